What follows belongs to an exercise in optimizing a design on an open flow for small area; a production flow would make more cautious choices. In this exercise RTL edits were held to simulation tests only and were not proved equivalent to the original. Runs are listed by start time; runs that overlapped did not see each other's results, and the first one shown may already differ from the original design. Some runs may be left out. An edit can pass the tests and still lose a function that they never use. The clock cells of runs 14 to 28 come from the design's own scripts or RTL, not from TritonCTS. The clock input has no modelled driver; a real chip could not lean on it and would need a root buffer or a full tree. No activity file was given, so power comes from the tool's default toggle rates.

[flow/design.v]
`default_nettype none
module ws2812_gammasight(input wire [7:0] in, output wire [7:0] out);
	assign out = in;
endmodule
`default_nettype none
module ws2812_output_shifter(input wire clk, input wire rst, input wire trigger, input wire [7:0] data_in, input wire data_valid,
		output wire data_request, output wire out);
	parameter INPUT_CLOCK = 12_000_000;
	localparam TIME_T0H   = ((INPUT_CLOCK/1000) * 350 / 1000000) - 1;
	localparam TIME_T0L   = ((INPUT_CLOCK/1000) * 1050 / 1000000) - 1;
	localparam TIME_T1H   = ((INPUT_CLOCK/1000) * 800 / 1000000) - 1;
	localparam TIME_T1L   = ((INPUT_CLOCK/1000) * 600 / 1000000) - 1;
	localparam TIME_RESET = ((INPUT_CLOCK/1000) * 60000 / 1000000) - 1;
	localparam MAXTIME_HI = (TIME_T0H > TIME_T1H) ? TIME_T0H : TIME_T1H;
	localparam MAXTIME_LO = (TIME_T0L > TIME_T1L) ? TIME_T0L : TIME_T1L;
	localparam IDLE = 0;
	localparam RECEIVE = 1;
	localparam TRANSMIT_HI = 2;
	localparam TRANSMIT_LO = 3;
	localparam TAILGUARD = 4;
	reg [$clog2(TAILGUARD):0] state;
	reg [6:0] tx_data;
	reg [$clog2(7)-1:0] tx_bits;
	reg [$clog2(MAXTIME_HI):0] timer_high;
	reg [$clog2(MAXTIME_LO):0] timer_low;
	reg [$clog2(TIME_RESET):0] timer_tail;
	assign data_request = (RECEIVE == state);
	assign out = (TRANSMIT_HI == state);
	always @ (posedge clk) begin
		if(rst) begin
			state <= TAILGUARD;
			timer_tail <= TIME_RESET;
		end else begin
			case(state)
				IDLE: begin
					if(trigger) begin
						state <= RECEIVE;
					end
				end
				RECEIVE: begin
					if(data_valid) begin
						timer_high <= (data_in[7]) ? TIME_T1H : TIME_T0H;
						timer_low  <= (data_in[7]) ? TIME_T1L : TIME_T0L;
						tx_data <= data_in[6:0];
						tx_bits <= 7;
						state <= TRANSMIT_HI;
					end else begin
						timer_tail <= TIME_RESET;
						state <= TAILGUARD;
					end
				end
				TRANSMIT_HI: begin
					if(timer_high) begin
						timer_high <= timer_high-1;
					end else begin
						state <= TRANSMIT_LO;
					end
				end
				TRANSMIT_LO: begin
					if(timer_low) begin
						timer_low <= timer_low-1;
					end else begin
						if(tx_bits) begin
							timer_high <= (tx_data[6]) ? TIME_T1H : TIME_T0H;
							timer_low  <= (tx_data[6]) ? TIME_T1L : TIME_T0L;
							tx_data <= {tx_data[5:0], 1'b0};
							tx_bits <= tx_bits-1;
							state <= TRANSMIT_HI;
						end else begin
							state <= RECEIVE;
						end
					end
				end
				TAILGUARD: begin
					if(timer_tail)
						timer_tail <= timer_tail-1;
					else
						state <= IDLE;
				end
				default: begin
					state <= TAILGUARD;
					timer_tail <= TIME_RESET;
				end
			endcase
		end
	end
endmodule
`default_nettype none
module ws2812_fancy_fader(input wire clk, input wire rst, input wire [15:0] random, input wire data_request,
		output wire trigger, output wire [7:0] color_now);
	parameter LEDS=128;
	parameter INTERPOLATIONS=16;
	parameter HOLDOFF_TIME=700000;
	localparam MILESTONES=((LEDS+INTERPOLATIONS-1)/INTERPOLATIONS) + 1;
	reg [$clog2(HOLDOFF_TIME)-1 : 0] holdoff;
	reg [7:0] milestones [MILESTONES:0][3-1:0];
	reg [$clog2(INTERPOLATIONS)-1:0] start_interpolation;
	reg [$clog2(LEDS)-1:0] current_led;
	reg [$clog2(MILESTONES)-1:0] forward_milestone;
	reg [$clog2(INTERPOLATIONS)-1:0] current_interpolation;
	reg [$clog2(3)-1:0] current_rgb;
	assign trigger = (0 == holdoff);
	wire [7:0] milestone_color_next = milestones[forward_milestone][current_rgb];
	wire [7:0] milestone_color_prev = milestones[forward_milestone+1][current_rgb];
	assign color_now =  (  milestone_color_next*(INTERPOLATIONS-current_interpolation)
				 + milestone_color_prev*current_interpolation
				) / INTERPOLATIONS;
	integer i;
	integer k;
	always @(posedge clk) begin
		if(rst) begin
			holdoff <= 0;
			for(i=0; i<MILESTONES; i=i+1)
				for(k=0; k<3; k=k+1)
					milestones[i][k] <= 0;
			start_interpolation <= 0;
			current_led <= 0;
			forward_milestone <= 0;
			current_interpolation <= 0;
			current_rgb <= 0;
		end else begin
			if(holdoff) begin
				holdoff <= holdoff-1;
			end else if(data_request) begin
				if(2 > current_rgb) begin
					current_rgb <= current_rgb+1;
				end else begin
					current_rgb <= 0;
					if(LEDS-1 > current_led) begin
						current_led <= current_led + 1;
						if(INTERPOLATIONS-1 > current_interpolation) begin
							current_interpolation <= current_interpolation+1;
						end else begin
							current_interpolation <= 0;
							forward_milestone <= forward_milestone+1;
						end
					end else begin
						holdoff <= HOLDOFF_TIME;
						current_led <= 0;
						forward_milestone <= 0;
						if(0 != start_interpolation) begin
							start_interpolation <= start_interpolation-1;
							current_interpolation <= start_interpolation-1;
						end else begin
							start_interpolation <= INTERPOLATIONS-1;
							current_interpolation <= INTERPOLATIONS-1;
							for(i=MILESTONES; i > 0; i=i-1)
								for(k=0; k<3; k=k+1)
									milestones[i][k] <= milestones[i-1][k];
							milestones[0][2] <= {random[14:10], 3'b0};
							milestones[0][1] <= {random[9:5], 3'b0};
							milestones[0][0] <= {random[4:0], 3'b0};
						end
					end
				end
			end
		end
	end
endmodule
`default_nettype none
module fancy_fader(input wire clk, input wire rst, input wire [15:0] random,
	output wire ws2812_out, output wire trigger, output wire data_request);
	wire [7:0] color_now;
	ws2812_fancy_fader #(.HOLDOFF_TIME(2000)) fader(clk, rst, random, data_request, trigger, color_now);
	wire [7:0] color_now_postgamma;
	ws2812_gammasight gammasight(color_now, color_now_postgamma);
	ws2812_output_shifter shifter(clk, rst, trigger, color_now_postgamma, trigger, data_request, ws2812_out);
endmodule
[flow/run.sh]
#!/bin/bash
# synth_recipe.tcl (not shown) runs the flow's synth.tcl, then flattens the netlist and writes it again
# the make line also repeats each setting of config.mk as NAME=value (left out here)
make -C /OpenROAD-flow-scripts/flow DESIGN_CONFIG=/design/flow/config.mk WORK_HOME=/design/flow/orfs CLKGATE_MAP_FILE= SYNTH_SCRIPT=/design/flow/synth_recipe.tcl finish
[flow/config.mk]
export PLATFORM = sky130hd
export DESIGN_NAME = fancy_fader
export DESIGN_NICKNAME = fancy_fader
export VERILOG_FILES = /design/flow/design.v
export SDC_FILE = /design/flow/constraint.sdc
export NUM_CORES = 4
export LEC_CHECK = 0
export CAP_MARGIN = 20
export CORE_MARGIN = 2
export CORE_UTILIZATION = 40
export SLEW_MARGIN = 20
[flow/constraint.sdc]
create_clock -name core_clock -period 12.0 [get_ports {clk}]
set_input_delay 2.4000 -clock core_clock [delete_from_list [all_inputs] [get_ports {clk}]]
set_output_delay 2.4000 -clock core_clock [all_outputs]
set_load 0.01 [all_outputs]
==> results of run 1 <==
## worst max-delay path, delay by kind of cell (launching register included)
kind | cells | cell delay [ns]
compound gates | 11 | 2.59
mux | 1 | 0.14
buf+inv | 4 | 0.48
flops | 1 | 0.58
simple gates | 2 | 0.54
xor+xnor | 3 | 1.34
fa+ha+maj | 10 | 4.15
## flip-flops by register name, indices dropped and copies added (netlist names)
signal                       count
fader.milestones               150
shifter.tx_data                  7
shifter.timer_low                5
shifter.tx_bits                  3
shifter.timer_tail              11
shifter.state                    3
fader.forward_milestone          4
shifter.timer_high               4
fader.current_led                7
fader.current_interpolation      4
fader.start_interpolation        4
fader.current_rgb                2
fader.holdoff                   11
## per-stage QoR
stage,util,cell area (µm²),setup WS [ns]
2_1_floorplan,-,13600,3.47
3_3_place_gp,0.421,14100,2.06
3_5_place_dp,0.421,14100,1.92
4_1_cts,0.446,14900,1.91
5_1_grt,0.446,14900,1.30
6_report,0.446,14900,1.95
## worst paths after layout
kind                             to                        from  depth (start not counted)
max           shifter.timer_high[3]  fader.forward_milestone[1]                         31
min          shifter.timer_tail[10]      shifter.timer_tail[10]                          1
max reg2reg   shifter.timer_high[3]  fader.forward_milestone[1]                         31
min reg2reg  shifter.timer_tail[10]      shifter.timer_tail[10]                          1
## cell type report
type / count / area [µm²] / share of cell area
repair buffers: 43 / 372 / 0.0249
clock buffers: 39 / 779 / 0.0522
multi-input cells: 1281 / 8250 / 0.553
well taps: 448 / 561 / 0.0376
clock inverters: 4 / 53.8 / 0.00361
flip-flops and latches: 215 / 4640 / 0.311
inverters: 69 / 259 / 0.0174
## cell usage in the layout (no fill, tap or decap), types with 9 or more instances in the layout
cell             instances
a211oi_1                18
a21oi_1                192
a221oi_1                13
a22o_1                  14
a22oi_1                 22
a31oi_1                 12
and2_1                  14
and3_1                  12
buf_4                   24
clkbuf_16               26
clkdlybuf4s50_1         18
dfxtp_1                181
edfxtp_1                34
fa_1                    32
ha_1                    53
inv_1                   69
mux2_2                  24
mux2i_1                 38
nand2_1                391
nand2b_1                17
nand3_1                 55
nand4_1                 21
nor2_1                  78
nor2b_1                 11
nor3_1                  17
o21ai_0                 39
or2_2                    9
xnor2_1                 21
xor2_1                  23
## logic make-up after synthesis
family / Yosys count / share of synthesized area
compound gates: 397 / 0.186
fa+ha+maj: 86 / 0.0971
flops: 215 / 0.343
xor+xnor: 52 / 0.0377
mux: 69 / 0.0585
buf+inv: 181 / 0.0521
simple gates: 677 / 0.226
## metal layers
| layer | routed length (µm) | share of wire | vias up |
|---|---|---|---|
| met2 | 17900 | 0.45 | 516 |
| met5 | 0 | 0 | - |
| li1 | - | - | 5791 |
| met4 | 1530 | 0.039 | 0 |
| met3 | 2940 | 0.074 | 103 |
| met1 | 17300 | 0.44 | 5739 |
## power by group
group,internal (mW),total (mW),switching (mW)
registers,0.749,0.768,0.0188
clock network,0.465,0.773,0.307
logic,0.0674,0.149,0.0814
total,1.28,1.69,0.408
==> results.cfg, run 1 <==
[route]
ant_nets = 0
drtIter0Drc = 1335
dr.pass1.iters = 5
drc = 0
via_per_inst = 5.79
routed_wl_mm = 39.7
vias = 12100
wl_per_cell_um = 18.9

[pwr]
p_total_mw = 1.69
power.leakage_nw = 5.35
peakVddDrop_mv = 0.102
cellPowerDensity_nw_per_um2 = 113

[cts]
cts_setup_buffers = 0
hold_buffers = 0
insertion_delay_ns = 0.54
clockBufferDepth = 3
clk_pin_slew_ns = 0.06
cts.sinks = 215
cts_tree = built
cts_buffers = 25
htree_levels = 1
cts_resized = 0
cts_root_buf = clkbuf_16

[timing]
max_freq_mhz = 99.5
hold_slack_ns = 0.471
setup_viol = 0
tns_ns = 0
worst_slew_pin_slew_ns = 1.35
rsz0062_at_grt = no
fin_crit_sh = 0.837
hold_viol_final = 0
fin_crit_ns = 10.05
skew_ns = 0.0296
drv_slew = 0
maxSlewHeadroom = 0.0962

[cells_and_area]
fin_nets = 1739
antenna_cells = 0
area.growth.synth_to_final_pct = 10.1
num-fill-cells = 3348
stdcell_count = 2099
drive_gt1_frac = 0.0775

[die]
core_area_um2 = 33400
dieHeight_um = 188
dieArea_um2 = 35400
die_x_um = 188
rows = 67
start_util = 0.405
pin_count = 21

[run]
maxCapViolCount = 0

[global_route]
grt_start_max_net_pins = 90
use_met3 = 0.0339
busiest_layer = met2
grt_util_met2 = 0.353
grt-ovfl-total = 0
met1_usage = 0.295
grt_pass1_vias = 11400
antenna_found_initial = 0
grt_pass1_wl_mm = 63.2
grt_use_total = 0.219

[critical_path]
arrival_ns = 10.32
slowest_stage = a211oi_1
slowest_delay_ns = 0.80
crit_required_ns = 12.27
r2r_slack_ns = 1.95
path_class = flop to flop
critPathCaptureType = flop
start_kind = flop
crit_fanout = 13

[yosys]
yosysTopAreaCell = dfxtp_1
synth-seq-area-share = 0.343
synthTopCellsByArea = dfxtp_1 27%, nand2_1 11%, edfxtp_1 7.5%
synth_edf_count = 34
synth_common_cells = 391 x nand2_1, 192 x a21oi_1, 181 x dfxtp_1
synth.distinct_cells = 85
synthCells = 1677
synthesis.nets = 1781
synth_top_cell_area_share = 0.267
synth.most_common_cell = nand2_1
synthArstFlopShare = 0
synth_seq_cells = 215
syn_avg_cell_area_um2 = 8.08
synthFlopType = dfxtp_1
synth_warnings = 3
synth_area_um2 = 13600

[placement]
place_inst = 2056
io_buffers = 19
hpwlAfterDp_mm = 26.7
gp_congestion = 0.932

[min_path]
min_path_type = flop to flop

[status]
status = no timing/DRC/antenna violations
==> inputs of run 2 (changes only) <==
==> flow/design.v (replaced) <==
`default_nettype none
`default_nettype none
`default_nettype none
`default_nettype none
module fancy_fader(input wire clk, input wire rst, input wire [15:0] random,
	output wire ws2812_out, output wire trigger, output wire data_request);
	reg [10:0] cnt;
	reg hold;
	reg [3:0] fm;
	reg [3:0] ci;
	reg [3:0] start;
	reg [1:0] rgb;
	reg [14:0] ring [0:9];
	reg [3:0] q;
	reg [14:0] newcol;
	reg pending;
	reg [7:0] tx;
	wire in_tx = (cnt[10:7] == 4'd0);
	wire req = (cnt == 11'd128);
	wire [7:0] led_next = {fm, ci} + 8'd1;
	wire last = (rgb == 2'd2) && (led_next == {4'd8, start});
	wire step = in_tx && (cnt[6:0] == 7'd64);
	assign data_request = req;
	assign trigger = ~hold;
	wire bit_now = tx[~cnt[6:4]];
	assign ws2812_out = in_tx && ((cnt[3:0] < 4'd4) || (bit_now && (cnt[3:0] < 4'd9)));
	always @(posedge clk) begin
		if (rst) begin
			cnt <= 11'd1280;
			hold <= 1'b0;
		end else begin
			if (req && !hold)
				cnt <= 11'd0;
			else if (cnt == 11'd2000)
				cnt <= 11'd128;
			else
				cnt <= cnt + 11'd1;
			if (req && !hold && last)
				hold <= 1'b1;
			else if (cnt == 11'd1999)
				hold <= 1'b0;
		end
	end
	always @(posedge clk) begin
		if (rst) begin
			fm <= 4'd0;
			ci <= 4'd0;
			start <= 4'd0;
			rgb <= 2'd0;
			pending <= 1'b0;
		end else begin
			if (step) begin
				if (rgb != 2'd2) begin
					rgb <= rgb + 2'd1;
				end else begin
					rgb <= 2'd0;
					if (!last) begin
						{fm, ci} <= led_next;
					end else begin
						fm <= 4'd0;
						ci <= start - 4'd1;
						start <= start - 4'd1;
						pending <= (start == 4'd0);
					end
				end
			end
			if (pending && q == 4'd8)
				pending <= 1'b0;
		end
	end
	always @(posedge clk)
		if (req && last)
			newcol <= random[14:0];
	wire clear = !hold && cnt[10] && !cnt[4];
	wire insert = pending && (q == 4'd8);
	integer i;
	always @(posedge clk) begin
		for (i = 1; i < 10; i = i + 1)
			ring[i] <= ring[i-1];
		ring[0] <= clear ? 15'd0 : insert ? newcol : ring[9];
	end
	always @(posedge clk) begin
		if (rst || q == 4'd9 || insert)
			q <= 4'd0;
		else
			q <= q + 4'd1;
	end
	wire [4:0] a = (rgb == 2'd0) ? ring[0][4:0] : (rgb == 2'd1) ? ring[0][9:5] : ring[0][14:10];
	wire [4:0] b = (rgb == 2'd0) ? ring[9][4:0] : (rgb == 2'd1) ? ring[9][9:5] : ring[9][14:10];
	wire [8:0] mix = a * (5'd16 - ci) + b * ci;
	wire load_ok = !in_tx || (cnt[6:3] == 4'hf) || (cnt[6:1] == 6'd0);
	always @(posedge clk)
		if (load_ok && q == fm)
			tx <= mix[8:1];
endmodule
==> run 2 against run 1 <==
  * Routed wire length down 69%
  * Largest cell class is now flip-flops and latches
  * Global-route usage fell by 8.7 points
  * Sequential share of layout area is 20 points higher
  * Maximum frequency increased by 86%
  * Die area is 45% lower
  * Final area down 43%
  * Clock skew shrank 0.020 ns
  * Via count fell by 65%
  * Cell count fell by 57%
  * Synthesized area decreased by 46%
==> results.cfg, run 2 <==
[status]
status = no timing/DRC/antenna violations

[yosys]
synthArstFlopShare = 0
synth_common_cells = 181 x dfxtp_1, 61 x nand2_1, 55 x inv_1
synth_warnings = 2
synthCells = 643
synth_edf_count = 23
synth.distinct_cells = 52
synth.most_common_cell = dfxtp_1
synth-seq-area-share = 0.585
synthFlopType = dfxtp_1
syn_avg_cell_area_um2 = 11.5
synth_area_um2 = 7380
synthTopCellsByArea = dfxtp_1 49%, edfxtp_1 9.4%, fa_1 7.3%
synth_top_cell_area_share = 0.491
synthesis.nets = 717
synth_seq_cells = 204
yosysTopAreaCell = dfxtp_1

[cells_and_area]
antenna_cells = 0
final_cell_mix = 181 x dfxtp_1, 61 x nand2_1, 55 x inv_1
drive_gt1_frac = 0.0636
reg.largest.list = ring: 150 flops, newcol: 15 flops, cnt: 11 flops
multiInputGateArea_um2 = 2760
largest_register_ffs = 150
fin_nets = 736
design_area_um2 = 8490
area.growth.synth_to_final_pct = 15.0
top_register = ring
layout_commonest_cell = dfxtp_1
regArea_um2 = 4310
num-fill-cells = 1668

[critical_path]
critPathCaptureType = flop
arrival_ns = 5.62
r2r_slack_ns = 6.61
critical_path.most_common_cell = fa_1
slowest_stage = dfxtp_1
start_kind = flop
crit_required_ns = 12.23
crit_fanout = 15
path_cells = mux2i_1, o21ai_0, nand2_1, fa_1, fa_1, inv_1, fa_1, fa_1, inv_1, fa_1, inv_1, a21oi_1, o21bai_1, a21o_1, a21oi_1, xnor2_1
path_class = flop to flop
slowest_delay_ns = 0.83

[cts]
cts_tree = built
clk_pin_slew_ns = 0.06
cts_root_buf = clkbuf_16
cts_resized = 0
cts.sinks = 204
hold_buffers = 0
cts_buffers = 21
clockBufferDepth = 3
insertion_delay_ns = 0.50
htree_levels = 1
cts_setup_buffers = 0

[global_route]
grt_pass1_vias = 4395
grt_use_total = 0.132
antenna_found_initial = 0
grt_start_max_net_pins = 26
grt-ovfl-total = 0
grt_pass1_wl_mm = 21.3

[timing]
fin_crit_sh = 0.449
fin_crit_ns = 5.39
skew_ns = 0.00973
setup_viol = 0
worst_slew_pin_slew_ns = 0.888
rsz0062_at_grt = no
hold_viol_final = 0
drv_slew = 0
tns_ns = 0
max_freq_mhz = 185
maxSlewHeadroom = 0.406

[route]
dr_wl_met3_um = 431
wl_met2_mm = 5.44
drt-met1-wl_mm = 6.08
vias = 4286
dr.pass1.iters = 4
wl_per_cell_um = 13.6
ant_nets = 0
drtIter0Drc = 131
top_layer = met4
drc = 0
via_per_inst = 4.74
routed_wl_mm = 12.3

[placement]
io_buffers = 19
gp_congestion = 0.860
hpwlAfterDp_mm = 8.59
place_area_um2 = 7760

[min_path]
min_path_type = flop to flop

[run]
maxCapViolCount = 0

[die]
core_area_um2 = 18000
start_util = 0.409
rows = 49
dieArea_um2 = 19600
pin_count = 21
dieHeight_um = 140
die_x_um = 140

[pwr]
cellPowerDensity_nw_per_um2 = 165
power.leakage_nw = 3.36
p_total_mw = 1.40
peakVddDrop_mv = 0.0996
## run 2: cell types whose count changed after synthesis, sizes merged, moves of 25 or more
cell / previous run / this run
clkbuf: 88 / 14
a21oi: 192 / 32
nand2: 391 / 61
ha: 54 / 29
o21ai: 39 / 9
mux2i: 39 / 13
mux2: 26 / 1
nand3: 55 / 11
nor2: 79 / 43
## run 2: worst max-delay path: cells and delay by family (launching register included)
kind | cells | cell delay [ns]
compound gates | 5 | 1.02
flops | 1 | 0.83
fa+ha+maj | 5 | 2.61
buf+inv | 3 | 0.20
mux | 1 | 0.15
simple gates | 1 | 0.17
xor+xnor | 1 | 0.13
## run 2: kinds of logic (layout without fill, tap and decap cells)
logic type / after synthesis / in the layout / synth area share
AO/OA/AOI/OAI: 61 / 61 / 0.0485
adder cells (fa/ha/maj): 56 / 56 / 0.122
flip-flops: 204 / 204 / 0.585
multiplexers: 16 / 16 / 0.0253
XOR/XNOR: 39 / 39 / 0.0463
AND/OR/NAND/NOR: 187 / 187 / 0.130
buffers and inverters: 80 / 113 / 0.0432
## run 2: final timing paths
check,from,to,depth (start not counted)
worst min register to register,ring[1][12],ring[2][12],0
worst min-delay path,ring[1][12],ring[2][12],0
worst max-delay path,rgb[0],tx[7],16
worst max register to register,rgb[0],tx[7],16
## run 2: where the power goes
part           switching [mW]  total (mW)  internal [mW]
registers             0.00682       0.703          0.696
clock network           0.261       0.667          0.406
logic                  0.0133      0.0274         0.0142
## run 2: metrics by stage
step	utilization	instances	setup WS, ns	hold slack (ns)
after global placement	0.431	868	6.68	0.310
after CTS	0.471	905	6.59	0.325
after global routing	0.471	905	6.22	0.330
final	0.471	905	6.61	0.320
after floorplan	-	643	7.12	0.310
after detailed placement	0.431	868	6.61	0.312
## run 2: layout make-up
cell class	count	area share
Timing Repair Buffer	20	0.0233
Clock buffer	28	0.0724
Sequential cell	204	0.508
Tap cell	229	0.0338
Multi-Input combinational cell	359	0.325
Inverter	56	0.0248
Clock inverter	9	0.0128
## run 2: per-layer routing
layer | vias up | GRT usage
met5 | - | 0
met4 | 0 | 0.0395
met3 | 27 | 0.0279
met2 | 54 | 0.209
met1 | 2060 | 0.183
li1 | 2145 | -
==> inputs of run 3 (changes only) <==
==> flow/design.v (replaced) <==
`default_nettype none
`default_nettype none
`default_nettype none
`default_nettype none
module fancy_fader(input wire clk, input wire rst, input wire [15:0] random,
	output wire ws2812_out, output wire trigger, output wire data_request);
	reg [10:0] cnt;
	reg hold;
	reg [3:0] fm;
	reg [3:0] ci;
	reg [3:0] start;
	reg [1:0] rgb;
	reg [14:0] ring [0:9];
	reg [3:0] q;
	reg curbit;
	wire in_tx = (cnt[10:7] == 4'd0);
	wire req = (cnt == 11'd128);
	wire [7:0] led_next = {fm, ci} + 8'd1;
	wire last = (rgb == 2'd2) && (led_next == {4'd8, start});
	wire step = in_tx && (cnt[6:0] == 7'd119);
	wire frame_end = step && last;
	wire renumber = frame_end && (start == 4'd0);
	wire insert = req && !hold && last && (start == 4'd0);
	assign data_request = req;
	assign trigger = ~hold;
	assign ws2812_out = in_tx && ((cnt[3:0] < 4'd4) || (curbit && (cnt[3:0] < 4'd9)));
	always @(posedge clk) begin
		if (rst) begin
			cnt <= 11'd1280;
			hold <= 1'b0;
		end else begin
			if (req && !hold)
				cnt <= 11'd0;
			else if (cnt == 11'd2000)
				cnt <= 11'd128;
			else
				cnt <= cnt + 11'd1;
			if (req && !hold && last)
				hold <= 1'b1;
			else if (cnt == 11'd1999)
				hold <= 1'b0;
		end
	end
	always @(posedge clk) begin
		if (rst) begin
			fm <= 4'd0;
			ci <= 4'd0;
			start <= 4'd0;
			rgb <= 2'd0;
		end else if (step) begin
			if (rgb != 2'd2) begin
				rgb <= rgb + 2'd1;
			end else begin
				rgb <= 2'd0;
				if (!last) begin
					{fm, ci} <= led_next;
				end else begin
					fm <= 4'd0;
					ci <= start - 4'd1;
					start <= start - 4'd1;
				end
			end
		end
	end
	wire clear = !hold && cnt[10] && !cnt[4];
	integer i;
	always @(posedge clk) begin
		for (i = 1; i < 10; i = i + 1)
			ring[i] <= ring[i-1];
		ring[0] <= clear ? 15'd0 : (insert && q[3]) ? random[14:0] : ring[9];
		ring[5] <= (insert && !q[3]) ? random[14:0] : ring[4];
	end
	wire [3:0] q_inc = renumber ? 4'd2 : 4'd1;
	wire [4:0] q_sum = q + q_inc;
	always @(posedge clk) begin
		if (rst)
			q <= 4'd0;
		else
			q <= (q_sum >= 5'd10) ? q_sum - 5'd10 : q_sum;
	end
	wire [4:0] a = (rgb == 2'd0) ? ring[0][4:0] : (rgb == 2'd1) ? ring[0][9:5] : ring[0][14:10];
	wire [4:0] b = (rgb == 2'd0) ? ring[9][4:0] : (rgb == 2'd1) ? ring[9][9:5] : ring[9][14:10];
	wire [8:0] mix = a * (5'd16 - ci) + b * ci;
	wire [2:0] bsel = in_tx ? cnt[6:4] + {2'd0, cnt[3]} : 3'd0;
	wire load_ok = !in_tx || (cnt[3:2] != 2'b01);
	wire [2:0] bpos = ~bsel;
	wire [7:0] color = mix[8:1];
	always @(posedge clk)
		if (load_ok && q == fm)
			curbit <= color[bpos];
endmodule
==> run 3 against run 2 <==
  * Still clean
  * Clock power fell by 13%
  * Via count grew 8.6%
  * Final area fell by 3.5%
  * Sequential cell count shrank 23
  * Core utilization fell by 1.2 points
  * Power decreased by 12%
  * Maximum frequency decreased by 3.0%
  * Largest cell class unchanged
==> results.cfg, run 3 <==
[status]
status = no timing/DRC/antenna violations

[global_route]
grt_pass1_wl_mm = 23.6
grt_start_max_net_pins = 32
antenna_found_initial = 0
grt_use_total = 0.154
grt-ovfl-total = 0
grt_pass1_vias = 4775

[cts]
cts_resized = 0
cts_buffers = 17
insertion_delay_ns = 0.43
clk_pin_slew_ns = 0.07
hold_buffers = 0
cts_root_buf = clkbuf_16
clockBufferDepth = 2
htree_levels = 4
cts_setup_buffers = 0
cts_tree = built
cts.sinks = 181

[pwr]
power.leakage_nw = 3.19
internal_power_mw = 0.973
p_sw_frac = 0.210
peakVddDrop_mv = 0.133
seqPwrFrac = 0.497
pwr-share-clk = 0.472
p_comb_frac = 0.031
switching_power_mw = 0.258
cellPowerDensity_nw_per_um2 = 150

[timing]
fin_crit_ns = 5.56
worst_slew_pin_slew_ns = 0.980
fin_crit_sh = 0.463
setup_viol = 0
maxSlewHeadroom = 0.347
tns_ns = 0
max_freq_mhz = 180
hold_viol_final = 0
drv_slew = 0
skew_ns = 0.0205
rsz0062_at_grt = no

[cells_and_area]
drive_gt1_frac = 0.0609
largest_register_ffs = 150
num-fill-cells = 1629
antenna_cells = 0
top_register = ring
final_cell_mix = 180 x dfxtp_1, 62 x inv_1, 48 x nor2_1
area.growth.synth_to_final_pct = 13.8
design_area_um2 = 8190
layout_commonest_cell = dfxtp_1
reg.largest.list = ring: 150 flops, cnt: 11 flops
fin_nets = 772

[die]
rows = 49
die_x_um = 138
dieArea_um2 = 19100
core_area_um2 = 17800
start_util = 0.404
pin_count = 21
dieHeight_um = 138

[critical_path]
rr_startpoint = rgb[0]
crit_buf_inv = 3
r2r-end = curbit
reg2regPathDepth = 18
critPathCaptureType = flop
r2r_slack_ns = 6.44
path_cells = mux2i_1, nor2_1, a21oi_1, or2_1, fa_1, inv_1, fa_1, fa_1, inv_1, fa_1, inv_1, ha_1, nor2b_1, o31a_1, o21ai_0, a21oi_1, and3b_1, o21ai_1
path_class = flop to flop
start_kind = flop
slowest_stage = dfxtp_1
slowest_delay_ns = 0.76
crit_fanout = 14
cp_top_family = adder cells
crit_required_ns = 12.17
arrival_ns = 5.73
critical_path.most_common_cell = fa_1

[yosys]
synth-seq-area-share = 0.505
synthTopCellsByArea = dfxtp_1 50%, fa_1 7.8%, ha_1 5.6%
synthArstFlopShare = 0
synth.most_common_cell = dfxtp_1
syn_avg_cell_area_um2 = 10.5
synth_warnings = 2
synthFlopType = dfxtp_1
synth_top_cell_area_share = 0.501
yosysTopAreaCell = dfxtp_1
synth_area_um2 = 7200
synthCells = 683
synthesis.nets = 761
synth_seq_cells = 181
synth_edf_count = 1
synth_common_cells = 180 x dfxtp_1, 62 x inv_1, 48 x nor2_1
synth.distinct_cells = 61

[min_path]
min_path_type = flop to flop
min_from = ring[6][14]
min_path_cells = 0
min_to = ring[7][14]

[route]
routed_wl_mm = 14.1
drc = 0
ant_nets = 0
vias = 4653
dr.pass1.iters = 4
wl_per_cell_um = 15.1
via_per_inst = 4.98
drtIter0Drc = 225

[placement]
hpwlAfterDp_mm = 10.0
place_area_um2 = 7560
io_buffers = 19
gp_congestion = 0.852

[run]
maxCapViolCount = 0
[run 3: cell types whose count changed after synthesis, sizes merged, moves of 5 or more]
cell    change
o21ai      +22
nand3       +7
nor3        +9
nor2        +5
or4b        +5
edfxtp     -22
mux2       +15
nand4      +12
inv         +7
nand2b      +7
clkbuf      +6
nand2      -36
[run 3: per-layer routing]
layer / wire (µm) / track usage / vias to the layer above
li1: - / - / 2325
met1: 6840 / 0.203 / 2234
met3: 445 / 0.0364 / 26
met5: 0 / 0 / -
met2: 6520 / 0.245 / 68
met4: 277 / 0.0623 / 0
[run 3: power groups by stage]
| stage | Sequential [mW] | Combinational, mW | Clock [mW] |
|---|---|---|---|
| after global placement | 0.624 | 0.0365 | 0 |
| after detailed placement | 0.625 | 0.0383 | 0 |
| final | 0.611 | 0.0386 | 0.581 |
| after floorplan | 0.621 | 0.0273 | 0 |
| after CTS | 0.611 | 0.0386 | 0.593 |
| after global routing | 0.611 | 0.0430 | 0.619 |
[run 3: cell type report]
cell class                      count  area, µm²  share of cell area
Clock buffer                       17        425              0.0519
Multi-Input combinational cell    410       3210               0.391
Timing Repair Buffer               21        205              0.0250
Tap cell                          229        287              0.0350
Sequential cell                   181       3630               0.443
Inverter                           63        236              0.0289
Clock inverter                     14        200              0.0244
[run 3: how the worst max path moves through the flow]
stage / slack (ns) / to / start / cells past startpoint
2_1_floorplan: 6.89 / curbit / rgb[0] / 19
3_3_place_gp: 6.54 / curbit / rgb[0] / 18
3_5_place_dp: 6.44 / curbit / rgb[0] / 18
4_1_cts: 6.44 / curbit / rgb[0] / 18
5_1_grt: 6.19 / curbit / rgb[0] / 18
6_report: 6.44 / curbit / rgb[0] / 18
[run 3: cells by family (layout without fill, tap and decap cells)]
| group | after synthesis | after routing | synth area share |
|---|---|---|---|
| simple gates | 191 | 191 | 0.147 |
| flops | 181 | 181 | 0.505 |
| compound gates | 97 | 97 | 0.0786 |
| buf+inv | 92 | 115 | 0.0516 |
| fa+ha+maj | 60 | 60 | 0.133 |
| xor+xnor | 34 | 34 | 0.0434 |
| mux | 28 | 28 | 0.0417 |
[run 3: per-stage QoR]
stage | utilization | setup WS (ns) | total power, mW | hold slack, ns | std cells
3_3_place_gp | 0.424 | 6.54 | 0.661 | 0.310 | 904
2_1_floorplan | - | 6.89 | 0.648 | 0.310 | 683
5_1_grt | 0.459 | 6.19 | 1.27 | 0.327 | 935
6_report | 0.459 | 6.44 | 1.23 | 0.318 | 935
4_1_cts | 0.459 | 6.44 | 1.24 | 0.324 | 935
3_5_place_dp | 0.424 | 6.44 | 0.663 | 0.312 | 904
==> inputs of run 4 (changes only) <==
--- a/flow/config.mk
+++ b/flow/config.mk
@@ -9,3 +9,5 @@
 export CORE_MARGIN = 2
 export CORE_UTILIZATION = 40
+export CTS_BUF_LIST = sky130_fd_sc_hd__clkbuf_8
+export CTS_CLUSTER_SIZE = 24
 export SLEW_MARGIN = 20
==> run 4 against run 3 <==
  * Routed wire length shrank 1.5%
  * Via count shrank 0.37%
  * Register-to-register slack is essentially flat
  * First-iteration DRC count grew 3.1%
  * Sequential power is essentially flat
  * Clock skew shrank 0.0070 ns
  * Sequential share of layout area grew 1.1 points
  * Synthesized area is the same
  * Die area is the same
  * Final area shrank 2.3%
  * Clock power shrank 24%
  * Synthesized cell count is the same
==> results.cfg, run 4 <==
[yosys]
synth_seq_cells = 181
synth.distinct_cells = 61
synthFlopType = dfxtp_1
synthTopCellsByArea = dfxtp_1 50%, fa_1 7.8%, ha_1 5.6%
synth_warnings = 2
synth_top_cell_area_share = 0.501
synth-seq-area-share = 0.505
yosysTopAreaCell = dfxtp_1
synth_fa_ha_area_frac = 0.133
syn_avg_cell_area_um2 = 10.5
synthesis.nets = 761
synth_top_family_by_area = simple AND/OR/NAND/NOR gates
synth_compound_area_frac = 0.0786
synthArstFlopShare = 0
synth_common_cells = 180 x dfxtp_1, 62 x inv_1, 48 x nor2_1
synthCells = 683
synth.area.mux_share = 0.0417
synth.most_common_cell = dfxtp_1
synthSimpleGateAreaFrac = 0.147
synth_area_um2 = 7200
synth_edf_count = 1
synth_xor_area_frac = 0.0434

[cts]
cts_setup_buffers = 0
cts_tree = built
cts_root_buf = clkbuf_8
htree_levels = 4
clockBufferDepth = 2
clk_pin_slew_ns = 0.10
cts_resized = 0
insertion_delay_ns = 0.44
hold_buffers = 0
cts_buffers = 17
cts.sinks = 181

[cells_and_area]
final_cell_mix = 180 x dfxtp_1, 62 x inv_1, 48 x nor2_1
drive_gt1_frac = 0.0622
layout_commonest_cell = dfxtp_1
stdcell_count = 936
largest_register_ffs = 150
top_register = ring
antenna_cells = 0
area.growth.synth_to_final_pct = 11.2
reg.largest.list = ring: 150 flops, cnt: 11 flops
fin_nets = 773

[timing]
rsz0062_at_grt = no
fin_crit_ns = 5.56
setup_viol = 0
drv_slew = 0
setup_slack_ns = 6.44
hold_viol_final = 0
max_freq_mhz = 180
fin_crit_sh = 0.464
worst_slew_pin_slew_ns = 0.941
maxSlewHeadroom = 0.373
tns_ns = 0
skew_ns = 0.0135

[critical_path]
start_kind = flop
reg2regPathDepth = 18
slowest_stage = dfxtp_1
slowest_delay_ns = 0.77
cp_top_family = adder cells
r2r_slack_ns = 6.44
crit_required_ns = 12.20
critPathCaptureType = flop
arrival_ns = 5.76
crit_buf_inv = 3
path_class = flop to flop
rr_startpoint = rgb[0]
r2r-end = curbit
critical_path.most_common_cell = fa_1
path_cells = mux2i_1, nor2_1, a21oi_1, or2_1, fa_1, inv_1, fa_1, fa_1, inv_1, fa_1, inv_1, ha_1, nor2b_1, o31a_1, o21ai_0, a21oi_1, and3b_1, o21ai_1
crit_fanout = 14

[die]
rows = 49
pin_count = 21
start_util = 0.404
core_area_um2 = 17800
dieHeight_um = 138
die_x_um = 138
dieArea_um2 = 19100

[global_route]
grt_start_max_net_pins = 32
grt_pass1_vias = 4697
antenna_found_initial = 0
grt-ovfl-total = 0
grt_use_total = 0.151
grt_pass1_wl_mm = 23.3

[route]
drc = 0
drtIter0Drc = 232
dr.pass1.iters = 4
via_per_inst = 4.95
vias = 4636
wl_per_cell_um = 14.8
routed_wl_mm = 13.9
ant_nets = 0

[pwr]
power.leakage_nw = 3.11
cellPowerDensity_nw_per_um2 = 136
peakVddDrop_mv = 0.158

[placement]
gp_congestion = 0.852
pre_cts_ws_ns = 6.44
place_inst = 904
io_buffers = 19
hpwlAfterDp_mm = 10.0

[min_path]
min_path_type = flop to flop
min_path_cells = 0
min_from = ring[3][0]
min_to = ring[4][0]

[run]
maxCapViolCount = 0

[status]
status = no timing/DRC/antenna violations
## run 4: cell types whose count changed in the layout (fill, tap and decap cells not counted), sizes merged
cell,previous run,this run
buf,2,3
## run 4: worst max path at each step
stage	cells after the start	endpoint	from	slack (ns)
3_5_place_dp	18	curbit	rgb[0]	6.44
5_1_grt	17	curbit	rgb[0]	6.18
3_3_place_gp	18	curbit	rgb[0]	6.54
6_report	18	curbit	rgb[0]	6.44
2_1_floorplan	19	curbit	rgb[0]	6.89
4_1_cts	18	curbit	rgb[0]	6.44
## run 4: cell families after synthesis
group	count (synthesis)
DFF	181
adders and majority gates	60
muxes	28
buffers and inverters	92
and+or+nand+nor	191
AOI/OAI and AO/OA	97
xor gates and xnor gates	34
## run 4: per-stage QoR
step | utilization | instance area, µm² | hold WS, ns | power, mW
after global routing | 0.449 | 8000 | 0.326 | 1.13
after CTS | 0.448 | 8000 | 0.325 | 1.10
after floorplan | - | 7200 | 0.310 | 0.648
final | 0.449 | 8000 | 0.322 | 1.09
after global placement | 0.424 | 7560 | 0.310 | 0.661
after detailed placement | 0.424 | 7560 | 0.312 | 0.663
## run 4: layer usage
| metal | vias to the layer above | share of wire | global-route usage |
|---|---|---|---|
| met5 | - | 0 | 0 |
| met3 | 20 | 0.030 | 0.0333 |
| met1 | 2226 | 0.49 | 0.203 |
| met2 | 62 | 0.46 | 0.243 |
| met4 | 0 | 0.014 | 0.0494 |
| li1 | 2328 | - | - |
## run 4: final cells by class
| cell class | count | area, µm² |
|---|---|---|
| Fill cell | 1652 | 9840 |
| Sequential cell | 181 | 3630 |
| Multi-Input combinational cell | 410 | 3200 |
| Tap cell | 229 | 287 |
| Inverter | 63 | 236 |
| Clock buffer | 17 | 234 |
| Timing Repair Buffer | 22 | 213 |
| Clock inverter | 14 | 200 |
## run 4: power by group
group	switching (mW)	internal (mW)	total, mW	leakage (nW)
clock network	0.212	0.229	0.441	0.211
logic	0.0207	0.0177	0.0385	1.44
registers	0.00618	0.604	0.611	1.46
==> inputs of run 5 (changes only) <==
--- a/flow/design.v
+++ b/flow/design.v
@@ -81,5 +81,9 @@
 	wire [4:0] a = (rgb == 2'd0) ? ring[0][4:0] : (rgb == 2'd1) ? ring[0][9:5] : ring[0][14:10];
 	wire [4:0] b = (rgb == 2'd0) ? ring[9][4:0] : (rgb == 2'd1) ? ring[9][9:5] : ring[9][14:10];
-	wire [8:0] mix = a * (5'd16 - ci) + b * ci;
+	wire [4:0] m0 = ci[0] ? b : a;
+	wire [4:0] m1 = ci[1] ? b : a;
+	wire [4:0] m2 = ci[2] ? b : a;
+	wire [4:0] m3 = ci[3] ? b : a;
+	wire [8:0] mix = {4'd0, a} + {4'd0, m0} + {3'd0, m1, 1'b0} + {2'd0, m2, 2'b0} + {1'b0, m3, 3'b0};
 	wire [2:0] bsel = in_tx ? cnt[6:4] + {2'd0, cnt[3]} : 3'd0;
 	wire load_ok = !in_tx || (cnt[3:2] != 2'b01);
==> flow/flow/run.sh (new file) <==
#!/bin/bash
# own flow: the standard flow (standard.sh, unchanged synthesis) with
# extra ORFS settings: no dummy clock loads in CTS, small port buffers,
# and power recovery (downsizing of gates off the critical paths).
cat >> config.mk <<'EOC'
export CTS_ARGS = -sink_clustering_enable -repair_clock_nets -buf_list sky130_fd_sc_hd__clkbuf_8 -sink_clustering_size 24 -dont_use_dummy_load
export RECOVER_POWER = 100
EOC
bash standard.sh > standard.log 2>&1
==> flow/standard.sh (new file) <==
#!/bin/bash
# synth_recipe.tcl (not shown) runs the flow's synth.tcl, then flattens the netlist and writes it again
# the make line also repeats each setting of config.mk as NAME=value (left out here)
make -C /OpenROAD-flow-scripts/flow DESIGN_CONFIG=/design/flow/config.mk WORK_HOME=/design/flow/orfs CLKGATE_MAP_FILE= SYNTH_SCRIPT=/design/flow/synth_recipe.tcl "${@:-finish}"
--- a/flow/config.mk
+++ b/flow/config.mk
@@ -9,5 +9,5 @@
 export CORE_MARGIN = 2
 export CORE_UTILIZATION = 40
-export CTS_BUF_LIST = sky130_fd_sc_hd__clkbuf_8
-export CTS_CLUSTER_SIZE = 24
 export SLEW_MARGIN = 20
+export CTS_ARGS = -sink_clustering_enable -repair_clock_nets -buf_list sky130_fd_sc_hd__clkbuf_8 -sink_clustering_size 24 -dont_use_dummy_load
+export RECOVER_POWER = 100
removed: flow/run.sh
==> run 5 against run 4 <==
  * Now fails the layout checks on capacitance limit, slew limit
  * Routed wire length down 20%
  * Synthesized cell count down 16%
  * Cell count down 14%
  * Synthesized area down 10%
  * Die area down 10%
  * Clock power down 32%
  * Non-clock buffer count down 1
  * Hold slack worse by 0.0095 ns
  * Sequential power about the same
==> results.cfg, run 5 <==
[status]
violations = capacitance limit, slew limit
status = finished with violations

[die]
pin_count = 21
dieHeight_um = 131
die_x_um = 131
rows = 46
start_util = 0.407
dieArea_um2 = 17200
core_area_um2 = 15800

[placement]
gp_congestion = 0.808
io_buffers = 19
pre_cts_ws_ns = 6.97
hpwlAfterDp_mm = 7.40
place_inst = 784

[cells_and_area]
final_core_util = 0.441
fin_nets = 640
top_register = ring
area.growth.synth_to_final_pct = 8.27
final_cell_mix = 180 x dfxtp_1, 61 x nor2_1, 33 x mux2i_1
drive_gt1_frac = 0.0632
layout_commonest_cell = dfxtp_1
largest_register_ffs = 150
stdcell_count = 801
antenna_cells = 0
reg.largest.list = ring: 150 flops, cnt: 11 flops

[timing]
fin_crit_ns = 4.98
fin_crit_sh = 0.415
worst_slew_pin_slew_ns = 1.56
setup_viol = 0
rsz0062_at_grt = no
drv_slew = 17
hold_viol_final = 0
skew_ns = 0.0360
setup_slack_ns = 7.02
maxSlewHeadroom = -0.0508
tns_ns = 0
max_freq_mhz = 201

[yosys]
synth.most_common_cell = dfxtp_1
synthTopCellsByArea = dfxtp_1 56%, mux2i_1 5.1%, ha_1 4.9%
synthCells = 572
synth_top_cell_area_share = 0.559
syn_avg_cell_area_um2 = 11.3
synth.distinct_cells = 53
synthFlopType = dfxtp_1
synth_seq_cells = 181
synthesis.nets = 625
synth_edf_count = 1
synthArstFlopShare = 0
yosysTopAreaCell = dfxtp_1
synth_warnings = 2
synth_common_cells = 180 x dfxtp_1, 61 x nor2_1, 33 x mux2i_1
synth-seq-area-share = 0.564
synth_area_um2 = 6450

[global_route]
grt-ovfl-total = 0
grt_start_max_net_pins = 26
grt_use_total = 0.143
antenna_found_initial = 0
grt_pass1_vias = 3841
grt_pass1_wl_mm = 18.7

[pwr]
cellPowerDensity_nw_per_um2 = 135
p_total_mw = 0.944
peakVddDrop_mv = 0.100
power.leakage_nw = 2.92

[critical_path]
critPathCaptureType = flop
crit_required_ns = 12.17
path_class = flop to flop
crit_fanout = 14
start_kind = flop
arrival_ns = 5.15
r2r_slack_ns = 7.02

[cts]
cts.sinks = 181
cts_resized = 0
cts_tree = built
cts_setup_buffers = 0
insertion_delay_ns = 0.45
htree_levels = 4
clockBufferDepth = 2
cts_root_buf = clkbuf_8
hold_buffers = 0
cts_buffers = 17
clk_pin_slew_ns = 0.09

[route]
ant_nets = 0
via_per_inst = 4.80
drc = 0
vias = 3844
routed_wl_mm = 11.1
wl_per_cell_um = 13.8
drtIter0Drc = 292
dr.pass1.iters = 4

[min_path]
min_path_type = flop to flop

[run]
maxCapViolCount = 1
[run 5: cell count changes after synthesis, sizes merged, moves of 6 or more]
cell | before | now
nor3 | 14 | 8
or4 | 6 | 0
inv | 62 | 32
nand4 | 22 | 7
ha | 32 | 25
a21oi | 35 | 29
nand3 | 18 | 9
nor2 | 48 | 61
mux2i | 12 | 33
fa | 28 | 10
nor2b | 13 | 4
nand2b | 10 | 4
o21ai | 31 | 14
[run 5: kinds of logic after synthesis]
logic type | Yosys count | synth area share
adders and majority gates | 35 | 0.0796
AOI/OAI and AO/OA | 76 | 0.0755
xor gates and xnor gates | 32 | 0.0456
and+or+nand+nor | 138 | 0.107
buffers and inverters | 57 | 0.0371
DFF | 181 | 0.564
muxes | 53 | 0.0920
[run 5: stage by stage]
step                instance area [µm²]  hold WS, ns
floorplan                          6450        0.310
global placement                   6800        0.310
detailed placement                 6800        0.312
CTS                                7040        0.320
global route                       6980        0.321
finish                             6980        0.313
[run 5: final timing paths]
path / startpoint / to / cells past startpoint
hold reg to reg: ring[5][13] / ring[6][13] / 0
setup / recovery: rgb[0] / curbit / 16
setup reg to reg: rgb[0] / curbit / 16
hold / removal: ring[5][13] / ring[6][13] / 0
[run 5: cell type report]
type / count / area (µm²)
fill: 1477 / 8850
timing repair buffer: 21 / 205
inverter: 32 / 120
clock buffer: 17 / 234
multi-input combinational: 334 / 2520
tap: 216 / 270
sequential: 181 / 3630
[run 5: power breakdown]
part | total (mW) | switching (mW) | leakage (nW) | internal, mW
Combinational | 0.0296 | 0.0148 | 1.33 | 0.0149
Clock | 0.302 | 0.177 | 0.122 | 0.125
Sequential | 0.612 | 0.00722 | 1.46 | 0.605
Total | 0.944 | 0.199 | 2.92 | 0.745
[run 5: routing by layer]
metal	vias up	global-route usage	routed length [µm]
met4	0	0.0594	172
met2	37	0.226	5210
met3	13	0.0371	270
met5	-	0	0
met1	1855	0.187	5440
li1	1939	-	-
[run 5: critical path, stage by stage (launching register included)]
cell and delay, ns:
dfxtp_1 0.83, mux2i_1 0.38, nor2_1 0.07, a21oi_1 0.31, mux2i_1 0.16, fa_1 0.53
inv_1 0.05, fa_1 0.50, fa_1 0.55, inv_1 0.07, fa_1 0.46, a21o_1 0.17
a21oi_1 0.16, xor2_1 0.16, nand3_1 0.10, a31oi_1 0.19, a21oi_1 0.06
==> inputs of run 6 (changes only) <==
--- a/flow/flow/run.sh
+++ b/flow/flow/run.sh
@@ -5,5 +5,5 @@
 cat >> config.mk <<'EOC'
 export CTS_ARGS = -sink_clustering_enable -repair_clock_nets -buf_list sky130_fd_sc_hd__clkbuf_8 -sink_clustering_size 24 -dont_use_dummy_load
-export RECOVER_POWER = 100
+export BUFFER_PORTS_ARGS = -buffer_cell sky130_fd_sc_hd__buf_1
 EOC
 bash standard.sh > standard.log 2>&1
--- a/flow/config.mk
+++ b/flow/config.mk
@@ -11,3 +11,3 @@
 export SLEW_MARGIN = 20
 export CTS_ARGS = -sink_clustering_enable -repair_clock_nets -buf_list sky130_fd_sc_hd__clkbuf_8 -sink_clustering_size 24 -dont_use_dummy_load
-export RECOVER_POWER = 100
+export BUFFER_PORTS_ARGS = -buffer_cell sky130_fd_sc_hd__buf_1
==> run 6 against run 5 <==
  * The run now finishes clean
  * Non-clock buffer count increased by 1
  * Critical path depth increased by 3
  * Sequential power is essentially flat
  * Sequential cell count stayed put
  * Hold slack lost 0.00052 ns
  * Register-to-register slack got worse by 0.06 ns
  * Worst setup slack worse by 0.057 ns
  * Clock skew up 0.0017 ns
  * Cell count up 0.12%
  * Sequential share of layout area rose by 0.40 points
  * Synthesized area did not move
  * Maximum frequency fell by 1.1%
==> results.cfg, run 6 <==
[status]
status = no timing/DRC/antenna violations

[min_path]
min_path_cells = 0
min_from = ring[6][13]
min_path_type = flop to flop

[timing]
max_freq_mhz = 198
rsz0062_at_grt = no
fin_crit_ns = 5.04
setup_viol = 0
tns_ns = 0
hold_viol_final = 0
maxSlewHeadroom = 0.370
drv_slew = 0
worst_slew_pin_slew_ns = 0.938
hold_slack_ns = 0.312
fin_crit_sh = 0.420
skew_ns = 0.0377

[critical_path]
r2r_slack_ns = 6.96
reg2regPathDepth = 19
crit_start = rgb[0]
crit_required_ns = 12.17
rr_startpoint = rgb[0]
crit_fanout = 14
path_class = flop to flop
start_kind = flop
critPathCaptureType = flop
arrival_ns = 5.21

[die]
dieHeight_um = 131
core_area_um2 = 15800
pin_count = 21
rows = 46
dieArea_um2 = 17200
start_util = 0.407
die_x_um = 131

[cells_and_area]
layout_commonest_cell = dfxtp_1
final_cell_mix = 180 x dfxtp_1, 61 x nor2_1, 33 x mux2i_1
largest_register_ffs = 150
stdcell_count = 802
fin_nets = 641
drive_gt1_frac = 0.0853
antenna_cells = 0
top_register = ring
design_area_um2 = 6930
area.growth.synth_to_final_pct = 7.43
reg.largest.list = ring: 150 flops, cnt: 11 flops

[yosys]
synthesis.nets = 625
synthArstFlopShare = 0
syn_avg_cell_area_um2 = 11.3
yosysTopAreaCell = dfxtp_1
synthFlopType = dfxtp_1
synth_warnings = 2
synth_top_cell_area_share = 0.559
synth_common_cells = 180 x dfxtp_1, 61 x nor2_1, 33 x mux2i_1
synthCells = 572
synthTopCellsByArea = dfxtp_1 56%, mux2i_1 5.1%, ha_1 4.9%
synth.distinct_cells = 53
synth-seq-area-share = 0.564
synth.most_common_cell = dfxtp_1
synth_seq_cells = 181
synth_area_um2 = 6450
synth_edf_count = 1

[cts]
cts_buffers = 17
insertion_delay_ns = 0.45
htree_levels = 4
hold_buffers = 0
cts_root_buf = clkbuf_8
cts_tree = built
clockBufferDepth = 2
cts.sinks = 181
cts_resized = 0
clk_pin_slew_ns = 0.10
cts_setup_buffers = 0

[placement]
place_area_um2 = 6690
place_inst = 785
hpwlAfterDp_mm = 7.46
io_buffers = 19
gp_congestion = 0.821

[run]
maxCapViolCount = 0

[route]
drtIter0Drc = 198
dr.pass1.iters = 4
vias = 3833
drc = 0
via_per_inst = 4.78
ant_nets = 0
routed_wl_mm = 11.0
wl_per_cell_um = 13.7

[pwr]
cellPowerDensity_nw_per_um2 = 136
power.leakage_nw = 2.95
peakVddDrop_mv = 0.101
p_total_mw = 0.942

[global_route]
antenna_found_initial = 0
grt_pass1_wl_mm = 18.2
grt_use_total = 0.140
grt_pass1_vias = 3687
grt-ovfl-total = 0
grt_start_max_net_pins = 26
==> run 6: cell types whose count changed in the layout (fill, tap and decap cells not counted), sizes merged <==
cell and delta:
dlygate4sd3 -19, buf +20
==> run 6: worst paths after layout <==
path	end
worst max-delay path	curbit
worst min-delay path	ring[7][13]
worst max register to register	curbit
worst min register to register	ring[7][13]
==> run 6: logic make-up (layout without fill, tap and decap cells) <==
family,Yosys count,count (layout),synth area share
flip-flops,181,181,0.564
AND/OR/NAND/NOR,138,138,0.107
AO/OA/AOI/OAI,76,76,0.0755
buffers and inverters,57,71,0.0371
multiplexers,53,53,0.0920
adder cells (fa/ha/maj),35,35,0.0796
XOR/XNOR,32,32,0.0456
==> run 6: metrics by stage <==
step                      utilization  setup slack (ns)
after floorplan                     -              7.24
after global placement          0.423              6.99
after detailed placement        0.423              6.97
after CTS                       0.438              6.92
after global routing            0.438              6.60
final                           0.438              6.96
==> run 6: area by class of cell <==
class	count	area, µm²
repair buffers	22	93.8
well taps	216	270
inverters	32	120
multi-input cells	334	2570
fillers	1492	8900
flip-flops and latches	181	3630
clock buffers	17	234
==> run 6: per-layer routing <==
| metal | part of all wire | GRT usage | up-vias |
|---|---|---|---|
| met5 | 0 | 0 | - |
| li1 | - | - | 1937 |
| met2 | 0.48 | 0.225 | 51 |
| met3 | 0.025 | 0.0342 | 21 |
| met4 | 0.023 | 0.0670 | 0 |
| met1 | 0.48 | 0.177 | 1824 |
==> run 6: worst max-delay path: stages, from the launching register on <==
cell,delay [ns]
dfxtp_1,0.83
mux2i_1,0.27
nor2_1,0.06
a21oi_1,0.40
xnor2_1,0.10
and2_1,0.17
ha_1,0.17
o21bai_1,0.17
fa_1,0.52
inv_1,0.05
fa_1,0.53
inv_1,0.04
ha_1,0.21
fa_1,0.40
a21o_1,0.17
a21oi_1,0.18
xor2_1,0.17
nand3_1,0.09
a31oi_1,0.17
a21oi_1,0.06
==> run 6: power by group <==
group          switching, mW  leakage [nW]  internal (mW)
clock                  0.176         0.122          0.125
sequential           0.00728          1.46          0.605
combinational         0.0154          1.37         0.0128
==> inputs of run 7 (changes only) <==
==> flow/flow/run.sh (replaced) <==
#!/bin/bash
# own flow: the standard flow (standard.sh, unchanged synthesis) with
# extra ORFS settings: no dummy clock loads in CTS, small port buffers,
# and logic cells taken down to their smallest drive strength before
# repair_design (flow/downsize.tcl).
HERE=$(pwd)
cat >> config.mk <<EOC
export CTS_ARGS = -sink_clustering_enable -repair_clock_nets -buf_list sky130_fd_sc_hd__clkbuf_8 -sink_clustering_size 24 -dont_use_dummy_load
export BUFFER_PORTS_ARGS = -buffer_cell sky130_fd_sc_hd__buf_1
export PRE_RESIZE_TCL = $HERE/flow/downsize.tcl
EOC
bash standard.sh > standard.log 2>&1
==> flow/flow/downsize.tcl (new file) <==
# PRE_RESIZE hook: move every combinational cell to the smallest drive
# strength of its function; repair_design, which runs right after, adds
# back buffering or sizing wherever slew, capacitance or fanout need it.
set block [ord::get_db_block]
set db [ord::get_db]
set n 0
foreach inst [$block getInsts] {
  set m [[$inst getMaster] getName]
  if { ![regexp {^sky130_fd_sc_hd__([a-z0-9]+)_([0-9]+)$} $m all base drive] } { continue }
  if { [regexp {^(df|edf|sdf|dl|tap|fill|decap|conb|clk|buf|inv)} $base] } { continue }
  if { $drive <= 1 } { continue }
  foreach d {0 1} {
    if { $d >= $drive } { break }
    set cand "sky130_fd_sc_hd__${base}_$d"
    set cm [$db findMaster $cand]
    if { $cm != "NULL" && [lsearch -exact $::env(DONT_USE_CELLS) $cand] < 0 } {
      replace_cell [$inst getName] $cand
      incr n
      break
    }
  }
}
puts "downsize.tcl: replaced $n cells"
--- a/flow/config.mk
+++ b/flow/config.mk
@@ -12,2 +12,3 @@
 export CTS_ARGS = -sink_clustering_enable -repair_clock_nets -buf_list sky130_fd_sc_hd__clkbuf_8 -sink_clustering_size 24 -dont_use_dummy_load
 export BUFFER_PORTS_ARGS = -buffer_cell sky130_fd_sc_hd__buf_1
+export PRE_RESIZE_TCL = /design/flow/flow/downsize.tcl
==> run 7 against run 6 <==
  * Via count barely moved
  * Critical path type unchanged
  * Hold slack improved by 0.0034 ns
  * Routed wire length barely moved
  * Non-clock buffer count rose by 1
  * Sequential share of layout area rose by 0.54 points
  * Register-to-register slack barely moved
  * Sequential cell count did not move
  * Sequential power barely moved
  * Core utilization fell by 0.44 points
  * Still clean on timing, DRC and antenna
  * Die area did not move
==> results.cfg, run 7 <==
[yosys]
synthCells = 572
synthesis.nets = 625
synth_edf_count = 1
synth_warnings = 2
syn_avg_cell_area_um2 = 11.3
synth_common_cells = 180 x dfxtp_1, 61 x nor2_1, 33 x mux2i_1
synthArstFlopShare = 0
synth_top_cell_area_share = 0.559
synth.most_common_cell = dfxtp_1
synth_area_um2 = 6450
synth-seq-area-share = 0.564
synth_seq_cells = 181
yosysTopAreaCell = dfxtp_1
synthFlopType = dfxtp_1
synthTopCellsByArea = dfxtp_1 56%, mux2i_1 5.1%, ha_1 4.9%
synth.distinct_cells = 53

[global_route]
grt_use_total = 0.142
grt-ovfl-total = 0
grt_pass1_vias = 3777
antenna_found_initial = 0
grt_start_max_net_pins = 26
grt_pass1_wl_mm = 18.6

[route]
routed_wl_mm = 11.0
dr.pass1.iters = 4
wl_per_cell_um = 13.7
drtIter0Drc = 220
vias = 3830
via_per_inst = 4.77
ant_nets = 0
drc = 0

[timing]
setup_viol = 0
max_freq_mhz = 199
skew_ns = 0.0406
drv_slew = 0
fin_crit_ns = 5.03
worst_slew_pin_slew_ns = 0.964
maxSlewHeadroom = 0.353
hold_viol_final = 0
tns_ns = 0
setup_slack_ns = 6.97
fin_crit_sh = 0.419
rsz0062_at_grt = no

[critical_path]
slowest_delay_ns = 0.85
crit_required_ns = 12.17
critPathCaptureType = flop
arrival_ns = 5.21
slowest_stage = dfxtp_1
critical_path.most_common_cell = fa_1
path_class = flop to flop
start_kind = flop
path_cells = mux2i_1, o21ai_0, xnor2_1, and2_1, ha_1, o21bai_1, fa_1, inv_1, fa_1, inv_1, ha_1, fa_1, a21o_1, a21oi_1, xor2_1, nand3_1, a31oi_1, a21oi_1
crit_fanout = 14

[cells_and_area]
drive_gt1_frac = 0.0358
layout_commonest_cell = dfxtp_1
top_register = ring
final_cell_mix = 180 x dfxtp_1, 61 x nor2_1, 33 x mux2i_1
area.growth.synth_to_final_pct = 6.35
antenna_cells = 0
fin_nets = 642
largest_register_ffs = 150
reg.largest.list = ring: 150 flops, cnt: 11 flops
num-fill-cells = 1480
design_area_um2 = 6860

[die]
pin_count = 21
dieHeight_um = 131
rows = 46
dieArea_um2 = 17200
start_util = 0.407
core_area_um2 = 15800
die_x_um = 131

[cts]
cts_setup_buffers = 0
cts.sinks = 181
insertion_delay_ns = 0.45
cts_root_buf = clkbuf_8
clockBufferDepth = 2
hold_buffers = 0
htree_levels = 4
cts_tree = built
clk_pin_slew_ns = 0.07
cts_buffers = 17
cts_resized = 0

[pwr]
switching_power_mw = 0.196
peakVddDrop_mv = 0.0963
p_comb_frac = 0.029
p_sw_frac = 0.209
internal_power_mw = 0.743
p_total_mw = 0.939
power.leakage_nw = 2.87
seqPwrFrac = 0.652
pwr-share-clk = 0.318
cellPowerDensity_nw_per_um2 = 137

[min_path]
min_path_type = flop to flop

[placement]
gp_congestion = 0.821
pre_cts_ws_ns = 6.97
hpwlAfterDp_mm = 7.52
place_area_um2 = 6620
io_buffers = 19

[status]
status = no timing/DRC/antenna violations

[run]
maxCapViolCount = 0
==> run 7: changes by cell type in the layout (fill, tap and decap cells not counted), moves of 2 or more <==
cell,before,now
o21ba_1,0,2
mux2_1,0,20
mux2_4,10,0
o21ba_2,2,0
mux2_2,10,0
==> run 7: logic make-up (layout without fill, tap and decap cells) <==
family,count (synthesis),in the layout,synth area share
muxes,53,53,0.0920
xor gates and xnor gates,32,32,0.0456
AOI/OAI and AO/OA,76,76,0.0755
buffers and inverters,57,72,0.0371
adders and majority gates,35,35,0.0796
DFF,181,181,0.564
and+or+nand+nor,138,138,0.107
==> run 7: power groups by stage <==
stage	sequential, mW	clock, mW	combinational, mW
finish	0.612	0.299	0.0274
global route	0.613	0.333	0.0310
CTS	0.612	0.312	0.0280
detailed placement	0.626	0	0.0278
global placement	0.626	0	0.0267
floorplan	0.622	0	0.0226
==> run 7: worst paths after layout <==
path	slack, ns	depth (start not counted)	end	start
setup / recovery	6.97	18	curbit	rgb[0]
hold reg to reg	0.32	0	ring[9][2]	ring[8][2]
setup reg to reg	6.97	18	curbit	rgb[0]
hold / removal	0.32	0	ring[9][2]	ring[8][2]
==> run 7: layout make-up <==
| type | instances | area (µm²) | share of cell area |
|---|---|---|---|
| well taps | 216 | 270 | 0.0394 |
| inverters | 32 | 120 | 0.0175 |
| multi-input cells | 334 | 2490 | 0.364 |
| flip-flops and latches | 181 | 3630 | 0.530 |
| clock buffers | 17 | 234 | 0.0341 |
| repair buffers | 23 | 105 | 0.0153 |
==> run 7: through the flow <==
step,std cells,hold slack (ns),util
finish,803,0.316,0.433
global route,803,0.318,0.433
CTS,803,0.317,0.433
detailed placement,786,0.312,0.418
global placement,785,0.311,0.423
floorplan,572,0.310,-
==> run 7: worst max-delay path: cells and delay by family, from the launching register on <==
kind                     cells  cell delay, ns
AO/OA/AOI/OAI                6            1.24
XOR/XNOR                     2            0.30
adder cells (fa/ha/maj)      5            1.83
buffers and inverters        2            0.10
flip-flops                   1            0.85
multiplexers                 1            0.19
AND/OR/NAND/NOR              2            0.27
==> run 7: per-layer routing <==
layer / share of wire / vias up / global-route usage
met3: 0.025 / 14 / 0.0354
met1: 0.49 / 1831 / 0.182
met4: 0.015 / 0 / 0.0632
met5: 0 / - / 0
met2: 0.47 / 44 / 0.227
li1: - / 1941 / -
==> inputs of run 8 (changes only) <==
--- a/flow/flow/run.sh
+++ b/flow/flow/run.sh
@@ -6,5 +6,5 @@
 HERE=$(pwd)
 cat >> config.mk <<EOC
-export CTS_ARGS = -sink_clustering_enable -repair_clock_nets -buf_list sky130_fd_sc_hd__clkbuf_8 -sink_clustering_size 24 -dont_use_dummy_load
+export CTS_ARGS = -sink_clustering_enable -repair_clock_nets -buf_list sky130_fd_sc_hd__clkbuf_8 -sink_clustering_size 30 -sink_clustering_max_diameter 100 -dont_use_dummy_load
 export BUFFER_PORTS_ARGS = -buffer_cell sky130_fd_sc_hd__buf_1
 export PRE_RESIZE_TCL = $HERE/flow/downsize.tcl
--- a/flow/config.mk
+++ b/flow/config.mk
@@ -10,5 +10,5 @@
 export CORE_UTILIZATION = 40
 export SLEW_MARGIN = 20
-export CTS_ARGS = -sink_clustering_enable -repair_clock_nets -buf_list sky130_fd_sc_hd__clkbuf_8 -sink_clustering_size 24 -dont_use_dummy_load
+export CTS_ARGS = -sink_clustering_enable -repair_clock_nets -buf_list sky130_fd_sc_hd__clkbuf_8 -sink_clustering_size 30 -sink_clustering_max_diameter 100 -dont_use_dummy_load
 export BUFFER_PORTS_ARGS = -buffer_cell sky130_fd_sc_hd__buf_1
 export PRE_RESIZE_TCL = /design/flow/flow/downsize.tcl
==> run 8 against run 7 <==
  * Maximum frequency stayed put
  * Cell count stayed put
  * Clock power hardly changed
  * Power stayed put
  * Still clean on timing, DRC and antenna
  * Combinational power hardly changed
  * Clock skew stayed put
==> results.cfg, run 8 <==
[yosys]
synthFlopType = dfxtp_1
synth_area_um2 = 6450
synth_top_cell_area_share = 0.559
synth.distinct_cells = 53
synth.most_common_cell = dfxtp_1
synth_edf_count = 1
synthArstFlopShare = 0
synthCells = 572
yosysTopAreaCell = dfxtp_1
syn_avg_cell_area_um2 = 11.3
synthTopCellsByArea = dfxtp_1 56%, mux2i_1 5.1%, ha_1 4.9%
synth-seq-area-share = 0.564
synth_common_cells = 180 x dfxtp_1, 61 x nor2_1, 33 x mux2i_1
synth_warnings = 2
synth_seq_cells = 181
synthesis.nets = 625

[timing]
hold_viol_final = 0
tns_ns = 0
rsz0062_at_grt = no
fin_crit_ns = 5.03
worst_slew_pin_slew_ns = 0.964
setup_viol = 0
max_freq_mhz = 199
drv_slew = 0
skew_ns = 0.0406
fin_crit_sh = 0.419
maxSlewHeadroom = 0.353

[cells_and_area]
largest_register_ffs = 150
final_cell_mix = 180 x dfxtp_1, 61 x nor2_1, 33 x mux2i_1
top_register = ring
antenna_cells = 0
layout_commonest_cell = dfxtp_1
fin_nets = 642
reg.largest.list = ring: 150 flops, cnt: 11 flops
area.growth.synth_to_final_pct = 6.35
drive_gt1_frac = 0.0358
num-fill-cells = 1480

[die]
rows = 46
dieArea_um2 = 17200
start_util = 0.407
die_x_um = 131
core_area_um2 = 15800
dieHeight_um = 131
pin_count = 21

[cts]
insertion_delay_ns = 0.45
cts_buffers = 17
cts_tree = built
cts_setup_buffers = 0
htree_levels = 4
cts.sinks = 181
clk_pin_slew_ns = 0.07
hold_buffers = 0
cts_resized = 0
clockBufferDepth = 2
cts_root_buf = clkbuf_8

[critical_path]
slowest_stage = dfxtp_1
start_kind = flop
crit_fanout = 14
path_cells = mux2i_1, o21ai_0, xnor2_1, and2_1, ha_1, o21bai_1, fa_1, inv_1, fa_1, inv_1, ha_1, fa_1, a21o_1, a21oi_1, xor2_1, nand3_1, a31oi_1, a21oi_1
slowest_delay_ns = 0.85
crit_required_ns = 12.17
path_class = flop to flop
arrival_ns = 5.21
critPathCaptureType = flop
critical_path.most_common_cell = fa_1

[placement]
gp_congestion = 0.821
hpwlAfterDp_mm = 7.52
io_buffers = 19

[global_route]
grt_pass1_vias = 3777
grt_start_max_net_pins = 26
grt-ovfl-total = 0
grt_use_total = 0.142
grt_pass1_wl_mm = 18.6
antenna_found_initial = 0

[route]
wl_per_cell_um = 13.7
via_per_inst = 4.77
routed_wl_mm = 11.0
ant_nets = 0
dr.pass1.iters = 4
drtIter0Drc = 220
drc = 0
vias = 3830

[status]
status = no timing/DRC/antenna violations

[pwr]
peakVddDrop_mv = 0.0963
p_total_mw = 0.939
power.leakage_nw = 2.87
cellPowerDensity_nw_per_um2 = 137

[run]
maxCapViolCount = 0

[min_path]
min_path_type = flop to flop
-- run 8: stage by stage --
step	hold WS (ns)	utilization	setup slack, ns	std cells	area [µm²]
2_1_floorplan	0.310	-	7.24	572	6450
3_3_place_gp	0.311	0.423	6.99	785	6690
3_5_place_dp	0.312	0.418	6.97	786	6620
4_1_cts	0.317	0.433	6.94	803	6860
5_1_grt	0.318	0.433	6.60	803	6860
6_report	0.316	0.433	6.97	803	6860
-- run 8: final timing paths --
kind | endpoint | slack, ns | from | cells after the start
worst min-delay path | ring[9][2] | 0.32 | ring[8][2] | 0
worst max register to register | curbit | 6.97 | rgb[0] | 18
worst min register to register | ring[9][2] | 0.32 | ring[8][2] | 0
worst max-delay path | curbit | 6.97 | rgb[0] | 18
-- run 8: worst max-delay path, delay by kind of cell, from the launching register on --
| family | cells | cell delay, ns |
|---|---|---|
| AND/OR/NAND/NOR | 2 | 0.27 |
| adder cells (fa/ha/maj) | 5 | 1.83 |
| multiplexers | 1 | 0.19 |
| buffers and inverters | 2 | 0.10 |
| flip-flops | 1 | 0.85 |
| XOR/XNOR | 2 | 0.30 |
| AO/OA/AOI/OAI | 6 | 1.24 |
-- run 8: cells by family after synthesis --
family,synth area share
AO/OA/AOI/OAI,0.0755
XOR/XNOR,0.0456
adder cells (fa/ha/maj),0.0796
buffers and inverters,0.0371
AND/OR/NAND/NOR,0.107
flip-flops,0.564
multiplexers,0.0920
-- run 8: layer usage --
layer  wire (µm)  track usage
met2        5210        0.227
met1        5340        0.182
met3         273       0.0354
met5           0            0
met4         163       0.0632
-- run 8: power by group --
group	switching, mW	internal [mW]	total (mW)	leakage (nW)
registers	0.00732	0.605	0.612	1.46
clock network	0.174	0.125	0.299	0.122
logic	0.0150	0.0124	0.0274	1.29
total	0.196	0.743	0.939	2.87
-- run 8: cell type report --
| type | instances | area, µm² | share of cell area |
|---|---|---|---|
| multi-input cells | 334 | 2490 | 0.364 |
| repair buffers | 23 | 105 | 0.0153 |
| well taps | 216 | 270 | 0.0394 |
| clock buffers | 17 | 234 | 0.0341 |
| inverters | 32 | 120 | 0.0175 |
| flip-flops and latches | 181 | 3630 | 0.530 |
==> inputs of run 9 (changes only) <==
--- a/flow/flow/run.sh
+++ b/flow/flow/run.sh
@@ -6,5 +6,5 @@
 HERE=$(pwd)
 cat >> config.mk <<EOC
-export CTS_ARGS = -sink_clustering_enable -repair_clock_nets -buf_list sky130_fd_sc_hd__clkbuf_8 -sink_clustering_size 30 -sink_clustering_max_diameter 100 -dont_use_dummy_load
+export CTS_ARGS = -sink_clustering_enable -repair_clock_nets -buf_list sky130_fd_sc_hd__clkbuf_16 -sink_clustering_size 40 -sink_clustering_max_diameter 120 -dont_use_dummy_load
 export BUFFER_PORTS_ARGS = -buffer_cell sky130_fd_sc_hd__buf_1
 export PRE_RESIZE_TCL = $HERE/flow/downsize.tcl
--- a/flow/config.mk
+++ b/flow/config.mk
@@ -10,5 +10,5 @@
 export CORE_UTILIZATION = 40
 export SLEW_MARGIN = 20
-export CTS_ARGS = -sink_clustering_enable -repair_clock_nets -buf_list sky130_fd_sc_hd__clkbuf_8 -sink_clustering_size 30 -sink_clustering_max_diameter 100 -dont_use_dummy_load
+export CTS_ARGS = -sink_clustering_enable -repair_clock_nets -buf_list sky130_fd_sc_hd__clkbuf_16 -sink_clustering_size 40 -sink_clustering_max_diameter 120 -dont_use_dummy_load
 export BUFFER_PORTS_ARGS = -buffer_cell sky130_fd_sc_hd__buf_1
 export PRE_RESIZE_TCL = /design/flow/flow/downsize.tcl
==> run 9 against run 8 <==
  * Critical endpoint unchanged
  * Non-clock buffer count unchanged
  * Maximum frequency about the same
  * Global-route usage up 0.19 points
  * Highest routed layer unchanged
  * Synthesized area unchanged
  * Largest power group unchanged
==> results.cfg, run 9 <==
[yosys]
synth_common_cells = 180 x dfxtp_1, 61 x nor2_1, 33 x mux2i_1
synth_area_um2 = 6450
synthesis.nets = 625
synth-seq-area-share = 0.564
synthTopCellsByArea = dfxtp_1 56%, mux2i_1 5.1%, ha_1 4.9%
synth_edf_count = 1
synth.most_common_cell = dfxtp_1
synthFlopType = dfxtp_1
synthCells = 572
synth.distinct_cells = 53
syn_avg_cell_area_um2 = 11.3
synth_seq_cells = 181
synth_top_cell_area_share = 0.559
synthArstFlopShare = 0
synth_warnings = 2
yosysTopAreaCell = dfxtp_1

[critical_path]
crit_fanout = 14
rr_startpoint = rgb[0]
r2r_slack_ns = 6.97
path_class = flop to flop
crit_buf_inv = 2
path_cells = mux2i_1, o21ai_0, xnor2_1, and2_1, ha_1, o21bai_1, fa_1, inv_1, fa_1, inv_1, ha_1, fa_1, a21o_1, a21oi_1, xor2_1, nand3_1, a31oi_1, a21oi_1
slowest_delay_ns = 0.84
slowest_stage = dfxtp_1
crit_required_ns = 12.15
reg2regPathDepth = 18
critical_path.most_common_cell = fa_1
critPathCaptureType = flop
start_kind = flop
r2r-end = curbit
arrival_ns = 5.18
cp_top_family = adder cells

[timing]
tns_ns = 0
setup_slack_ns = 6.97
worst_slew_pin_slew_ns = 0.964
setup_viol = 0
skew_ns = 0.0282
fin_crit_ns = 5.03
maxSlewHeadroom = 0.353
max_freq_mhz = 199
hold_viol_final = 0
rsz0062_at_grt = no
fin_crit_sh = 0.419
drv_slew = 0

[cells_and_area]
antenna_cells = 0
largest_register_ffs = 150
reg.largest.list = ring: 150 flops, cnt: 11 flops
regArea_um2 = 3630
drive_gt1_frac = 0.0358
layout_commonest_cell = dfxtp_1
num-fill-cells = 1468
multiInputGateArea_um2 = 2490
final_cell_mix = 180 x dfxtp_1, 61 x nor2_1, 33 x mux2i_1
top_register = ring
area.growth.synth_to_final_pct = 9.31
final_core_util = 0.445
fin_nets = 642

[cts]
clk_pin_slew_ns = 0.07
htree_levels = 4
cts_root_buf = clkbuf_16
clockBufferDepth = 2
insertion_delay_ns = 0.42
cts_buffers = 17
cts_setup_buffers = 0
cts_resized = 0
cts.sinks = 181
hold_buffers = 0
cts_tree = built

[die]
dieHeight_um = 131
pin_count = 21
rows = 46
core_area_um2 = 15800
dieArea_um2 = 17200
die_x_um = 131
start_util = 0.407

[pwr]
cellPowerDensity_nw_per_um2 = 153
pwr-share-clk = 0.407
internal_power_mw = 0.864
p_sw_frac = 0.200
power.leakage_nw = 2.96
peakVddDrop_mv = 0.107
p_total_mw = 1.08
p_comb_frac = 0.025
seqPwrFrac = 0.568
switching_power_mw = 0.216

[min_path]
min_to = ring[7][13]
min_path_type = flop to flop
min_path_cells = 0
min_from = ring[6][13]

[route]
dr.pass1.iters = 4
via_per_inst = 4.80
vias = 3852
routed_wl_mm = 11.1
drc = 0
wl_per_cell_um = 13.8
ant_nets = 0
drtIter0Drc = 207

[placement]
pre_cts_ws_ns = 6.97
io_buffers = 19
hpwlAfterDp_mm = 7.52
gp_congestion = 0.821

[run]
maxCapViolCount = 0

[global_route]
grt_pass1_wl_mm = 18.8
grt-ovfl-total = 0
antenna_found_initial = 0
grt_start_max_net_pins = 26
grt_pass1_vias = 3788
grt_use_total = 0.144

[status]
status = no timing/DRC/antenna violations
## run 9: cell counts after synthesis
Identical to the previous run, type by type.
## run 9: layer usage
layer / part of all wire / routed length [µm] / global-route usage / vias up
li1: - / - / - / 1942
met1: 0.49 / 5420 / 0.183 / 1841
met2: 0.47 / 5170 / 0.229 / 48
met3: 0.023 / 252 / 0.0379 / 21
met4: 0.021 / 235 / 0.0651 / 0
met5: 0 / 0 / 0 / -
## run 9: worst reg2reg max path, cell delays in order, from the launching register on
cell      delay [ns]
dfxtp_1         0.84
mux2i_1         0.20
o21ai_0         0.49
xnor2_1         0.13
and2_1          0.17
ha_1            0.17
o21bai_1        0.17
fa_1            0.52
inv_1           0.06
fa_1            0.53
inv_1           0.04
ha_1            0.21
fa_1            0.40
a21o_1          0.17
a21oi_1         0.18
xor2_1          0.17
nand3_1         0.10
a31oi_1         0.17
a21oi_1         0.05
## run 9: worst max path at each step
stage | to | startpoint | cells past startpoint
6_report | curbit | rgb[0] | 18
5_1_grt | curbit | rgb[0] | 19
4_1_cts | curbit | rgb[0] | 18
3_5_place_dp | curbit | rgb[0] | 18
3_3_place_gp | curbit | rgb[0] | 18
2_1_floorplan | curbit | rgb[0] | 21
## run 9: stage by stage
step                cells  instance area, µm²  hold WS (ns)
floorplan             572                6450         0.310
global placement      785                6690         0.311
detailed placement    786                6620         0.312
CTS                   803                7050         0.319
global route          803                7050         0.321
finish                803                7050         0.318
## run 9: final cells by class
class | instances | area share
timing repair buffer | 23 | 0.0149
sequential | 181 | 0.516
inverter | 32 | 0.0170
multi-input combinational | 334 | 0.354
clock buffer | 17 | 0.0604
tap | 216 | 0.0383
## run 9: cell families (layout without fill, tap and decap cells)
family / Yosys count / in the layout / synth area share
xor gates and xnor gates: 32 / 32 / 0.0456
muxes: 53 / 53 / 0.0920
DFF: 181 / 181 / 0.564
buffers and inverters: 57 / 72 / 0.0371
AOI/OAI and AO/OA: 76 / 76 / 0.0755
adders and majority gates: 35 / 35 / 0.0796
and+or+nand+nor: 138 / 138 / 0.107
## run 9: power by group through the flow
stage / Sequential [mW] / Clock [mW] / Combinational [mW]
2_1_floorplan: 0.622 / 0 / 0.0226
3_3_place_gp: 0.626 / 0 / 0.0267
3_5_place_dp: 0.626 / 0 / 0.0278
4_1_cts: 0.613 / 0.451 / 0.0280
5_1_grt: 0.614 / 0.474 / 0.0310
6_report: 0.613 / 0.439 / 0.0274
==> inputs of run 10 (changes only) <==
--- a/flow/flow/run.sh
+++ b/flow/flow/run.sh
@@ -6,5 +6,5 @@
 HERE=$(pwd)
 cat >> config.mk <<EOC
-export CTS_ARGS = -sink_clustering_enable -repair_clock_nets -buf_list sky130_fd_sc_hd__clkbuf_16 -sink_clustering_size 40 -sink_clustering_max_diameter 120 -dont_use_dummy_load
+export CTS_ARGS = -sink_clustering_enable -repair_clock_nets -buf_list sky130_fd_sc_hd__clkbuf_16 -sink_buffer_max_cap_derate 1.0 -sink_clustering_size 40 -sink_clustering_max_diameter 150 -dont_use_dummy_load
 export BUFFER_PORTS_ARGS = -buffer_cell sky130_fd_sc_hd__buf_1
 export PRE_RESIZE_TCL = $HERE/flow/downsize.tcl
--- a/flow/config.mk
+++ b/flow/config.mk
@@ -10,5 +10,5 @@
 export CORE_UTILIZATION = 40
 export SLEW_MARGIN = 20
-export CTS_ARGS = -sink_clustering_enable -repair_clock_nets -buf_list sky130_fd_sc_hd__clkbuf_16 -sink_clustering_size 40 -sink_clustering_max_diameter 120 -dont_use_dummy_load
+export CTS_ARGS = -sink_clustering_enable -repair_clock_nets -buf_list sky130_fd_sc_hd__clkbuf_16 -sink_buffer_max_cap_derate 1.0 -sink_clustering_size 40 -sink_clustering_max_diameter 150 -dont_use_dummy_load
 export BUFFER_PORTS_ARGS = -buffer_cell sky130_fd_sc_hd__buf_1
 export PRE_RESIZE_TCL = /design/flow/flow/downsize.tcl
==> run 10 against run 9 <==
  * Via count stayed put
  * Synthesized area stayed put
  * Critical path depth stayed put
  * Count of clock-buffer cells in the layout stayed put
  * Cell count stayed put
  * Clock skew stayed put
  * Die area stayed put
  * Sequential power hardly changed
  * Still clean on timing, DRC and antenna
  * Combinational power hardly changed
  * First-iteration DRC count stayed put
==> results.cfg, run 10 <==
[cells_and_area]
multiInputGateArea_um2 = 2490
reg.largest.list = ring: 150 flops, cnt: 11 flops
layout_commonest_cell = dfxtp_1
drive_gt1_frac = 0.0358
antenna_cells = 0
regArea_um2 = 3630
fin_nets = 642
num-fill-cells = 1468
largest_register_ffs = 150
area.growth.synth_to_final_pct = 9.31
final_cell_mix = 180 x dfxtp_1, 61 x nor2_1, 33 x mux2i_1
top_register = ring

[cts]
clk_pin_slew_ns = 0.07
cts_setup_buffers = 0
clockBufferDepth = 2
hold_buffers = 0
cts_resized = 0
cts_tree = built
cts.sinks = 181
insertion_delay_ns = 0.42
cts_root_buf = clkbuf_16
htree_levels = 4
cts_buffers = 17

[yosys]
synthesis.nets = 625
yosysTopAreaCell = dfxtp_1
synth_top_cell_area_share = 0.559
synth_area_um2 = 6450
synthCells = 572
synth_edf_count = 1
synth_seq_cells = 181
synthArstFlopShare = 0
synthFlopType = dfxtp_1
synthTopCellsByArea = dfxtp_1 56%, mux2i_1 5.1%, ha_1 4.9%
synth_warnings = 2
synth.distinct_cells = 53
synth-seq-area-share = 0.564
syn_avg_cell_area_um2 = 11.3
synth.most_common_cell = dfxtp_1
synth_common_cells = 180 x dfxtp_1, 61 x nor2_1, 33 x mux2i_1

[die]
pin_count = 21
die_x_um = 131
dieHeight_um = 131
dieArea_um2 = 17200
rows = 46
start_util = 0.407
core_area_um2 = 15800

[timing]
max_freq_mhz = 199
drv_slew = 0
hold_slack_ns = 0.318
skew_ns = 0.0282
hold_viol_final = 0
fin_crit_sh = 0.419
fin_crit_ns = 5.03
tns_ns = 0
maxSlewHeadroom = 0.353
setup_viol = 0
worst_slew_pin_slew_ns = 0.964
rsz0062_at_grt = no

[status]
status = no timing/DRC/antenna violations

[critical_path]
cp_top_family = adder cells
crit_required_ns = 12.15
path_class = flop to flop
path_cells = mux2i_1, o21ai_0, xnor2_1, and2_1, ha_1, o21bai_1, fa_1, inv_1, fa_1, inv_1, ha_1, fa_1, a21o_1, a21oi_1, xor2_1, nand3_1, a31oi_1, a21oi_1
arrival_ns = 5.18
r2r_slack_ns = 6.97
start_kind = flop
crit_buf_inv = 2
slowest_stage = dfxtp_1
critical_path.most_common_cell = fa_1
crit_fanout = 14
critPathCaptureType = flop
slowest_delay_ns = 0.84

[global_route]
grt_pass1_wl_mm = 18.8
antenna_found_initial = 0
grt_start_max_net_pins = 26
grt-ovfl-total = 0
grt_use_total = 0.144
grt_pass1_vias = 3788

[route]
wl_per_cell_um = 13.8
ant_nets = 0
drc = 0
dr.pass1.iters = 4
via_per_inst = 4.80
drtIter0Drc = 207
routed_wl_mm = 11.1
vias = 3852

[placement]
io_buffers = 19
hpwlAfterDp_mm = 7.52
gp_congestion = 0.821

[pwr]
peakVddDrop_mv = 0.107
cellPowerDensity_nw_per_um2 = 153
power.leakage_nw = 2.96

[min_path]
min_path_type = flop to flop

[run]
maxCapViolCount = 0
[run 10: cell counts after synthesis]
No cell type changed its count.
[run 10: path summary, 6_finish.rpt]
path	from	end	cells past startpoint
setup / recovery	rgb[0]	curbit	18
hold / removal	ring[6][13]	ring[7][13]	0
setup reg to reg	rgb[0]	curbit	18
hold reg to reg	ring[6][13]	ring[7][13]	0
[run 10: final cells by class]
class,instances,area share
tap,216,0.0383
timing repair buffer,23,0.0149
clock buffer,17,0.0604
sequential,181,0.516
inverter,32,0.0170
multi-input combinational,334,0.354
[run 10: worst register-to-register path: cells and delay by family (launching register included)]
| kind | cells | cell delay [ns] |
|---|---|---|
| AOI/OAI and AO/OA | 6 | 1.23 |
| xor gates and xnor gates | 2 | 0.30 |
| adders and majority gates | 5 | 1.83 |
| buffers and inverters | 2 | 0.10 |
| DFF | 1 | 0.84 |
| muxes | 1 | 0.20 |
| and+or+nand+nor | 2 | 0.27 |
[run 10: metal layers]
layer | vias up | track usage | wire, µm
met5 | - | 0 | 0
li1 | 1942 | - | -
met2 | 48 | 0.229 | 5170
met1 | 1841 | 0.183 | 5420
met3 | 21 | 0.0379 | 252
met4 | 0 | 0.0651 | 235
[run 10: cell families after synthesis]
| kind of cell | Yosys count | synth area share |
|---|---|---|
| DFF | 181 | 0.564 |
| AOI/OAI and AO/OA | 76 | 0.0755 |
| buffers and inverters | 57 | 0.0371 |
| muxes | 53 | 0.0920 |
| xor gates and xnor gates | 32 | 0.0456 |
| adders and majority gates | 35 | 0.0796 |
| and+or+nand+nor | 138 | 0.107 |
[run 10: power by group]
part | internal, mW | switching (mW)
clock network | 0.246 | 0.193
registers | 0.606 | 0.00729
logic | 0.0125 | 0.0150
[run 10: through the flow]
step	setup slack (ns)	util	total power, mW	area, µm²	cells
after global placement	6.99	0.423	0.653	6690	785
after detailed placement	6.97	0.418	0.654	6620	786
after CTS	6.95	0.445	1.09	7050	803
final	6.97	0.445	1.08	7050	803
after floorplan	7.24	-	0.645	6450	572
after global routing	6.61	0.445	1.12	7050	803
==> inputs of run 11 (changes only) <==
--- a/flow/flow/run.sh
+++ b/flow/flow/run.sh
@@ -6,5 +6,5 @@
 HERE=$(pwd)
 cat >> config.mk <<EOC
-export CTS_ARGS = -sink_clustering_enable -repair_clock_nets -buf_list sky130_fd_sc_hd__clkbuf_16 -sink_buffer_max_cap_derate 1.0 -sink_clustering_size 40 -sink_clustering_max_diameter 150 -dont_use_dummy_load
+export CTS_ARGS = -sink_clustering_enable -repair_clock_nets -buf_list sky130_fd_sc_hd__clkbuf_8 -sink_buffer_max_cap_derate 1.0 -dont_use_dummy_load
 export BUFFER_PORTS_ARGS = -buffer_cell sky130_fd_sc_hd__buf_1
 export PRE_RESIZE_TCL = $HERE/flow/downsize.tcl
==> flow/config.mk (replaced) <==
export PLATFORM = sky130hd
export DESIGN_NAME = fancy_fader
export DESIGN_NICKNAME = fancy_fader
export VERILOG_FILES = /design/flow/design.v
export SDC_FILE = /design/flow/constraint.sdc
export NUM_CORES = 4
export LEC_CHECK = 0
export CAP_MARGIN = 20
export CORE_MARGIN = 2
export CORE_UTILIZATION = 40
export SLEW_MARGIN = 20
export CTS_ARGS = -sink_clustering_enable -repair_clock_nets -buf_list sky130_fd_sc_hd__clkbuf_8 -sink_buffer_max_cap_derate 1.0 -dont_use_dummy_load
export BUFFER_PORTS_ARGS = -buffer_cell sky130_fd_sc_hd__buf_1
export PRE_RESIZE_TCL = /design/flow/flow/downsize.tcl
==> run 11 against run 10 <==
  * Still clean
  * Routed wire length shrank 0.82%
  * Combinational power barely moved
  * Count of clock-buffer cells in the layout did not move
  * Largest cell class unchanged
  * Largest power group unchanged
  * Highest routed layer unchanged
==> results.cfg, run 11 <==
[placement]
place_inst = 786
hpwlAfterDp_mm = 7.52
pre_cts_ws_ns = 6.97
gp_congestion = 0.821
io_buffers = 19

[critical_path]
critical_path.most_common_cell = fa_1
slowest_delay_ns = 0.85
path_class = flop to flop
start_kind = flop
crit_required_ns = 12.17
critPathCaptureType = flop
cp_top_family = adder cells
path_cells = mux2i_1, o21ai_0, xnor2_1, and2_1, ha_1, o21bai_1, fa_1, inv_1, fa_1, inv_1, ha_1, fa_1, a21o_1, a21oi_1, xor2_1, nand3_1, a31oi_1, a21oi_1
crit_buf_inv = 2
arrival_ns = 5.21
crit_fanout = 14
slowest_stage = dfxtp_1

[cells_and_area]
reg.largest.list = ring: 150 flops, cnt: 11 flops
top_register = ring
fin_nets = 642
drive_gt1_frac = 0.0358
layout_commonest_cell = dfxtp_1
antenna_cells = 0
stdcell_count = 803
area.growth.synth_to_final_pct = 6.35
final_cell_mix = 180 x dfxtp_1, 61 x nor2_1, 33 x mux2i_1
num-fill-cells = 1480
largest_register_ffs = 150

[cts]
cts.sinks = 181
cts_resized = 0
htree_levels = 4
cts_root_buf = clkbuf_8
hold_buffers = 0
insertion_delay_ns = 0.45
clockBufferDepth = 2
cts_buffers = 17
cts_tree = built
cts_setup_buffers = 0
clk_pin_slew_ns = 0.07

[timing]
fin_crit_sh = 0.419
hold_slack_ns = 0.316
setup_viol = 0
fin_crit_ns = 5.03
worst_slew_pin_slew_ns = 0.964
max_freq_mhz = 199
tns_ns = 0
hold_viol_final = 0
maxSlewHeadroom = 0.353
rsz0062_at_grt = no
setup_slack_ns = 6.97
skew_ns = 0.0406
drv_slew = 0

[die]
die_x_um = 131
dieHeight_um = 131
pin_count = 21
rows = 46
dieArea_um2 = 17200
core_area_um2 = 15800
start_util = 0.407

[yosys]
synthFlopType = dfxtp_1
synth.distinct_cells = 53
synth-seq-area-share = 0.564
synth_top_cell_area_share = 0.559
synth.most_common_cell = dfxtp_1
synthCells = 572
synth_common_cells = 180 x dfxtp_1, 61 x nor2_1, 33 x mux2i_1
synth_seq_cells = 181
synth_warnings = 2
synth_area_um2 = 6450
synthTopCellsByArea = dfxtp_1 56%, mux2i_1 5.1%, ha_1 4.9%
synthesis.nets = 625
yosysTopAreaCell = dfxtp_1
synth_edf_count = 1
synthArstFlopShare = 0
syn_avg_cell_area_um2 = 11.3

[pwr]
switching_power_mw = 0.196
p_sw_frac = 0.209
internal_power_mw = 0.743
seqPwrFrac = 0.652
power.leakage_nw = 2.87
pwr-share-clk = 0.318
p_total_mw = 0.939
peakVddDrop_mv = 0.0963
p_comb_frac = 0.029
cellPowerDensity_nw_per_um2 = 137

[global_route]
grt_pass1_wl_mm = 18.6
grt-ovfl-total = 0
antenna_found_initial = 0
grt_start_max_net_pins = 26
grt_pass1_vias = 3777
grt_use_total = 0.142

[run]
maxCapViolCount = 0

[route]
ant_nets = 0
via_per_inst = 4.77
routed_wl_mm = 11.0
drc = 0
vias = 3830
wl_per_cell_um = 13.7
drtIter0Drc = 220
dr.pass1.iters = 4

[min_path]
min_path_type = flop to flop

[status]
status = no timing/DRC/antenna violations
run 11: cell counts after synthesis:
No cell type changed its count.
run 11: final timing paths:
kind	startpoint	cells past startpoint	slack [ns]	end
setup reg to reg	rgb[0]	18	6.97	curbit
hold reg to reg	ring[8][2]	0	0.32	ring[9][2]
setup / recovery	rgb[0]	18	6.97	curbit
hold / removal	ring[8][2]	0	0.32	ring[9][2]
run 11: per-stage QoR:
| stage | utilization | area [µm²] |
|---|---|---|
| 2_1_floorplan | - | 6450 |
| 3_3_place_gp | 0.423 | 6690 |
| 3_5_place_dp | 0.418 | 6620 |
| 4_1_cts | 0.433 | 6860 |
| 5_1_grt | 0.433 | 6860 |
| 6_report | 0.433 | 6860 |
run 11: cell type report:
cell class | instances | area (µm²) | share of cell area
clock buffers | 17 | 234 | 0.0341
repair buffers | 23 | 105 | 0.0153
inverters | 32 | 120 | 0.0175
flip-flops and latches | 181 | 3630 | 0.530
well taps | 216 | 270 | 0.0394
multi-input cells | 334 | 2490 | 0.364
run 11: logic make-up (layout without fill, tap and decap cells):
kind of cell	count (synthesis)	after routing	share of synthesized area
xor gates and xnor gates	32	32	0.0456
buffers and inverters	57	72	0.0371
AOI/OAI and AO/OA	76	76	0.0755
muxes	53	53	0.0920
DFF	181	181	0.564
and+or+nand+nor	138	138	0.107
adders and majority gates	35	35	0.0796
run 11: power by group through the flow:
stage	logic (mW)	registers (mW)	clock network, mW
finish	0.0274	0.612	0.299
CTS	0.0280	0.612	0.312
floorplan	0.0226	0.622	0
global placement	0.0267	0.626	0
global route	0.0310	0.613	0.333
detailed placement	0.0278	0.626	0
run 11: metal layers:
layer	global-route usage	wire length, µm	vias to the layer above
li1	-	-	1941
met1	0.182	5340	1831
met2	0.227	5210	44
met3	0.0354	273	14
met4	0.0632	163	0
met5	0	0	-
run 11: worst register-to-register path, cell delays in order (launching register included):
cell and delay, ns:
dfxtp_1 0.85, mux2i_1 0.19, o21ai_0 0.49, xnor2_1 0.13, and2_1 0.17, ha_1 0.17
o21bai_1 0.17, fa_1 0.52, inv_1 0.06, fa_1 0.53, inv_1 0.04, ha_1 0.21
fa_1 0.40, a21o_1 0.17, a21oi_1 0.18, xor2_1 0.17, nand3_1 0.10, a31oi_1 0.17
a21oi_1 0.06
==> inputs of run 12 (changes only) <==
--- a/flow/design.v
+++ b/flow/design.v
@@ -12,13 +12,12 @@
 	reg [1:0] rgb;
 	reg [14:0] ring [0:9];
-	reg [3:0] q;
+	reg [3:0] d;
 	reg curbit;
 	wire in_tx = (cnt[10:7] == 4'd0);
 	wire req = (cnt == 11'd128);
 	wire [7:0] led_next = {fm, ci} + 8'd1;
-	wire last = (rgb == 2'd2) && (led_next == {4'd8, start});
+	wire led_end = (rgb == 2'd2);
+	wire last = led_end && (led_next == {4'd8, start});
 	wire step = in_tx && (cnt[6:0] == 7'd119);
-	wire frame_end = step && last;
-	wire renumber = frame_end && (start == 4'd0);
 	wire insert = req && !hold && last && (start == 4'd0);
 	assign data_request = req;
@@ -49,5 +48,5 @@
 			rgb <= 2'd0;
 		end else if (step) begin
-			if (rgb != 2'd2) begin
+			if (!led_end) begin
 				rgb <= rgb + 2'd1;
 			end else begin
@@ -57,9 +56,18 @@
 				end else begin
 					fm <= 4'd0;
-					ci <= start - 4'd1;
-					start <= start - 4'd1;
+					start <= ci;
 				end
 			end
 		end
+	end
+	wire d_hold = step && led_end && !last && (ci == 4'hf);
+	wire d_dec = step && last;
+	always @(posedge clk) begin
+		if (rst)
+			d <= 4'd0;
+		else if (d_dec)
+			d <= (d == 4'd0) ? 4'd9 : d - 4'd1;
+		else if (!d_hold)
+			d <= (d == 4'd9) ? 4'd0 : d + 4'd1;
 	end
 	wire clear = !hold && cnt[10] && !cnt[4];
@@ -68,14 +76,6 @@
 		for (i = 1; i < 10; i = i + 1)
 			ring[i] <= ring[i-1];
-		ring[0] <= clear ? 15'd0 : (insert && q[3]) ? random[14:0] : ring[9];
-		ring[5] <= (insert && !q[3]) ? random[14:0] : ring[4];
-	end
-	wire [3:0] q_inc = renumber ? 4'd2 : 4'd1;
-	wire [4:0] q_sum = q + q_inc;
-	always @(posedge clk) begin
-		if (rst)
-			q <= 4'd0;
-		else
-			q <= (q_sum >= 5'd10) ? q_sum - 5'd10 : q_sum;
+		ring[0] <= clear ? 15'd0 : (insert && !d[2]) ? random[14:0] : ring[9];
+		ring[5] <= (insert && d[2]) ? random[14:0] : ring[4];
 	end
 	wire [4:0] a = (rgb == 2'd0) ? ring[0][4:0] : (rgb == 2'd1) ? ring[0][9:5] : ring[0][14:10];
@@ -91,5 +91,5 @@
 	wire [7:0] color = mix[8:1];
 	always @(posedge clk)
-		if (load_ok && q == fm)
+		if (load_ok && d == 4'd0)
 			curbit <= color[bpos];
 endmodule
--- a/flow/flow/run.sh
+++ b/flow/flow/run.sh
@@ -6,5 +6,5 @@
 HERE=$(pwd)
 cat >> config.mk <<EOC
-export CTS_ARGS = -sink_clustering_enable -repair_clock_nets -buf_list sky130_fd_sc_hd__clkbuf_8 -sink_buffer_max_cap_derate 1.0 -dont_use_dummy_load
+export CTS_ARGS = -sink_clustering_enable -repair_clock_nets -buf_list sky130_fd_sc_hd__clkbuf_8 -sink_clustering_size 24 -dont_use_dummy_load
 export BUFFER_PORTS_ARGS = -buffer_cell sky130_fd_sc_hd__buf_1
 export PRE_RESIZE_TCL = $HERE/flow/downsize.tcl
--- a/flow/config.mk
+++ b/flow/config.mk
@@ -10,5 +10,5 @@
 export CORE_UTILIZATION = 40
 export SLEW_MARGIN = 20
-export CTS_ARGS = -sink_clustering_enable -repair_clock_nets -buf_list sky130_fd_sc_hd__clkbuf_8 -sink_buffer_max_cap_derate 1.0 -dont_use_dummy_load
+export CTS_ARGS = -sink_clustering_enable -repair_clock_nets -buf_list sky130_fd_sc_hd__clkbuf_8 -sink_clustering_size 24 -dont_use_dummy_load
 export BUFFER_PORTS_ARGS = -buffer_cell sky130_fd_sc_hd__buf_1
 export PRE_RESIZE_TCL = /design/flow/flow/downsize.tcl
==> run 12 against run 11 <==
  * Maximum frequency is 2.1% lower
  * Final area down 1.2%
  * Cell count increased by 0.37%
  * Non-clock buffer count fell by 1
  * Hold slack got worse by 0.015 ns
  * Clock skew is 0.0041 ns higher
  * Register-to-register slack got worse by 0.11 ns
  * Synthesized area fell by 1.3%
  * Global-route usage is 0.76 points higher
  * Core utilization fell by 0.20 points
==> results.cfg, run 12 <==
[status]
status = no timing/DRC/antenna violations

[cts]
cts_setup_buffers = 0
hold_buffers = 0
cts_root_buf = clkbuf_8
htree_levels = 4
cts_buffers = 17
cts_resized = 0
cts.sinks = 181
insertion_delay_ns = 0.46
clk_pin_slew_ns = 0.10
clockBufferDepth = 2
cts_tree = built

[route]
ant_nets = 0
dr.pass1.iters = 4
vias = 3995
via_per_inst = 4.96
drtIter0Drc = 261
wl_per_cell_um = 14.6
drc = 0
routed_wl_mm = 11.7

[yosys]
synth_common_cells = 180 x dfxtp_1, 52 x nor2_1, 42 x a21oi_1
yosysTopAreaCell = dfxtp_1
synth_seq_cells = 181
synth-seq-area-share = 0.571
synth.distinct_cells = 61
synth.most_common_cell = dfxtp_1
synthArstFlopShare = 0
synth_top_cell_area_share = 0.566
synth_area_um2 = 6370
synth_edf_count = 1
syn_avg_cell_area_um2 = 11.0
synthTopCellsByArea = dfxtp_1 57%, ha_1 3.9%, mux2i_1 3.9%
synthFlopType = dfxtp_1
synthesis.nets = 624
synthCells = 577
synth_warnings = 2

[global_route]
grt_pass1_wl_mm = 19.4
grt-ovfl-total = 0
grt_use_total = 0.149
antenna_found_initial = 0
grt_pass1_vias = 3963
grt_start_max_net_pins = 25

[critical_path]
arrival_ns = 5.41
crit_fanout = 14
critPathCaptureType = flop
start_kind = flop
crit_required_ns = 12.26
path_class = flop to flop

[timing]
skew_ns = 0.0447
max_freq_mhz = 195
hold_slack_ns = 0.301
maxSlewHeadroom = 0.419
tns_ns = 0
hold_viol_final = 0
fin_crit_sh = 0.428
rsz0062_at_grt = no
fin_crit_ns = 5.14
drv_slew = 0
worst_slew_pin_slew_ns = 0.871
setup_viol = 0

[cells_and_area]
antenna_cells = 0
fin_nets = 639
num-fill-cells = 1463
design_area_um2 = 6780
area.growth.synth_to_final_pct = 6.43
final_cell_mix = 180 x dfxtp_1, 52 x nor2_1, 42 x a21oi_1
layout_commonest_cell = dfxtp_1
largest_register_ffs = 150
top_register = ring
drive_gt1_frac = 0.0373
reg.largest.list = ring: 150 flops, cnt: 11 flops

[pwr]
pwr-share-clk = 0.315
power.leakage_nw = 2.66
p_sw_frac = 0.214
internal_power_mw = 0.744
switching_power_mw = 0.202
p_total_mw = 0.946
p_comb_frac = 0.034
cellPowerDensity_nw_per_um2 = 140
peakVddDrop_mv = 0.0998
seqPwrFrac = 0.651

[placement]
io_buffers = 19
hpwlAfterDp_mm = 8.02
place_area_um2 = 6540
gp_congestion = 0.803

[min_path]
min_path_type = flop to flop

[die]
die_x_um = 130
dieHeight_um = 130
start_util = 0.405
rows = 46
dieArea_um2 = 16900
pin_count = 21
core_area_um2 = 15700

[run]
maxCapViolCount = 0
run 12: cells by family after synthesis:
kind of cell,after synthesis,share of synthesized area
xor+xnor,30,0.0413
fa+ha+maj,29,0.0676
flops,181,0.571
compound gates,97,0.0902
buf+inv,52,0.0338
simple gates,144,0.118
mux,44,0.0788
run 12: layer usage:
metal / vias to the layer above / wire (µm) / share of wire / track usage
met5: - / 0 / 0 / 0
met4: 0 / 218 / 0.019 / 0.0620
met3: 18 / 386 / 0.033 / 0.0418
met2: 67 / 5460 / 0.47 / 0.239
met1: 1912 / 5680 / 0.48 / 0.191
li1: 1998 / - / - / -
run 12: worst max-delay path: stages (launching register included):
cell	delay, ns
dfxtp_1	0.79
mux2i_1	0.27
nor2_1	0.06
a21oi_1	0.47
mux2i_1	0.16
ha_1	0.23
o21bai_1	0.17
fa_1	0.53
inv_1	0.06
fa_1	0.54
inv_1	0.04
ha_1	0.23
fa_1	0.41
a21o_1	0.18
a21oi_1	0.17
xnor2_1	0.16
o31ai_1	0.09
a211o_1	0.30
a22oi_1	0.14
run 12: power groups by stage:
stage	Combinational (mW)	Clock (mW)	Sequential, mW
2_1_floorplan	0.0288	0	0.622
3_3_place_gp	0.0320	0	0.630
3_5_place_dp	0.0322	0	0.630
4_1_cts	0.0324	0.307	0.616
5_1_grt	0.0364	0.333	0.617
6_report	0.0320	0.298	0.616
run 12: final cells by class:
type | instances | area, µm² | share of cell area
Sequential cell | 181 | 3630 | 0.536
Multi-Input combinational cell | 344 | 2450 | 0.361
Tap cell | 216 | 270 | 0.0399
Clock buffer | 17 | 234 | 0.0345
Inverter | 26 | 97.6 | 0.0144
Timing Repair Buffer | 22 | 93.8 | 0.0139
run 12: final timing paths:
path / from / to / slack, ns / depth (start not counted)
worst min-delay path: ring[7][5] / ring[8][5] / 0.30 / 0
worst max register to register: rgb[0] / curbit / 6.86 / 18
worst max-delay path: rgb[0] / curbit / 6.86 / 18
worst min register to register: ring[7][5] / ring[8][5] / 0.30 / 0
run 12: metrics by stage:
step	utilization	std cells	worst slack (ns)
after floorplan	-	577	7.23
after global placement	0.421	788	6.94
after detailed placement	0.416	789	6.84
after CTS	0.431	806	6.83
after global routing	0.431	806	6.51
final	0.431	806	6.86
==> inputs of run 13 (changes only) <==
--- a/flow/design.v
+++ b/flow/design.v
@@ -12,12 +12,13 @@
 	reg [1:0] rgb;
 	reg [14:0] ring [0:9];
-	reg [3:0] d;
+	reg [3:0] q;
 	reg curbit;
 	wire in_tx = (cnt[10:7] == 4'd0);
 	wire req = (cnt == 11'd128);
 	wire [7:0] led_next = {fm, ci} + 8'd1;
-	wire led_end = (rgb == 2'd2);
-	wire last = led_end && (led_next == {4'd8, start});
+	wire last = (rgb == 2'd2) && (led_next == {4'd8, start});
 	wire step = in_tx && (cnt[6:0] == 7'd119);
+	wire frame_end = step && last;
+	wire renumber = frame_end && (start == 4'd0);
 	wire insert = req && !hold && last && (start == 4'd0);
 	assign data_request = req;
@@ -48,5 +49,5 @@
 			rgb <= 2'd0;
 		end else if (step) begin
-			if (!led_end) begin
+			if (rgb != 2'd2) begin
 				rgb <= rgb + 2'd1;
 			end else begin
@@ -56,18 +57,9 @@
 				end else begin
 					fm <= 4'd0;
-					start <= ci;
+					ci <= start - 4'd1;
+					start <= start - 4'd1;
 				end
 			end
 		end
-	end
-	wire d_hold = step && led_end && !last && (ci == 4'hf);
-	wire d_dec = step && last;
-	always @(posedge clk) begin
-		if (rst)
-			d <= 4'd0;
-		else if (d_dec)
-			d <= (d == 4'd0) ? 4'd9 : d - 4'd1;
-		else if (!d_hold)
-			d <= (d == 4'd9) ? 4'd0 : d + 4'd1;
 	end
 	wire clear = !hold && cnt[10] && !cnt[4];
@@ -76,6 +68,14 @@
 		for (i = 1; i < 10; i = i + 1)
 			ring[i] <= ring[i-1];
-		ring[0] <= clear ? 15'd0 : (insert && !d[2]) ? random[14:0] : ring[9];
-		ring[5] <= (insert && d[2]) ? random[14:0] : ring[4];
+		ring[0] <= clear ? 15'd0 : (insert && q[3]) ? random[14:0] : ring[9];
+		ring[5] <= (insert && !q[3]) ? random[14:0] : ring[4];
+	end
+	wire [3:0] q_inc = renumber ? 4'd2 : 4'd1;
+	wire [4:0] q_sum = q + q_inc;
+	always @(posedge clk) begin
+		if (rst)
+			q <= 4'd0;
+		else
+			q <= (q_sum >= 5'd10) ? q_sum - 5'd10 : q_sum;
 	end
 	wire [4:0] a = (rgb == 2'd0) ? ring[0][4:0] : (rgb == 2'd1) ? ring[0][9:5] : ring[0][14:10];
@@ -91,5 +91,5 @@
 	wire [7:0] color = mix[8:1];
 	always @(posedge clk)
-		if (load_ok && d == 4'd0)
+		if (load_ok && q == fm)
 			curbit <= color[bpos];
 endmodule
==> flow/flow/run.sh (replaced) <==
#!/bin/bash
# own flow: the standard flow (standard.sh, unchanged synthesis) with
# extra ORFS settings: a hand-built two-level clock tree (flow/mycts.tcl)
# instead of TritonCTS, small port buffers, and logic cells taken down to
# their smallest drive strength before repair_design (flow/downsize.tcl).
HERE=$(pwd)
cat >> config.mk <<EOC
export CTS_LEAVES = 10
export CTS_LEAF_CELL = sky130_fd_sc_hd__clkbuf_8
export CTS_ROOT_CELL = sky130_fd_sc_hd__clkbuf_8
export PRE_CTS_TCL = $HERE/flow/mycts.tcl
export BUFFER_PORTS_ARGS = -buffer_cell sky130_fd_sc_hd__buf_1
export PRE_RESIZE_TCL = $HERE/flow/downsize.tcl
EOC
bash standard.sh > standard.log 2>&1
==> flow/flow/mycts.tcl (new file) <==
# PRE_CTS hook: a two-level clock tree built here instead of TritonCTS.
# The flip-flops are split into CTS_LEAVES groups of neighbours (recursive
# halving along the longer side), each group gets a clock buffer at its
# centre, and one root buffer driven by the clock port feeds the group
# buffers. Every register sees the same two buffer levels; the rest of
# cts.tcl (placement legalisation, timing repair) runs as usual, and
# clock_tree_synthesis itself is turned into a no-op below.
set leaves $::env(CTS_LEAVES)
set leafcell $::env(CTS_LEAF_CELL)
set rootcell $::env(CTS_ROOT_CELL)

set block [ord::get_db_block]
set clknet [$block findNet clk]

set pts {}
foreach it [$clknet getITerms] {
  set inst [$it getInst]
  set bb [$inst getBBox]
  set x [expr {([$bb xMin] + [$bb xMax]) / 2}]
  set y [expr {([$bb yMin] + [$bb yMax]) / 2}]
  lappend pts [list $x $y [$inst getName] [[$it getMTerm] getName]]
}
puts "mycts: [llength $pts] clock sinks, $leaves groups"

proc split_groups {pts k} {
  if {$k <= 1 || [llength $pts] <= 1} { return [list $pts] }
  set xs [lmap p $pts {lindex $p 0}]
  set ys [lmap p $pts {lindex $p 1}]
  set w [expr {[tcl::mathfunc::max {*}$xs] - [tcl::mathfunc::min {*}$xs]}]
  set h [expr {[tcl::mathfunc::max {*}$ys] - [tcl::mathfunc::min {*}$ys]}]
  set axis [expr {$w >= $h ? 0 : 1}]
  set sorted [lsort -integer -index $axis $pts]
  set k1 [expr {$k / 2}]
  set n1 [expr {int(round(double([llength $pts]) * $k1 / $k))}]
  return [concat [split_groups [lrange $sorted 0 [expr {$n1 - 1}]] $k1] \
                 [split_groups [lrange $sorted $n1 end] [expr {$k - $k1}]]]
}

set groups [split_groups $pts $leaves]

proc place_at {name x y} {
  set inst [[ord::get_db_block] findInst $name]
  set m [$inst getMaster]
  set x [expr {$x - [$m getWidth] / 2}]
  set y [expr {$y - [$m getHeight] / 2}]
  $inst setLocation $x $y
  $inst setPlacementStatus PLACED
}

make_net clk_root
[$block findNet clk_root] setSigType CLOCK
make_instance cts_root $rootcell
connect_pin clk cts_root/A
connect_pin clk_root cts_root/X

set i 0
set sx 0
set sy 0
foreach g $groups {
  set n [llength $g]
  set cx 0
  set cy 0
  foreach p $g {
    set cx [expr {$cx + [lindex $p 0]}]
    set cy [expr {$cy + [lindex $p 1]}]
  }
  set cx [expr {$cx / $n}]
  set cy [expr {$cy / $n}]
  set net "clk_leaf_$i"
  set buf "cts_leaf_$i"
  make_net $net
  [$block findNet $net] setSigType CLOCK
  make_instance $buf $leafcell
  connect_pin clk_root $buf/A
  connect_pin $net $buf/X
  foreach p $g {
    set pin "[lindex $p 2]/[lindex $p 3]"
    disconnect_pin clk $pin
    connect_pin $net $pin
  }
  place_at $buf $cx $cy
  puts "mycts: group $i: $n sinks at ($cx, $cy)"
  set sx [expr {$sx + $cx}]
  set sy [expr {$sy + $cy}]
  incr i
}
place_at cts_root [expr {$sx / $i}] [expr {$sy / $i}]

set_propagated_clock [all_clocks]
detailed_placement
estimate_parasitics -placement
report_clock_skew
proc clock_tree_synthesis {args} { puts "mycts: clock_tree_synthesis skipped, the tree is built by mycts.tcl" }
--- a/flow/config.mk
+++ b/flow/config.mk
@@ -10,5 +10,8 @@
 export CORE_UTILIZATION = 40
 export SLEW_MARGIN = 20
-export CTS_ARGS = -sink_clustering_enable -repair_clock_nets -buf_list sky130_fd_sc_hd__clkbuf_8 -sink_clustering_size 24 -dont_use_dummy_load
+export CTS_LEAVES = 10
+export CTS_LEAF_CELL = sky130_fd_sc_hd__clkbuf_8
+export CTS_ROOT_CELL = sky130_fd_sc_hd__clkbuf_8
+export PRE_CTS_TCL = /design/flow/flow/mycts.tcl
 export BUFFER_PORTS_ARGS = -buffer_cell sky130_fd_sc_hd__buf_1
 export PRE_RESIZE_TCL = /design/flow/flow/downsize.tcl
==> run 13 against run 12 <==
  * Synthesized area increased by 1.3%
  * The flow now stops in 4_1_cts
  * Synthesized cell count shrank 0.87%
==> results.cfg, run 13 <==
[status]
status = did not finish
error = Error: cts.tcl, 6 invalid command name "NULL"
lastStage = 4_1_cts

[yosys]
synthCells = 572
synth_warnings = 2
synthArstFlopShare = 0
yosysTopAreaCell = dfxtp_1
synth_common_cells = 180 x dfxtp_1, 61 x nor2_1, 33 x mux2i_1
synthTopCellsByArea = dfxtp_1 56%, mux2i_1 5.1%, ha_1 4.9%
synth_edf_count = 1
synth.most_common_cell = dfxtp_1
synthFlopType = dfxtp_1
synth.distinct_cells = 53
synth-seq-area-share = 0.564
synth_area_um2 = 6450
synthesis.nets = 625
synth_seq_cells = 181
synth_top_cell_area_share = 0.559
syn_avg_cell_area_um2 = 11.3

[placement]
gp_congestion = 0.821
hpwlAfterDp_mm = 7.52
io_buffers = 19

[die]
die_x_um = 131
dieHeight_um = 131
start_util = 0.407
rows = 46
pin_count = 21
[run 13: cell count changes after synthesis, sizes merged, moves of 7 or more]
cell,previous run,this run
mux2i,25,33
nand3,23,9
inv,25,32
nor2,52,61
o21ai,25,14
a21oi,42,29
[run 13: how the worst max path moves through the flow]
stage	endpoint	slack (ns)	cells after the start
floorplan	curbit	7.24	21
global placement	curbit	6.99	18
detailed placement	curbit	6.97	18
[run 13: kinds of logic after synthesis]
| logic type | after synthesis | share of synthesized area |
|---|---|---|
| simple gates | 138 | 0.107 |
| compound gates | 76 | 0.0755 |
| flops | 181 | 0.564 |
| fa+ha+maj | 35 | 0.0796 |
| mux | 53 | 0.0920 |
| xor+xnor | 32 | 0.0456 |
| buf+inv | 57 | 0.0371 |
[run 13: stage by stage]
stage                     setup slack, ns  std cells  instance area, µm²   util
after floorplan                      7.24        572                6450      -
after global placement               6.99        785                6690  0.423
after detailed placement             6.97        786                6620  0.418
[run 13: power by group through the flow]
| stage | Sequential, mW | Combinational (mW) | Clock (mW) |
|---|---|---|---|
| after detailed placement | 0.626 | 0.0278 | 0 |
| after global placement | 0.626 | 0.0267 | 0 |
| after floorplan | 0.622 | 0.0226 | 0 |
==> inputs of run 14 (changes only) <==
--- a/flow/flow/run.sh
+++ b/flow/flow/run.sh
@@ -6,5 +6,5 @@
 HERE=$(pwd)
 cat >> config.mk <<EOC
-export CTS_LEAVES = 10
+export CTS_LEAVES = 12
 export CTS_LEAF_CELL = sky130_fd_sc_hd__clkbuf_8
 export CTS_ROOT_CELL = sky130_fd_sc_hd__clkbuf_8
--- a/flow/flow/mycts.tcl
+++ b/flow/flow/mycts.tcl
@@ -48,9 +48,18 @@
 }
 
-make_net clk_root
-[$block findNet clk_root] setSigType CLOCK
-make_instance cts_root $rootcell
-connect_pin clk cts_root/A
-connect_pin clk_root cts_root/X
+set db [ord::get_db]
+proc new_buf {name cell in out} {
+  set inst [odb::dbInst_create [ord::get_db_block] [[ord::get_db] findMaster $cell] $name]
+  [$inst findITerm A] connect $in
+  [$inst findITerm X] connect $out
+  return $inst
+}
+proc new_net {name} {
+  set net [odb::dbNet_create [ord::get_db_block] $name]
+  $net setSigType CLOCK
+  return $net
+}
+set rootnet [new_net clk_root]
+new_buf cts_root $rootcell $clknet $rootnet
 
 set i 0
@@ -69,13 +78,10 @@
   set net "clk_leaf_$i"
   set buf "cts_leaf_$i"
-  make_net $net
-  [$block findNet $net] setSigType CLOCK
-  make_instance $buf $leafcell
-  connect_pin clk_root $buf/A
-  connect_pin $net $buf/X
+  set leafnet [new_net $net]
+  new_buf $buf $leafcell $rootnet $leafnet
   foreach p $g {
-    set pin "[lindex $p 2]/[lindex $p 3]"
-    disconnect_pin clk $pin
-    connect_pin $net $pin
+    set it [[$block findInst [lindex $p 2]] findITerm [lindex $p 3]]
+    $it disconnect
+    $it connect $leafnet
   }
   place_at $buf $cx $cy
--- a/flow/config.mk
+++ b/flow/config.mk
@@ -10,5 +10,5 @@
 export CORE_UTILIZATION = 40
 export SLEW_MARGIN = 20
-export CTS_LEAVES = 10
+export CTS_LEAVES = 12
 export CTS_LEAF_CELL = sky130_fd_sc_hd__clkbuf_8
 export CTS_ROOT_CELL = sky130_fd_sc_hd__clkbuf_8
==> run 14 against run 13 <==
  * Synthesized area is the same
  * The run now finishes clean
  * Synthesized cell count did not move
==> results.cfg, run 14 <==
[status]
status = no timing/DRC/antenna violations

[yosys]
synthTopCellsByArea = dfxtp_1 56%, mux2i_1 5.1%, ha_1 4.9%
synth-seq-area-share = 0.564
synth_top_cell_area_share = 0.559
synthFlopType = dfxtp_1
synthesis.nets = 625
synthCells = 572
synth_area_um2 = 6450
synth_edf_count = 1
yosysTopAreaCell = dfxtp_1
synth.distinct_cells = 53
synth_seq_cells = 181
synthArstFlopShare = 0
synth_warnings = 2
synth_common_cells = 180 x dfxtp_1, 61 x nor2_1, 33 x mux2i_1
synth.most_common_cell = dfxtp_1
syn_avg_cell_area_um2 = 11.3

[cells_and_area]
largest_register_ffs = 150
antenna_cells = 0
drive_gt1_frac = 0.0292
final_cell_mix = 180 x dfxtp_1, 61 x nor2_1, 33 x mux2i_1
area.growth.synth_to_final_pct = 5.49
fin_nets = 638
top_register = ring
num-fill-cells = 1491
reg.largest.list = ring: 150 flops, cnt: 11 flops
layout_commonest_cell = dfxtp_1

[route]
routed_wl_mm = 11.0
drc = 0
drtIter0Drc = 221
via_per_inst = 4.79
ant_nets = 0
wl_per_cell_um = 13.8
vias = 3827
dr.pass1.iters = 4

[placement]
hpwlAfterDp_mm = 7.52
pre_cts_ws_ns = 6.97
io_buffers = 19
gp_congestion = 0.821

[pwr]
p_sw_frac = 0.212
switching_power_mw = 0.193
p_comb_frac = 0.030
power.leakage_nw = 2.84
seqPwrFrac = 0.675
peakVddDrop_mv = 0.0977
cellPowerDensity_nw_per_um2 = 133
internal_power_mw = 0.714
pwr-share-clk = 0.295

[global_route]
grt_start_max_net_pins = 26
grt_use_total = 0.132
grt-ovfl-total = 0
antenna_found_initial = 0
grt_pass1_vias = 3752
grt_pass1_wl_mm = 18.7

[critical_path]
critPathCaptureType = flop
start_kind = flop
crit_required_ns = 12.20
reg2regPathDepth = 19
arrival_ns = 5.20
r2r_slack_ns = 6.99
r2r-end = curbit
rr_startpoint = rgb[0]
crit_fanout = 14
path_class = flop to flop

[timing]
setup_slack_ns = 6.99
worst_slew_pin_slew_ns = 0.962
skew_ns = 0.0222
setup_viol = 0
hold_viol_final = 0
rsz0062_at_grt = no
drv_slew = 0
fin_crit_ns = 5.01
maxSlewHeadroom = 0.354
fin_crit_sh = 0.417
max_freq_mhz = 200
tns_ns = 0

[die]
die_x_um = 131
start_util = 0.407
pin_count = 21
rows = 46
dieHeight_um = 131
core_area_um2 = 15800
dieArea_um2 = 17200

[min_path]
min_from = ring[1][1]
min_path_type = flop to flop
min_to = ring[2][1]
min_path_cells = 0

[cts]
cts_resized = 0
insertion_delay_ns = 0.44
cts_setup_buffers = 0
clk_pin_slew_ns = 0.11
hold_buffers = 0

[run]
maxCapViolCount = 0
-- run 14: cell counts after synthesis --
Identical to the previous run, type by type.
-- run 14: power groups by stage --
stage	clock, mW	sequential [mW]	combinational (mW)
after floorplan	0	0.622	0.0226
after CTS	0.279	0.612	0.0280
after global placement	0	0.626	0.0267
after detailed placement	0	0.626	0.0278
final	0.268	0.612	0.0274
after global routing	0.300	0.613	0.0311
-- run 14: layer usage --
layer,routed length [µm],GRT usage,vias up
li1,-,-,1937
met2,5150,0.226,38
met3,206,0.00977,21
met5,0,0,-
met1,5360,0.183,1831
met4,279,0.0325,0
-- run 14: worst max-delay path by stage --
stage / start / end / slack, ns / cells past startpoint
after global placement: rgb[0] / curbit / 6.99 / 18
after CTS: rgb[0] / curbit / 6.97 / 18
after global routing: rgb[0] / curbit / 6.63 / 19
after detailed placement: rgb[0] / curbit / 6.97 / 18
final: rgb[0] / curbit / 6.99 / 19
after floorplan: rgb[0] / curbit / 7.24 / 21
-- run 14: through the flow --
step | total power, mW | hold slack [ns] | instance area, µm² | util | instances
after global placement | 0.653 | 0.311 | 6690 | 0.423 | 785
after detailed placement | 0.654 | 0.312 | 6620 | 0.418 | 786
after global routing | 0.944 | 0.332 | 6800 | 0.430 | 799
final | 0.907 | 0.326 | 6800 | 0.430 | 799
after CTS | 0.919 | 0.330 | 6800 | 0.430 | 799
after floorplan | 0.645 | 0.310 | 6450 | - | 572
-- run 14: area by class of cell --
class,instances,area (µm²),area share
multi-input combinational,334,2490,0.367
sequential,181,3630,0.534
inverter,32,120,0.0177
tap,216,270,0.0397
timing repair buffer,23,105,0.0155
buffer,13,179,0.0263
-- run 14: worst max-delay path, cell delays in order, from the launching register on --
cell	delay, ns
dfxtp_1	0.85
mux2i_1	0.26
nor2_1	0.06
a21oi_1	0.39
xnor2_1	0.10
and2_1	0.17
ha_1	0.17
o21bai_1	0.17
fa_1	0.52
inv_1	0.06
fa_1	0.53
inv_1	0.04
ha_1	0.21
fa_1	0.40
a21o_1	0.17
a21oi_1	0.18
xor2_1	0.17
nand3_1	0.09
a31oi_1	0.17
a21oi_1	0.05
-- run 14: kinds of logic (layout without fill, tap and decap cells) --
family / count (synthesis) / in the layout / share of synthesized area
AO/OA/AOI/OAI: 76 / 76 / 0.0755
multiplexers: 53 / 53 / 0.0920
buffers and inverters: 57 / 68 / 0.0371
AND/OR/NAND/NOR: 138 / 138 / 0.107
flip-flops: 181 / 181 / 0.564
XOR/XNOR: 32 / 32 / 0.0456
adder cells (fa/ha/maj): 35 / 35 / 0.0796
==> inputs of run 15 (changes only) <==
--- a/flow/flow/run.sh
+++ b/flow/flow/run.sh
@@ -6,5 +6,5 @@
 HERE=$(pwd)
 cat >> config.mk <<EOC
-export CTS_LEAVES = 12
+export CTS_LEAVES = 10
 export CTS_LEAF_CELL = sky130_fd_sc_hd__clkbuf_8
 export CTS_ROOT_CELL = sky130_fd_sc_hd__clkbuf_8
--- a/flow/config.mk
+++ b/flow/config.mk
@@ -10,5 +10,5 @@
 export CORE_UTILIZATION = 40
 export SLEW_MARGIN = 20
-export CTS_LEAVES = 12
+export CTS_LEAVES = 10
 export CTS_LEAF_CELL = sky130_fd_sc_hd__clkbuf_8
 export CTS_ROOT_CELL = sky130_fd_sc_hd__clkbuf_8
==> run 15 against run 14 <==
  * Still clean
  * Hold slack lost 0.0060 ns
  * Sequential share of layout area grew 0.22 points
  * Via count is essentially flat
  * Synthesized cell count is the same
  * Die area is the same
  * Core utilization shrank 0.17 points
  * Critical path type unchanged
  * Combinational power is essentially flat
  * Final area shrank 0.40%
  * First-iteration DRC count grew 1.4%
  * Worst setup slack lost 0.0068 ns
  * Critical path depth shrank 1
==> results.cfg, run 15 <==
[yosys]
synth_xor_area_frac = 0.0456
synth.area.mux_share = 0.0920
synth_fa_ha_area_frac = 0.0796
yosysTopAreaCell = dfxtp_1
synthSimpleGateAreaFrac = 0.107
synthFlopType = dfxtp_1
synthCells = 572
synth_area_um2 = 6450
synth_top_family_by_area = simple AND/OR/NAND/NOR gates
syn_avg_cell_area_um2 = 11.3
synth.most_common_cell = dfxtp_1
synth_warnings = 2
synthArstFlopShare = 0
synth_seq_cells = 181
synth_compound_area_frac = 0.0755
synthTopCellsByArea = dfxtp_1 56%, mux2i_1 5.1%, ha_1 4.9%
synth_edf_count = 1
synth_top_cell_area_share = 0.559
synth_common_cells = 180 x dfxtp_1, 61 x nor2_1, 33 x mux2i_1
synth.distinct_cells = 53
synthesis.nets = 625
synth-seq-area-share = 0.564

[cells_and_area]
fin_nets = 636
reg.largest.list = ring: 150 flops, cnt: 11 flops
top_register = ring
drive_gt1_frac = 0.0258
stdcell_count = 797
design_area_um2 = 6770
final_cell_mix = 180 x dfxtp_1, 61 x nor2_1, 33 x mux2i_1
layout_commonest_cell = dfxtp_1
area.growth.synth_to_final_pct = 5.07
antenna_cells = 0
largest_register_ffs = 150

[route]
routed_wl_mm = 11.0
dr.pass1.iters = 4
top_layer = met4
drc = 0
vias = 3830
drt-met1-wl_mm = 5.24
wl_per_cell_um = 13.8
via_per_inst = 4.81
dr_wl_met3_um = 257
drtIter0Drc = 224
wl_met2_mm = 5.18
ant_nets = 0

[timing]
worst_slew_pin_slew_ns = 0.961
rsz0062_at_grt = no
fin_crit_ns = 5.01
maxSlewHeadroom = 0.355
hold_viol_final = 0
setup_viol = 0
skew_ns = 0.0210
max_freq_mhz = 199
tns_ns = 0
drv_slew = 0
fin_crit_sh = 0.418

[die]
dieHeight_um = 131
pin_count = 21
die_x_um = 131
start_util = 0.407
dieArea_um2 = 17200
core_area_um2 = 15800
rows = 46

[critical_path]
path_class = flop to flop
r2r_slack_ns = 6.99
crit_fanout = 14
rr_startpoint = rgb[0]
critical_path.most_common_cell = fa_1
crit_start = rgb[0]
arrival_ns = 5.21
r2r-end = curbit
crit_required_ns = 12.19
cp_top_family = adder cells
critPathCaptureType = flop
cp.depth = 18
crit_buf_inv = 2
slowest_delay_ns = 0.86
start_kind = flop
slowest_stage = dfxtp_1
path_cells = mux2i_1, o21ai_0, xnor2_1, and2_1, ha_1, o21bai_1, fa_1, inv_1, fa_1, inv_1, ha_1, fa_1, a21o_1, a21oi_1, xor2_1, nand3_1, a31oi_1, a21oi_1
endpoint = curbit
reg2regPathDepth = 18

[status]
status = no timing/DRC/antenna violations

[placement]
io_buffers = 19
place_area_um2 = 6620
hpwlAfterDp_mm = 7.52
gp_congestion = 0.821
place_inst = 786

[cts]
insertion_delay_ns = 0.43
cts_resized = 0
cts_setup_buffers = 0
clk_pin_slew_ns = 0.12
hold_buffers = 0

[pwr]
power.leakage_nw = 2.83
cellPowerDensity_nw_per_um2 = 131
peakVddDrop_mv = 0.0910

[global_route]
grt_use_total = 0.132
antenna_found_initial = 0
grt-ovfl-total = 0
grt_start_max_net_pins = 26
grt_pass1_vias = 3728
grt_pass1_wl_mm = 18.6

[min_path]
min_path_type = flop to flop

[run]
maxCapViolCount = 0
-- run 15: cell type report --
cell class / count / area, µm²
fillers: 1496 / 9050
flip-flops and latches: 181 / 3630
multi-input cells: 334 / 2490
well taps: 216 / 270
plain buffers: 11 / 151
inverters: 32 / 120
repair buffers: 23 / 105
-- run 15: cell families after synthesis --
group                      after synthesis
muxes                                   53
buffers and inverters                   57
adders and majority gates               35
xor gates and xnor gates                32
and+or+nand+nor                        138
AOI/OAI and AO/OA                       76
DFF                                    181
-- run 15: how the worst min path moves through the flow --
stage	from	to	slack, ns	depth (start not counted)
final	ring[8][14]	ring[9][14]	0.32	0
after global routing	ring[6][0]	ring[7][0]	0.33	0
after CTS	ring[6][0]	ring[7][0]	0.32	0
after detailed placement	ring[3][2]	ring[4][2]	0.31	0
after global placement	ring[5][1]	ring[6][1]	0.31	0
after floorplan	ring[1][0]	ring[2][0]	0.31	0
-- run 15: metrics by stage --
stage / util / hold slack, ns / worst slack (ns) / power, mW
global route: 0.428 / 0.325 / 6.63 / 0.928
CTS: 0.428 / 0.321 / 6.96 / 0.902
detailed placement: 0.418 / 0.312 / 6.97 / 0.654
finish: 0.428 / 0.320 / 6.99 / 0.890
floorplan: - / 0.310 / 7.24 / 0.645
global placement: 0.423 / 0.311 / 6.99 / 0.653
-- run 15: layer usage --
layer,vias to the layer above,global-route usage
li1,1931,-
met1,1830,0.181
met3,20,0.0114
met4,0,0.0313
met5,-,0
met2,49,0.226
-- run 15: where the power goes --
| part | internal [mW] | total [mW] | switching (mW) |
|---|---|---|---|
| registers | 0.605 | 0.612 | 0.00732 |
| clock network | 0.0830 | 0.250 | 0.167 |
| logic | 0.0124 | 0.0274 | 0.0150 |
==> inputs of run 16 (changes only) <==
--- a/flow/design.v
+++ b/flow/design.v
@@ -12,13 +12,12 @@
 	reg [1:0] rgb;
 	reg [14:0] ring [0:9];
-	reg [3:0] q;
+	reg [3:0] d;
 	reg curbit;
 	wire in_tx = (cnt[10:7] == 4'd0);
 	wire req = (cnt == 11'd128);
 	wire [7:0] led_next = {fm, ci} + 8'd1;
-	wire last = (rgb == 2'd2) && (led_next == {4'd8, start});
+	wire led_end = (rgb == 2'd2);
+	wire last = led_end && (led_next == {4'd8, start});
 	wire step = in_tx && (cnt[6:0] == 7'd119);
-	wire frame_end = step && last;
-	wire renumber = frame_end && (start == 4'd0);
 	wire insert = req && !hold && last && (start == 4'd0);
 	assign data_request = req;
@@ -49,5 +48,5 @@
 			rgb <= 2'd0;
 		end else if (step) begin
-			if (rgb != 2'd2) begin
+			if (!led_end) begin
 				rgb <= rgb + 2'd1;
 			end else begin
@@ -57,9 +56,15 @@
 				end else begin
 					fm <= 4'd0;
-					ci <= start - 4'd1;
-					start <= start - 4'd1;
+					start <= ci;
 				end
 			end
 		end
+	end
+	wire d_hold = in_tx && led_end && (cnt[6:1] == 6'd59) && (last || (cnt[0] && ci == 4'hf));
+	always @(posedge clk) begin
+		if (rst)
+			d <= 4'd0;
+		else if (!d_hold)
+			d <= (d == 4'd9) ? 4'd0 : d + 4'd1;
 	end
 	wire clear = !hold && cnt[10] && !cnt[4];
@@ -68,14 +73,6 @@
 		for (i = 1; i < 10; i = i + 1)
 			ring[i] <= ring[i-1];
-		ring[0] <= clear ? 15'd0 : (insert && q[3]) ? random[14:0] : ring[9];
-		ring[5] <= (insert && !q[3]) ? random[14:0] : ring[4];
-	end
-	wire [3:0] q_inc = renumber ? 4'd2 : 4'd1;
-	wire [4:0] q_sum = q + q_inc;
-	always @(posedge clk) begin
-		if (rst)
-			q <= 4'd0;
-		else
-			q <= (q_sum >= 5'd10) ? q_sum - 5'd10 : q_sum;
+		ring[0] <= clear ? 15'd0 : (insert && !d[2]) ? random[14:0] : ring[9];
+		ring[5] <= (insert && d[2]) ? random[14:0] : ring[4];
 	end
 	wire [4:0] a = (rgb == 2'd0) ? ring[0][4:0] : (rgb == 2'd1) ? ring[0][9:5] : ring[0][14:10];
@@ -91,5 +88,5 @@
 	wire [7:0] color = mix[8:1];
 	always @(posedge clk)
-		if (load_ok && q == fm)
+		if (load_ok && d == 4'd0)
 			curbit <= color[bpos];
 endmodule
--- a/flow/flow/run.sh
+++ b/flow/flow/run.sh
@@ -6,5 +6,5 @@
 HERE=$(pwd)
 cat >> config.mk <<EOC
-export CTS_LEAVES = 10
+export CTS_LEAVES = 12
 export CTS_LEAF_CELL = sky130_fd_sc_hd__clkbuf_8
 export CTS_ROOT_CELL = sky130_fd_sc_hd__clkbuf_8
--- a/flow/config.mk
+++ b/flow/config.mk
@@ -10,5 +10,5 @@
 export CORE_UTILIZATION = 40
 export SLEW_MARGIN = 20
-export CTS_LEAVES = 10
+export CTS_LEAVES = 12
 export CTS_LEAF_CELL = sky130_fd_sc_hd__clkbuf_8
 export CTS_ROOT_CELL = sky130_fd_sc_hd__clkbuf_8
==> run 16 against run 15 <==
  * Core utilization grew 0.58 points
  * Still clean
  * Clock skew shrank 0.0010 ns
  * Largest power group unchanged
  * Cell count shrank 3.0%
  * Final area shrank 1.9%
  * Hold slack gained 0.0076 ns
  * Global-route usage shrank 0.18 points
  * Sequential cell count is the same
  * Critical endpoint unchanged
  * Synthesized cell count shrank 4.9%
==> results.cfg, run 16 <==
[timing]
rsz0062_at_grt = no
worst_slew_pin_slew_ns = 1.02
setup_viol = 0
skew_ns = 0.0200
hold_viol_final = 0
tns_ns = 0
fin_crit_sh = 0.432
fin_crit_ns = 5.19
maxSlewHeadroom = 0.318
max_freq_mhz = 193
drv_slew = 0

[min_path]
min_path_cells = 0
min_from = ring[7][1]
min_path_type = flop to flop
min_to = ring[8][1]

[yosys]
synth_area_um2 = 6330
synth_edf_count = 1
synthesis.nets = 592
synth.distinct_cells = 58
synth.most_common_cell = dfxtp_1
synthArstFlopShare = 0
synthFlopType = dfxtp_1
synthTopCellsByArea = dfxtp_1 57%, mux2i_1 6.2%, ha_1 4.2%
yosysTopAreaCell = dfxtp_1
synth_warnings = 2
synth_top_cell_area_share = 0.569
synthCells = 544
synth-seq-area-share = 0.574
syn_avg_cell_area_um2 = 11.6
synth_common_cells = 180 x dfxtp_1, 61 x nor2_1, 39 x mux2i_1
synth_seq_cells = 181

[critical_path]
start_kind = flop
slowest_stage = dfxtp_1
r2r_slack_ns = 6.81
reg2regPathDepth = 19
rr_startpoint = rgb[0]
slowest_delay_ns = 0.85
crit_fanout = 14
r2r-end = curbit
critical_path.most_common_cell = fa_1
crit_required_ns = 12.19
arrival_ns = 5.38
path_class = flop to flop
path_cells = mux2i_1, nor2_1, a21oi_1, xnor2_1, and2_1, ha_1, o21bai_1, fa_1, inv_1, fa_1, inv_1, ha_1, fa_1, a21o_1, a21oi_1, xor2_1, nor4_1, a31oi_1, a31oi_1
critPathCaptureType = flop

[pwr]
power.leakage_nw = 2.61
peakVddDrop_mv = 0.0968
cellPowerDensity_nw_per_um2 = 133

[cts]
insertion_delay_ns = 0.44
hold_buffers = 0
cts_resized = 0
cts_setup_buffers = 0
clk_pin_slew_ns = 0.11

[cells_and_area]
drive_gt1_frac = 0.0285
num-fill-cells = 1474
area.growth.synth_to_final_pct = 4.92
multiInputGateArea_um2 = 2370
layout_commonest_cell = dfxtp_1
largest_register_ffs = 150
regArea_um2 = 3630
final_cell_mix = 180 x dfxtp_1, 61 x nor2_1, 39 x mux2i_1
top_register = ring
reg.largest.list = ring: 150 flops, cnt: 11 flops
fin_nets = 612
antenna_cells = 0
final_core_util = 0.434

[global_route]
grt-ovfl-total = 0
grt_start_max_net_pins = 27
antenna_found_initial = 0
grt_pass1_wl_mm = 18.0
grt_use_total = 0.130
grt_pass1_vias = 3709

[die]
rows = 45
start_util = 0.413
core_area_um2 = 15300
pin_count = 21
dieArea_um2 = 16900
die_x_um = 130
dieHeight_um = 130

[placement]
gp_congestion = 0.833
io_buffers = 19
hpwlAfterDp_mm = 7.62

[route]
drtIter0Drc = 162
wl_per_cell_um = 13.9
dr.pass1.iters = 4
routed_wl_mm = 10.8
vias = 3711
ant_nets = 0
via_per_inst = 4.80
drc = 0

[run]
maxCapViolCount = 0

[status]
status = no timing/DRC/antenna violations
-- run 16: area by class of cell --
cell class,count,area share
inverter,28,0.0158
buffer,13,0.0269
sequential,181,0.547
multi-input combinational,318,0.356
timing repair buffer,22,0.0141
tap,211,0.0397
-- run 16: how the worst max path moves through the flow --
stage	start	to	depth (start not counted)
2_1_floorplan	rgb[0]	curbit	21
5_1_grt	rgb[0]	curbit	18
6_report	rgb[0]	curbit	19
4_1_cts	rgb[0]	curbit	19
3_5_place_dp	rgb[0]	curbit	19
3_3_place_gp	rgb[0]	curbit	19
-- run 16: metal layers --
metal / up-vias / routed length [µm] / share of wire / GRT usage
li1: 1875 / - / - / -
met1: 1775 / 5200 / 0.48 / 0.180
met2: 43 / 4960 / 0.46 / 0.220
met3: 18 / 348 / 0.032 / 0.0168
met4: 0 / 259 / 0.024 / 0.0291
met5: - / 0 / 0 / 0
-- run 16: cell families after synthesis --
kind of cell,synth area share
buf+inv,0.0296
flops,0.574
compound gates,0.0656
fa+ha+maj,0.0700
mux,0.101
simple gates,0.124
xor+xnor,0.0360
-- run 16: power breakdown --
part	switching (mW)	leakage [nW]	internal, mW
Combinational	0.00950	1.06	0.00607
Clock	0.167	0.0935	0.0970
Sequential	0.00342	1.46	0.603
-- run 16: stage by stage --
stage          area (µm²)  cells  total power [mW]  hold slack, ns  setup WS, ns
2_1_floorplan        6330    544             0.630           0.310          7.25
3_3_place_gp         6610    760             0.637           0.311          6.93
3_5_place_dp         6460    760             0.637           0.312          6.87
6_report             6640    773             0.886           0.328          6.81
4_1_cts              6640    773             0.901           0.328          6.84
5_1_grt              6640    773             0.925           0.331          6.47
-- run 16: worst max-delay path, delay by kind of cell, from the launching register on --
| kind | cells | cell delay, ns |
|---|---|---|
| AOI/OAI and AO/OA | 6 | 1.13 |
| xor gates and xnor gates | 2 | 0.30 |
| adders and majority gates | 5 | 1.87 |
| buffers and inverters | 2 | 0.10 |
| DFF | 1 | 0.85 |
| muxes | 1 | 0.37 |
| and+or+nand+nor | 3 | 0.33 |
==> inputs of run 17 (changes only) <==
--- a/flow/design.v
+++ b/flow/design.v
@@ -7,8 +7,8 @@
 	reg [10:0] cnt;
 	reg hold;
-	reg [3:0] fm;
 	reg [3:0] ci;
 	reg [3:0] start;
-	reg [1:0] rgb;
+	reg [2:0] e;
+	reg [2:0] rgb;    
 	reg [14:0] ring [0:9];
 	reg [3:0] d;
@@ -16,7 +16,8 @@
 	wire in_tx = (cnt[10:7] == 4'd0);
 	wire req = (cnt == 11'd128);
-	wire [7:0] led_next = {fm, ci} + 8'd1;
-	wire led_end = (rgb == 2'd2);
-	wire last = led_end && (led_next == {4'd8, start});
+	wire [3:0] ci_next = ci + 4'd1;
+	wire led_end = rgb[2];
+	wire sixteenth = (ci_next == start);
+	wire last = led_end && sixteenth && (e == 3'd7);
 	wire step = in_tx && (cnt[6:0] == 7'd119);
 	wire insert = req && !hold && last && (start == 4'd0);
@@ -43,17 +44,19 @@
 	always @(posedge clk) begin
 		if (rst) begin
-			fm <= 4'd0;
 			ci <= 4'd0;
 			start <= 4'd0;
-			rgb <= 2'd0;
+			e <= 3'd0;
+			rgb <= 3'b001;
 		end else if (step) begin
 			if (!led_end) begin
-				rgb <= rgb + 2'd1;
+				rgb <= {rgb[1:0], 1'b0};
 			end else begin
-				rgb <= 2'd0;
+				rgb <= 3'b001;
 				if (!last) begin
-					{fm, ci} <= led_next;
+					ci <= ci_next;
+					if (sixteenth)
+						e <= e + 3'd1;
 				end else begin
-					fm <= 4'd0;
+					e <= 3'd0;
 					start <= ci;
 				end
@@ -76,11 +79,13 @@
 		ring[5] <= (insert && d[2]) ? random[14:0] : ring[4];
 	end
-	wire [4:0] a = (rgb == 2'd0) ? ring[0][4:0] : (rgb == 2'd1) ? ring[0][9:5] : ring[0][14:10];
-	wire [4:0] b = (rgb == 2'd0) ? ring[9][4:0] : (rgb == 2'd1) ? ring[9][9:5] : ring[9][14:10];
+	wire [4:0] a = ({5{rgb[0]}} & ring[0][4:0]) | ({5{rgb[1]}} & ring[0][9:5]) | ({5{rgb[2]}} & ring[0][14:10]);
+	wire [4:0] b = ({5{rgb[0]}} & ring[9][4:0]) | ({5{rgb[1]}} & ring[9][9:5]) | ({5{rgb[2]}} & ring[9][14:10]);
 	wire [4:0] m0 = ci[0] ? b : a;
 	wire [4:0] m1 = ci[1] ? b : a;
 	wire [4:0] m2 = ci[2] ? b : a;
 	wire [4:0] m3 = ci[3] ? b : a;
-	wire [8:0] mix = {4'd0, a} + {4'd0, m0} + {3'd0, m1, 1'b0} + {2'd0, m2, 2'b0} + {1'b0, m3, 3'b0};
+	wire [5:0] s0 = a + m0;
+	wire [6:0] s1 = {m2, 1'b0} + m1;
+	wire [8:0] mix = {s1, 1'b0} + s0 + {m3, 3'b0};
 	wire [2:0] bsel = in_tx ? cnt[6:4] + {2'd0, cnt[3]} : 3'd0;
 	wire load_ok = !in_tx || (cnt[3:2] != 2'b01);
==> run 17 against run 16 <==
  * Final area fell by 3.8%
  * Cell count fell by 7.0%
  * Power fell by 0.15%
  * Clock skew fell by 0.0024 ns
  * Critical endpoint unchanged
  * Largest cell class unchanged
  * Largest power group unchanged
==> results.cfg, run 17 <==
[status]
status = no timing/DRC/antenna violations

[yosys]
syn_avg_cell_area_um2 = 11.5
synthTopCellsByArea = dfxtp_1 60%, ha_1 5.0%, mux2i_1 3.7%
synthCells = 523
yosysTopAreaCell = dfxtp_1
synth.distinct_cells = 47
synthSimpleGateAreaFrac = 0.106
synthArstFlopShare = 0
synth_warnings = 2
synth-seq-area-share = 0.606
synth_edf_count = 1
synth_seq_cells = 181
synth.area.mux_share = 0.0687
synth_top_family_by_area = simple AND/OR/NAND/NOR gates
synth_compound_area_frac = 0.0680
synth_area_um2 = 5990
synth.most_common_cell = dfxtp_1
synth_common_cells = 180 x dfxtp_1, 55 x nor2_1, 31 x nand2_1
synth_fa_ha_area_frac = 0.0802
synth_xor_area_frac = 0.0417
synth_top_cell_area_share = 0.601
synthFlopType = dfxtp_1
synthesis.nets = 574

[cells_and_area]
area.growth.synth_to_final_pct = 6.62
largest_register_ffs = 150
layout_commonest_cell = dfxtp_1
final_core_util = 0.438
antenna_cells = 0
stdcell_count = 719
final_cell_mix = 180 x dfxtp_1, 55 x nor2_1, 31 x nand2_1
design_area_um2 = 6390
top_register = ring
reg.largest.list = ring: 150 flops, cnt: 11 flops
drive_gt1_frac = 0.0299
fin_nets = 588

[critical_path]
r2r-end = curbit
reg2regPathDepth = 15
critical_path.most_common_cell = ha_1
crit_required_ns = 12.19
r2r_slack_ns = 7.62
path_class = flop to flop
slowest_stage = a222oi_1
arrival_ns = 4.57
path_cells = a222oi_1, a21oi_1, ha_1, fa_1, a21o_1, a21oi_1, xnor2_1, ha_1, inv_1, fa_1, inv_1, ha_1, xnor2_1, o311ai_0, a2bb2oi_1
crit_start = rgb[0]
rr_startpoint = rgb[0]
critPathCaptureType = flop
crit_fanout = 12
start_kind = flop
slowest_delay_ns = 0.68

[die]
rows = 44
die_x_um = 126
start_util = 0.411
core_area_um2 = 14600
dieArea_um2 = 16000
dieHeight_um = 126
pin_count = 21

[route]
routed_wl_mm = 10.1
via_per_inst = 4.95
ant_nets = 0
vias = 3559
drc = 0
dr.pass1.iters = 4
wl_per_cell_um = 14.1
drtIter0Drc = 248

[cts]
hold_buffers = 0
cts_setup_buffers = 0
cts_resized = 0
clk_pin_slew_ns = 0.10
insertion_delay_ns = 0.43

[timing]
worst_slew_pin_slew_ns = 1.03
drv_slew = 0
fin_crit_ns = 4.38
hold_viol_final = 0
rsz0062_at_grt = no
max_freq_mhz = 228
setup_viol = 0
maxSlewHeadroom = 0.315
tns_ns = 0
hold_slack_ns = 0.327
fin_crit_sh = 0.365
skew_ns = 0.0176

[pwr]
power.leakage_nw = 2.62
cellPowerDensity_nw_per_um2 = 138
peakVddDrop_mv = 0.0993

[global_route]
grt_pass1_wl_mm = 17.2
grt-ovfl-total = 0
antenna_found_initial = 0
grt_pass1_vias = 3605
grt_use_total = 0.126
grt_start_max_net_pins = 26

[min_path]
min_path_cells = 0
min_from = ring[2][9]
min_path_type = flop to flop
min_to = ring[3][9]

[placement]
place_inst = 706
hpwlAfterDp_mm = 7.01
place_area_um2 = 6210
gp_congestion = 0.791
io_buffers = 19

[run]
maxCapViolCount = 0
-- run 17: metrics by stage --
| step | setup WS [ns] | total power, mW |
|---|---|---|
| finish | 7.62 | 0.884 |
| global route | 7.19 | 0.922 |
| detailed placement | 7.62 | 0.637 |
| floorplan | 8.03 | 0.630 |
| global placement | 7.69 | 0.636 |
| CTS | 7.60 | 0.897 |
-- run 17: cell families (layout without fill, tap and decap cells) --
group                    after synthesis  in the layout
multiplexers                          39             39
XOR/XNOR                              27             27
buffers and inverters                 43             55
flip-flops                           181            181
AND/OR/NAND/NOR                      136            136
adder cells (fa/ha/maj)               33             33
AO/OA/AOI/OAI                         64             64
-- run 17: worst max-delay path: cells and delay by family (launching register included) --
family | cells | cell delay (ns)
adders and majority gates | 5 | 1.64
AOI/OAI and AO/OA | 6 | 1.63
DFF | 1 | 0.50
xor gates and xnor gates | 2 | 0.28
buffers and inverters | 2 | 0.09
-- run 17: worst max path at each step --
stage              to  depth (start not counted)
2_1_floorplan  curbit                         17
3_3_place_gp   curbit                         15
3_5_place_dp   curbit                         15
4_1_cts        curbit                         15
5_1_grt        curbit                         15
6_report       curbit                         15
-- run 17: power by group --
part / internal (mW) / switching [mW] / leakage (nW)
clock network: 0.0970 / 0.165 / 0.0935
logic: 0.00611 / 0.00933 / 1.07
registers: 0.603 / 0.00362 / 1.46
total: 0.706 / 0.178 / 2.62
-- run 17: area by class of cell --
type / instances / area, µm²
plain buffers: 13 / 179
fillers: 1361 / 8200
inverters: 21 / 78.8
multi-input cells: 299 / 2180
flip-flops and latches: 181 / 3630
well taps: 184 / 230
repair buffers: 21 / 87.6
-- run 17: per-layer routing --
layer	up-vias	track usage	wire length (µm)
met5	-	0	0
met4	0	0.0284	257
met3	18	0.0152	410
met2	57	0.213	4530
met1	1701	0.175	4910
li1	1783	-	-
==> inputs of run 18 (changes only) <==
--- a/flow/flow/run.sh
+++ b/flow/flow/run.sh
@@ -6,6 +6,6 @@
 HERE=$(pwd)
 cat >> config.mk <<EOC
-export CTS_LEAVES = 12
-export CTS_LEAF_CELL = sky130_fd_sc_hd__clkbuf_8
+export CTS_LEAVES = 16
+export CTS_LEAF_CELL = sky130_fd_sc_hd__clkbuf_4
 export CTS_ROOT_CELL = sky130_fd_sc_hd__clkbuf_8
 export PRE_CTS_TCL = $HERE/flow/mycts.tcl
--- a/flow/config.mk
+++ b/flow/config.mk
@@ -10,6 +10,6 @@
 export CORE_UTILIZATION = 40
 export SLEW_MARGIN = 20
-export CTS_LEAVES = 12
-export CTS_LEAF_CELL = sky130_fd_sc_hd__clkbuf_8
+export CTS_LEAVES = 16
+export CTS_LEAF_CELL = sky130_fd_sc_hd__clkbuf_4
 export CTS_ROOT_CELL = sky130_fd_sc_hd__clkbuf_8
 export PRE_CTS_TCL = /design/flow/flow/mycts.tcl
==> run 18 against run 17 <==
  * Critical path depth stayed put
  * Global-route usage is 0.090 points higher
  * Largest power group unchanged
  * Sequential power hardly changed
  * Synthesized area stayed put
  * Synthesized cell count stayed put
  * Clock power is 11% lower
  * Highest routed layer unchanged
  * Die area stayed put
  * Clock skew is 0.0018 ns lower
==> results.cfg, run 18 <==
[global_route]
grt_use_total = 0.127
grt_pass1_vias = 3645
grt_pass1_wl_mm = 17.3
antenna_found_initial = 0
grt-ovfl-total = 0
grt_start_max_net_pins = 26

[die]
rows = 44
start_util = 0.411
core_area_um2 = 14600
die_x_um = 126
pin_count = 21
dieArea_um2 = 16000
dieHeight_um = 126

[cts]
cts_resized = 0
insertion_delay_ns = 0.45
cts_setup_buffers = 0
clk_pin_slew_ns = 0.12
hold_buffers = 0

[timing]
rsz0062_at_grt = no
drv_slew = 0
setup_viol = 0
skew_ns = 0.0158
fin_crit_sh = 0.369
tns_ns = 0
fin_crit_ns = 4.43
hold_viol_final = 0
maxSlewHeadroom = 0.315
worst_slew_pin_slew_ns = 1.03
max_freq_mhz = 226

[critical_path]
start_kind = flop
slowest_stage = a222oi_1
crit_required_ns = 12.20
slowest_delay_ns = 0.67
path_cells = a222oi_1, a21oi_1, ha_1, fa_1, a21o_1, a21oi_1, xnor2_1, ha_1, inv_1, fa_1, inv_1, ha_1, xnor2_1, o311ai_0, a2bb2oi_1
crit_fanout = 12
critical_path.most_common_cell = ha_1
path_class = flop to flop
arrival_ns = 4.63
critPathCaptureType = flop

[cells_and_area]
area.growth.synth_to_final_pct = 5.87
fin_nets = 592
layout_commonest_cell = dfxtp_1
final_core_util = 0.435
reg.largest.list = ring: 150 flops, cnt: 11 flops
drive_gt1_frac = 0.0371
regArea_um2 = 3630
top_register = ring
multiInputGateArea_um2 = 2180
largest_register_ffs = 150
final_cell_mix = 180 x dfxtp_1, 55 x nor2_1, 31 x nand2_1
antenna_cells = 0
num-fill-cells = 1371

[yosys]
synthFlopType = dfxtp_1
synth_edf_count = 1
synth_top_cell_area_share = 0.601
synthArstFlopShare = 0
synth.most_common_cell = dfxtp_1
synth.distinct_cells = 47
synth-seq-area-share = 0.606
synth_area_um2 = 5990
synthTopCellsByArea = dfxtp_1 60%, ha_1 5.0%, mux2i_1 3.7%
syn_avg_cell_area_um2 = 11.5
synth_warnings = 2
synth_common_cells = 180 x dfxtp_1, 55 x nor2_1, 31 x nand2_1
synth_seq_cells = 181
synthesis.nets = 574
synthCells = 523
yosysTopAreaCell = dfxtp_1

[placement]
gp_congestion = 0.791
hpwlAfterDp_mm = 7.01
io_buffers = 19

[pwr]
peakVddDrop_mv = 0.0823
cellPowerDensity_nw_per_um2 = 135
power.leakage_nw = 2.61

[route]
vias = 3569
dr.pass1.iters = 4
via_per_inst = 4.94
ant_nets = 0
routed_wl_mm = 10.1
wl_per_cell_um = 14.0
drc = 0
drtIter0Drc = 204

[min_path]
min_path_type = flop to flop

[run]
maxCapViolCount = 0

[status]
status = no timing/DRC/antenna violations
[run 18: per-layer routing]
| metal | global-route usage | vias to the layer above | part of all wire |
|---|---|---|---|
| met4 | 0.0226 | 0 | 0.015 |
| met1 | 0.174 | 1689 | 0.48 |
| li1 | - | 1798 | - |
| met2 | 0.218 | 68 | 0.45 |
| met5 | 0 | - | 0 |
| met3 | 0.0186 | 14 | 0.055 |
[run 18: critical path: cells and delay by family, from the launching register on]
family          cells  cell delay (ns)
buf+inv             2             0.09
xor+xnor            2             0.28
compound gates      6             1.68
flops               1             0.51
fa+ha+maj           5             1.64
[run 18: through the flow]
stage | cell area (µm²) | power (mW) | hold slack [ns] | cells | worst slack, ns
finish | 6350 | 0.856 | 0.331 | 723 | 7.57
CTS | 6340 | 0.871 | 0.331 | 723 | 7.59
global placement | 6220 | 0.636 | 0.311 | 706 | 7.69
floorplan | 5990 | 0.630 | 0.310 | 523 | 8.03
detailed placement | 6210 | 0.637 | 0.312 | 706 | 7.62
global route | 6350 | 0.897 | 0.334 | 723 | 7.18
[run 18: power by group]
part	switching, mW	internal (mW)	total [mW]
Combinational	0.00943	0.00611	0.0155
Clock	0.163	0.0695	0.233
Sequential	0.00359	0.604	0.607
[run 18: final cells by class]
type / instances / area share
inverters: 21 / 0.0124
well taps: 184 / 0.0363
multi-input cells: 299 / 0.344
repair buffers: 21 / 0.0138
flip-flops and latches: 181 / 0.573
plain buffers: 17 / 0.0211
[run 18: final timing paths]
path | from | to | slack [ns] | cells after the start
hold reg to reg | ring[6][10] | ring[7][10] | 0.33 | 0
hold / removal | ring[6][10] | ring[7][10] | 0.33 | 0
setup reg to reg | rgb[0] | curbit | 7.57 | 15
setup / recovery | rgb[0] | curbit | 7.57 | 15
[run 18: cells by family after synthesis]
logic type / count (synthesis) / synth area share
simple gates: 136 / 0.106
compound gates: 64 / 0.0680
xor+xnor: 27 / 0.0417
mux: 39 / 0.0687
fa+ha+maj: 33 / 0.0802
buf+inv: 43 / 0.0290
flops: 181 / 0.606
==> inputs of run 19 (changes only) <==
--- a/flow/flow/run.sh
+++ b/flow/flow/run.sh
@@ -6,7 +6,7 @@
 HERE=$(pwd)
 cat >> config.mk <<EOC
-export CTS_LEAVES = 16
-export CTS_LEAF_CELL = sky130_fd_sc_hd__clkbuf_4
-export CTS_ROOT_CELL = sky130_fd_sc_hd__clkbuf_8
+export CTS_LEAVES = 12
+export CTS_LEAF_CELL = sky130_fd_sc_hd__clkbuf_8
+export CTS_ROOT_CELL = sky130_fd_sc_hd__clkbuf_4
 export PRE_CTS_TCL = $HERE/flow/mycts.tcl
 export BUFFER_PORTS_ARGS = -buffer_cell sky130_fd_sc_hd__buf_1
--- a/flow/config.mk
+++ b/flow/config.mk
@@ -10,7 +10,7 @@
 export CORE_UTILIZATION = 40
 export SLEW_MARGIN = 20
-export CTS_LEAVES = 16
-export CTS_LEAF_CELL = sky130_fd_sc_hd__clkbuf_4
-export CTS_ROOT_CELL = sky130_fd_sc_hd__clkbuf_8
+export CTS_LEAVES = 12
+export CTS_LEAF_CELL = sky130_fd_sc_hd__clkbuf_8
+export CTS_ROOT_CELL = sky130_fd_sc_hd__clkbuf_4
 export PRE_CTS_TCL = /design/flow/flow/mycts.tcl
 export BUFFER_PORTS_ARGS = -buffer_cell sky130_fd_sc_hd__buf_1
==> run 19 against run 18 <==
  * Sequential power about the same
  * First-iteration DRC count increased by 28%
  * Still clean on timing, DRC and antenna
  * Clock skew increased by 0.00089 ns
  * Cell count decreased by 0.55%
  * Largest cell class unchanged
==> results.cfg, run 19 <==
[status]
status = no timing/DRC/antenna violations

[yosys]
synth.distinct_cells = 47
synthCells = 523
synth_seq_cells = 181
synthesis.nets = 574
synthTopCellsByArea = dfxtp_1 60%, ha_1 5.0%, mux2i_1 3.7%
synthArstFlopShare = 0
synthFlopType = dfxtp_1
synth.most_common_cell = dfxtp_1
synth_edf_count = 1
yosysTopAreaCell = dfxtp_1
syn_avg_cell_area_um2 = 11.5
synth_area_um2 = 5990
synth_common_cells = 180 x dfxtp_1, 55 x nor2_1, 31 x nand2_1
synth-seq-area-share = 0.606
synth_warnings = 2
synth_top_cell_area_share = 0.601

[pwr]
peakVddDrop_mv = 0.0990
seqPwrFrac = 0.690
internal_power_mw = 0.701
power.leakage_nw = 2.62
switching_power_mw = 0.178
cellPowerDensity_nw_per_um2 = 138
p_sw_frac = 0.203
p_comb_frac = 0.018
pwr-share-clk = 0.293

[die]
core_area_um2 = 14600
pin_count = 21
start_util = 0.411
die_x_um = 126
dieArea_um2 = 16000
rows = 44
dieHeight_um = 126

[cells_and_area]
largest_register_ffs = 150
layout_commonest_cell = dfxtp_1
multiInputGateArea_um2 = 2180
num-fill-cells = 1363
area.growth.synth_to_final_pct = 6.51
reg.largest.list = ring: 150 flops, cnt: 11 flops
final_cell_mix = 180 x dfxtp_1, 55 x nor2_1, 31 x nand2_1
drive_gt1_frac = 0.0299
antenna_cells = 0
top_register = ring
regArea_um2 = 3630
fin_nets = 588

[critical_path]
crit_start = rgb[0]
r2r_slack_ns = 7.61
crit_required_ns = 12.32
arrival_ns = 4.71
crit_fanout = 12
start_kind = flop
reg2regPathDepth = 15
path_class = flop to flop
r2r-end = curbit
rr_startpoint = rgb[0]
critPathCaptureType = flop

[timing]
maxSlewHeadroom = 0.313
tns_ns = 0
skew_ns = 0.0167
setup_slack_ns = 7.61
worst_slew_pin_slew_ns = 1.03
rsz0062_at_grt = no
hold_slack_ns = 0.327
max_freq_mhz = 228
drv_slew = 0
fin_crit_ns = 4.39
fin_crit_sh = 0.366
hold_viol_final = 0
setup_viol = 0

[global_route]
antenna_found_initial = 0
grt_pass1_wl_mm = 17.2
grt_pass1_vias = 3605
grt_start_max_net_pins = 26
grt-ovfl-total = 0
grt_use_total = 0.126

[placement]
hpwlAfterDp_mm = 7.01
gp_congestion = 0.791
io_buffers = 19
pre_cts_ws_ns = 7.62

[cts]
hold_buffers = 0
insertion_delay_ns = 0.56
cts_setup_buffers = 0
clk_pin_slew_ns = 0.10
cts_resized = 0

[route]
drtIter0Drc = 262
dr.pass1.iters = 5
routed_wl_mm = 10.0
ant_nets = 0
wl_per_cell_um = 13.9
vias = 3536
via_per_inst = 4.92
drc = 0

[min_path]
min_to = ring[3][9]
min_path_type = flop to flop
min_from = ring[2][9]
min_path_cells = 0

[run]
maxCapViolCount = 0
run 19: changes by cell type in the layout (fill, tap and decap cells not counted), sizes merged:
cell    before  now
clkbuf      18   14
run 19: power by group through the flow:
stage	combinational [mW]	clock, mW	sequential, mW
finish	0.0154	0.257	0.607
global route	0.0176	0.292	0.608
CTS	0.0158	0.270	0.607
detailed placement	0.0157	0	0.621
global placement	0.0154	0	0.621
floorplan	0.0107	0	0.619
run 19: worst max-delay path, stage by stage, from the launching register on:
cell	delay (ns)
dfxtp_1	0.49
a222oi_1	0.68
a21oi_1	0.16
ha_1	0.26
fa_1	0.42
a21o_1	0.21
a21oi_1	0.17
xnor2_1	0.14
ha_1	0.17
inv_1	0.05
fa_1	0.48
inv_1	0.04
ha_1	0.31
xnor2_1	0.14
o311ai_0	0.31
a2bb2oi_1	0.11
run 19: through the flow:
step	power [mW]	std cells	util	cell area [µm²]
floorplan	0.630	523	-	5990
global placement	0.636	706	0.426	6220
detailed placement	0.637	706	0.426	6210
CTS	0.892	719	0.438	6380
global route	0.917	719	0.438	6380
finish	0.880	719	0.438	6380
run 19: worst max-delay path by stage:
| stage | to | depth (start not counted) |
|---|---|---|
| after floorplan | curbit | 17 |
| after global placement | curbit | 15 |
| after detailed placement | curbit | 15 |
| after CTS | ws2812_out | 3 |
| after global routing | curbit | 15 |
| final | curbit | 15 |
run 19: cells by family (layout without fill, tap and decap cells):
kind of cell | Yosys count | after routing | share of synthesized area
buffers and inverters | 43 | 55 | 0.0290
multiplexers | 39 | 39 | 0.0687
AND/OR/NAND/NOR | 136 | 136 | 0.106
AO/OA/AOI/OAI | 64 | 64 | 0.0680
XOR/XNOR | 27 | 27 | 0.0417
adder cells (fa/ha/maj) | 33 | 33 | 0.0802
flip-flops | 181 | 181 | 0.606
run 19: final cells by class:
type / count / area share
Buffer: 13 / 0.0270
Inverter: 21 / 0.0123
Multi-Input combinational cell: 299 / 0.342
Sequential cell: 181 / 0.569
Tap cell: 184 / 0.0361
Timing Repair Buffer: 21 / 0.0137
run 19: per-layer routing:
layer,share of wire,track usage
met5,0,0
met4,0.021,0.0284
met3,0.037,0.0152
met2,0.47,0.213
met1,0.48,0.175
==> inputs of run 20 (changes only) <==
--- a/flow/flow/run.sh
+++ b/flow/flow/run.sh
@@ -6,7 +6,7 @@
 HERE=$(pwd)
 cat >> config.mk <<EOC
-export CTS_LEAVES = 12
-export CTS_LEAF_CELL = sky130_fd_sc_hd__clkbuf_8
-export CTS_ROOT_CELL = sky130_fd_sc_hd__clkbuf_4
+export CTS_LEAVES = 20
+export CTS_LEAF_CELL = sky130_fd_sc_hd__clkbuf_4
+export CTS_ROOT_CELL = sky130_fd_sc_hd__clkbuf_8
 export PRE_CTS_TCL = $HERE/flow/mycts.tcl
 export BUFFER_PORTS_ARGS = -buffer_cell sky130_fd_sc_hd__buf_1
--- a/flow/config.mk
+++ b/flow/config.mk
@@ -10,7 +10,7 @@
 export CORE_UTILIZATION = 40
 export SLEW_MARGIN = 20
-export CTS_LEAVES = 12
-export CTS_LEAF_CELL = sky130_fd_sc_hd__clkbuf_8
-export CTS_ROOT_CELL = sky130_fd_sc_hd__clkbuf_4
+export CTS_LEAVES = 20
+export CTS_LEAF_CELL = sky130_fd_sc_hd__clkbuf_4
+export CTS_ROOT_CELL = sky130_fd_sc_hd__clkbuf_8
 export PRE_CTS_TCL = /design/flow/flow/mycts.tcl
 export BUFFER_PORTS_ARGS = -buffer_cell sky130_fd_sc_hd__buf_1
==> run 20 against run 19 <==
  * Still clean
  * Hold slack worse by 0.0036 ns
  * Via count up 1.6%
  * Global-route usage up 0.14 points
  * Combinational power about the same
  * Final area down 0.14%
  * Power down 0.70%
  * Synthesized area unchanged
  * Register-to-register slack worse by 0.04 ns
  * Sequential power about the same
  * Clock power down 2%
  * Clock skew up 0.0013 ns
  * Critical endpoint unchanged
  * Largest cell class unchanged
==> results.cfg, run 20 <==
[timing]
hold_viol_final = 0
setup_viol = 0
max_freq_mhz = 226
hold_slack_ns = 0.323
setup_slack_ns = 7.57
drv_slew = 0
rsz0062_at_grt = no
fin_crit_sh = 0.369
tns_ns = 0
worst_slew_pin_slew_ns = 1.02
fin_crit_ns = 4.43
maxSlewHeadroom = 0.318
skew_ns = 0.0180

[min_path]
min_path_cells = 0
min_from = ring[8][5]
min_path_type = flop to flop
min_to = ring[9][5]

[yosys]
synth-seq-area-share = 0.606
synthArstFlopShare = 0
yosysTopAreaCell = dfxtp_1
synth_top_cell_area_share = 0.601
syn_avg_cell_area_um2 = 11.5
synth.most_common_cell = dfxtp_1
synth_seq_cells = 181
synth_common_cells = 180 x dfxtp_1, 55 x nor2_1, 31 x nand2_1
synthesis.nets = 574
synth_edf_count = 1
synthTopCellsByArea = dfxtp_1 60%, ha_1 5.0%, mux2i_1 3.7%
synthCells = 523
synthFlopType = dfxtp_1
synth_warnings = 2
synth_area_um2 = 5990
synth.distinct_cells = 47

[cells_and_area]
reg.largest.list = ring: 150 flops, cnt: 11 flops
largest_register_ffs = 150
antenna_cells = 0
drive_gt1_frac = 0.0442
area.growth.synth_to_final_pct = 6.37
num-fill-cells = 1365
design_area_um2 = 6380
fin_nets = 596
multiInputGateArea_um2 = 2180
regArea_um2 = 3630
stdcell_count = 727
top_register = ring
final_cell_mix = 180 x dfxtp_1, 55 x nor2_1, 31 x nand2_1
layout_commonest_cell = dfxtp_1

[global_route]
grt-ovfl-total = 0
grt_start_max_net_pins = 26
antenna_found_initial = 0
grt_pass1_wl_mm = 17.4
grt_pass1_vias = 3688
grt_use_total = 0.128

[route]
drc = 0
routed_wl_mm = 10.1
ant_nets = 0
wl_per_cell_um = 13.9
drtIter0Drc = 240
via_per_inst = 4.94
dr.pass1.iters = 4
vias = 3592

[die]
die_x_um = 126
core_area_um2 = 14600
dieHeight_um = 126
pin_count = 21
start_util = 0.411
dieArea_um2 = 16000
rows = 44

[critical_path]
slowest_delay_ns = 0.66
r2r-end = curbit
rr_startpoint = rgb[1]
slowest_stage = a222oi_1
arrival_ns = 4.64
path_class = flop to flop
crit_buf_inv = 2
r2r_slack_ns = 7.57
crit_required_ns = 12.21
reg2regPathDepth = 15
cp_top_family = compound AO/OA/AOI/OAI gates
crit_fanout = 12
critical_path.most_common_cell = ha_1
start_kind = flop
critPathCaptureType = flop
path_cells = a222oi_1, a21oi_1, ha_1, fa_1, a21o_1, a21oi_1, xnor2_1, ha_1, inv_1, fa_1, inv_1, ha_1, xnor2_1, o311ai_0, a2bb2oi_1

[placement]
io_buffers = 19
hpwlAfterDp_mm = 7.01
gp_congestion = 0.791
place_area_um2 = 6210
place_inst = 706
pre_cts_ws_ns = 7.62

[cts]
hold_buffers = 0
cts_resized = 0
cts_setup_buffers = 0
clk_pin_slew_ns = 0.11
insertion_delay_ns = 0.46

[status]
status = no timing/DRC/antenna violations

[pwr]
peakVddDrop_mv = 0.0862
cellPowerDensity_nw_per_um2 = 137
power.leakage_nw = 2.63

[run]
maxCapViolCount = 0
==> run 20: cell counts after synthesis <==
Identical to the previous run, type by type.
==> run 20: final cells by class <==
| class | count | area share |
|---|---|---|
| Multi-Input combinational cell | 299 | 0.342 |
| Buffer | 21 | 0.0257 |
| Tap cell | 184 | 0.0361 |
| Inverter | 21 | 0.0124 |
| Timing Repair Buffer | 21 | 0.0137 |
| Sequential cell | 181 | 0.570 |
==> run 20: cell families after synthesis <==
group	Yosys count	share of synthesized area
AND/OR/NAND/NOR	136	0.106
XOR/XNOR	27	0.0417
buffers and inverters	43	0.0290
multiplexers	39	0.0687
flip-flops	181	0.606
adder cells (fa/ha/maj)	33	0.0802
AO/OA/AOI/OAI	64	0.0680
==> run 20: per-layer routing <==
layer	global-route usage	part of all wire	vias to the layer above
met5	0	0	-
met4	0.0297	0.022	0
met3	0.0156	0.056	22
met2	0.217	0.45	75
met1	0.175	0.47	1681
li1	-	-	1814
==> run 20: through the flow <==
| step | utilization | total power [mW] |
|---|---|---|
| 2_1_floorplan | - | 0.630 |
| 3_3_place_gp | 0.426 | 0.636 |
| 4_1_cts | 0.437 | 0.888 |
| 5_1_grt | 0.437 | 0.916 |
| 3_5_place_dp | 0.426 | 0.637 |
| 6_report | 0.437 | 0.874 |
==> run 20: where the power goes <==
| part | total, mW | switching [mW] | internal, mW |
|---|---|---|---|
| sequential | 0.607 | 0.00359 | 0.603 |
| combinational | 0.0155 | 0.00937 | 0.00611 |
| clock | 0.251 | 0.167 | 0.0843 |
==> run 20: worst max path at each step <==
stage,startpoint,endpoint,slack [ns],cells past startpoint
after CTS,rgb[0],curbit,7.60,15
after floorplan,rgb[2],curbit,8.03,17
final,rgb[1],curbit,7.57,15
after detailed placement,rgb[0],curbit,7.62,15
after global placement,rgb[0],curbit,7.69,15
after global routing,rgb[0],curbit,7.20,15
==> run 20: worst register-to-register path, cell delays in order (launching register included) <==
cell and delay [ns]:
dfxtp_1 0.50, a222oi_1 0.66, a21oi_1 0.15, ha_1 0.26, fa_1 0.42, a21o_1 0.21
a21oi_1 0.17, xnor2_1 0.14, ha_1 0.17, inv_1 0.05, fa_1 0.48, inv_1 0.04
ha_1 0.31, xnor2_1 0.14, o311ai_0 0.36, a2bb2oi_1 0.12
==> inputs of run 21 (changes only) <==
--- a/flow/flow/run.sh
+++ b/flow/flow/run.sh
@@ -6,7 +6,7 @@
 HERE=$(pwd)
 cat >> config.mk <<EOC
-export CTS_LEAVES = 20
+export CTS_LEAVES = 18
 export CTS_LEAF_CELL = sky130_fd_sc_hd__clkbuf_4
-export CTS_ROOT_CELL = sky130_fd_sc_hd__clkbuf_8
+export CTS_ROOT_CELL = sky130_fd_sc_hd__clkbuf_4
 export PRE_CTS_TCL = $HERE/flow/mycts.tcl
 export BUFFER_PORTS_ARGS = -buffer_cell sky130_fd_sc_hd__buf_1
--- a/flow/config.mk
+++ b/flow/config.mk
@@ -10,7 +10,7 @@
 export CORE_UTILIZATION = 40
 export SLEW_MARGIN = 20
-export CTS_LEAVES = 20
+export CTS_LEAVES = 18
 export CTS_LEAF_CELL = sky130_fd_sc_hd__clkbuf_4
-export CTS_ROOT_CELL = sky130_fd_sc_hd__clkbuf_8
+export CTS_ROOT_CELL = sky130_fd_sc_hd__clkbuf_4
 export PRE_CTS_TCL = /design/flow/flow/mycts.tcl
 export BUFFER_PORTS_ARGS = -buffer_cell sky130_fd_sc_hd__buf_1
==> run 21 against run 20 <==
  * Clock skew up 0.0021 ns
  * First-iteration DRC count down 5.8%
  * Final area down 0.33%
  * Sequential power about the same
  * Global-route usage down 0.11 points
  * Critical path depth unchanged
  * Combinational power about the same
  * Cell count down 0.28%
  * Worst setup slack worse by 0.0061 ns
  * Synthesized cell count unchanged
==> results.cfg, run 21 <==
[cells_and_area]
layout_commonest_cell = dfxtp_1
reg.largest.list = ring: 150 flops, cnt: 11 flops
largest_register_ffs = 150
fin_nets = 594
final_cell_mix = 180 x dfxtp_1, 55 x nor2_1, 31 x nand2_1
stdcell_count = 725
drive_gt1_frac = 0.0407
antenna_cells = 0
area.growth.synth_to_final_pct = 6.01
top_register = ring

[critical_path]
path_class = flop to flop
r2r-end = curbit
crit_required_ns = 12.36
cp_top_family = compound AO/OA/AOI/OAI gates
r2r_slack_ns = 7.57
reg2regPathDepth = 15
arrival_ns = 4.79
crit_buf_inv = 2
critical_path.most_common_cell = ha_1
slowest_stage = a222oi_1
start_kind = flop
crit_fanout = 12
critPathCaptureType = flop
path_cells = a222oi_1, a21oi_1, ha_1, fa_1, a21o_1, a21oi_1, xnor2_1, ha_1, inv_1, fa_1, inv_1, ha_1, xnor2_1, o311ai_0, a2bb2oi_1
slowest_delay_ns = 0.68
rr_startpoint = rgb[0]

[placement]
gp_congestion = 0.791
pre_cts_ws_ns = 7.62
place_inst = 706
hpwlAfterDp_mm = 7.01
io_buffers = 19

[yosys]
synth-seq-area-share = 0.606
synthTopCellsByArea = dfxtp_1 60%, ha_1 5.0%, mux2i_1 3.7%
synth_warnings = 2
synth_seq_cells = 181
synth_top_cell_area_share = 0.601
yosysTopAreaCell = dfxtp_1
synth_area_um2 = 5990
synth_common_cells = 180 x dfxtp_1, 55 x nor2_1, 31 x nand2_1
syn_avg_cell_area_um2 = 11.5
synthCells = 523
synth_edf_count = 1
synth.most_common_cell = dfxtp_1
synthFlopType = dfxtp_1
synthesis.nets = 574
synth.distinct_cells = 47
synthArstFlopShare = 0

[pwr]
p_total_mw = 0.860
switching_power_mw = 0.178
power.leakage_nw = 2.61
internal_power_mw = 0.682
pwr-share-clk = 0.276
cellPowerDensity_nw_per_um2 = 135
p_sw_frac = 0.207
seqPwrFrac = 0.706
peakVddDrop_mv = 0.0775
p_comb_frac = 0.018

[die]
start_util = 0.411
dieArea_um2 = 16000
dieHeight_um = 126
die_x_um = 126
pin_count = 21
rows = 44
core_area_um2 = 14600

[min_path]
min_to = ring[8][7]
min_from = ring[7][7]
min_path_cells = 0
min_path_type = flop to flop

[timing]
fin_crit_sh = 0.369
maxSlewHeadroom = 0.317
drv_slew = 0
tns_ns = 0
hold_viol_final = 0
rsz0062_at_grt = no
setup_slack_ns = 7.57
hold_slack_ns = 0.328
skew_ns = 0.0200
fin_crit_ns = 4.43
worst_slew_pin_slew_ns = 1.02
max_freq_mhz = 226
setup_viol = 0

[global_route]
grt_pass1_vias = 3651
antenna_found_initial = 0
grt-ovfl-total = 0
grt_use_total = 0.127
grt_start_max_net_pins = 26
grt_pass1_wl_mm = 17.3

[cts]
hold_buffers = 0
cts_resized = 0
clk_pin_slew_ns = 0.11
insertion_delay_ns = 0.60
cts_setup_buffers = 0

[run]
maxCapViolCount = 0

[route]
drtIter0Drc = 226
routed_wl_mm = 10.1
dr.pass1.iters = 7
via_per_inst = 4.93
wl_per_cell_um = 13.9
vias = 3577
drc = 0
ant_nets = 0

[status]
status = no timing/DRC/antenna violations
==> run 21: cell counts after synthesis <==
Identical to the previous run, type by type.
==> run 21: cell type report <==
type                       count  area, µm²
timing repair buffer          21       87.6
fill                        1362       8230
sequential                   181       3630
buffer                        19        143
multi-input combinational    299       2180
inverter                      21       78.8
tap                          184        230
==> run 21: logic make-up after synthesis <==
logic type	Yosys count	share of synthesized area
buffers and inverters	43	0.0290
muxes	39	0.0687
xor gates and xnor gates	27	0.0417
adders and majority gates	33	0.0802
AOI/OAI and AO/OA	64	0.0680
DFF	181	0.606
and+or+nand+nor	136	0.106
==> run 21: metrics by stage <==
stage | area [µm²] | util
2_1_floorplan | 5990 | -
3_3_place_gp | 6220 | 0.426
3_5_place_dp | 6210 | 0.426
4_1_cts | 6350 | 0.436
5_1_grt | 6350 | 0.436
6_report | 6350 | 0.436
==> run 21: routing by layer <==
| layer | track usage | vias to the layer above | part of all wire |
|---|---|---|---|
| met1 | 0.174 | 1692 | 0.48 |
| li1 | - | 1802 | - |
| met5 | 0 | - | 0 |
| met3 | 0.0148 | 23 | 0.048 |
| met4 | 0.0297 | 0 | 0.025 |
| met2 | 0.215 | 60 | 0.45 |
==> run 21: power by group through the flow <==
stage                     combinational, mW  sequential, mW  clock (mW)
after floorplan                      0.0107           0.619           0
after global placement               0.0154           0.621           0
after detailed placement             0.0157           0.621           0
after CTS                            0.0158           0.607       0.251
after global routing                 0.0176           0.608       0.274
final                                0.0155           0.607       0.237
==> run 21: worst max path at each step <==
stage	from	to	slack, ns	cells after the start
detailed placement	rgb[0]	curbit	7.62	15
global placement	rgb[0]	curbit	7.69	15
finish	rgb[0]	curbit	7.57	15
global route	rgb[0]	curbit	7.18	15
CTS	cnt[7]	ws2812_out	7.50	3
floorplan	rgb[2]	curbit	8.03	17
==> inputs of run 22 (changes only) <==
--- a/flow/design.v
+++ b/flow/design.v
@@ -23,20 +23,19 @@
 	wire insert = req && !hold && last && (start == 4'd0);
 	assign data_request = req;
-	assign trigger = ~hold;
+	wire gap_end = &cnt;
+	assign trigger = ~hold | gap_end;
 	assign ws2812_out = in_tx && ((cnt[3:0] < 4'd4) || (curbit && (cnt[3:0] < 4'd9)));
 	always @(posedge clk) begin
 		if (rst) begin
-			cnt <= 11'd1280;
+			cnt <= 11'd1327;
 			hold <= 1'b0;
 		end else begin
-			if (req && !hold)
-				cnt <= 11'd0;
-			else if (cnt == 11'd2000)
-				cnt <= 11'd128;
+			if (req)
+				cnt <= hold ? 11'd176 : 11'd0;
 			else
-				cnt <= cnt + 11'd1;
+				cnt <= (cnt + 11'd1) | {3'd0, gap_end, 7'd0};
 			if (req && !hold && last)
 				hold <= 1'b1;
-			else if (cnt == 11'd1999)
+			else if (gap_end)
 				hold <= 1'b0;
 		end
==> run 22 against run 21 <==
  * Synthesized area did not move
  * Cell count rose by 0.69%
  * Clock power barely moved
  * Via count hardly changed
  * Critical endpoint unchanged
  * Sequential cell count unchanged
  * Largest power group unchanged
  * Synthesized cell count decreased by 0.76%
  * Sequential power rose by 1%
==> results.cfg, run 22 <==
[route]
drc = 0
routed_wl_mm = 10.2
wl_per_cell_um = 13.9
vias = 3576
dr.pass1.iters = 4
via_per_inst = 4.90
ant_nets = 0
drtIter0Drc = 204

[critical_path]
crit_required_ns = 12.30
cp.depth = 15
crit_start = rgb[0]
start_kind = flop
crit_fanout = 12
crit_buf_inv = 2
reg2regPathDepth = 15
r2r_slack_ns = 7.50
rr_startpoint = rgb[0]
critical_path.most_common_cell = ha_1
slowest_delay_ns = 0.75
critPathCaptureType = flop
path_cells = a222oi_1, a21oi_1, ha_1, fa_1, a21o_1, a21oi_1, xnor2_1, ha_1, inv_1, fa_1, inv_1, ha_1, xnor2_1, o311ai_0, a32oi_1
arrival_ns = 4.80
cp_top_family = compound AO/OA/AOI/OAI gates
r2r-end = curbit
slowest_stage = a222oi_1
path_class = flop to flop
endpoint = curbit

[timing]
fin_crit_ns = 4.50
max_freq_mhz = 222
fin_crit_sh = 0.375
skew_ns = 0.0164
setup_viol = 0
tns_ns = 0
worst_slew_pin_slew_ns = 1.08
rsz0062_at_grt = no
maxSlewHeadroom = 0.282
hold_viol_final = 0
drv_slew = 0
hold_slack_ns = 0.324

[die]
pin_count = 21
rows = 44
dieArea_um2 = 16000
dieHeight_um = 126
die_x_um = 126
core_area_um2 = 14600
start_util = 0.411

[yosys]
syn_avg_cell_area_um2 = 11.6
synth_common_cells = 180 x dfxtp_1, 46 x nor2_1, 35 x nand2_1
synth-seq-area-share = 0.606
synthFlopType = dfxtp_1
synth.distinct_cells = 48
synth_top_cell_area_share = 0.601
synth_edf_count = 1
synth_area_um2 = 5990
synth.most_common_cell = dfxtp_1
synth_warnings = 2
synthArstFlopShare = 0
synthTopCellsByArea = dfxtp_1 60%, ha_1 5.0%, fa_1 3.0%
yosysTopAreaCell = dfxtp_1
synthesis.nets = 570
synth_seq_cells = 181
synthCells = 519

[cells_and_area]
fin_nets = 598
area.growth.synth_to_final_pct = 6.12
largest_register_ffs = 150
layout_commonest_cell = dfxtp_1
stdcell_count = 730
multiInputGateArea_um2 = 2170
final_core_util = 0.436
num-fill-cells = 1341
final_cell_mix = 180 x dfxtp_1, 46 x nor2_1, 35 x nand2_1
top_register = ring
design_area_um2 = 6360
drive_gt1_frac = 0.0440
reg.largest.list = ring: 150 flops, cnt: 11 flops
regArea_um2 = 3630

[pwr]
cellPowerDensity_nw_per_um2 = 140
power.leakage_nw = 2.55
peakVddDrop_mv = 0.0868

[status]
status = no timing/DRC/antenna violations

[cts]
hold_buffers = 0
insertion_delay_ns = 0.58
clk_pin_slew_ns = 0.11
cts_setup_buffers = 0
cts_resized = 0

[min_path]
min_path_type = flop to flop
min_from = ring[2][0]

[placement]
place_inst = 710
hpwlAfterDp_mm = 6.99
io_buffers = 19
gp_congestion = 0.810
place_area_um2 = 6210

[global_route]
antenna_found_initial = 0
grt-ovfl-total = 0
grt_pass1_vias = 3714
grt_start_max_net_pins = 31
grt_pass1_wl_mm = 17.5
grt_use_total = 0.129

[run]
maxCapViolCount = 0
## run 22: changes by cell type after synthesis, moves of 3 or more
| cell | delta |
|---|---|
| a21o_1 | +3 |
| a21oi_1 | +5 |
| buf_2 | -3 |
| clkbuf_1 | -5 |
| mux2_2 | -4 |
| mux2i_1 | -4 |
| nand2_1 | +4 |
| nand2b_1 | +3 |
| nor2_1 | -9 |
| nor4_1 | -3 |
| o21ai_0 | +6 |
| or3_1 | -3 |
## run 22: layout make-up
cell class                 instances  area share
antenna                            1    0.000393
buffer                            19      0.0224
inverter                          21      0.0124
multi-input combinational        302       0.341
sequential                       181       0.571
tap                              184      0.0362
timing repair buffer              22      0.0159
## run 22: power by group
group	leakage (nW)	internal, mW	switching [mW]
combinational	0.998	0.0167	0.0230
sequential	1.46	0.605	0.00780
clock	0.0874	0.0721	0.165
total	2.55	0.694	0.196
## run 22: logic make-up after synthesis
logic type               count (synthesis)  share of synthesized area
AO/OA/AOI/OAI                           79                     0.0814
adder cells (fa/ha/maj)                 33                     0.0802
buffers and inverters                   36                     0.0263
XOR/XNOR                                25                     0.0388
multiplexers                            33                     0.0582
flip-flops                             181                      0.606
AND/OR/NAND/NOR                        132                      0.109
## run 22: through the flow
stage / setup slack, ns / total power, mW
final: 7.50 / 0.890
after global routing: 7.17 / 0.934
after CTS: 7.45 / 0.905
after detailed placement: 7.45 / 0.667
after global placement: 7.54 / 0.665
after floorplan: 8.04 / 0.654
## run 22: worst min path at each step
stage                  end  slack (ns)  depth (start not counted)
4_1_cts         ring[3][0]        0.32                          0
2_1_floorplan   ring[2][0]        0.31                          0
6_report        ring[3][0]        0.32                          0
3_3_place_gp   ring[3][14]        0.31                          0
5_1_grt         ring[3][0]        0.33                          0
3_5_place_dp   ring[6][12]        0.31                          0
## run 22: routing by layer
layer	global-route usage	vias up	part of all wire
met5	0	-	0
met4	0.0323	0	0.023
met3	0.0139	18	0.035
met2	0.214	51	0.45
met1	0.182	1684	0.50
li1	-	1823	-
==> inputs of run 23 (changes only) <==
--- a/flow/config.mk
+++ b/flow/config.mk
@@ -9,4 +9,5 @@
 export CORE_MARGIN = 2
 export CORE_UTILIZATION = 40
+export GPL_TIMING_DRIVEN = 0
 export SLEW_MARGIN = 20
 export CTS_LEAVES = 18
==> run 23 against run 22 <==
  * Still clean on timing, DRC and antenna
  * Maximum frequency shrank 3.6%
  * Synthesized area unchanged
  * Clock power hardly changed
  * Clock skew up 0.0025 ns
  * Sequential power barely moved
  * Hold slack lost 0.0014 ns
  * Power is 0.28% higher
==> results.cfg, run 23 <==
[status]
status = no timing/DRC/antenna violations

[yosys]
synth_edf_count = 1
synth_seq_cells = 181
synth_warnings = 2
synth-seq-area-share = 0.606
synthArstFlopShare = 0
yosysTopAreaCell = dfxtp_1
synth_top_family_by_area = simple AND/OR/NAND/NOR gates
synth.distinct_cells = 48
synthFlopType = dfxtp_1
synth_xor_area_frac = 0.0388
synthTopCellsByArea = dfxtp_1 60%, ha_1 5.0%, fa_1 3.0%
synth_compound_area_frac = 0.0814
syn_avg_cell_area_um2 = 11.6
synth_fa_ha_area_frac = 0.0802
synthSimpleGateAreaFrac = 0.109
synth.most_common_cell = dfxtp_1
synth.area.mux_share = 0.0582
synthCells = 519
synth_area_um2 = 5990
synthesis.nets = 570
synth_top_cell_area_share = 0.601
synth_common_cells = 180 x dfxtp_1, 46 x nor2_1, 35 x nand2_1

[pwr]
internal_power_mw = 0.694
p_total_mw = 0.893
pwr-share-clk = 0.268
cellPowerDensity_nw_per_um2 = 139
power.leakage_nw = 2.56
p_comb_frac = 0.047
p_sw_frac = 0.223
seqPwrFrac = 0.685
peakVddDrop_mv = 0.0907
switching_power_mw = 0.199

[cells_and_area]
largest_register_ffs = 150
top_register = ring
num-fill-cells = 1396
drive_gt1_frac = 0.0414
final_cell_mix = 180 x dfxtp_1, 47 x nor2_1, 35 x nand2_1
fin_nets = 609
reg.largest.list = ring: 150 flops, cnt: 11 flops
multiInputGateArea_um2 = 2170
layout_commonest_cell = dfxtp_1
area.growth.synth_to_final_pct = 6.83
regArea_um2 = 3630

[timing]
hold_viol_final = 0
setup_viol = 0
drv_slew = 0
fin_crit_ns = 4.67
max_freq_mhz = 214
worst_slew_pin_slew_ns = 1.03
fin_crit_sh = 0.389
tns_ns = 0
maxSlewHeadroom = 0.306
rsz0062_at_grt = no
skew_ns = 0.0189

[global_route]
grt-ovfl-total = 0
grt_pass1_vias = 3649
grt_use_total = 0.131
grt_start_max_net_pins = 19
grt_pass1_wl_mm = 17.6
antenna_found_initial = 0

[min_path]
min_path_cells = 0
min_path_type = flop to flop

[die]
dieArea_um2 = 16000
rows = 44
die_x_um = 126
core_area_um2 = 14600
dieHeight_um = 126
pin_count = 21
start_util = 0.411

[run]
maxCapViolCount = 0

[route]
via_per_inst = 4.97
drtIter0Drc = 122
routed_wl_mm = 10.7
wl_per_cell_um = 14.5
ant_nets = 0
dr.pass1.iters = 5
vias = 3680
drc = 0

[critical_path]
critical_path.most_common_cell = ha_1
start_kind = flop
crit_required_ns = 12.30
path_cells = clkbuf_1, a222oi_1, a21oi_1, ha_1, fa_1, a21o_1, a21oi_1, xnor2_1, ha_1, inv_1, fa_1, inv_1, ha_1, xnor2_1, o311ai_0, a32oi_1
slowest_stage = a222oi_1
slowest_delay_ns = 0.65
reg2regPathDepth = 16
crit_fanout = 10
cp_top_family = compound AO/OA/AOI/OAI gates
critPathCaptureType = flop
arrival_ns = 4.97
crit_buf_inv = 3
path_class = flop to flop
cp.depth = 16

[cts]
clk_pin_slew_ns = 0.11
cts_resized = 0
cts_setup_buffers = 0
hold_buffers = 0
insertion_delay_ns = 0.58

[placement]
hpwlAfterDp_mm = 7.59
gp_congestion = 0.820
io_buffers = 18
## run 23: cell count changes in the layout (fill, tap and decap cells not counted)
cell      previous run  this run
nor3b_2              0         1
nor3_1               9        10
nor3b_1              2         1
buf_1               19        18
nor3_2               1         0
nor2_1              46        47
nor2_2               1         0
buf_4                2         1
buf_6                0         1
clkbuf_1             0        12
## run 23: area by class of cell
cell class | count | area share
sequential | 181 | 0.567
antenna | 1 | 0.000391
buffer | 34 | 0.0346
tap | 184 | 0.0360
inverter | 21 | 0.0123
timing repair buffer | 18 | 0.0106
multi-input combinational | 302 | 0.339
## run 23: worst paths after layout
kind / end / start / slack (ns)
setup / recovery: curbit / rgb[2] / 7.33
hold / removal: ring[2][14] / ring[1][14] / 0.32
setup reg to reg: curbit / rgb[2] / 7.33
hold reg to reg: ring[2][14] / ring[1][14] / 0.32
## run 23: power groups by stage
| stage | logic, mW | registers [mW] | clock network [mW] |
|---|---|---|---|
| finish | 0.0416 | 0.612 | 0.239 |
| global route | 0.0472 | 0.613 | 0.274 |
| CTS | 0.0426 | 0.612 | 0.251 |
| detailed placement | 0.0421 | 0.626 | 0 |
| global placement | 0.0402 | 0.625 | 0 |
| floorplan | 0.0303 | 0.624 | 0 |
## run 23: stage by stage
stage          area (µm²)  hold slack (ns)  setup WS [ns]   util  instances
3_5_place_dp         6260            0.312           7.38  0.429        721
2_1_floorplan        5990            0.310           8.04      -        519
6_report             6400            0.323           7.33  0.439        741
4_1_cts              6400            0.328           7.31  0.439        740
3_3_place_gp         6290            0.311           7.43  0.431        721
5_1_grt              6400            0.325           7.05  0.439        740
## run 23: per-layer routing
| metal | vias to the layer above | global-route usage | share of wire |
|---|---|---|---|
| li1 | 1848 | - | - |
| met1 | 1730 | 0.182 | 0.48 |
| met2 | 80 | 0.220 | 0.45 |
| met3 | 22 | 0.0169 | 0.046 |
| met4 | 0 | 0.0265 | 0.023 |
| met5 | - | 0 | 0 |
## run 23: cells by family (layout without fill, tap and decap cells)
kind of cell / count (synthesis) / after routing
other: 0 / 1
buffers and inverters: 36 / 73
AND/OR/NAND/NOR: 132 / 132
AO/OA/AOI/OAI: 79 / 79
multiplexers: 33 / 33
XOR/XNOR: 25 / 25
flip-flops: 181 / 181
adder cells (fa/ha/maj): 33 / 33
==> inputs of run 24 (changes only) <==
--- a/flow/config.mk
+++ b/flow/config.mk
@@ -6,9 +6,8 @@
 export NUM_CORES = 4
 export LEC_CHECK = 0
-export CAP_MARGIN = 20
+export CAP_MARGIN = 5
 export CORE_MARGIN = 2
 export CORE_UTILIZATION = 40
-export GPL_TIMING_DRIVEN = 0
-export SLEW_MARGIN = 20
+export SLEW_MARGIN = 5
 export CTS_LEAVES = 18
 export CTS_LEAF_CELL = sky130_fd_sc_hd__clkbuf_4
==> run 24 against run 23 <==
  * Sequential power about the same
  * Combinational power decreased by 4.8%
  * Sequential cell count unchanged
  * Still clean
  * Global-route usage decreased by 0.12 points
  * Synthesized area unchanged
  * Largest cell class unchanged
  * Cell count decreased by 1.5%
==> results.cfg, run 24 <==
[timing]
hold_slack_ns = 0.324
hold_viol_final = 0
max_freq_mhz = 222
rsz0062_at_grt = no
fin_crit_ns = 4.50
tns_ns = 0
worst_slew_pin_slew_ns = 1.10
fin_crit_sh = 0.375
maxSlewHeadroom = 0.263
skew_ns = 0.0164
drv_slew = 0
setup_viol = 0

[route]
ant_nets = 0
drtIter0Drc = 213
vias = 3570
via_per_inst = 4.89
routed_wl_mm = 10.2
drc = 0
dr.pass1.iters = 4
wl_per_cell_um = 13.9

[cells_and_area]
multiInputGateArea_um2 = 2170
area.growth.synth_to_final_pct = 6.03
layout_commonest_cell = dfxtp_1
num-fill-cells = 1341
final_cell_mix = 180 x dfxtp_1, 46 x nor2_1, 35 x nand2_1
fin_nets = 598
reg.largest.list = ring: 150 flops, cnt: 11 flops
top_register = ring
drive_gt1_frac = 0.0422
regArea_um2 = 3630
largest_register_ffs = 150

[critical_path]
slowest_stage = a222oi_1
critical_path.most_common_cell = ha_1
arrival_ns = 4.80
crit_fanout = 12
start_kind = flop
slowest_delay_ns = 0.74
crit_required_ns = 12.30
cp_top_family = compound AO/OA/AOI/OAI gates
crit_buf_inv = 2
path_cells = a222oi_1, a21oi_1, ha_1, fa_1, a21o_1, a21oi_1, xnor2_1, ha_1, inv_1, fa_1, inv_1, ha_1, xnor2_1, o311ai_0, a32oi_1
path_class = flop to flop
critPathCaptureType = flop

[yosys]
syn_avg_cell_area_um2 = 11.6
synth.distinct_cells = 48
synth_xor_area_frac = 0.0388
synth.most_common_cell = dfxtp_1
synth_common_cells = 180 x dfxtp_1, 46 x nor2_1, 35 x nand2_1
synth_fa_ha_area_frac = 0.0802
yosysTopAreaCell = dfxtp_1
synthArstFlopShare = 0
synth_top_family_by_area = simple AND/OR/NAND/NOR gates
synth_warnings = 2
synthesis.nets = 570
synthSimpleGateAreaFrac = 0.109
synthFlopType = dfxtp_1
synth_compound_area_frac = 0.0814
synth_seq_cells = 181
synthTopCellsByArea = dfxtp_1 60%, ha_1 5.0%, fa_1 3.0%
synth-seq-area-share = 0.606
synth.area.mux_share = 0.0582
synth_top_cell_area_share = 0.601
synth_edf_count = 1
synth_area_um2 = 5990
synthCells = 519

[pwr]
power.leakage_nw = 2.55
peakVddDrop_mv = 0.0868
p_total_mw = 0.890
cellPowerDensity_nw_per_um2 = 140

[die]
core_area_um2 = 14600
start_util = 0.411
die_x_um = 126
rows = 44
pin_count = 21
dieArea_um2 = 16000
dieHeight_um = 126

[global_route]
grt_pass1_vias = 3714
grt_use_total = 0.129
grt_start_max_net_pins = 31
grt_pass1_wl_mm = 17.5
grt-ovfl-total = 0
antenna_found_initial = 0

[placement]
io_buffers = 19
gp_congestion = 0.810
hpwlAfterDp_mm = 6.99

[cts]
insertion_delay_ns = 0.58
cts_setup_buffers = 0
hold_buffers = 0
cts_resized = 0
clk_pin_slew_ns = 0.11

[min_path]
min_path_type = flop to flop

[run]
maxCapViolCount = 0

[status]
status = no timing/DRC/antenna violations
## run 24: cell types whose count changed in the layout (fill, tap and decap cells not counted), sizes merged
cell	delta
buf	+1
clkbuf	-12
## run 24: through the flow
step	cell area (µm²)	worst slack, ns	util	std cells
floorplan	5990	8.04	-	519
global placement	6240	7.54	0.428	709
detailed placement	6210	7.45	0.426	710
finish	6360	7.50	0.436	730
CTS	6350	7.45	0.436	729
global route	6350	7.17	0.436	729
## run 24: layout make-up
type | instances | share of cell area
antenna | 1 | 0.000394
buffer | 19 | 0.0224
inverter | 21 | 0.0124
multi-input combinational | 302 | 0.341
sequential | 181 | 0.572
tap | 184 | 0.0362
timing repair buffer | 22 | 0.0159
## run 24: cell families after synthesis
kind of cell,Yosys count
adder cells (fa/ha/maj),33
multiplexers,33
AO/OA/AOI/OAI,79
flip-flops,181
AND/OR/NAND/NOR,132
XOR/XNOR,25
buffers and inverters,36
## run 24: power by group
| part | switching (mW) | internal [mW] | total (mW) |
|---|---|---|---|
| Combinational | 0.0229 | 0.0167 | 0.0396 |
| Sequential | 0.00784 | 0.605 | 0.613 |
| Clock | 0.165 | 0.0721 | 0.238 |
## run 24: worst paths after layout
path	cells past startpoint	endpoint	from	slack [ns]
setup / recovery	15	curbit	rgb[0]	7.50
setup reg to reg	15	curbit	rgb[0]	7.50
hold / removal	0	ring[6][12]	ring[5][12]	0.32
hold reg to reg	0	ring[6][12]	ring[5][12]	0.32
## run 24: layer usage
layer	up-vias	wire, µm	global-route usage
met5	-	0	0
met3	18	352	0.0139
met2	50	4570	0.214
li1	1825	-	-
met4	0	231	0.0323
met1	1677	5020	0.182
==> inputs of run 25 (changes only) <==
--- a/flow/design.v
+++ b/flow/design.v
@@ -75,9 +75,9 @@
 		for (i = 1; i < 10; i = i + 1)
 			ring[i] <= ring[i-1];
-		ring[0] <= clear ? 15'd0 : (insert && !d[2]) ? random[14:0] : ring[9];
-		ring[5] <= (insert && d[2]) ? random[14:0] : ring[4];
+		ring[0] <= clear ? 15'd0 : (insert && !d[2]) ? random[14:0] : ~ring[9];
+		ring[5] <= (insert && d[2]) ? ~random[14:0] : ~ring[4];
 	end
 	wire [4:0] a = ({5{rgb[0]}} & ring[0][4:0]) | ({5{rgb[1]}} & ring[0][9:5]) | ({5{rgb[2]}} & ring[0][14:10]);
-	wire [4:0] b = ({5{rgb[0]}} & ring[9][4:0]) | ({5{rgb[1]}} & ring[9][9:5]) | ({5{rgb[2]}} & ring[9][14:10]);
+	wire [4:0] b = ~(({5{rgb[0]}} & ring[9][4:0]) | ({5{rgb[1]}} & ring[9][9:5]) | ({5{rgb[2]}} & ring[9][14:10]));
 	wire [4:0] m0 = ci[0] ? b : a;
 	wire [4:0] m1 = ci[1] ? b : a;
--- a/flow/config.mk
+++ b/flow/config.mk
@@ -6,8 +6,8 @@
 export NUM_CORES = 4
 export LEC_CHECK = 0
-export CAP_MARGIN = 5
+export CAP_MARGIN = 20
 export CORE_MARGIN = 2
 export CORE_UTILIZATION = 40
-export SLEW_MARGIN = 5
+export SLEW_MARGIN = 20
 export CTS_LEAVES = 18
 export CTS_LEAF_CELL = sky130_fd_sc_hd__clkbuf_4
==> run 25 against run 24 <==
  * Synthesized area about the same
  * Die area hardly changed
  * Critical path type is now flop to output pin
  * Hold slack got worse by 0.0030 ns
  * Routed wire length grew 2.6%
  * Cell count up 0.82%
  * Worst setup slack lost 0.13 ns
  * Via count up 2.9%
  * Still clean on timing, DRC and antenna
  * Largest power group unchanged
==> results.cfg, run 25 <==
[timing]
hold_slack_ns = 0.321
skew_ns = 0.0254
setup_slack_ns = 7.38
fin_crit_sh = 0.385
setup_viol = 0
max_freq_mhz = 216
fin_crit_ns = 4.62
worst_slew_pin_slew_ns = 1.03
maxSlewHeadroom = 0.313
tns_ns = 0
hold_viol_final = 0
rsz0062_at_grt = no
drv_slew = 0

[placement]
gp_congestion = 0.814
io_buffers = 19
hpwlAfterDp_mm = 7.23
pre_cts_ws_ns = 7.40
place_inst = 717

[global_route]
antenna_found_initial = 0
grt_pass1_wl_mm = 17.7
grt_pass1_vias = 3613
grt_use_total = 0.132
grt-ovfl-total = 0
grt_start_max_net_pins = 31

[critical_path]
path_class = flop to output pin
crit_required_ns = 9.60
start_kind = flop
path_cells = ha_1, nand4_1, nor2_1, nand3_1, nand2_1, buf_1
slowest_delay_ns = 0.43
arrival_ns = 2.22
reg2regPathDepth = 15
crit_fanout = 6
critPathCaptureType = output pin
slowest_stage = dfxtp_1

[yosys]
synth_warnings = 2
synthCells = 531
syn_avg_cell_area_um2 = 11.3
synthArstFlopShare = 0
synthTopCellsByArea = dfxtp_1 60%, ha_1 5.0%, a21oi_1 3.5%
synth_edf_count = 1
synth.most_common_cell = dfxtp_1
synthesis.nets = 582
synthFlopType = dfxtp_1
synth_common_cells = 180 x dfxtp_1, 47 x nand2_1, 42 x a21oi_1
synth.distinct_cells = 53
synth-seq-area-share = 0.606
yosysTopAreaCell = dfxtp_1
synth_area_um2 = 6000
synth_seq_cells = 181
synth_top_cell_area_share = 0.601

[pwr]
cellPowerDensity_nw_per_um2 = 142
power.leakage_nw = 2.49
p_comb_frac = 0.045
pwr-share-clk = 0.268
p_total_mw = 0.896
peakVddDrop_mv = 0.0821
p_sw_frac = 0.223
switching_power_mw = 0.199
internal_power_mw = 0.696
seqPwrFrac = 0.687

[die]
pin_count = 21
dieArea_um2 = 16000
die_x_um = 126
dieHeight_um = 126
core_area_um2 = 14600
start_util = 0.411
rows = 44

[cts]
hold_buffers = 0
cts_setup_buffers = 0
insertion_delay_ns = 0.60
clk_pin_slew_ns = 0.12
cts_resized = 0

[status]
status = no timing/DRC/antenna violations

[route]
drc = 0
dr.pass1.iters = 6
ant_nets = 0
drtIter0Drc = 175
vias = 3675
routed_wl_mm = 10.4
wl_per_cell_um = 14.2
via_per_inst = 4.99

[cells_and_area]
final_cell_mix = 180 x dfxtp_1, 48 x nand2_1, 42 x a21oi_1
area.growth.synth_to_final_pct = 5.53
fin_nets = 605
num-fill-cells = 1378
antenna_cells = 0
layout_commonest_cell = dfxtp_1
top_register = ring
stdcell_count = 736
reg.largest.list = ring: 150 flops, cnt: 11 flops
largest_register_ffs = 150
drive_gt1_frac = 0.0399

[min_path]
min_path_type = flop to flop
min_path_cells = 0

[run]
maxCapViolCount = 0
[run 25: final cells by class]
| class | instances | area (µm²) | share of cell area |
|---|---|---|---|
| sequential | 181 | 3630 | 0.574 |
| multi-input combinational | 313 | 2170 | 0.342 |
| tap | 184 | 230 | 0.0364 |
| buffer | 19 | 143 | 0.0225 |
| timing repair buffer | 21 | 86.3 | 0.0136 |
| inverter | 18 | 67.6 | 0.0107 |
[run 25: layer usage]
| layer | GRT usage | up-vias | share of wire |
|---|---|---|---|
| met5 | 0 | - | 0 |
| li1 | - | 1850 | - |
| met3 | 0.0143 | 18 | 0.034 |
| met1 | 0.182 | 1741 | 0.48 |
| met4 | 0.0317 | 0 | 0.024 |
| met2 | 0.224 | 66 | 0.46 |
[run 25: cells by family after synthesis]
logic type | count (synthesis) | synth area share
AOI/OAI and AO/OA | 88 | 0.0891
xor gates and xnor gates | 24 | 0.0376
adders and majority gates | 33 | 0.0801
buffers and inverters | 37 | 0.0261
DFF | 181 | 0.606
muxes | 21 | 0.0355
and+or+nand+nor | 147 | 0.126
[run 25: worst paths after layout]
kind / startpoint / end / slack (ns)
max: cnt[0] / trigger / 7.38
min: ring[7][14] / ring[8][14] / 0.32
max reg2reg: rgb[2] / curbit / 7.40
min reg2reg: ring[7][14] / ring[8][14] / 0.32
[run 25: per-stage QoR]
step	util	cell area, µm²
after floorplan	-	6000
after global placement	0.427	6230
after detailed placement	0.424	6180
after CTS	0.434	6330
after global routing	0.434	6330
final	0.434	6330
[run 25: worst max-delay path, delay by kind of cell, from the launching register on]
family | cells | cell delay [ns]
simple gates | 4 | 0.77
flops | 1 | 0.43
fa+ha+maj | 1 | 0.26
buf+inv | 1 | 0.17
[run 25: power groups by stage]
stage	logic [mW]	registers (mW)	clock network (mW)
2_1_floorplan	0.0336	0.625	0
4_1_cts	0.0414	0.615	0.252
6_report	0.0404	0.615	0.240
3_3_place_gp	0.0411	0.629	0
3_5_place_dp	0.0411	0.629	0
5_1_grt	0.0467	0.617	0.274
==> inputs of run 26 (changes only) <==
==> flow/flow/run.sh (replaced) <==
#!/bin/bash
# own flow: the standard flow (standard.sh) with these changes:
# - after the standard synthesis, the gates between the flip-flops are
#   re-mapped with a stronger ABC script (flow/resynth.sh); the flip-flops
#   stay exactly as the standard synthesis made them;
# - a hand-built two-level clock tree (flow/mycts.tcl) instead of TritonCTS;
# - small port buffers;
# - logic cells taken down to their smallest drive strength before
#   repair_design (flow/downsize.tcl).
set -euo pipefail
HERE=$(pwd)
cat >> config.mk <<EOC
export CTS_LEAVES = 18
export CTS_LEAF_CELL = sky130_fd_sc_hd__clkbuf_4
export CTS_ROOT_CELL = sky130_fd_sc_hd__clkbuf_4
export PRE_CTS_TCL = $HERE/flow/mycts.tcl
export BUFFER_PORTS_ARGS = -buffer_cell sky130_fd_sc_hd__buf_1
export PRE_RESIZE_TCL = $HERE/flow/downsize.tcl
EOC
R=orfs/results/$FLOW_PLATFORM/fancy_fader/base
bash standard.sh synth > standard_synth.log 2>&1
cp $R/1_2_yosys.v standard_1_2_yosys.v
bash flow/resynth.sh standard_1_2_yosys.v $R/1_2_yosys.v
bash standard.sh do-1_synth > standard_synth_odb.log 2>&1
bash standard.sh > standard.log 2>&1
==> flow/flow/resynth.sh (new file) <==
#!/bin/bash
# Re-map the combinational logic of the standard synthesis netlist with a
# stronger ABC script. The flip-flops are kept as they are (same instances,
# names and cell types): only the gates between them are rebuilt.
# usage: resynth.sh NETLIST_IN NETLIST_OUT
set -euo pipefail
IN=$1; OUT=$2
LIB=$FLOW_HOME/platforms/sky130hd/lib/sky130_fd_sc_hd__tt_025C_1v80.lib
# models of the combinational cells, from the liberty functions
yosys -q -l resynth_cells.log -p "read_liberty -ignore_miss_func $LIB; delete sky130_fd_sc_hd__df* sky130_fd_sc_hd__edf* sky130_fd_sc_hd__sdf* sky130_fd_sc_hd__dl* sky130_fd_sc_hd__lpflow* sky130_fd_sc_hd__probe*; write_verilog -noattr resynth_comb.v"
DU=""
for c in $(sed -n '/DONT_USE_CELLS/,/^$/p' $FLOW_HOME/platforms/sky130hd/config.mk | grep -o 'sky130_fd_sc_hd__[a-z0-9_]*'); do DU="$DU -dont_use $c"; done
SCRIPT='+strash;&get,-n;&deepsyn,-J,50;&put;&get,-n;&nf,-R,1000;&put'
yosys -l resynth.log -p "read_liberty -lib $LIB; read_verilog $IN; hierarchy -top $FLOW_TOP; techmap -map resynth_comb.v; techmap; opt -fast; abc -liberty $LIB $DU -script $SCRIPT; opt_clean -purge; setundef -zero; splitnets; opt_clean -purge; hilomap -singleton -hicell sky130_fd_sc_hd__conb_1 HI -locell sky130_fd_sc_hd__conb_1 LO; rename -enumerate -pattern rsyn_%; check -assert; stat -liberty $LIB; write_verilog -noattr -nohex -nodec resynth_out.v" > /dev/null
# keep the result only if it is a plain netlist of cell instances
if grep -q -E '^\s*assign\b' resynth_out.v || grep -q -E '\\[^ ]*[:/]' resynth_out.v; then
  echo "resynth: result not used (assign statements or odd names); keeping the standard netlist"
  cp "$IN" "$OUT"
else
  cp resynth_out.v "$OUT"
fi
==> run 26 against run 25 <==
  * Maximum frequency shrank 9.3%
  * Hold slack gained 0.0071 ns
  * Sequential power is essentially flat
  * Critical path type unchanged
  * Worst setup slack lost 0.48 ns
  * Still clean on timing, DRC and antenna
  * Synthesized area shrank 7.5%
  * Highest routed layer unchanged
  * Final area shrank 5.2%
==> results.cfg, run 26 <==
[cts]
cts_setup_buffers = 0
clk_pin_slew_ns = 0.11
cts_resized = 0
hold_buffers = 0
insertion_delay_ns = 0.60

[die]
dieHeight_um = 122
die_x_um = 122
dieArea_um2 = 14800
pin_count = 21
core_area_um2 = 13700
start_util = 0.404
rows = 43

[timing]
setup_slack_ns = 6.90
hold_slack_ns = 0.328
max_freq_mhz = 196
rsz0062_at_grt = no
skew_ns = 0.0201
tns_ns = 0
setup_viol = 0
fin_crit_sh = 0.425
drv_slew = 0
hold_viol_final = 0
maxSlewHeadroom = 0.297
worst_slew_pin_slew_ns = 1.05
fin_crit_ns = 5.10

[route]
wl_per_cell_um = 13.4
vias = 3448
ant_nets = 0
routed_wl_mm = 9.52
via_per_inst = 4.86
drtIter0Drc = 194
drc = 0
dr.pass1.iters = 6

[cells_and_area]
area.growth.synth_to_final_pct = 8.19
layout_commonest_cell = dfxtp_1
final_cell_mix = 180 x dfxtp_1, 45 x nand2_1, 36 x nor2_1
antenna_cells = 0
top_register = ring
largest_register_ffs = 150
fin_nets = 549
drive_gt1_frac = 0.0397
final_core_util = 0.437
reg.largest.list = ring: 150 flops, cnt: 11 flops

[placement]
io_buffers = 19
hpwlAfterDp_mm = 6.40
gp_congestion = 0.826
pre_cts_ws_ns = 7.31

[yosys]
synth_area_um2 = 5540
synthesis.nets = 507
synthCells = 489
syn_avg_cell_area_um2 = 11.3
synth_warnings = 2

[global_route]
grt_pass1_wl_mm = 16.1
grt_start_max_net_pins = 27
grt_pass1_vias = 3392
grt_use_total = 0.131
grt-ovfl-total = 0
antenna_found_initial = 0

[pwr]
p_total_mw = 0.885
power.leakage_nw = 2.39
peakVddDrop_mv = 0.0638
cellPowerDensity_nw_per_um2 = 148

[critical_path]
crit_fanout = 8
crit_required_ns = 9.60
path_class = flop to output pin
arrival_ns = 2.70
start_kind = flop
critPathCaptureType = output pin

[run]
maxCapViolCount = 0

[status]
status = no timing/DRC/antenna violations

[min_path]
min_path_type = flop to flop
==> run 26: report_power, final <==
| part | total [mW] | switching (mW) | internal [mW] | leakage (nW) |
|---|---|---|---|---|
| registers | 0.614 | 0.00743 | 0.606 | 1.47 |
| clock network | 0.238 | 0.166 | 0.0721 | 0.0874 |
| logic | 0.0328 | 0.0193 | 0.0135 | 0.836 |
==> run 26: layout make-up <==
cell class | count | area, µm²
Fill cell | 1329 | 7720
Sequential cell | 181 | 3630
Multi-Input combinational cell | 301 | 1880
Tap cell | 180 | 225
Buffer | 19 | 143
Timing Repair Buffer | 21 | 86.3
Inverter | 7 | 26.3
==> run 26: layer usage <==
layer | share of wire | global-route usage | vias up
met3 | 0.040 | 0.0173 | 18
li1 | - | - | 1799
met4 | 0.025 | 0.0330 | 0
met5 | 0 | 0 | -
met2 | 0.44 | 0.216 | 42
met1 | 0.50 | 0.184 | 1589
==> run 26: worst paths after layout <==
check | startpoint | endpoint | slack (ns) | cells after the start
worst max-delay path | cnt[0] | trigger | 6.90 | 8
worst min-delay path | ring[6][8] | ring[7][8] | 0.33 | 0
worst max register to register | rgb[2] | curbit | 7.27 | 20
worst min register to register | ring[6][8] | ring[7][8] | 0.33 | 0
==> run 26: metrics by stage <==
stage | instance area (µm²) | cells
4_1_cts | 6000 | 709
2_1_floorplan | 5540 | 489
3_5_place_dp | 5860 | 690
3_3_place_gp | 5860 | 690
5_1_grt | 6000 | 709
6_report | 6000 | 709
==> run 26: critical path, cell delays in order, from the launching register on <==
cell and delay (ns):
dfxtp_1 0.49, and3_1 0.23, and2_0 0.24, and3_1 0.25, and3_1 0.21, and2_0 0.26, nand3_1 0.16, nand2_1 0.12
buf_1 0.15
==> inputs of run 27 (changes only) <==
--- a/flow/flow/resynth.sh
+++ b/flow/flow/resynth.sh
@@ -11,5 +11,5 @@
 DU=""
 for c in $(sed -n '/DONT_USE_CELLS/,/^$/p' $FLOW_HOME/platforms/sky130hd/config.mk | grep -o 'sky130_fd_sc_hd__[a-z0-9_]*'); do DU="$DU -dont_use $c"; done
-SCRIPT='+strash;&get,-n;&deepsyn,-J,50;&put;&get,-n;&nf,-R,1000;&put'
+SCRIPT='+strash;&get,-n;&deepsyn,-J,100;&put;&get,-n;&dch,-f;&nf,-R,1000;&put'
 yosys -l resynth.log -p "read_liberty -lib $LIB; read_verilog $IN; hierarchy -top $FLOW_TOP; techmap -map resynth_comb.v; techmap; opt -fast; abc -liberty $LIB $DU -script $SCRIPT; opt_clean -purge; setundef -zero; splitnets; opt_clean -purge; hilomap -singleton -hicell sky130_fd_sc_hd__conb_1 HI -locell sky130_fd_sc_hd__conb_1 LO; rename -enumerate -pattern rsyn_%; check -assert; stat -liberty $LIB; write_verilog -noattr -nohex -nodec resynth_out.v" > /dev/null
 # keep the result only if it is a plain netlist of cell instances
==> run 27 against run 26 <==
  * Sequential power hardly changed
  * Register-to-register slack better by 0.28 ns
  * Combinational power is 7.6% lower
  * Sequential cell count stayed put
  * Cell count is 1.4% lower
  * Largest cell class unchanged
==> results.cfg, run 27 <==
[global_route]
grt_use_total = 0.131
grt_pass1_wl_mm = 15.8
grt-ovfl-total = 0
grt_pass1_vias = 3287
antenna_found_initial = 0
grt_start_max_net_pins = 27

[yosys]
synthesis.nets = 501
syn_avg_cell_area_um2 = 11.3
synth_warnings = 2
synth_area_um2 = 5450
synthCells = 483

[placement]
hpwlAfterDp_mm = 6.32
pre_cts_ws_ns = 7.58
place_area_um2 = 5760
place_inst = 680
io_buffers = 19
gp_congestion = 0.775

[critical_path]
crit_fanout = 9
arrival_ns = 2.43
crit_required_ns = 9.60
slowest_stage = dfxtp_1
slowest_delay_ns = 0.54
critical_path.most_common_cell = and3_1
path_class = flop to output pin
critPathCaptureType = output pin
path_cells = and3_1, and3_1, and3_1, nand3_1, nand2_1, buf_1
crit_buf_inv = 1
cp_top_family = simple AND/OR/NAND/NOR gates
start_kind = flop

[run]
maxCapViolCount = 0

[cells_and_area]
fin_nets = 543
drive_gt1_frac = 0.0402
design_area_um2 = 5900
top_register = ring
final_cell_mix = 180 x dfxtp_1, 42 x nand2_1, 33 x nor2_1
reg.largest.list = ring: 150 flops, cnt: 11 flops
largest_register_ffs = 150
area.growth.synth_to_final_pct = 8.24
num-fill-cells = 1259
layout_commonest_cell = dfxtp_1
final_core_util = 0.444
stdcell_count = 699
antenna_cells = 0

[pwr]
peakVddDrop_mv = 0.0888
p_sw_frac = 0.218
power.leakage_nw = 2.28
pwr-share-clk = 0.272
switching_power_mw = 0.193
cellPowerDensity_nw_per_um2 = 150
seqPwrFrac = 0.694
p_comb_frac = 0.034
p_total_mw = 0.883
internal_power_mw = 0.691

[die]
pin_count = 21
rows = 42
dieArea_um2 = 14600
dieHeight_um = 121
start_util = 0.410
die_x_um = 121
core_area_um2 = 13300

[timing]
fin_crit_ns = 4.83
maxSlewHeadroom = 0.295
skew_ns = 0.0106
drv_slew = 0
setup_slack_ns = 7.17
hold_slack_ns = 0.331
worst_slew_pin_slew_ns = 1.05
max_freq_mhz = 207
tns_ns = 0
setup_viol = 0
hold_viol_final = 0
rsz0062_at_grt = no
fin_crit_sh = 0.402

[cts]
insertion_delay_ns = 0.60
cts_setup_buffers = 0
cts_resized = 0
hold_buffers = 0
clk_pin_slew_ns = 0.11

[route]
ant_nets = 0
via_per_inst = 4.85
wl_per_cell_um = 13.6
vias = 3389
routed_wl_mm = 9.50
dr.pass1.iters = 7
drtIter0Drc = 204
drc = 0

[min_path]
min_path_type = flop to flop

[status]
status = no timing/DRC/antenna violations
[run 27: cell count changes in the layout (fill, tap and decap cells not counted), sizes merged, moves of 4 or more]
cell,change
xnor2,+7
a22oi,-6
nor2b,+5
nand3,-7
nand4,+4
nand2b,+4
o21ai,+8
mux2i,-11
and2,-5
o21bai,-4
a222oi,+5
a21oi,+8
[run 27: worst paths after layout]
kind / startpoint / depth (start not counted) / endpoint / slack (ns)
max: cnt[3] / 6 / trigger / 7.17
min: ring[1][13] / 0 / ring[2][13] / 0.33
max reg2reg: rgb[2] / 20 / curbit / 7.55
min reg2reg: ring[1][13] / 0 / ring[2][13] / 0.33
[run 27: worst register-to-register path: stages, from the launching register on]
cell	delay, ns
dfxtp_1	0.51
a222oi_1	0.81
nand2_1	0.18
a21oi_1	0.25
a21oi_1	0.13
xnor2_1	0.27
nor2_1	0.08
a21oi_1	0.15
nor2b_1	0.24
nor3_1	0.09
nor2_1	0.09
nor2_1	0.06
a21oi_1	0.19
a21oi_1	0.13
o21ai_0	0.23
nand2_1	0.10
o21ai_0	0.14
xnor2_1	0.19
a21oi_1	0.10
o211ai_1	0.15
o21ai_0	0.13
[run 27: layer usage]
layer	vias up	GRT usage	routed length, µm	share of wire
li1	1759	-	-	-
met5	-	0	0	0
met1	1566	0.182	4640	0.49
met4	0	0.0378	246	0.026
met2	44	0.214	4220	0.44
met3	20	0.0175	393	0.041
[run 27: power by group through the flow]
stage / combinational (mW) / clock (mW) / sequential (mW)
4_1_cts: 0.0302 / 0.251 / 0.613
3_5_place_dp: 0.0301 / 0 / 0.627
5_1_grt: 0.0345 / 0.274 / 0.614
6_report: 0.0303 / 0.240 / 0.613
2_1_floorplan: 0.0205 / 0 / 0.625
3_3_place_gp: 0.0293 / 0 / 0.627
[run 27: area by class of cell]
cell class	count	area, µm²	share of cell area
Multi-Input combinational cell	296	1800	0.304
Timing Repair Buffer	21	86.3	0.0146
Inverter	6	22.5	0.00382
Sequential cell	181	3630	0.616
Tap cell	176	220	0.0373
Buffer	19	143	0.0242
==> inputs of run 28 (changes only) <==
--- a/flow/design.v
+++ b/flow/design.v
@@ -5,5 +5,6 @@
 module fancy_fader(input wire clk, input wire rst, input wire [15:0] random,
 	output wire ws2812_out, output wire trigger, output wire data_request);
-	reg [10:0] cnt;
+	reg [7:0] cnt;
+	reg g;
 	reg hold;
 	reg [3:0] ci;
@@ -14,6 +15,6 @@
 	reg [3:0] d;
 	reg curbit;
-	wire in_tx = (cnt[10:7] == 4'd0);
-	wire req = (cnt == 11'd128);
+	wire in_tx = !g && !cnt[7];
+	wire req = !g && (cnt == 8'd128);
 	wire [3:0] ci_next = ci + 4'd1;
 	wire led_end = rgb[2];
@@ -23,16 +24,24 @@
 	wire insert = req && !hold && last && (start == 4'd0);
 	assign data_request = req;
-	wire gap_end = &cnt;
+	wire [10:0] gap_next = {e, cnt} + 11'd1;
+	wire gap_end = g && (&{e, cnt});
 	assign trigger = ~hold | gap_end;
 	assign ws2812_out = in_tx && ((cnt[3:0] < 4'd4) || (curbit && (cnt[3:0] < 4'd9)));
 	always @(posedge clk) begin
 		if (rst) begin
-			cnt <= 11'd1327;
+			cnt <= 8'd47;
+			g <= 1'b1;
 			hold <= 1'b0;
 		end else begin
-			if (req)
-				cnt <= hold ? 11'd176 : 11'd0;
+			if (g)
+				cnt <= gap_next[7:0] | {gap_end, 7'd0};
+			else if (req)
+				cnt <= hold ? 8'd176 : 8'd0;
 			else
-				cnt <= (cnt + 11'd1) | {3'd0, gap_end, 7'd0};
+				cnt <= cnt + 8'd1;
+			if (gap_end)
+				g <= 1'b0;
+			else if (req && hold)
+				g <= 1'b1;
 			if (req && !hold && last)
 				hold <= 1'b1;
@@ -45,6 +54,8 @@
 			ci <= 4'd0;
 			start <= 4'd0;
-			e <= 3'd0;
+			e <= 3'd5;
 			rgb <= 3'b001;
+		end else if (g) begin
+			e <= gap_next[10:8];
 		end else if (step) begin
 			if (!led_end) begin
@@ -70,5 +81,5 @@
 			d <= (d == 4'd9) ? 4'd0 : d + 4'd1;
 	end
-	wire clear = !hold && cnt[10] && !cnt[4];
+	wire clear = g && !hold && !cnt[4];
 	integer i;
 	always @(posedge clk) begin
==> run 28 against run 27 <==
  * First-iteration DRC count rose by 6.9%
  * Hold slack lost 0.00055 ns
  * Sequential power fell by 1%
  * Combinational power grew 4%
  * Register-to-register slack lost 0.13 ns
  * Maximum frequency is 1.2% higher
  * Die area fell by 0.98%
  * Clock skew is 0.0091 ns higher
  * Largest power group unchanged
==> results.cfg, run 28 <==
[critical_path]
path_cells = and3_1, and3_1, nand3_1, or2_0, nand2_1, buf_1
crit_start = cnt[3]
cp_top_family = simple AND/OR/NAND/NOR gates
crit_fanout = 10
start_kind = flop
crit_buf_inv = 1
path_class = flop to output pin
arrival_ns = 2.37
slowest_delay_ns = 0.52
critPathCaptureType = output pin
slowest_stage = dfxtp_1
crit_required_ns = 9.60
critical_path.most_common_cell = and3_1
rr_startpoint = rgb[0]

[min_path]
min_path_type = flop to flop
min_from = ring[5][14]

[cells_and_area]
num-fill-cells = 1234
regArea_um2 = 3590
drive_gt1_frac = 0.0424
final_core_util = 0.444
top_register = ring
reg.largest.list = ring: 150 flops, cnt: 8 flops
fin_nets = 539
largest_register_ffs = 150
final_cell_mix = 178 x dfxtp_1, 42 x nand2_1, 37 x o21ai_0
layout_commonest_cell = dfxtp_1
multiInputGateArea_um2 = 1760
design_area_um2 = 5850
antenna_cells = 0
area.growth.synth_to_final_pct = 8.46

[placement]
gp_congestion = 0.832
io_buffers = 19
hpwlAfterDp_mm = 6.25
place_area_um2 = 5710

[yosys]
synthCells = 478
syn_avg_cell_area_um2 = 11.3
synth_area_um2 = 5400
synth_warnings = 2
synthesis.nets = 496

[timing]
fin_crit_ns = 4.77
drv_slew = 0
skew_ns = 0.0197
setup_viol = 0
worst_slew_pin_slew_ns = 0.905
maxSlewHeadroom = 0.396
fin_crit_sh = 0.397
tns_ns = 0
rsz0062_at_grt = no
hold_viol_final = 0
max_freq_mhz = 210

[cts]
cts_resized = 0
hold_buffers = 0
insertion_delay_ns = 0.59
cts_setup_buffers = 0
clk_pin_slew_ns = 0.12

[status]
status = no timing/DRC/antenna violations

[route]
drtIter0Drc = 218
vias = 3421
routed_wl_mm = 9.31
wl_per_cell_um = 13.4
drc = 0
ant_nets = 0
via_per_inst = 4.92
dr.pass1.iters = 5

[die]
rows = 42
start_util = 0.409
pin_count = 21
die_x_um = 120
core_area_um2 = 13200
dieArea_um2 = 14400
dieHeight_um = 120

[pwr]
power.leakage_nw = 2.26
cellPowerDensity_nw_per_um2 = 149
peakVddDrop_mv = 0.0813
p_total_mw = 0.870

[global_route]
grt_pass1_wl_mm = 15.6
grt-ovfl-total = 0
grt_pass1_vias = 3204
grt_use_total = 0.130
antenna_found_initial = 0
grt_start_max_net_pins = 25

[run]
maxCapViolCount = 0
run 28: layer usage:
layer / vias up / routed length, µm / global-route usage / share of wire
li1: 1751 / - / - / -
met4: 0 / 188 / 0.0316 / 0.020
met1: 1593 / 4720 / 0.187 / 0.51
met2: 57 / 4010 / 0.208 / 0.43
met5: - / 0 / 0 / 0
met3: 20 / 388 / 0.0162 / 0.042
run 28: layout make-up:
class                           count  share of cell area
Multi-Input combinational cell    287               0.300
Sequential cell                   179               0.614
Timing Repair Buffer               22              0.0160
Tap cell                          176              0.0376
Buffer                             19              0.0244
Inverter                           12             0.00769
run 28: path summary, 6_finish.rpt:
check             depth (start not counted)  slack [ns]          end
setup / recovery                          6        7.23      trigger
hold / removal                            0        0.33  ring[6][14]
setup reg to reg                         18        7.42       curbit
hold reg to reg                           0        0.33  ring[6][14]
run 28: power breakdown:
part	switching [mW]	internal, mW
clock	0.161	0.0720
sequential	0.00687	0.599
combinational	0.0193	0.0121
run 28: metrics by stage:
| stage | cells | hold WS (ns) | setup slack, ns |
|---|---|---|---|
| 3_5_place_dp | 676 | 0.312 | 7.44 |
| 5_1_grt | 695 | 0.340 | 6.88 |
| 6_report | 695 | 0.331 | 7.23 |
| 3_3_place_gp | 676 | 0.310 | 7.54 |
| 2_1_floorplan | 478 | 0.310 | 8.08 |
| 4_1_cts | 695 | 0.335 | 7.19 |

-- port drivers added, routing unchanged --
The flow's constraints put no driver on any port. The routed layouts listed below were extracted and timed again, unchanged, in two steps.
Step 1 assumes that a clkbuf_16 drives the clock port and a buf_2 every other input.
Step 2 moves the port delays by t, midway between the first and last clock arrival at a register: inputs arrive t later, outputs are due t later. That takes back most of the time a late clock gives input paths.
Slacks: ideal ports / drivers / drivers and shift; pairs: ideal ports / drivers.
run	shift t [ns]	setup WS [ns]	latest minus earliest clock arrival (ns)	worst data-port slew with drivers (ns)	pins driven straight from the clock port
run 1	0.578	1.952 / 1.952 / 1.952	0.030 / 0.030	0.06	1
run 2	0.530	6.609 / 6.609 / 6.609	0.011 / 0.011	0.03	1
run 3	0.462	6.440 / 6.440 / 6.440	0.021 / 0.021	0.04	1
run 4	0.472	6.437 / 6.437 / 6.437	0.013 / 0.014	0.04	1
run 5	0.471	7.015 / 7.015 / 7.015	0.036 / 0.036	0.04	1
run 6	0.470	6.959 / 6.959 / 6.959	0.038 / 0.038	0.04	1
run 7	0.470	6.968 / 6.968 / 6.968	0.041 / 0.040	0.04	1
run 8	0.470	6.968 / 6.968 / 6.968	0.041 / 0.040	0.04	1
run 9	0.450	6.968 / 6.968 / 6.968	0.028 / 0.028	0.04	1
run 10	0.450	6.968 / 6.968 / 6.968	0.028 / 0.028	0.04	1
run 11	0.470	6.968 / 6.968 / 6.968	0.041 / 0.040	0.04	1
run 12	0.472	6.859 / 6.859 / 6.859	0.045 / 0.045	0.03	1
run 14	0.459	6.994 / 6.994 / 6.994	0.022 / 0.022	0.04	1
run 15	0.453	6.987 / 6.987 / 6.987	0.021 / 0.021	0.04	1
run 16	0.455	6.812 / 6.812 / 6.812	0.020 / 0.020	0.03	1
run 17	0.454	7.618 / 7.618 / 7.618	0.018 / 0.017	0.04	1
run 18	0.468	7.566 / 7.566 / 7.566	0.015 / 0.016	0.04	1
run 19	0.581	7.610 / 7.592 / 7.610	0.016 / 0.017	0.04	1
run 20	0.477	7.573 / 7.573 / 7.573	0.020 / 0.019	0.04	1
run 21	0.619	7.567 / 7.540 / 7.567	0.021 / 0.021	0.04	1
run 22	0.603	7.499 / 7.498 / 7.499	0.016 / 0.017	0.04	1
run 23	0.601	7.332 / 7.332 / 7.332	0.019 / 0.019	0.06	1
run 24	0.604	7.504 / 7.498 / 7.504	0.017 / 0.016	0.04	1
run 25	0.611	7.379 / 7.352 / 7.404	0.025 / 0.025	0.04	1
run 26	0.617	6.904 / 6.872 / 7.272	0.021 / 0.021	0.03	1
run 27	0.625	7.175 / 7.143 / 7.548	0.010 / 0.011	0.03	1
run 28	0.613	7.231 / 7.200 / 7.418	0.019 / 0.020	0.03	1
